Source: an optimization exercise on an open RTL-to-GDS flow (aim: small area, a short achievable clock period and few clock cycles per item). Production flows keep margins and buffers that such runs may drop. In this exercise RTL edits were held to simulation tests only and were not proved equivalent to the original. Runs are listed by start time; runs that overlapped did not see each other's results, and the first one shown may already differ from the original design. Not every run is shown, and edits may drop behaviour that the tests do not exercise. Power and IR drop assume default switching activity.

--- flow/run.sh ---
#!/bin/bash
# synth_recipe.tcl (not shown) runs the flow's synth.tcl, then flattens the netlist and writes it again
# the make line also repeats each setting of config.mk as NAME=value (left out here)
make -C /OpenROAD-flow-scripts/flow DESIGN_CONFIG=/design/flow/config.mk WORK_HOME=/design/flow/orfs CLKGATE_MAP_FILE= SYNTH_SCRIPT=/design/flow/synth_recipe.tcl finish
--- flow/config.mk ---
export PLATFORM = sky130hd
export DESIGN_NAME = ldpc_encoder
export DESIGN_NICKNAME = ldpc_encoder
export VERILOG_FILES = /design/flow/design.v
export SDC_FILE = /design/flow/constraint.sdc
export NUM_CORES = 8
export LEC_CHECK = 0
export CAP_MARGIN = 30
export CORE_MARGIN = 2
export CORE_UTILIZATION = 40
export SLEW_MARGIN = 30
--- flow/constraint.sdc ---
create_clock -name core_clock -period 12.0 [get_ports {clk}]
set_input_delay 2.4000 -clock core_clock [delete_from_list [all_inputs] [get_ports {clk}]]
set_output_delay 2.4000 -clock core_clock [all_outputs]
set_load 0.01 [all_outputs]
--- flow/design.v ---
`timescale 1ns / 1ps
module rotate_left_vector #(
    parameter MAX_BLOCK_SIZE = 64,   
    localparam WIDTH = $clog2(MAX_BLOCK_SIZE)   
) (
    input wire [MAX_BLOCK_SIZE-1:0] in_vector,   
    input wire [WIDTH-1:0] shift_amount,   
    input wire [WIDTH-1:0] width,   
    output wire [MAX_BLOCK_SIZE-1:0] out_vector   
);
  reg [MAX_BLOCK_SIZE-1:0] effective_bits;
  wire [MAX_BLOCK_SIZE-1:0] only_effective_bits, rotated_bits;
  always @(width) begin
    effective_bits = ~((1 << (MAX_BLOCK_SIZE - width))-1);
  end
  assign only_effective_bits = (in_vector & effective_bits);
  assign rotated_bits = (only_effective_bits << shift_amount) | 
                        (only_effective_bits >> (width-shift_amount));
  assign out_vector = 
    (shift_amount == ((1 << WIDTH) - 1)) ? 0 : rotated_bits & effective_bits;
endmodule
`timescale 1ns / 1ps
module ldpc_encoder #(
    parameter MAX_BLOCK_SIZE = 64,   
    parameter MAX_ROWS = 12,   
    parameter MAX_COLS = 24,   
    localparam CODE_LEN = MAX_COLS * MAX_BLOCK_SIZE,
    localparam WIDTH_BLOCK = $clog2(MAX_BLOCK_SIZE),
    localparam WIDTH_COLS = $clog2(MAX_COLS + 1),
    localparam WIDTH_ROWS = $clog2(MAX_ROWS + 1),
    localparam MAX_ITERATIONS = 
      ((MAX_ROWS * MAX_COLS * WIDTH_BLOCK + MAX_BLOCK_SIZE - 1) 
                                              / MAX_BLOCK_SIZE),
    localparam WIDTH_ITERATIONS = $clog2(MAX_ITERATIONS + 1)
) (
    input wire clk,   
    input wire rst_n,   
    input wire start_input,   
    input wire start_conf_input,
    input wire [MAX_BLOCK_SIZE-1:0] data_in,
    output wire [MAX_BLOCK_SIZE-1:0] data_out,
    output wire done   
);
  reg [MAX_ROWS*MAX_COLS*WIDTH_BLOCK-1:0] g_matrix;
  reg [WIDTH_BLOCK-1:0] block_size;
  reg [WIDTH_ITERATIONS-1:0] iteration;
  reg [WIDTH_ROWS-1:0] row_index, read_index, rows;
  reg [WIDTH_COLS-1:0] col_index, cols, save_index;
  reg [CODE_LEN-1:0] codeword;
  reg [7:0] state, next_state;
  reg [MAX_BLOCK_SIZE-1:0] temp;
  wire [MAX_BLOCK_SIZE-1:0] block_in;
  wire [MAX_BLOCK_SIZE-1:0] block_out;
  wire [WIDTH_BLOCK-1:0] shift;
  wire last_row, last_col;
  localparam IDLE = 8'h1;
  localparam INPUT_METADATA = 8'h2;
  localparam INPUT_MATRIX = 8'h4;
  localparam INPUT_DATA = 8'h8;
  localparam CLC_1 = 8'h10;
  localparam SAVE = 8'h20;
  localparam CLC_2 = 8'h40;
  localparam RET = 8'h80;
  rotate_left_vector #(
      .MAX_BLOCK_SIZE(MAX_BLOCK_SIZE)
  ) rlv (
      .in_vector(block_in),
      .out_vector(block_out),
      .shift_amount(shift),
      .width(block_size)
  );
  always @* begin
    case (state)
      IDLE: begin
        if (start_conf_input) begin
          next_state = INPUT_METADATA;
        end else if (start_input) begin
          next_state = INPUT_DATA;
        end else begin
          next_state = IDLE;
        end
      end
      INPUT_METADATA: begin
        next_state = INPUT_MATRIX;
      end
      INPUT_MATRIX: begin
        if (start_conf_input) begin
          next_state = IDLE;
        end else begin
          next_state = INPUT_MATRIX;
        end
      end
      INPUT_DATA: begin
        if (last_col) begin
          next_state = CLC_1;
        end else begin
          next_state = INPUT_DATA;
        end
      end
      CLC_1: begin
        if (last_row & last_col) begin
          next_state = SAVE;
        end else begin
          next_state = CLC_1;
        end
      end
      SAVE: begin
        if (last_row) begin
          next_state = RET;
        end else begin
          next_state = CLC_2;
        end
      end
      CLC_2: begin
        if (last_col) begin
          next_state = SAVE;
        end else begin
          next_state = CLC_2;
        end
      end
      RET: begin
        if (last_col) begin
          next_state = IDLE;
        end else begin
          next_state = RET;
        end
      end
      default: begin
        next_state = IDLE;
      end
    endcase
  end
  always @(posedge clk or negedge rst_n) begin
    if (!rst_n) state <= IDLE;
    else state <= next_state;
  end
  always @(posedge clk) begin
    if (state == IDLE & start_conf_input) begin
      rows <= data_in[WIDTH_ROWS-1:0];
      cols <= data_in[WIDTH_COLS+7:8];
      block_size <= data_in[WIDTH_BLOCK+15:16];
    end else if (state == INPUT_MATRIX) begin
      g_matrix[iteration*MAX_BLOCK_SIZE+:MAX_BLOCK_SIZE] <= data_in;
    end
  end
  always @(posedge clk or negedge rst_n) begin
    if (!rst_n) begin
      row_index <= 0;
    end else if (state == INPUT_DATA) begin
      row_index <= rows - 1;
    end else if (state == CLC_1 & last_row & last_col) begin
      row_index <= rows - 1;
    end else if (state == CLC_1 & last_col) begin
      row_index <= row_index - 1;
    end else if (state == SAVE) begin
      row_index <= row_index - 1;
    end
  end
  always @(posedge clk or negedge rst_n) begin
    if (!rst_n) begin
      read_index <= 0;
    end else if (state == INPUT_DATA) begin
      read_index <= rows - 1;
    end else if (state == CLC_1 & last_row & last_col) begin
      read_index <= rows - 1;
    end else if (state == CLC_1 & last_col) begin
      read_index <= row_index - 1;
    end else if (state == SAVE) begin
      read_index <= row_index;
    end
  end
  always @(posedge clk) begin
    if (!rst_n) begin
      col_index <= 0;
    end else if (start_input) begin
      col_index <= rows;
    end else if (state == CLC_1 & last_col) begin
      col_index <= rows;
    end else if (state == SAVE) begin
      col_index <= 0;
    end else if (last_col) begin
      col_index <= 0;
    end else if (state == RET | state == INPUT_DATA | state == CLC_1 | state == CLC_2) begin
      col_index <= col_index + 1;
    end
  end
  always @(posedge clk or negedge rst_n) begin
    if (!rst_n) begin
      iteration <= 0;
    end else if (state == INPUT_METADATA) begin
      iteration <= 0;
    end else if (state == INPUT_MATRIX) begin
      iteration <= iteration + 1;
    end
  end
  always @(posedge clk or negedge rst_n) begin
    if (!rst_n) begin
      codeword <= 0;
    end else if (start_input) begin
      codeword <= 0;
    end else if (state == INPUT_DATA) begin
      codeword[col_index*MAX_BLOCK_SIZE+:MAX_BLOCK_SIZE] <= data_in;
    end else if (state == SAVE) begin
      codeword[save_index*MAX_BLOCK_SIZE+:MAX_BLOCK_SIZE] <= temp;
    end
  end
  always @(posedge clk) begin
    case (state)
      INPUT_DATA: begin
        temp <= 0;
      end
      SAVE: begin
        temp <= 0;
      end
      CLC_1: begin
        temp <= temp ^ block_out;
      end
      CLC_2: begin
        temp <= temp ^ block_out;
      end
      default: begin
      end
    endcase
  end
  always @(posedge clk) begin
    if (start_input) begin
      save_index <= rows - 1;
    end else if (state == SAVE) begin
      save_index <= save_index - 1;
    end
  end
  assign shift = g_matrix[(read_index*MAX_COLS+col_index)*WIDTH_BLOCK+:WIDTH_BLOCK];
  assign block_in = codeword[col_index*MAX_BLOCK_SIZE+:MAX_BLOCK_SIZE];
  assign done = (state == RET) ? 1'b1 : 1'b0;
  assign last_row = (row_index == 0) ? 1'b1 : 1'b0;
  assign last_col = (col_index == cols - 1) ? 1'b1 : 1'b0;
  assign data_out = codeword[col_index*MAX_BLOCK_SIZE+:MAX_BLOCK_SIZE];
endmodule
==> results of run 1 <==
## per-layer routing
| layer | up-vias | global-route usage | share of wire |
|---|---|---|---|
| li1 | 75400 | - | - |
| met1 | 93200 | 0.432 | 0.39 |
| met2 | 12000 | 0.480 | 0.44 |
| met3 | 2378 | 0.0811 | 0.12 |
| met4 | 22 | 0.152 | 0.055 |
| met5 | - | 0.000529 | 0.00047 |
## power by group
group / leakage, nW / internal [mW] / switching (mW)
clock: 6.17 / 6.85 / 5.37
sequential: 37.3 / 13.1 / 0.356
combinational: 49.0 / 9.87 / 24.1
total: 92.5 / 29.8 / 29.8
## cells in the mapped netlist, types with 14 or more instances
cell       count
o21ai_0     3774
mux2_2      2150
nand2_1     1983
clkbuf_1    1840
edfxtp_1    1812
a21oi_1     1759
nor2_1      1724
dfrtp_1     1556
mux2i_1     1261
mux4_2       798
a211oi_1     242
buf_1        180
a211o_1      168
nand3_1      118
buf_2        114
buf_4        100
nor3_1        97
a22oi_1       81
inv_1         81
o211ai_1      77
buf_6         58
mux4_1        53
nand2b_1      50
o22ai_1       48
or3_1         45
a31oi_1       42
xnor2_1       40
and2_1        38
a221oi_1      34
or2_2         34
xor2_1        34
nand4_1       32
and3_1        31
o221ai_1      31
nor2b_1       30
o31ai_1       30
ha_1          26
a21o_1        22
nor4_1        22
a2111oi_0     19
a32oi_1       16
a22o_1        15
o21bai_1      14
## logic make-up (layout without fill, tap and decap cells)
group	count (synthesis)	after routing	synth area share
AOI/OAI and AO/OA	6545	6545	0.168
buffers and inverters	2399	1546	0.0476
xor gates and xnor gates	74	74	0.00303
muxes	4266	4266	0.263
other	1	65	0.0000175
adders and majority gates	29	29	0.00180
DFF	3374	3374	0.437
and+or+nand+nor	4260	4260	0.0804
## area by class of cell
type	instances	share of cell area
flip-flops and latches	3374	0.400
clock buffers	564	0.0465
inverters	91	0.00153
multi-input cells	15200	0.477
well taps	7020	0.0375
clock inverters	153	0.00765
diodes	64	0.000685
repair buffers	738	0.0295
## stage by stage
stage          hold slack, ns  area [sq um]  setup WS [ns]  utilization
2_1_floorplan           0.461        214000           2.97            -
3_3_place_gp            0.478        220000           2.60        0.413
4_1_cts                 0.502        233000           2.65        0.438
5_1_grt                 0.526        234000           2.40        0.439
3_5_place_dp            0.489        221000           2.80        0.414
6_report                0.500        234000           2.46        0.439
## worst register-to-register path: stages, from the launching register on
cell and delay (ns):
dfrtp_1 0.43, ha_1 0.33, inv_1 0.06, fa_4 1.10
and2_1 0.89, a211oi_1 0.21, o211ai_1 0.15, nand3_1 0.11
nor4bb_1 0.88, buf_4 0.28, nor4_2 0.06, a21o_2 0.32
inv_2 0.17, ha_2 0.19, inv_1 0.08, fa_2 0.42
xnor2_2 0.58, buf_4 0.37, buf_4 0.51, mux2_2 0.43
o21ai_0 0.55, mux2i_1 0.15, o21ai_0 0.21, a21oi_1 0.07
o32a_1 0.36, or3_1 0.32, a21oi_1 0.16
## path summary, 6_finish.rpt
kind                               start             end  slack [ns]  depth (start not counted)
max reg2reg                read_index[0]        temp[23]        2.46                         26
max in group asynchronous          rst_n   codeword[246]        8.48                          3
max                        read_index[0]        temp[23]        2.46                         26
min in group asynchronous          rst_n  codeword[1423]        1.16                          1
min reg2reg                codeword[608]   codeword[608]        0.50                          2
min                        codeword[608]   codeword[608]        0.50                          2
==> impl_metrics.csv, run 1 <==
group,metric,value,unit
logic_synthesis,synthTopCellsByArea,"edfxtp_1 (25%), dfrtp_1 (18%), mux2_2 (11%)",
clock_tree,post_cts_resized,0,
global_route,track_usage,0.320,
logic_synthesis,syn_inst,20900,
detailed_routing,post-route-drc-count,0,
setup_path,worstPathRequired,12.87,ns
timing,tns,0,ns
clock_tree,clock-root-buffer,"clkbuf_16",
logic_synthesis,synth-async-reset-ratio,0.461,
placed_design,portBuffers,132,
logic_synthesis,yosysTopAreaCellShare,0.254,
run,max_cap_viol_count,0,
detailed_routing,first_pass_iters,9,
clock_tree,clk_pin_slew,0.06,ns
min_path,hp-class,"reg2reg",
cells_and_area,reg_top3,"g_matrix x1728, codeword x1536, temp x64",
clock_tree,clockBufferDepth,4,
timing,finalHoldViolCount,0,
timing,tightest_slew,1.18,ns
global_route,grt_pass1_vias,173000,
setup_path,end_kind,"flop",
logic_synthesis,syn_area_per_cell,10.2,sq um
logic_synthesis,yosysWarnings,2,
cells_and_area,multi_input_area,0.112,sq mm
placed_design,dpl.cell_count,26400,
power_and_ir_drop,leakagePower,92.5,nW
logic_synthesis,ys_seq_elements,3374,
status,status,"finished clean",
detailed_routing,postRouteAntennaNets,0,
global_route,gr-total-overflow,0,
clock_tree,clkSinkCount,3374,
detailed_routing,drt_iter0_drc,27200,
cells_and_area,syn2layout_area_growth,9.29,%
clock_tree,postCtsSetupRepairBufs,0,
timing,period_minus_slack,9.54,ns
cells_and_area,instances_no_fill,27200,
timing,finalCritPeriodShare,0.795,
power_and_ir_drop,peakVddDrop,0.00124,V
die,dieArea,0.541,sq mm
power_and_ir_drop,powerDensity,255,mW/mm^2
cells_and_area,fillers,49200,
global_route,grt_max_degree,228,
cells_and_area,regArea,0.0935,sq mm
cells_and_area,nNetsFinal,19900,
detailed_routing,wl,899000,microns
power_and_ir_drop,power,59.6,mW
timing,setup_viol,0,
timing,slew_viol_final,0,
setup_path,worstPathArrival,10.42,ns
die,ios,133,
logic_synthesis,synth_ff_type,"edfxtp_1",
clock_tree,insertion_delay,1.07,ns
detailed_routing,detail_route.vias_per_cell,6.73,
global_route,grt_pass1_wl,1280000,microns
timing,rsz0062_at_grt,"no",
global_route,antenna_found_initial,93,
timing,fmax,0.105,GHz
placed_design,dp_hpwl,526000,microns
cells_and_area,layout_common_cells,"o21ai_0 (3769), mux2_2 (2150), nand2_1 (1957), edfxtp_1 (1812), a21oi_1 (1755)",
die,std_cell_rows,268,
clock_tree,cts_buffers,391,
setup_path,path_class,"reg2reg",
logic_synthesis,yosysTopAreaCell,"edfxtp_1",
die,initial_utilization,0.402,
setup_path,slowest_stage,"fa_4",
logic_synthesis,yosysSeqAreaShare,0.437,
cells_and_area,drive_gt1_frac,0.220,
timing,slew_headroom,0.213,
clock_tree,htree_levels,5,
placed_design,place_congestion,1.02,
setup_path,worstPathMaxFanout,37,
logic_synthesis,syn_area,0.214,sq mm
clock_tree,hold_buffers,0,
setup_path,cp_common_cell,"buf_4",
timing,clock_skew,0.101,ns
die,core_area,0.533,sq mm
logic_synthesis,synth_edf_count,1812,
setup_path,crit_path_start_kind,"flop",
clock_tree,cts_tree,"yes",
setup_path,timing.critical_path.buf_inv,6,
cells_and_area,largest_register_ffs,1728,
cells_and_area,layout_commonest_cell,"o21ai_0",
logic_synthesis,synth.distinct_cells,113,
setup_path,crit_family,"simple AND/OR/NAND/NOR gates",
setup_path,max_stage_delay,1.10,ns
cells_and_area,max_flop_register,"g_matrix",
die,die_x,736,microns
detailed_routing,num_vias,183000,
logic_synthesis,syn_nets,21000,
die,die_h,736,microns
detailed_routing,wl_per_cell,33.1,microns
Testbench counts, summed over its fixed seeds: cycles 63,808, items 192.
==> run 2, diff against run 1 <==
==> flow/design.v (replaced) <==
`timescale 1ns / 1ps
module rotate_left_vector (
    input  wire [124:0] d_vec,
    input  wire [5:0]   shift_amount,
    output wire [62:0]  out_vector
);
  wire [124:0] shifted = d_vec << shift_amount;
  assign out_vector = shifted[124:62];
endmodule
`timescale 1ns / 1ps
module ldpc_encoder (
    input  wire        clk,
    input  wire        rst_n,
    input  wire        start_input,
    input  wire        start_conf_input,
    input  wire [63:0] data_in,
    output wire [63:0] data_out,
    output wire        done
);
  localparam NR = 12;
  localparam NC = 24;
  localparam S_IDLE = 2'd0;
  localparam S_CONF = 2'd1;
  localparam S_ENC = 2'd2;
  reg [3:0] rows;
  reg [4:0] cols;
  reg [5:0] zsz;
  reg [NR*NC*6-1:0] g;
  reg [6:0] k_nmsg;       
  reg [6:0] k_t0;         
  reg [6:0] k_msgout;     
  reg [6:0] k_last;       
  reg [6:0] k_chain0;     
  reg [6:0] k_chain1;     
  reg [62:0] zmask;
  always @(posedge clk) begin
    k_nmsg   <= {2'b0, cols} - {3'b0, rows};
    k_t0     <= ({2'b0, cols} + {3'b0, rows} >= 7'd23) ? {2'b0, cols} + 7'd2 : 7'd25 - {3'b0, rows};
    k_chain0 <= {2'b0, cols} - {3'b0, rows} + 7'd3;
    k_chain1 <= {2'b0, cols} + 7'd1;
    zmask    <= ~({63{1'b1}} >> zsz);
  end
  always @(posedge clk) begin
    k_msgout <= k_t0 + {3'b0, rows} - 7'd1;
    k_last   <= k_t0 + {2'b0, cols} - 7'd1;
  end
  reg [1:0] state;
  reg [5:0] cyc;
  reg [1:0] nstate;
  always @* begin
    nstate = state;
    case (state)
      S_IDLE:
        if (start_conf_input) nstate = S_CONF;
        else if (start_input) nstate = S_ENC;
      S_CONF:
        if (cyc == 6'd28) nstate = S_IDLE;
      S_ENC:
        if ({1'b0, cyc} == k_last) nstate = S_IDLE;
      default: nstate = S_IDLE;
    endcase
  end
  wire [6:0] cn = (state == S_IDLE) ? 7'd1 : {1'b0, cyc} + 7'd1;
  wire n_enc = (nstate == S_ENC);
  wire n_conf = (nstate == S_CONF);
  reg f_gshift, f_srshift, f_s1msg, f_total, f_chain, f_par, f_msgout, f_clr;
  reg done_r;
  reg [4:0] gcol;    
  reg [3:0] pidx;    
  reg [3:0] rlim;    
  wire [6:0] c_next = {2'b0, cols} + 7'd2 - cn;       
  wire [6:0] k_par  = cn - k_t0 + 7'd2;
  wire f_chain_n = n_enc && cn >= k_chain0 && cn <= k_chain1;
  always @(posedge clk or negedge rst_n) begin
    if (!rst_n) begin
      state <= S_IDLE;
      cyc <= 6'd0;
      f_gshift <= 1'b0;
      f_srshift <= 1'b0;
      f_s1msg <= 1'b0;
      f_total <= 1'b0;
      f_chain <= 1'b0;
      f_par <= 1'b0;
      f_msgout <= 1'b0;
      f_clr <= 1'b0;
      done_r <= 1'b0;
    end else begin
      state <= nstate;
      cyc <= (nstate == S_IDLE) ? 6'd0 : cn[5:0];
      f_gshift <= n_conf && cn >= 7'd2;
      f_srshift <= n_enc && (cn <= 7'd23 || (cn >= k_msgout && cn < k_last));
      f_s1msg <= n_enc && cn >= 7'd2 && cn <= k_nmsg + 7'd1;
      f_total <= n_enc && cn == k_nmsg + 7'd2;
      f_chain <= f_chain_n;
      f_par <= n_enc && cn >= k_t0 && cn < k_msgout;
      f_msgout <= n_enc && cn >= k_msgout && cn < k_last;
      f_clr <= n_enc && cn == 7'd1;
      done_r <= n_enc && cn >= k_t0 && cn <= k_last;
    end
  end
  always @(posedge clk) begin
    if (cn <= k_nmsg + 7'd1) gcol <= rows + cn[4:0] - 5'd2;
    else gcol <= c_next[4:0];
    rlim <= c_next[3:0];
    if (cn < k_t0) pidx <= (c_next[3:0] >= rows) ? 4'd0 : c_next[3:0];
    else if (k_par[3:0] == rows) pidx <= 4'd0;
    else pidx <= k_par[3:0];
  end
  always @(posedge clk) begin
    if (state == S_IDLE && start_conf_input) begin
      rows <= data_in[3:0];
      cols <= data_in[12:8];
      zsz <= data_in[21:16];
    end
    if (f_gshift) g <= {data_in, g[NR*NC*6-1:64]};
  end
  reg [62:0] sr[0:22];
  integer i;
  always @(posedge clk) begin
    if (f_srshift) begin
      sr[0] <= data_in[63:1];
      for (i = 1; i < 23; i = i + 1) sr[i] <= sr[i-1];
    end
  end
  reg [62:0] p_reg;      
  reg [124:0] d_reg;
  reg [5:0] gc_reg[0:NR-1];
  reg [NR-1:0] act;
  wire [62:0] s1_x = f_s1msg ? (sr[0] & zmask) : p_reg;
  wire [124:0] s1_wide = {s1_x, 62'b0};
  wire [124:0] s1_dup = s1_wide | (s1_wide >> zsz);
  integer r;
  always @(posedge clk) begin
    d_reg <= s1_dup;
    for (r = 0; r < NR; r = r + 1) begin
      gc_reg[r] <= g[(r*NC+gcol)*6+:6];
      act[r] <= (g[(r*NC+gcol)*6+:6] != 6'h3f) &&
                ((f_s1msg && r < rows) || (f_chain && r >= 1 && r <= rlim));
    end
  end
  reg [62:0] acc[0:NR-1];
  wire [62:0] rot[0:NR-1];
  reg [62:0] acc_next[0:NR-1];
  reg [62:0] total;
  genvar gr;
  generate
    for (gr = 0; gr < NR; gr = gr + 1) begin : g_row
      rotate_left_vector u_rot (
          .d_vec(d_reg),
          .shift_amount(gc_reg[gr]),
          .out_vector(rot[gr])
      );
    end
  endgenerate
  always @* begin
    total = 63'b0;
    for (r = 0; r < NR; r = r + 1) begin
      acc_next[r] = (acc[r] & {63{~f_clr}}) ^ (rot[r] & {63{act[r]}});
      total = total ^ acc_next[r];
    end
  end
  always @(posedge clk) begin
    for (r = 1; r < NR; r = r + 1) acc[r] <= acc_next[r];
    acc[0] <= f_total ? total : acc_next[0];
  end
  reg [5:0] ds, dzs;
  reg dzero;
  wire [5:0] gdiag = g[(c_next[3:0]*NC+c_next[3:0])*6+:6];
  always @(posedge clk) begin
    ds <= gdiag;
    dzs <= zsz - gdiag;
    dzero <= (gdiag == 6'h3f) || !f_chain_n;
  end
  wire [62:0] fast = ((p_reg << ds) | (p_reg >> dzs)) & {63{~dzero}};
  wire [62:0] accsel = acc_next[pidx];
  always @(posedge clk) begin
    if (f_total) p_reg <= total & zmask;
    else if (f_chain || f_par) p_reg <= (accsel ^ fast) & zmask;
    else if (f_msgout) p_reg <= sr[22];
  end
  assign data_out = {p_reg, 1'b0};
  assign done = done_r;
endmodule
==> run 2 against run 1 <==
The layout now fails its checks (antenna violations). Critical path type unchanged. Hold slack worse by 0.14 ns. Final area up 45%. Clock skew up 0.087 ns. Die area up 42%. Wire length up 100%. Sequential share of layout area down 4.3 points. Highest routed layer unchanged.
==> impl_metrics.csv, run 2 <==
group,metric,value,unit
placed_design,dp_hpwl,1340000,microns
die,std_cell_rows,320,
clock_tree,clk_pin_slew,0.06,ns
timing,rsz0062_at_grt,"no",
timing,slew_headroom,0.115,
status,violations,"antenna violations",
cells_and_area,drive_gt1_frac,0.326,
logic_synthesis,ys_seq_elements,4365,
cells_and_area,largest_register_ffs,1728,
die,core_area,0.759,sq mm
timing,slew_viol_final,0,
die,ios,133,
cells_and_area,reg_top3,"g x1728, sr x1449, acc x756",
setup_path,worstPathRequired,12.97,ns
detailed_routing,postRouteAntennaNets,1,
logic_synthesis,yosysWarnings,9,
status,status,"complete, but fails checks",
timing,period_minus_slack,7.75,ns
setup_path,worstPathArrival,8.73,ns
setup_path,path_cells,"inv_1, ha_1, nand2_1, inv_1, fa_4, inv_1, ha_1, fa_1, xor2_4, buf_12, mux4_2, mux2i_2, o32a_1, o21ai_0, nand2_1, ha_1, a21o_1, a21o_1, a21o_1, a21oi_1, xnor2_1, xnor2_1",
logic_synthesis,yosysTopAreaCellShare,0.321,
cells_and_area,max_flop_register,"g",
die,dieArea,0.768,sq mm
clock_tree,htree_levels,5,
clock_tree,hold_buffers,0,
detailed_routing,post-route-drc-count,0,
clock_tree,cts_buffers,471,
clock_tree,post_cts_resized,0,
logic_synthesis,syn_area,0.305,sq mm
logic_synthesis,synth_commonest_cells,"mux4_2 (3726), edfxtp_1 (3255), nand2_1 (2242)",
placed_design,portBuffers,131,
logic_synthesis,syn_nets,23200,
timing,finalHoldViolCount,0,
setup_path,slowest_stage,"fa_4",
logic_synthesis,syn_area_per_cell,13.2,sq um
detailed_routing,wl_per_cell,54.3,microns
timing,tightest_slew,1.32,ns
setup_path,crit_path_start_kind,"flop",
global_route,track_usage,0.455,
global_route,grt_max_degree,193,
timing,setup_viol,0,
clock_tree,clockBufferDepth,4,
min_path,hp-class,"reg2reg",
cells_and_area,layout_common_cells,"mux4_2 (3725), edfxtp_1 (3255), nand2_1 (2233), mux2i_1 (1715), buf_4 (1227)",
die,die_h,877,microns
cells_and_area,nNetsFinal,22400,
clock_tree,cts_tree,"yes",
cells_and_area,layout_commonest_cell,"mux4_2",
setup_path,worstPathMaxFanout,25,
logic_synthesis,synth.distinct_cells,120,
clock_tree,insertion_delay,1.21,ns
setup_path,max_stage_delay,1.19,ns
clock_tree,postCtsSetupRepairBufs,0,
clock_tree,clkSinkCount,4365,
die,die_x,877,microns
setup_path,rrSetupSlack,4.25,ns
logic_synthesis,yosysTopAreaCell,"edfxtp_1",
detailed_routing,num_vias,249000,
logic_synthesis,synthTopCellsByArea,"edfxtp_1 (32%), mux4_2 (28%), dfxtp_1 (7.2%)",
placed_design,place_ws,4.27,ns
clock_tree,clock-root-buffer,"clkbuf_16",
global_route,grt_pass1_vias,228000,
global_route,antenna_found_initial,331,
detailed_routing,detail_route.vias_per_cell,7.49,
global_route,grt_pass1_wl,2330000,microns
logic_synthesis,synth_ff_type,"edfxtp_1",
timing,fin_ws,4.25,ns
logic_synthesis,synth_edf_count,3255,
timing,fmax,0.129,GHz
setup_path,path_class,"reg2reg",
logic_synthesis,synth.most_common_cell,"mux4_2",
timing,clock_skew,0.188,ns
detailed_routing,first_pass_iters,10,
global_route,gr-total-overflow,0,
placed_design,place_congestion,1.10,
timing,finalCritPeriodShare,0.646,
logic_synthesis,syn_inst,23100,
die,initial_utilization,0.401,
detailed_routing,wl,1810000,microns
detailed_routing,drt_iter0_drc,48300,
logic_synthesis,synth-async-reset-ratio,0.00389,
cells_and_area,syn2layout_area_growth,11.1,%
setup_path,end_kind,"flop",
logic_synthesis,yosysSeqAreaShare,0.394,
run,max_cap_viol_count,0,
[run 2: cell count changes after synthesis, moves of 310 or more]
| cell | change |
|---|---|
| edfxtp_1 | +1443 |
| dfrtp_1 | -1539 |
| xnor2_1 | +1105 |
| nor2b_1 | +310 |
| nor2_1 | -814 |
| dfxtp_1 | +1088 |
| mux4_2 | +2928 |
| o21ai_0 | -3251 |
| mux2_2 | -1342 |
| mux2i_1 | +457 |
| a21oi_1 | -1230 |
| buf_2 | +472 |
[run 2: critical path, delay by kind of cell, from the launching register on]
family	cells	cell delay [ns]
AOI/OAI and AO/OA	6	1.14
xor gates and xnor gates	3	0.46
adders and majority gates	5	2.79
buffers and inverters	4	0.95
DFF	1	0.47
muxes	2	1.25
and+or+nand+nor	2	0.48
[run 2: cells by family (layout without fill, tap and decap cells)]
logic type	after synthesis	in the layout	share of synthesized area
muxes	6311	6311	0.367
and+or+nand+nor	4428	4428	0.0641
DFF	4365	4365	0.394
AOI/OAI and AO/OA	3267	3267	0.0760
buffers and inverters	3101	2719	0.0463
xor gates and xnor gates	1461	1461	0.0476
adders and majority gates	116	116	0.00498
other	1	485	0.0000123
[run 2: path summary, 6_finish.rpt]
path | start | to | depth (start not counted)
setup / recovery | cyc[0] | dzs[5] | 22
hold / removal | sr[11][31] | sr[12][31] | 0
setup reg to reg | cyc[0] | dzs[5] | 22
hold reg to reg | sr[11][31] | sr[12][31] | 0
max in group asynchronous | rst_n | f_total | 1
min in group asynchronous | rst_n | cyc[4] | 1
[run 2: cell type report]
cell class,instances,area [sq um]
inverters,357,1380
diodes,484,1210
multi-input cells,15600,174000
clock inverters,298,3220
repair buffers,1486,12800
flip-flops and latches,4365,121000
clock buffers,578,12500
fillers,68300,421000
well taps,10100,12700
[run 2: layer usage]
metal	vias to the layer above	global-route usage	wire, microns
li1	90600	-	-
met1	129000	0.555	636000
met2	23700	0.625	724000
met3	5637	0.203	260000
met4	84	0.360	187000
met5	-	0.00234	817
[run 2: per-stage QoR]
step	TNS (ns)	util	hold slack, ns	instances	cell area, sq um
floorplan	-643.08	-	0.400	23100	305000
finish	0	0.446	0.364	33300	338000
global placement	0	0.421	0.400	31900	319000
detailed placement	0	0.423	0.405	31900	321000
CTS	0	0.443	0.351	32800	337000
global route	0	0.444	0.362	32900	337000
Testbench counts for the RTL of run 2, summed over its fixed seeds: cycles 10,528, items 192.
Power of run 2 is not shown: the default activity estimate is doubtful for this run.
==> run 3, diff against run 2 <==
==> flow/design.v (replaced) <==
`timescale 1ns / 1ps
module rotate_left_vector #(
    parameter N = 125
) (
    input  wire [N-1:0] d_vec,
    input  wire [3:0]   h,
    input  wire [3:0]   m,
    input  wire [3:0]   l,
    output wire [62:0]  out_vector
);
  wire [N+2:0] d = {d_vec, 3'b0};
  reg [77:0] a;
  reg [65:0] b;
  reg [62:0] o;
  integer i;
  always @* begin
    for (i = 0; i < 78; i = i + 1)
      a[77-i] = (h[0] & d[N+2-i]) | (h[1] & d[N+2-i-16]) | (h[2] & d[N+2-i-32]) |
                (h[3] & d[N+2-i-48]);
    for (i = 0; i < 66; i = i + 1)
      b[65-i] = (m[0] & a[77-i]) | (m[1] & a[73-i]) | (m[2] & a[69-i]) | (m[3] & a[65-i]);
    for (i = 0; i < 63; i = i + 1)
      o[62-i] = (l[0] & b[65-i]) | (l[1] & b[64-i]) | (l[2] & b[63-i]) | (l[3] & b[62-i]);
  end
  assign out_vector = o;
endmodule
`timescale 1ns / 1ps
module ldpc_encoder (
    input  wire        clk,
    input  wire        rst_n,
    input  wire        start_input,
    input  wire        start_conf_input,
    input  wire [63:0] data_in,
    output wire [63:0] data_out,
    output wire        done
);
  localparam NR = 12;
  localparam NC = 24;
  localparam S_IDLE = 2'd0;
  localparam S_CONF = 2'd1;
  localparam S_ENC = 2'd2;
  reg [3:0] rows;
  reg [4:0] cols;
  reg [5:0] zsz;
  reg [NR*NC*6-1:0] g;
  always @(posedge clk) begin
    if (state == S_IDLE && start_conf_input) begin
      rows <= data_in[3:0];
      cols <= data_in[12:8];
      zsz <= data_in[21:16];
    end
    if (f_gshift) g <= {data_in, g[NR*NC*6-1:64]};
  end
  reg [6:0] k_nmsg;     
  reg [6:0] k_t0;       
  reg [6:0] k_msgout;   
  reg [6:0] k_last;     
  reg [6:0] k_chain0;   
  reg [6:0] k_chain1;   
  reg [5:0] k_nz;       
  reg [62:0] zmask;
  wire [6:0] r7 = {3'b0, rows};
  wire [6:0] c7 = {2'b0, cols};
  always @(posedge clk) begin
    k_nmsg <= c7 - r7;
    if (rows == 4'd1) k_t0 <= (c7 >= 7'd22) ? c7 + 7'd3 : 7'd24;
    else k_t0 <= (c7 + r7 >= 7'd23) ? c7 + 7'd2 : 7'd25 - r7;
    k_chain0 <= c7 - r7 + 7'd3;
    k_chain1 <= (rows == 4'd1) ? c7 + 7'd2 : c7 + 7'd1;
    k_nz <= 6'd63 - zsz;
    zmask <= ~({63{1'b1}} >> zsz);
    k_msgout <= k_t0 + r7 - 7'd1;
    k_last <= k_t0 + c7 - 7'd1;
  end
  reg [1:0] state;
  reg [5:0] cyc;
  reg [1:0] nstate;
  always @* begin
    nstate = state;
    case (state)
      S_IDLE:
        if (start_conf_input) nstate = S_CONF;
        else if (start_input) nstate = S_ENC;
      S_CONF:
        if (cyc == 6'd28) nstate = S_IDLE;
      S_ENC:
        if ({1'b0, cyc} == k_last) nstate = S_IDLE;
      default: nstate = S_IDLE;
    endcase
  end
  wire [6:0] cn = (state == S_IDLE) ? 7'd1 : {1'b0, cyc} + 7'd1;
  wire n_enc = (nstate == S_ENC);
  wire n_conf = (nstate == S_CONF);
  wire [6:0] c_next = c7 + 7'd2 - cn;         
  wire [6:0] m_next = r7 + cn - 7'd2;         
  wire [6:0] k_par = cn - k_t0 + 7'd2;        
  wire n_s1msg = n_enc && cn >= 7'd2 && cn <= k_nmsg + 7'd1;
  wire n_chain = n_enc && cn >= k_chain0 && cn <= k_chain1;
  wire n_par = n_enc && cn >= k_t0 && cn < k_msgout;
  reg f_gshift, f_srshift, f_s1msg, f_first, f_chain, f_par, f_msgout, f_clr;
  reg done_r;
  always @(posedge clk or negedge rst_n) begin
    if (!rst_n) begin
      state <= S_IDLE;
      cyc <= 6'd0;
      f_gshift <= 1'b0;
      f_srshift <= 1'b0;
      f_s1msg <= 1'b0;
      f_first <= 1'b0;
      f_chain <= 1'b0;
      f_par <= 1'b0;
      f_msgout <= 1'b0;
      f_clr <= 1'b0;
      done_r <= 1'b0;
    end else begin
      state <= nstate;
      cyc <= (nstate == S_IDLE) ? 6'd0 : cn[5:0];
      f_gshift <= n_conf && cn >= 7'd2;
      f_srshift <= n_enc && (cn <= 7'd23 || (cn >= k_msgout && cn < k_last));
      f_s1msg <= n_s1msg;
      f_first <= n_enc && cn == k_chain0;
      f_chain <= n_chain;
      f_par <= n_par;
      f_msgout <= n_enc && cn >= k_msgout && cn < k_last;
      f_clr <= n_enc && cn == 7'd1;
      done_r <= n_enc && cn >= k_t0 && cn <= k_last;
    end
  end
  reg [NC-1:0] gsel;    
  reg [NR-1:0] rmask;   
  reg [NR-1:0] psel;    
  integer r;
  always @(posedge clk) begin
    for (r = 0; r < NC; r = r + 1)
      gsel[r] <= n_s1msg ? (m_next == r) : (c_next == r);
    for (r = 0; r < NR; r = r + 1) begin
      rmask[r] <= n_s1msg ? (r < rows) : (n_chain && r >= 1 && c_next >= r);
      psel[r] <= n_par ? ((k_par == r) || (r == 0 && k_par == r7)) : (r >= 1 && c_next == r);
    end
  end
  reg [62:0] sr[0:22];
  integer i;
  always @(posedge clk) begin
    if (f_srshift) begin
      sr[0] <= data_in[63:1];
      for (i = 1; i < 23; i = i + 1) sr[i] <= sr[i-1];
    end
  end
  reg [62:0] acc[0:NR-1];
  reg [62:0] acc_next[0:NR-1];
  reg [62:0] total;
  wire [62:0] rot[0:NR-1];
  always @* begin
    total = 63'b0;
    for (r = 0; r < NR; r = r + 1) begin
      acc_next[r] = (acc[r] & {63{~f_clr}}) ^ rot[r];
      total = total ^ acc[r];
    end
  end
  wire [62:0] total_m = total & zmask;
  reg [62:0] p_reg;      
  reg [124:0] d_reg;
  reg [3:0] sh[0:NR-1], sm[0:NR-1], sl[0:NR-1];
  wire [62:0] s1_x = f_s1msg ? (sr[0] & zmask) : f_first ? total_m : p_reg;
  wire [124:0] s1_dup = {s1_x, 62'b0} | ({s1_x, 62'b0} >> zsz);
  reg [5:0] gcv;
  integer c;
  always @(posedge clk) begin
    d_reg <= s1_dup;
    for (r = 0; r < NR; r = r + 1) begin
      gcv = 6'd0;
      for (c = 0; c < NC; c = c + 1)
        gcv = gcv | ({6{gsel[c]}} & g[(r*NC+c)*6+:6]);
      sh[r] <= 4'b1 << gcv[5:4];
      sm[r] <= 4'b1 << gcv[3:2];
      sl[r] <= {4{rmask[r] && gcv != 6'h3f}} & (4'b1 << gcv[1:0]);
    end
  end
  genvar gr;
  generate
    for (gr = 0; gr < NR; gr = gr + 1) begin : g_row
      rotate_left_vector #(.N(125)) u_rot (
          .d_vec(d_reg),
          .h(sh[gr]),
          .m(sm[gr]),
          .l(sl[gr]),
          .out_vector(rot[gr])
      );
    end
  endgenerate
  always @(posedge clk) begin
    for (r = 1; r < NR; r = r + 1) acc[r] <= acc_next[r];
    acc[0] <= f_first ? total : acc_next[0];
  end
  reg [3:0] dc;    
  always @(posedge clk) dc <= cols[3:0] - cyc[3:0];
  reg [5:0] gdiag;
  integer q;
  always @* begin
    gdiag = 6'd0;    
    for (q = 1; q < NR; q = q + 1)
      if (dc == q) gdiag = g[(q*NC+q)*6+:6];
  end
  wire [5:0] gdu = gdiag + k_nz;    
  wire dlive = (gdiag != 6'h3f) && n_chain;
  reg [3:0] fh, fm, fl, uh, um, ul;
  always @(posedge clk) begin
    fh <= 4'b1 << gdiag[5:4];
    fm <= 4'b1 << gdiag[3:2];
    fl <= {4{dlive}} & (4'b1 << gdiag[1:0]);
    uh <= 4'b1 << gdu[5:4];
    um <= 4'b1 << gdu[3:2];
    ul <= {4{dlive}} & (4'b1 << gdu[1:0]);
  end
  wire [62:0] fx = f_first ? total_m : p_reg;
  wire [62:0] f_left, f_right;
  rotate_left_vector #(.N(125)) u_fl (
      .d_vec({fx, 62'b0}),
      .h(fh),
      .m(fm),
      .l(fl),
      .out_vector(f_left)
  );
  rotate_left_vector #(.N(126)) u_fr (
      .d_vec({63'b0, fx}),
      .h(uh),
      .m(um),
      .l(ul),
      .out_vector(f_right)
  );
  reg [62:0] accsel;
  always @* begin
    accsel = 63'b0;
    for (r = 0; r < NR; r = r + 1) accsel = accsel | ({63{psel[r]}} & acc_next[r]);
  end
  wire [62:0] p_new = (accsel ^ f_left ^ f_right) & zmask;
  reg [62:0] out_reg;
  always @(posedge clk) begin
    if (f_chain || f_par) begin
      p_reg <= p_new;
      out_reg <= p_new;
    end else if (f_msgout) begin
      out_reg <= sr[22];
    end
  end
  assign data_out = {out_reg, 1'b0};
  assign done = done_r;
endmodule
==> run 3 against run 2 <==
Now clean on timing, DRC and antenna. Sequential share of layout area is 8.3 points higher. Final area is 16% lower. Critical path type unchanged. Die area is 18% lower. Core utilization is 1.3 points higher. Area after synthesis is 19% lower. Clock skew is 0.037 ns lower.
==> impl_metrics.csv, run 3 <==
group,metric,value,unit
clock_tree,cts_buffers,482,
logic_synthesis,synth.distinct_cells,104,
clock_tree,insertion_delay,1.23,ns
logic_synthesis,ys_seq_elements,4544,
die,die_h,792,microns
clock_tree,postCtsSetupRepairBufs,0,
setup_path,crit_family,"compound AO/OA/AOI/OAI gates",
cells_and_area,layout_common_cells,"edfxtp_1 (3318), o21ai_0 (2929), a22o_1 (2429), xnor2_1 (1346), a41oi_1 (1209)",
clock_tree,clock-root-buffer,"clkbuf_16",
logic_synthesis,synthTopCellsByArea,"edfxtp_1 (40%), dfxtp_1 (9.8%), a22o_1 (8.6%)",
logic_synthesis,synth_edf_count,3318,
logic_synthesis,yosysSeqAreaShare,0.501,
global_route,track_usage,0.498,
setup_path,worstPathRequired,12.86,ns
die,std_cell_rows,289,
timing,slew_viol_final,0,
global_route,grt_pass1_wl,2090000,microns
power_and_ir_drop,peakVddDrop,0.000657,V
setup_path,slowest_stage,"nand4_1",
logic_synthesis,yosysTopAreaCell,"edfxtp_1",
power_and_ir_drop,leakagePower,93.3,nW
run,max_cap_viol_count,0,
min_path,hold_path_depth,0,
power_and_ir_drop,pwr-share-comb,0.538,
setup_path,cp-startpoint,"d_reg[64]",
setup_path,path_cells,"buf_4, buf_4, a22o_1, o21ai_0, nand4_1, a22oi_1, a21oi_1, nor3b_1, a2111oi_1, nand4_1, xnor3_1, and2_1, mux2_2",
setup_path,timing.rr.end,"out_reg[57]",
clock_tree,clockBufferDepth,4,
cells_and_area,reg_top3,"g x1728, sr x1449, acc x756",
detailed_routing,wl,1630000,microns
timing,tightest_slew,1.29,ns
cells_and_area,largest_register_ffs,1728,
cells_and_area,multi_input_area,0.117,sq mm
die,core_area,0.619,sq mm
cells_and_area,fillers,57000,
detailed_routing,detail_route.vias_per_cell,7.80,
clock_tree,clk_pin_slew,0.06,ns
timing,clock_skew,0.151,ns
global_route,grt_max_degree,198,
setup_path,max_stage_delay,1.05,ns
setup_path,rrSetupSlack,4.96,ns
detailed_routing,post-route-drc-count,0,
setup_path,worstPathMaxFanout,20,
timing,slew_headroom,0.140,
global_route,gr-total-overflow,0,
placed_design,place_ws,5.65,ns
global_route,antenna_found_initial,293,
die,ios,133,
cells_and_area,drive_gt1_frac,0.135,
timing,rsz0062_at_grt,"no",
timing,finalHoldViolCount,0,
setup_path,crit_path_start_kind,"flop",
min_path,hp-class,"reg2reg",
power_and_ir_drop,powerDensity,332,mW/mm^2
setup_path,r2r-start,"d_reg[64]",
placed_design,dp_hpwl,1180000,microns
cells_and_area,syn2layout_area_growth,14.4,%
power_and_ir_drop,seqPwrFrac,0.295,
cells_and_area,layout_commonest_cell,"edfxtp_1",
placed_design,portBuffers,131,
die,initial_utilization,0.401,
status,status,"finished clean",
logic_synthesis,syn_area_per_cell,10.9,sq um
logic_synthesis,syn_area,0.248,sq mm
die,die_x,792,microns
placed_design,placed_cell_area,0.265,sq mm
cells_and_area,nNetsFinal,22700,
power_and_ir_drop,p_sw,49.8,mW
logic_synthesis,syn_inst,22700,
clock_tree,htree_levels,5,
logic_synthesis,yosysTopAreaCellShare,0.402,
setup_path,worst-r2r-cell-count,13,
clock_tree,hold_buffers,0,
timing,fmax,0.142,GHz
detailed_routing,drt_iter0_drc,51900,
timing,finalCritPeriodShare,0.586,
power_and_ir_drop,power_frac_clock,0.167,
global_route,grt_pass1_vias,213000,
setup_path,timing.critical_path.buf_inv,2,
setup_path,cp-endpoint,"out_reg[57]",
timing,period_minus_slack,7.04,ns
timing,fin_ws,4.96,ns
setup_path,end_kind,"flop",
cells_and_area,regArea,0.125,sq mm
detailed_routing,first_pass_iters,15,
setup_path,worstPathArrival,7.90,ns
clock_tree,clkSinkCount,4544,
cells_and_area,finalInstanceArea,0.284,sq mm
timing,tns,0,ns
cells_and_area,max_flop_register,"g",
power_and_ir_drop,p_sw_frac,0.529,
setup_path,path_class,"reg2reg",
detailed_routing,num_vias,247000,
logic_synthesis,synth-async-reset-ratio,0.00374,
detailed_routing,wl_per_cell,51.6,microns
placed_design,place_congestion,1.19,
clock_tree,cts_tree,"yes",
timing,setup_viol,0,
logic_synthesis,synth_ff_type,"edfxtp_1",
detailed_routing,postRouteAntennaNets,0,
die,dieArea,0.626,sq mm
clock_tree,post_cts_resized,0,
logic_synthesis,syn_nets,22900,
setup_path,path_depth,13,
power_and_ir_drop,internal_power,44.4,mW
cells_and_area,utilization,0.459,
logic_synthesis,yosysWarnings,15,
logic_synthesis,synth.most_common_cell,"edfxtp_1",
logic_synthesis,synth_commonest_cells,"edfxtp_1 (3318), o21ai_0 (2946), a22o_1 (2430)",
## run 3: metal layers
| metal | routed length, microns | GRT usage | up-vias |
|---|---|---|---|
| met5 | 5820 | 0.0574 | - |
| met4 | 190000 | 0.438 | 139 |
| met3 | 284000 | 0.317 | 7606 |
| met2 | 606000 | 0.642 | 25000 |
| met1 | 548000 | 0.556 | 122000 |
| li1 | - | - | 92200 |
## run 3: worst register-to-register path: cells and delay by family (launching register included)
kind | cells | cell delay (ns)
AO/OA/AOI/OAI | 5 | 1.99
multiplexers | 1 | 0.27
XOR/XNOR | 1 | 0.67
AND/OR/NAND/NOR | 4 | 1.73
buffers and inverters | 2 | 1.42
flip-flops | 1 | 0.70
## run 3: final cells by class
cell class                      instances  share of cell area
Sequential cell                      4544               0.440
Multi-Input combinational cell      15700               0.414
Clock buffer                          615              0.0457
Timing Repair Buffer                 1480              0.0449
Tap cell                             8293              0.0366
Clock inverter                        294              0.0122
Antenna cell                          461             0.00406
Inverter                              251             0.00335
## run 3: how the worst min path moves through the flow
stage / startpoint / endpoint / slack (ns)
after floorplan: sr[9][0] / sr[10][0] / 0.40
after global placement: sr[3][47] / sr[4][47] / 0.40
after detailed placement: sr[9][33] / sr[10][33] / 0.40
after CTS: sr[5][46] / sr[6][46] / 0.33
after global routing: sr[5][46] / sr[6][46] / 0.33
final: sr[5][46] / sr[6][46] / 0.34
## run 3: logic make-up after synthesis
family | synth area share
AOI/OAI and AO/OA | 0.301
DFF | 0.501
and+or+nand+nor | 0.0762
buffers and inverters | 0.0426
xor gates and xnor gates | 0.0600
muxes | 0.0126
adders and majority gates | 0.00636
other | 0.0000151
## run 3: stage by stage
step | total power [mW] | instances | hold slack, ns
2_1_floorplan | 47.2 | 22700 | 0.400
3_5_place_dp | 72.4 | 30200 | 0.405
4_1_cts | 88.2 | 31100 | 0.332
3_3_place_gp | 72.1 | 30100 | 0.400
5_1_grt | 92.8 | 31300 | 0.331
6_report | 94.3 | 31600 | 0.344
## run 3: power groups by stage
stage	Sequential, mW	Clock, mW	Combinational, mW
floorplan	26.1	0	21.1
global placement	27.7	0	44.4
detailed placement	27.8	0	44.6
CTS	27.5	15.8	44.8
global route	27.9	16.4	48.5
finish	27.8	15.8	50.7
Testbench counts for the RTL of run 3, summed over its fixed seeds: cycles 10,528, items 192.
==> run 4, diff against run 3 <==
==> flow/flow/run.sh (new file) <==
#!/bin/bash
# The standard layout (standard.sh), with two repair settings changed:
#  - repair_timing aims for 7.4 ns of setup slack instead of 0, so the layout is
#    optimised for speed (the clock period and constraints are unchanged);
#  - more antenna-repair passes after detailed routing.
# make's full output goes to flow.log in the work folder; ORFS keeps each
# step's log under orfs/logs.
set -euo pipefail
sed 's/CLKGATE_MAP_FILE= /CLKGATE_MAP_FILE= SETUP_SLACK_MARGIN=7.4 MAX_REPAIR_ANTENNAS_ITER_DRT=15 /' \
  standard.sh > standard_tuned.sh
bash standard_tuned.sh > flow.log 2>&1
==> flow/standard.sh (new file) <==
#!/bin/bash
# synth_recipe.tcl (not shown) runs the flow's synth.tcl, then flattens the netlist and writes it again
# the make line also repeats each setting of config.mk as NAME=value (left out here)
make -C /OpenROAD-flow-scripts/flow DESIGN_CONFIG=/design/flow/config.mk WORK_HOME=/design/flow/orfs CLKGATE_MAP_FILE= SYNTH_SCRIPT=/design/flow/synth_recipe.tcl "${@:-finish}"
--- a/flow/config.mk
+++ b/flow/config.mk
@@ -9,3 +9,3 @@
 export CORE_MARGIN = 2
-export CORE_UTILIZATION = 40
+export CORE_UTILIZATION = 55
 export SLEW_MARGIN = 30
removed: flow/run.sh
==> run 4 against run 3 <==
The run now fails in 5_1_grt. Area after synthesis unchanged. Synthesized cell count did not move.
==> impl_metrics.csv, run 4 <==
group,metric,value,unit
placed_design,dpl.cell_count,27700,
die,initial_utilization,0.552,
logic_synthesis,yosysWarnings,15,
clock_tree,clock-root-buffer,"clkbuf_16",
logic_synthesis,synth_commonest_cells,"edfxtp_1 (3318), o21ai_0 (2946), a22o_1 (2430)",
logic_synthesis,yosysTopAreaCell,"edfxtp_1",
die,ios,133,
logic_synthesis,yosysSeqAreaShare,0.501,
die,die_h,676,microns
status,stop_stage,"5_1_grt",
logic_synthesis,ys_seq_elements,4544,
logic_synthesis,synth_ff_type,"edfxtp_1",
global_route,grt_pass1_wl,2350000,microns
placed_design,place_congestion,1.23,
global_route,gr-total-overflow,379,
global_route,track_usage,0.753,
logic_synthesis,syn_area_per_cell,10.9,sq um
global_route,grt_pass1_vias,255000,
clock_tree,htree_levels,5,
clock_tree,clkSinkCount,4544,
logic_synthesis,synth.distinct_cells,104,
logic_synthesis,synthTopCellsByArea,"edfxtp_1 (40%), dfxtp_1 (9.8%), a22o_1 (8.6%)",
logic_synthesis,yosysTopAreaCellShare,0.402,
logic_synthesis,syn_inst,22700,
clock_tree,clockBufferDepth,4,
status,tool.error,"[ERROR GRT-0116] Global routing finished with congestion. Check the congestion regions in the DRC Viewer.",
logic_synthesis,syn_area,0.248,sq mm
logic_synthesis,syn_nets,22900,
placed_design,placed_cell_area,0.259,sq mm
die,std_cell_rows,246,
logic_synthesis,synth-async-reset-ratio,0.00374,
clock_tree,cts_buffers,438,
status,status,"stopped before the end",
placed_design,portBuffers,131,
logic_synthesis,synth.most_common_cell,"edfxtp_1",
placed_design,dp_hpwl,1150000,microns
logic_synthesis,synth_edf_count,3318,
clock_tree,hold_buffers,0,
global_route,grt_max_degree,217,
die,die_x,676,microns
run 4: cell counts after synthesis:
Identical to the previous run, type by type.
run 4: logic make-up after synthesis:
logic type,share of synthesized area
AOI/OAI and AO/OA,0.301
DFF,0.501
and+or+nand+nor,0.0762
buffers and inverters,0.0426
xor gates and xnor gates,0.0600
muxes,0.0126
adders and majority gates,0.00636
other,0.0000151
run 4: what timing repair did:
action                                  in CTS
endpoints found under the setup margin     316
pin swaps                                  403
gates resized for setup                   2328
hold endpoints to repair                     0
setup buffers                              412
cloned                                      31
run 4: stage by stage:
stage,setup TNS (ns),utilization,setup WS (ns)
after global placement,0,0.574,5.17
after CTS,0,0.640,7.13
after detailed placement,0,0.578,5.72
after floorplan,-643.08,-,-0.372
run 4: worst max-delay path by stage:
| stage | endpoint | slack, ns | depth (start not counted) |
|---|---|---|---|
| 3_5_place_dp | out_reg[32] | 5.72 | 14 |
| 3_3_place_gp | out_reg[53] | 5.17 | 13 |
| 4_1_cts | out_reg[32] | 7.13 | 13 |
| 2_1_floorplan | g[0] | -0.37 | 0 |
run 4: routing by layer:
metal / GRT overflow / GRT usage
met1: 9 / 0.757
met2: 193 / 0.898
met5: 2 / 0.433
met4: 170 / 0.735
met3: 5 / 0.609
==> run 5, diff against run 4 <==
--- a/flow/design.v
+++ b/flow/design.v
@@ -25,2 +25,35 @@
   assign out_vector = o;
+endmodule
+module double_block (
+    input  wire [62:0]  x,
+    input  wire [3:0]   h,
+    input  wire [3:0]   m,
+    input  wire [3:0]   l,
+    output wire [124:0] out_vector
+);
+  reg [124:0] s1, s2, s3;
+  reg [124:0] wide;
+  integer k;
+  always @* begin
+    wide = {x, 62'b0};
+    for (k = 0; k < 125; k = k + 1) begin
+      s1[124-k] = (h[0] & wide[124-k]) |
+                  (h[1] & (k >= 16 ? wide[124-k+16] : 1'b0)) |
+                  (h[2] & (k >= 32 ? wide[124-k+32] : 1'b0)) |
+                  (h[3] & (k >= 48 ? wide[124-k+48] : 1'b0));
+    end
+    for (k = 0; k < 125; k = k + 1) begin
+      s2[124-k] = (m[0] & s1[124-k]) |
+                  (m[1] & (k >= 4 ? s1[124-k+4] : 1'b0)) |
+                  (m[2] & (k >= 8 ? s1[124-k+8] : 1'b0)) |
+                  (m[3] & (k >= 12 ? s1[124-k+12] : 1'b0));
+    end
+    for (k = 0; k < 125; k = k + 1) begin
+      s3[124-k] = (l[0] & s2[124-k]) |
+                  (l[1] & (k >= 1 ? s2[124-k+1] : 1'b0)) |
+                  (l[2] & (k >= 2 ? s2[124-k+2] : 1'b0)) |
+                  (l[3] & (k >= 3 ? s2[124-k+3] : 1'b0));
+    end
+  end
+  assign out_vector = wide | s3;
 endmodule
@@ -41,2 +74,6 @@
   localparam S_ENC = 2'd2;
+  reg [1:0] state;
+  reg [5:0] cyc;
+  reg f_gshift, f_srshift, f_s1msg, f_first, f_chain, f_par, f_msgout, f_clr;
+  reg done_r;
   reg [3:0] rows;
@@ -53,50 +90,55 @@
   end
-  reg [6:0] k_nmsg;     
   reg [6:0] k_t0;       
-  reg [6:0] k_msgout;   
+  reg [6:0] e_nm;       
+  reg [6:0] e_dld;      
+  reg [6:0] e_f;        
+  reg [6:0] e_ch1;      
+  reg [6:0] e_t0;       
+  reg [6:0] e_mo;       
+  reg [6:0] e_last;     
   reg [6:0] k_last;     
-  reg [6:0] k_chain0;   
-  reg [6:0] k_chain1;   
+  reg [62:0] zmask;
   reg [5:0] k_nz;       
-  reg [62:0] zmask;
+  reg [3:0] zh, zm, zl;    
+  reg [NC-1:0] oh_r;    
+  reg [NC-1:0] oh_r1;   
+  reg [NR-1:0] th_r;    
+  reg [NR-1:0] p_st;    
   wire [6:0] r7 = {3'b0, rows};
   wire [6:0] c7 = {2'b0, cols};
-  always @(posedge clk) begin
-    k_nmsg <= c7 - r7;
-    if (rows == 4'd1) k_t0 <= (c7 >= 7'd22) ? c7 + 7'd3 : 7'd24;
-    else k_t0 <= (c7 + r7 >= 7'd23) ? c7 + 7'd2 : 7'd25 - r7;
-    k_chain0 <= c7 - r7 + 7'd3;
-    k_chain1 <= (rows == 4'd1) ? c7 + 7'd2 : c7 + 7'd1;
+  integer r;
+  always @(posedge clk) begin
+    if (rows == 4'd1) k_t0 <= (c7 >= 7'd22) ? c7 + 7'd2 : 7'd24;
+    else k_t0 <= (c7 + r7 >= 7'd24) ? c7 + 7'd1 : 7'd25 - r7;
+    e_nm <= c7 - r7 - 7'd1;
+    e_dld <= c7 - r7;
+    e_f <= c7 - r7 + 7'd1;
+    e_ch1 <= (rows == 4'd1) ? c7 : c7 - 7'd1;
+    e_t0 <= k_t0 - 7'd1;
+    e_mo <= k_t0 + r7 - 7'd2;
+    e_last <= k_t0 + c7 - 7'd2;
+    k_last <= k_t0 + c7 - 7'd1;
+    zmask <= ~({63{1'b1}} >> zsz);
     k_nz <= 6'd63 - zsz;
-    zmask <= ~({63{1'b1}} >> zsz);
-    k_msgout <= k_t0 + r7 - 7'd1;
-    k_last <= k_t0 + c7 - 7'd1;
-  end
-  reg [1:0] state;
-  reg [5:0] cyc;
-  reg [1:0] nstate;
-  always @* begin
-    nstate = state;
-    case (state)
-      S_IDLE:
-        if (start_conf_input) nstate = S_CONF;
-        else if (start_input) nstate = S_ENC;
-      S_CONF:
-        if (cyc == 6'd28) nstate = S_IDLE;
-      S_ENC:
-        if ({1'b0, cyc} == k_last) nstate = S_IDLE;
-      default: nstate = S_IDLE;
-    endcase
-  end
-  wire [6:0] cn = (state == S_IDLE) ? 7'd1 : {1'b0, cyc} + 7'd1;
-  wire n_enc = (nstate == S_ENC);
-  wire n_conf = (nstate == S_CONF);
-  wire [6:0] c_next = c7 + 7'd2 - cn;         
-  wire [6:0] m_next = r7 + cn - 7'd2;         
-  wire [6:0] k_par = cn - k_t0 + 7'd2;        
-  wire n_s1msg = n_enc && cn >= 7'd2 && cn <= k_nmsg + 7'd1;
-  wire n_chain = n_enc && cn >= k_chain0 && cn <= k_chain1;
-  wire n_par = n_enc && cn >= k_t0 && cn < k_msgout;
-  reg f_gshift, f_srshift, f_s1msg, f_first, f_chain, f_par, f_msgout, f_clr;
-  reg done_r;
+    zh <= 4'b1 << zsz[5:4];
+    zm <= 4'b1 << zsz[3:2];
+    zl <= 4'b1 << zsz[1:0];
+    for (r = 0; r < NC; r = r + 1) begin
+      oh_r[r] <= (rows == r);
+      oh_r1[r] <= (rows == r + 1);
+    end
+    for (r = 0; r < NR; r = r + 1) begin
+      th_r[r] <= (r < rows);
+      p_st[r] <= (rows >= 4'd3) ? (r == 2) : (rows == 4'd2 && r == 0);
+    end
+  end
+  wire [6:0] c6 = {1'b0, cyc};
+  wire n_enc = (state == S_IDLE) ? (start_input && !start_conf_input) :
+               (state == S_ENC) && (c6 != k_last);
+  wire n_conf = (state == S_IDLE) ? start_conf_input : (state == S_CONF) && (cyc != 6'd28);
+  wire n_s1msg = n_enc && c6 <= e_nm;
+  wire n_first = n_enc && c6 == e_f;
+  wire n_chain = n_enc && c6 >= e_f && c6 <= e_ch1;
+  wire n_par = n_enc && c6 >= e_t0 && c6 < e_mo;
+  wire n_msgout = n_enc && c6 >= e_mo && c6 <= e_last;
   always @(posedge clk or negedge rst_n) begin
@@ -115,13 +157,13 @@
     end else begin
-      state <= nstate;
-      cyc <= (nstate == S_IDLE) ? 6'd0 : cn[5:0];
-      f_gshift <= n_conf && cn >= 7'd2;
-      f_srshift <= n_enc && (cn <= 7'd23 || (cn >= k_msgout && cn < k_last));
+      state <= n_conf ? S_CONF : n_enc ? S_ENC : S_IDLE;
+      cyc <= (n_conf || n_enc) ? cyc + 6'd1 : 6'd0;
+      f_gshift <= n_conf && cyc != 6'd0;
+      f_srshift <= n_enc && (c6 <= 7'd22 || n_msgout);
       f_s1msg <= n_s1msg;
-      f_first <= n_enc && cn == k_chain0;
+      f_first <= n_first;
       f_chain <= n_chain;
       f_par <= n_par;
-      f_msgout <= n_enc && cn >= k_msgout && cn < k_last;
-      f_clr <= n_enc && cn == 7'd1;
-      done_r <= n_enc && cn >= k_t0 && cn <= k_last;
+      f_msgout <= n_msgout;
+      f_clr <= n_enc && cyc == 6'd0;
+      done_r <= n_enc && c6 >= e_t0;
     end
@@ -131,10 +173,19 @@
   reg [NR-1:0] psel;    
-  integer r;
-  always @(posedge clk) begin
-    for (r = 0; r < NC; r = r + 1)
-      gsel[r] <= n_s1msg ? (m_next == r) : (c_next == r);
-    for (r = 0; r < NR; r = r + 1) begin
-      rmask[r] <= n_s1msg ? (r < rows) : (n_chain && r >= 1 && c_next >= r);
-      psel[r] <= n_par ? ((k_par == r) || (r == 0 && k_par == r7)) : (r >= 1 && c_next == r);
-    end
+  reg [NR-1:0] dsel;    
+  always @(posedge clk) begin
+    if (state == S_IDLE || !n_enc) gsel <= oh_r;
+    else if (n_s1msg) gsel <= gsel << 1;
+    else if (n_first) gsel <= oh_r1;
+    else gsel <= gsel >> 1;
+    if (n_s1msg) rmask <= th_r;
+    else if (n_first) rmask <= th_r & ~12'b1;
+    else if (n_chain) rmask <= rmask & (rmask >> 1);
+    else rmask <= 12'b0;
+    if (n_first) psel <= oh_r1[NR-1:0] & ~12'b1;
+    else if (n_chain) psel <= psel >> 1;
+    else if (n_enc && c6 == e_t0) psel <= p_st;
+    else if (!n_par) psel <= 12'b0;
+    else if (n_par) psel <= (psel & oh_r1[NR-1:0]) != 12'b0 ? 12'b1 : psel << 1;
+    if (n_enc && c6 == e_dld) dsel <= oh_r1[NR-1:0];
+    else dsel <= dsel >> 1;
   end
@@ -159,3 +210,2 @@
   end
-  wire [62:0] total_m = total & zmask;
   reg [62:0] p_reg;      
@@ -163,4 +213,17 @@
   reg [3:0] sh[0:NR-1], sm[0:NR-1], sl[0:NR-1];
-  wire [62:0] s1_x = f_s1msg ? (sr[0] & zmask) : f_first ? total_m : p_reg;
-  wire [124:0] s1_dup = {s1_x, 62'b0} | ({s1_x, 62'b0} >> zsz);
+  reg [62:0] zm_msg, zm_first;
+  always @(posedge clk) begin
+    zm_msg <= zmask & {63{n_s1msg}};
+    zm_first <= zmask & {63{n_first}};
+  end
+  wire [62:0] total_f = total & zm_first;
+  wire [62:0] s1_x = (data_in[63:1] & zm_msg) | total_f | p_reg;
+  wire [124:0] s1_dup;
+  double_block u_dbl (
+      .x(s1_x),
+      .h(zh),
+      .m(zm),
+      .l(zl),
+      .out_vector(s1_dup)
+  );
   reg [5:0] gcv;
@@ -194,5 +257,4 @@
   end
-  reg [3:0] dc;    
-  always @(posedge clk) dc <= cols[3:0] - cyc[3:0];
-  reg [5:0] gdiag;
+  wire n_gap = n_enc && c6 > e_ch1 && c6 < e_t0;
+  reg [5:0] gdiag, gsub;
   integer q;
@@ -200,8 +262,14 @@
     gdiag = 6'd0;    
-    for (q = 1; q < NR; q = q + 1)
-      if (dc == q) gdiag = g[(q*NC+q)*6+:6];
+    gsub = 6'h3f;
+    for (q = 1; q < NR; q = q + 1) begin
+      gdiag = gdiag | ({6{dsel[q] & ~n_gap}} & g[(q*NC+q)*6+:6]);
+      if (q >= 2) gsub = gsub & ({6{~dsel[q]}} | g[((q-1)*NC+q)*6+:6]);
+    end
   end
   wire [5:0] gdu = gdiag + k_nz;    
-  wire dlive = (gdiag != 6'h3f) && n_chain;
+  wire [5:0] gsu = gsub + k_nz;
+  wire dlive = (gdiag != 6'h3f) && (n_chain || n_gap);
+  wire slive = (gsub != 6'h3f) && n_chain;
   reg [3:0] fh, fm, fl, uh, um, ul;
+  reg [3:0] bh, bm, bl, vh, vm, vl;
   always @(posedge clk) begin
@@ -213,4 +281,10 @@
     ul <= {4{dlive}} & (4'b1 << gdu[1:0]);
-  end
-  wire [62:0] fx = f_first ? total_m : p_reg;
+    bh <= 4'b1 << gsub[5:4];
+    bm <= 4'b1 << gsub[3:2];
+    bl <= {4{slive}} & (4'b1 << gsub[1:0]);
+    vh <= 4'b1 << gsu[5:4];
+    vm <= 4'b1 << gsu[3:2];
+    vl <= {4{slive}} & (4'b1 << gsu[1:0]);
+  end
+  wire [62:0] fx = total_f | p_reg;
   wire [62:0] f_left, f_right;
@@ -230,2 +304,19 @@
   );
+  wire [62:0] s_left, s_right;
+  rotate_left_vector #(.N(125)) u_sl (
+      .d_vec({fx, 62'b0}),
+      .h(bh),
+      .m(bm),
+      .l(bl),
+      .out_vector(s_left)
+  );
+  rotate_left_vector #(.N(126)) u_sr (
+      .d_vec({63'b0, fx}),
+      .h(vh),
+      .m(vm),
+      .l(vl),
+      .out_vector(s_right)
+  );
+  reg [62:0] pend;
+  always @(posedge clk) pend <= s_left ^ s_right;
   reg [62:0] accsel;
@@ -233,13 +324,9 @@
     accsel = 63'b0;
-    for (r = 0; r < NR; r = r + 1) accsel = accsel | ({63{psel[r]}} & acc_next[r]);
-  end
-  wire [62:0] p_new = (accsel ^ f_left ^ f_right) & zmask;
+    for (r = 0; r < NR; r = r + 1) accsel = accsel | ({63{psel[r]}} & acc[r]);
+  end
+  wire [62:0] p_new = (accsel ^ pend ^ f_left ^ f_right) & zmask;
   reg [62:0] out_reg;
   always @(posedge clk) begin
-    if (f_chain || f_par) begin
-      p_reg <= p_new;
-      out_reg <= p_new;
-    end else if (f_msgout) begin
-      out_reg <= sr[22];
-    end
+    p_reg <= p_new;
+    out_reg <= p_new | (sr[22] & {63{f_msgout}});
   end
--- a/flow/config.mk
+++ b/flow/config.mk
@@ -9,3 +9,5 @@
 export CORE_MARGIN = 2
-export CORE_UTILIZATION = 55
+export CORE_UTILIZATION = 40
+export CTS_CLUSTER_DIAMETER = 60
+export CTS_CLUSTER_SIZE = 30
 export SLEW_MARGIN = 30
==> run 5 against run 4 <==
The run now finishes clean. Area after synthesis shrank 0.43%. Synthesized cell count grew 0.58%.
==> impl_metrics.csv, run 5 <==
group,metric,value,unit
setup_path,worstPathRequired,13.04,ns
logic_synthesis,ys_seq_elements,4822,
timing,slew_headroom,0.163,
logic_synthesis,synthTopCellsByArea,"edfxtp_1 (39%), a22oi_1 (14%), dfxtp_1 (13%)",
power_and_ir_drop,peakVddDrop,0.000398,V
logic_synthesis,yosysTopAreaCellShare,0.388,
min_path,hold_path_depth,0,
timing,finalCritPeriodShare,0.403,
cells_and_area,fillers,57000,
logic_synthesis,syn_nets,23000,
cells_and_area,reg_top3,"g x1728, sr x1449, acc x756",
timing,finalHoldViolCount,0,
placed_design,dpl.cell_count,29500,
logic_synthesis,synth.distinct_cells,92,
power_and_ir_drop,leakagePower,95.8,nW
detailed_routing,first_pass_iters,13,
logic_synthesis,syn_inst,22800,
clock_tree,cts_tree,"yes",
logic_synthesis,yosysSeqAreaShare,0.520,
detailed_routing,wl_per_cell,43.3,microns
placed_design,place_ws,5.40,ns
clock_tree,clock-root-buffer,"clkbuf_16",
die,dieArea,0.624,sq mm
placed_design,portBuffers,131,
logic_synthesis,synth_ff_type,"edfxtp_1",
timing,tightest_slew,1.26,ns
cells_and_area,syn2layout_area_growth,11.0,%
detailed_routing,wl,1320000,microns
clock_tree,clk_pin_slew,0.10,ns
setup_path,cp_common_cell,"buf_4",
logic_synthesis,synth_commonest_cells,"a22oi_1 (4497), edfxtp_1 (3192), nand2_1 (2406)",
cells_and_area,layout_common_cells,"a22oi_1 (4496), edfxtp_1 (3192), nand2_1 (2406), xnor2_1 (1471), a22o_1 (1405)",
setup_path,worstPathMaxFanout,28,
global_route,track_usage,0.403,
global_route,antenna_found_initial,157,
logic_synthesis,synth.most_common_cell,"a22oi_1",
die,core_area,0.615,sq mm
detailed_routing,detail_route.vias_per_cell,7.32,
cells_and_area,instances_no_fill,30500,
setup_path,slowest_stage,"xnor3_2",
clock_tree,cts_buffers,399,
die,die_h,790,microns
logic_synthesis,yosysTopAreaCell,"edfxtp_1",
setup_path,worst-r2r-cell-count,11,
setup_path,worstPathArrival,5.88,ns
clock_tree,insertion_delay,1.16,ns
cells_and_area,largest_register_ffs,1728,
detailed_routing,drt_iter0_drc,44300,
global_route,grt_pass1_vias,205000,
global_route,gr-total-overflow,0,
die,die_x,790,microns
status,status,"finished clean",
die,initial_utilization,0.402,
global_route,grt_max_degree,194,
timing,clock_skew,0.148,ns
setup_path,crit_path_start_kind,"flop",
logic_synthesis,syn_area_per_cell,10.8,sq um
die,ios,133,
run,max_cap_viol_count,0,
cells_and_area,max_flop_register,"g",
placed_design,dp_hpwl,941000,microns
clock_tree,clockBufferDepth,4,
cells_and_area,drive_gt1_frac,0.101,
logic_synthesis,synth-async-reset-ratio,0.00290,
timing,period_minus_slack,4.83,ns
timing,slew_viol_final,0,
timing,rsz0062_at_grt,"yes",
logic_synthesis,synth_edf_count,3192,
timing,fin_ws,7.17,ns
cells_and_area,nNetsFinal,22000,
global_route,grt_pass1_wl,1760000,microns
timing,fmax,0.207,GHz
setup_path,path_class,"reg2reg",
clock_tree,htree_levels,5,
detailed_routing,num_vias,224000,
setup_path,max_stage_delay,0.65,ns
placed_design,place_congestion,1.10,
logic_synthesis,yosysWarnings,16,
setup_path,end_kind,"flop",
setup_path,path_cells,"buf_4, buf_4, inv_1, nor2_2, buf_4, a21oi_1, nand3_1, a21oi_1, o21ai_0, xnor3_2, o21ai_0",
clock_tree,hold_buffers,0,
timing,setup_viol,0,
cells_and_area,layout_commonest_cell,"a22oi_1",
die,std_cell_rows,288,
min_path,hp-class,"reg2reg",
detailed_routing,post-route-drc-count,0,
clock_tree,clkSinkCount,4822,
logic_synthesis,syn_area,0.247,sq mm
detailed_routing,postRouteAntennaNets,0,
power_and_ir_drop,powerDensity,269,mW/mm^2
-- run 5: changes by cell type after synthesis, moves of 407 or more --
cell      before   now
a22oi_1     1040  4497
o21ai_0     2946   313
a221oi_1     550  1230
dfxtp_1     1209  1616
nand2_1      767  2406
clkbuf_1    1466  2149
nand4_1      853   169
a41oi_1     1209     1
a22o_1      2430  1406
-- run 5: power by group --
part | total (mW) | internal [mW] | switching, mW
logic | 28.7 | 6.82 | 21.9
clock network | 14.9 | 7.31 | 7.56
registers | 30.2 | 24.5 | 5.64
-- run 5: metal layers --
layer	global-route usage	wire length (microns)
met1	0.495	474000
met3	0.198	211000
met4	0.282	118000
met5	0.00664	1260
met2	0.548	517000
-- run 5: timing repair --
action / in CTS / in global routing
setup buffers: 13 / 19
cloned: 2 / 1
pin swaps: 8 / 21
gates resized for setup: 67 / 75
endpoints found under the setup margin: 205 / 114
hold endpoints to repair: 0 / 0
-- run 5: worst max-delay path: cells and delay by family, from the launching register on --
kind,cells,cell delay (ns)
buffers and inverters,4,1.61
DFF,1,0.34
xor gates and xnor gates,1,0.65
and+or+nand+nor,2,0.83
AOI/OAI and AO/OA,4,1.22
-- run 5: through the flow --
| stage | instance area, sq um | power (mW) | TNS (ns) | utilization | hold WS (ns) |
|---|---|---|---|---|---|
| 6_report | 274000 | 73.7 | 0 | 0.446 | 0.385 |
| 5_1_grt | 274000 | 74.4 | 0 | 0.445 | 0.366 |
| 4_1_cts | 273000 | 71.0 | 0 | 0.443 | 0.346 |
| 3_5_place_dp | 257000 | 56.2 | 0 | 0.418 | 0.405 |
| 3_3_place_gp | 257000 | 55.9 | 0 | 0.417 | 0.400 |
| 2_1_floorplan | 247000 | 42.0 | -643.08 | - | 0.346 |
-- run 5: final cells by class --
class / count / area, sq um / share of cell area
inverters: 282 / 1070 / 0.00389
multi-input cells: 15300 / 109000 / 0.399
well taps: 8120 / 10200 / 0.0371
flip-flops and latches: 4822 / 129000 / 0.471
clock buffers: 432 / 10400 / 0.0379
diodes: 248 / 621 / 0.00226
repair buffers: 1061 / 8780 / 0.0320
clock inverters: 318 / 4610 / 0.0168
-- run 5: worst paths after layout --
| check | startpoint | end | slack [ns] |
|---|---|---|---|
| max | um[2] | out_reg[29] | 7.17 |
| min | sr[20][26] | sr[21][26] | 0.38 |
| max reg2reg | um[2] | out_reg[29] | 7.17 |
| min reg2reg | sr[20][26] | sr[21][26] | 0.38 |
| max in group asynchronous | rst_n | f_first | 10.24 |
| min in group asynchronous | rst_n | state[1] | 1.26 |
-- run 5: kinds of logic after synthesis --
kind of cell | count (synthesis) | share of synthesized area
AO/OA/AOI/OAI | 8919 | 0.283
flip-flops | 4822 | 0.520
AND/OR/NAND/NOR | 4522 | 0.0845
buffers and inverters | 2742 | 0.0418
XOR/XNOR | 1699 | 0.0651
adder cells (fa/ha/maj) | 94 | 0.00494
multiplexers | 15 | 0.000669
other | 1 | 0.0000152
Testbench counts for the RTL of run 5, summed over its fixed seeds: cycles 10,336, items 192.
==> run 6, diff against run 5 <==
==> flow/design.v (replaced) <==
`timescale 1ns / 1ps
module rotate_left_vector #(
    parameter N = 125
) (
    input  wire [N-1:0] d_vec,
    input  wire [3:0]   h,
    input  wire [3:0]   m,
    input  wire [3:0]   l,
    output wire [62:0]  out_vector
);
  wire [N+2:0] d = {d_vec, 3'b0};
  reg [77:0] a;
  reg [65:0] b;
  reg [62:0] o;
  integer i;
  always @* begin
    for (i = 0; i < 78; i = i + 1)
      a[77-i] = (h[0] & d[N+2-i]) | (h[1] & d[N+2-i-16]) | (h[2] & d[N+2-i-32]) |
                (h[3] & d[N+2-i-48]);
    for (i = 0; i < 66; i = i + 1)
      b[65-i] = (m[0] & a[77-i]) | (m[1] & a[73-i]) | (m[2] & a[69-i]) | (m[3] & a[65-i]);
    for (i = 0; i < 63; i = i + 1)
      o[62-i] = (l[0] & b[65-i]) | (l[1] & b[64-i]) | (l[2] & b[63-i]) | (l[3] & b[62-i]);
  end
  assign out_vector = o;
endmodule
module double_block (
    input  wire [62:0]  x,
    input  wire [3:0]   h,
    input  wire [3:0]   m,
    input  wire [3:0]   l,
    output wire [124:0] out_vector
);
  reg [124:0] s1, s2, s3;
  reg [124:0] wide;
  integer k;
  always @* begin
    wide = {x, 62'b0};
    for (k = 0; k < 125; k = k + 1) begin
      s1[124-k] = (h[0] & wide[124-k]) |
                  (h[1] & (k >= 16 ? wide[124-k+16] : 1'b0)) |
                  (h[2] & (k >= 32 ? wide[124-k+32] : 1'b0)) |
                  (h[3] & (k >= 48 ? wide[124-k+48] : 1'b0));
    end
    for (k = 0; k < 125; k = k + 1) begin
      s2[124-k] = (m[0] & s1[124-k]) |
                  (m[1] & (k >= 4 ? s1[124-k+4] : 1'b0)) |
                  (m[2] & (k >= 8 ? s1[124-k+8] : 1'b0)) |
                  (m[3] & (k >= 12 ? s1[124-k+12] : 1'b0));
    end
    for (k = 0; k < 125; k = k + 1) begin
      s3[124-k] = (l[0] & s2[124-k]) |
                  (l[1] & (k >= 1 ? s2[124-k+1] : 1'b0)) |
                  (l[2] & (k >= 2 ? s2[124-k+2] : 1'b0)) |
                  (l[3] & (k >= 3 ? s2[124-k+3] : 1'b0));
    end
  end
  assign out_vector = wide | s3;
endmodule
`timescale 1ns / 1ps
module ldpc_encoder (
    input  wire        clk,
    input  wire        rst_n,
    input  wire        start_input,
    input  wire        start_conf_input,
    input  wire [63:0] data_in,
    output wire [63:0] data_out,
    output wire        done
);
  localparam NR = 12;
  localparam NC = 24;
  localparam S_IDLE = 2'd0;
  localparam S_CONF = 2'd1;
  localparam S_ENC = 2'd2;
  reg [1:0] state;
  reg [6:0] cyc;
  reg f_gshift, f_s1msg, f_tot, f_keep, f_first, f_msgout, f_clr;
  reg done_r;
  reg [3:0] rows;
  reg [4:0] cols;
  reg [5:0] zsz;
  reg [NR*NC*6-1:0] g;
  always @(posedge clk) begin
    if (state == S_IDLE && start_conf_input) begin
      rows <= data_in[3:0];
      cols <= data_in[12:8];
      zsz <= data_in[21:16];
    end
    if (f_gshift) g <= {data_in, g[NR*NC*6-1:64]};
  end
  reg fm_ok, fmode;
  integer fc, fj;
  always @* begin
    fm_ok = (rows >= 4'd3);
    for (fc = 1; fc <= NR - 2; fc = fc + 1)
      for (fj = fc; fj <= NR - 2; fj = fj + 1)
        if (fj + 2 <= rows)
          fm_ok = fm_ok && ((fj == fc) ? (g[(fc*NC+fj)*6+:6] == 6'd0) :
                                         (g[(fc*NC+fj)*6+:6] == 6'h3f));
  end
  always @(posedge clk) fmode <= fm_ok;
  reg [6:0] k_t0;       
  reg [6:0] e_nm;       
  reg [6:0] e_f;        
  reg [6:0] e_ch;       
  reg [6:0] e_ld;       
  reg [6:0] e_kp;       
  reg [6:0] e_mo;       
  reg [6:0] e_last;     
  reg [6:0] k_last;     
  reg [62:0] zmask;
  reg [3:0] zh, zm, zl;   
  reg [NC-1:0] oh_r;    
  reg [NC-1:0] oh_r1;   
  reg [NR-1:0] th_r;    
  reg [NR-1:0] p_st;    
  reg [NR-1:0] p_lst;   
  wire [6:0] r7 = {3'b0, rows};
  wire [6:0] c7 = {2'b0, cols};
  integer r;
  always @(posedge clk) begin
    if (fmode || rows == 4'd1 || c7 + r7 + r7 <= 7'd28) k_t0 <= 7'd29 - r7;
    else k_t0 <= 7'd56 - r7;
    e_nm <= c7 - r7 - 7'd1;
    e_f <= c7 - r7 + 7'd1;
    e_ch <= fmode ? 7'd0 : c7 + r7 - 7'd3;
    e_ld <= k_t0 - 7'd2;
    e_kp <= k_t0 + r7 - 7'd4;
    e_mo <= k_t0 + r7 - 7'd2;
    e_last <= k_t0 + c7 - 7'd2;
    k_last <= k_t0 + c7 - 7'd1;
    zmask <= ~({63{1'b1}} >> zsz);
    zh <= 4'b1 << zsz[5:4];
    zm <= 4'b1 << zsz[3:2];
    zl <= 4'b1 << zsz[1:0];
    for (r = 0; r < NC; r = r + 1) begin
      oh_r[r] <= (rows == r);
      oh_r1[r] <= (rows == r + 1);
    end
    for (r = 0; r < NR; r = r + 1) begin
      th_r[r] <= (r < rows);
      p_st[r] <= (fmode || rows == 4'd1) ? (r == 0) : (r == 1);
      p_lst[r] <= fmode ? (rows == r + 2) : (rows == r + 1);
    end
  end
  wire [6:0] c6 = cyc;
  wire n_enc = (state == S_IDLE) ? (start_input && !start_conf_input) :
               (state == S_ENC) && (c6 != k_last);
  wire n_conf = (state == S_IDLE) ? start_conf_input : (state == S_CONF) && (cyc != 7'd28);
  wire n_s1msg = n_enc && c6 <= e_nm;
  wire n_first = n_enc && c6 == e_f;
  wire [6:0] d_f = c6 - e_f;
  wire n_lch = n_enc && !fmode && c6 > e_f && c6 <= e_ch && !d_f[0];
  wire n_lch0 = n_lch && d_f == 7'd2;
  wire n_load = n_enc && c6 >= e_ld && c6 < e_mo;
  wire n_tot = n_first || (n_enc && fmode && c6 == e_ld);
  wire n_keep = n_enc && fmode && c6 > e_ld && c6 <= e_kp;
  wire n_msgout = n_enc && c6 >= e_mo && c6 <= e_last;
  always @(posedge clk or negedge rst_n) begin
    if (!rst_n) begin
      state <= S_IDLE;
      cyc <= 7'd0;
      f_gshift <= 1'b0;
      f_s1msg <= 1'b0;
      f_tot <= 1'b0;
      f_keep <= 1'b0;
      f_first <= 1'b0;
      f_msgout <= 1'b0;
      f_clr <= 1'b0;
      done_r <= 1'b0;
    end else begin
      state <= n_conf ? S_CONF : n_enc ? S_ENC : S_IDLE;
      cyc <= (n_conf || n_enc) ? cyc + 7'd1 : 7'd0;
      f_gshift <= n_conf && cyc != 7'd0;
      f_s1msg <= n_s1msg;
      f_tot <= n_tot;
      f_keep <= n_keep;
      f_first <= n_first;
      f_msgout <= n_msgout;
      f_clr <= n_enc && cyc == 7'd0;
      done_r <= n_enc && c6 > e_ld;
    end
  end
  reg [NC-1:0] gsel;    
  reg [NR-1:0] rth;     
  reg [NR-1:0] rmask;   
  reg [NR-1:0] psel;    
  always @(posedge clk) begin
    if (state == S_IDLE || !n_enc) gsel <= oh_r;
    else if (n_s1msg) gsel <= gsel << 1;
    else if (n_first) gsel <= oh_r1;
    else if (n_lch) gsel <= gsel >> 1;
    if (n_first) rth <= th_r & ~12'b1;
    else if (n_lch) rth <= rth & (rth >> 1);
    if (n_s1msg) rmask <= th_r;
    else if (n_first) rmask <= th_r & ~12'b1;
    else if (n_lch) rmask <= rth & (rth >> 1);
    else rmask <= 12'b0;
    if (n_lch0) psel <= oh_r1[NR-1:0];
    else if (n_lch) psel <= psel >> 1;
    else if (n_enc && c6 == e_ld) psel <= p_st;
    else if (n_load) psel <= (psel & p_lst) != 12'b0 ? 12'b1 : psel << 1;
    else if (!(n_enc && !fmode && c6 > e_f && c6 <= e_ch)) psel <= 12'b0;
  end
  reg [62:0] sr[0:26];
  integer i;
  always @(posedge clk) begin
    sr[0] <= f_s1msg ? data_in[63:1] : sr[26];
    for (i = 1; i < 27; i = i + 1) sr[i] <= sr[i-1];
  end
  reg [62:0] acc[0:NR-1];
  reg [62:0] acc_next[0:NR-1];
  reg [62:0] total;
  reg [62:0] accsel;
  wire [62:0] rot[0:NR-1];
  always @* begin
    total = 63'b0;
    accsel = 63'b0;
    for (r = 0; r < NR; r = r + 1) begin
      acc_next[r] = (acc[r] & {63{~f_clr}}) ^ rot[r];
      total = total ^ acc[r];
      accsel = accsel | ({63{psel[r]}} & acc[r]);
    end
  end
  wire [62:0] total_g = total & zmask & {63{f_tot}};
  reg [124:0] d_reg;
  reg [3:0] sh[0:NR-1], sm[0:NR-1], sl[0:NR-1];
  wire [62:0] s1_x = (data_in[63:1] & zmask & {63{f_s1msg}}) | total_g | (accsel & zmask);
  wire [124:0] s1_dup;
  double_block u_dbl (
      .x(s1_x),
      .h(zh),
      .m(zm),
      .l(zl),
      .out_vector(s1_dup)
  );
  reg [5:0] gcv;
  integer c;
  always @(posedge clk) begin
    d_reg <= s1_dup;
    for (r = 0; r < NR; r = r + 1) begin
      gcv = 6'd0;
      for (c = 0; c < NC; c = c + 1)
        gcv = gcv | ({6{gsel[c]}} & g[(r*NC+c)*6+:6]);
      sh[r] <= 4'b1 << gcv[5:4];
      sm[r] <= 4'b1 << gcv[3:2];
      sl[r] <= {4{rmask[r] && gcv != 6'h3f}} & (4'b1 << gcv[1:0]);
    end
  end
  genvar gr;
  generate
    for (gr = 0; gr < NR; gr = gr + 1) begin : g_row
      rotate_left_vector #(.N(125)) u_rot (
          .d_vec(d_reg),
          .h(sh[gr]),
          .m(sm[gr]),
          .l(sl[gr]),
          .out_vector(rot[gr])
      );
    end
  endgenerate
  always @(posedge clk) begin
    for (r = 1; r < NR; r = r + 1) acc[r] <= acc_next[r];
    acc[0] <= f_first ? total : acc_next[0];
  end
  reg [62:0] p_reg;
  wire [62:0] p_new = (accsel & zmask) ^ total_g ^ (p_reg & {63{f_keep}});
  reg [62:0] out_reg;
  always @(posedge clk) begin
    p_reg <= p_new;
    out_reg <= p_new | (sr[26] & {63{f_msgout}});
  end
  assign data_out = {out_reg, 1'b0};
  assign done = done_r;
endmodule
==> run 6 against run 5 <==
Clock skew is 0.064 ns lower. Clock power shrank 3%. Critical path depth is 1 higher. Largest power group unchanged. Highest routed layer unchanged.
==> impl_metrics.csv, run 6 <==
group,metric,value,unit
status,status,"finished clean",
placed_design,place_ws,5.23,ns
setup_path,end_kind,"flop",
logic_synthesis,yosysWarnings,15,
clock_tree,clk_pin_slew,0.09,ns
detailed_routing,first_pass_iters,11,
placed_design,portBuffers,131,
setup_path,worstPathMaxFanout,29,
logic_synthesis,synth_compound_area_frac,0.264,
cells_and_area,max_flop_register,"g",
die,die_h,742,microns
logic_synthesis,synth_commonest_cells,"a22oi_1 (4477), dfxtp_1 (3051), nand2_1 (2369)",
logic_synthesis,yosysTopAreaCellShare,0.280,
logic_synthesis,synth-simple-area-share,0.0895,
logic_synthesis,syn_area_per_cell,10.6,sq um
timing,fmax,0.213,GHz
clock_tree,clockBufferDepth,4,
timing,finalHoldViolCount,0,
global_route,grt_pass1_wl,1520000,microns
detailed_routing,post-route-drc-count,0,
timing,rsz0062_at_grt,"yes",
logic_synthesis,yosysSeqAreaShare,0.527,
die,ios,133,
cells_and_area,syn2layout_area_growth,10.9,%
setup_path,crit_path_start_kind,"flop",
die,std_cell_rows,271,
logic_synthesis,synth-async-reset-ratio,0.00351,
placed_design,dp_hpwl,807000,microns
clock_tree,cts_tree,"yes",
cells_and_area,largest_register_ffs,1728,
die,initial_utilization,0.401,
setup_path,path_class,"reg2reg",
clock_tree,cts_buffers,390,
clock_tree,clkSinkCount,4850,
timing,setup_viol,0,
logic_synthesis,syn_nets,20700,
die,core_area,0.544,sq mm
clock_tree,clock-root-buffer,"clkbuf_16",
logic_synthesis,synth_edf_count,1782,
timing,fin_ws,7.31,ns
global_route,gr-total-overflow,0,
detailed_routing,detail_route.vias_per_cell,7.04,
logic_synthesis,synth.most_common_cell,"a22oi_1",
power_and_ir_drop,leakagePower,89.1,nW
timing,slew_headroom,0.228,
cells_and_area,layout_common_cells,"a22oi_1 (4457), dfxtp_1 (2789), nand2_1 (2330), edfxtp_1 (1782), xnor2_1 (1345)",
clock_tree,insertion_delay,1.10,ns
clock_tree,htree_levels,5,
global_route,antenna_found_initial,91,
logic_synthesis,syn_inst,20500,
min_path,hp-class,"reg2reg",
cells_and_area,regArea,0.116,sq mm
timing,tightest_slew,1.16,ns
detailed_routing,postRouteAntennaNets,0,
placed_design,place_congestion,1.09,
logic_synthesis,synth-xor-area-share,0.0667,
setup_path,worstPathRequired,12.91,ns
die,die_x,742,microns
timing,slew_viol_final,0,
cells_and_area,multi_input_area,0.0953,sq mm
cells_and_area,nNetsFinal,19800,
detailed_routing,wl,1140000,microns
timing,period_minus_slack,4.69,ns
global_route,grt_pass1_vias,171000,
logic_synthesis,ys_seq_elements,4850,
logic_synthesis,synth.area.mux_share,0.00631,
logic_synthesis,synth_ff_type,"dfxtp_1",
logic_synthesis,yosysTopAreaCell,"dfxtp_1",
detailed_routing,wl_per_cell,42.0,microns
die,dieArea,0.551,sq mm
logic_synthesis,syn_area,0.218,sq mm
run,max_cap_viol_count,0,
timing,clock_skew,0.0845,ns
cells_and_area,layout_commonest_cell,"a22oi_1",
logic_synthesis,synthTopCellsByArea,"dfxtp_1 (28%), edfxtp_1 (25%), a22oi_1 (15%)",
setup_path,worstPathArrival,5.61,ns
global_route,grt_max_degree,185,
cells_and_area,fillers,50800,
timing,finalCritPeriodShare,0.391,
power_and_ir_drop,peakVddDrop,0.000239,V
cells_and_area,utilization,0.445,
logic_synthesis,synth.distinct_cells,104,
global_route,track_usage,0.397,
cells_and_area,reg_top3,"g x1728, sr x1701, acc x756",
cells_and_area,drive_gt1_frac,0.0976,
logic_synthesis,synth_top_family_by_area,"compound AO/OA/AOI/OAI gates",
logic_synthesis,synth_adder_area_share,0.00550,
detailed_routing,num_vias,192000,
power_and_ir_drop,powerDensity,293,mW/mm^2
detailed_routing,drt_iter0_drc,37600,
-- run 6: cell count changes in the layout (fill, tap and decap cells not counted), moves of 167 or more --
cell      change
a22o_1      -456
a221oi_1    -272
edfxtp_1   -1410
diode_2     -167
dfxtp_1    +1485
buf_4       -259
-- run 6: worst max-delay path: stages, from the launching register on --
cell and delay, ns:
edfxtp_1 0.51, buf_6 0.30, buf_8 0.33, a22oi_1 0.32, nand2_1 0.37, a2111oi_0 0.51
o32ai_1 0.16, buf_4 0.25, or2_0 0.37, a222oi_1 0.42, a2bb2oi_2 0.35, o21ai_0 0.13
or3_1 0.34
-- run 6: kinds of logic after synthesis --
logic type | count (synthesis)
AOI/OAI and AO/OA | 7388
DFF | 4850
and+or+nand+nor | 4227
buffers and inverters | 2264
xor gates and xnor gates | 1565
muxes | 125
adders and majority gates | 93
other | 1
-- run 6: what timing repair did --
item	in CTS	in global routing
hold buffers	0	0
gates resized for setup	79	105
pin swaps	10	27
setup buffers	10	15
hold endpoints to repair	0	0
setup endpoints to repair	89	88
-- run 6: area by class of cell --
class	instances	area share
Sequential cell	4850	0.478
Multi-Input combinational cell	13400	0.394
Clock buffer	430	0.0420
Tap cell	7234	0.0374
Timing Repair Buffer	770	0.0272
Clock inverter	287	0.0176
Inverter	184	0.00288
Antenna cell	81	0.000838
-- run 6: final timing paths --
kind                       slack (ns)        from         end  cells past startpoint
setup / recovery                 7.31     psel[2]  d_reg[104]                     12
hold reg to reg                  0.31  sr[22][30]  sr[23][30]                      0
setup reg to reg                 7.31     psel[2]  d_reg[104]                     12
hold / removal                   0.31  sr[22][30]  sr[23][30]                      0
max in group asynchronous        9.73       rst_n     f_s1msg                      2
min in group asynchronous        1.79       rst_n    f_gshift                      2
-- run 6: per-stage QoR --
step | std cells | power [mW] | setup TNS (ns) | cell area, sq um | hold WS [ns]
2_1_floorplan | 20500 | 41.4 | -643.08 | 218000 | 0.310
3_3_place_gp | 26400 | 54.2 | 0 | 226000 | 0.309
3_5_place_dp | 26400 | 54.6 | 0 | 226000 | 0.312
4_1_cts | 27100 | 68.9 | 0 | 241000 | 0.276
5_1_grt | 27200 | 71.7 | 0 | 242000 | 0.308
6_report | 27200 | 70.8 | 0 | 242000 | 0.307
-- run 6: report_power, final --
part,internal (mW),switching [mW]
logic,6.83,18.7
registers,24.3,6.46
clock network,7.14,7.30
-- run 6: metal layers --
layer,share of wire,vias up,GRT usage
li1,-,76800,-
met4,0.12,29,0.364
met5,0.00026,-,0.00210
met3,0.12,4423,0.130
met2,0.39,16800,0.546
met1,0.36,93600,0.490
Testbench counts for the RTL of run 6, summed over its fixed seeds: cycles 9,664, items 192.
==> run 7, diff against run 6 <==
--- a/flow/design.v
+++ b/flow/design.v
@@ -110,3 +110,3 @@
   reg [6:0] k_last;     
-  reg [62:0] zmask;
+  wire [62:0] zmask = ~({63{1'b1}} >> zsz);
   reg [3:0] zh, zm, zl;   
@@ -131,3 +131,2 @@
     k_last <= k_t0 + c7 - 7'd1;
-    zmask <= ~({63{1'b1}} >> zsz);
     zh <= 4'b1 << zsz[5:4];
@@ -265,9 +264,5 @@
   end
-  reg [62:0] p_reg;
-  wire [62:0] p_new = (accsel & zmask) ^ total_g ^ (p_reg & {63{f_keep}});
   reg [62:0] out_reg;
-  always @(posedge clk) begin
-    p_reg <= p_new;
-    out_reg <= p_new | (sr[26] & {63{f_msgout}});
-  end
+  wire [62:0] p_new = (accsel & zmask) ^ total_g ^ (out_reg & {63{f_keep}});
+  always @(posedge clk) out_reg <= p_new | (sr[26] & {63{f_msgout}});
   assign data_out = {out_reg, 1'b0};
==> flow/flow/run.sh (replaced) <==
#!/bin/bash
# The standard layout (standard.sh), with these settings changed:
#  - repair_timing aims for 8.0 ns of setup slack instead of 0, so the layout
#    is optimised for speed (the clock period and constraints are unchanged);
#  - the port buffers are sky130_fd_sc_hd__buf_4 rather than the cell the
#    resizer picks by default (a delay cell);
#  - more antenna-repair passes after detailed routing.
# make's full output goes to flow.log in the work folder; ORFS keeps each
# step's log under orfs/logs.
set -euo pipefail
sed "s/CLKGATE_MAP_FILE= /CLKGATE_MAP_FILE= SETUP_SLACK_MARGIN=8.0 MAX_REPAIR_ANTENNAS_ITER_DRT=15 'BUFFER_PORTS_ARGS=-buffer_cell sky130_fd_sc_hd__buf_4' /" \
  standard.sh > standard_tuned.sh
bash standard_tuned.sh > flow.log 2>&1
==> run 7 against run 6 <==
Sequential share of layout area down 0.72 points. Register-to-register slack better by 0.43 ns. Cell count about the same. Combinational power up 2%. Critical path type unchanged. Hold slack worse by 0.011 ns. Global-route usage down 0.59 points. Power down 2.2%. Final area down 0.61%.
==> impl_metrics.csv, run 7 <==
group,metric,value,unit
die,initial_utilization,0.402,
power_and_ir_drop,power_frac_clock,0.195,
setup_path,path_cells,"buf_4, buf_4, a22oi_1, nand2_1, a22oi_1, nand2_1, a22o_1, a221oi_1, xnor2_1, nor2_1, a21oi_1",
clock_tree,hold_buffers,0,
global_route,grt_use_met3,0.219,
clock_tree,insertion_delay,1.17,ns
min_path,min_from,"sr[2][19]",
logic_synthesis,synth_edf_count,1782,
logic_synthesis,yosysTopAreaCell,"dfxtp_1",
clock_tree,clk_pin_slew,0.10,ns
clock_tree,clockBufferDepth,4,
die,ios,133,
setup_path,r2r-start,"d_reg[67]",
timing,finalHoldViolCount,0,
clock_tree,htree_levels,5,
clock_tree,cts_buffers,371,
power_and_ir_drop,seqPwrFrac,0.431,
global_route,grt_pass1_vias,177000,
logic_synthesis,syn_nets,20500,
logic_synthesis,synth.most_common_cell,"a22oi_1",
logic_synthesis,synth-async-reset-ratio,0.00360,
cells_and_area,largest_register_ffs,1728,
setup_path,rrSetupSlack,7.74,ns
timing,finalCritPeriodShare,0.355,
global_route,grt_util_met2,0.530,
min_path,hp-class,"reg2reg",
setup_path,worstPathArrival,5.20,ns
power_and_ir_drop,internal_power,37.1,mW
power_and_ir_drop,peakVddDrop,0.000314,V
clock_tree,clkSinkCount,4724,
logic_synthesis,ys_seq_elements,4724,
placed_design,place_congestion,1.14,
timing,period_minus_slack,4.26,ns
cells_and_area,instances_no_fill,27200,
cells_and_area,max_flop_register,"g",
global_route,busiest_layer,"met2",
global_route,gr-total-overflow,0,
clock_tree,clock-root-buffer,"clkbuf_16",
detailed_routing,detail_route.vias_per_cell,7.18,
cells_and_area,reg_top3,"g x1728, sr x1701, acc x756",
timing,fin_ws,7.74,ns
detailed_routing,drt_iter0_drc,39000,
timing,tightest_slew,1.28,ns
placed_design,place_ws,6.30,ns
timing,slew_viol_final,0,
detailed_routing,wl_per_cell,41.4,microns
setup_path,cp-startpoint,"d_reg[67]",
die,dieArea,0.542,sq mm
cells_and_area,syn2layout_area_growth,12.0,%
placed_design,portBuffers,131,
setup_path,path_class,"reg2reg",
setup_path,crit_path_start_kind,"flop",
setup_path,end_kind,"flop",
placed_design,dpl.cell_count,26200,
logic_synthesis,synthTopCellsByArea,"dfxtp_1 (27%), edfxtp_1 (25%), a22oi_1 (15%)",
logic_synthesis,syn_inst,20300,
global_route,grtUsageMet1,0.465,
detailed_routing,post-route-drc-count,0,
logic_synthesis,yosysSeqAreaShare,0.524,
die,std_cell_rows,268,
logic_synthesis,syn_area_per_cell,10.6,sq um
power_and_ir_drop,p_sw,32.1,mW
logic_synthesis,yosysWarnings,15,
setup_path,worstPathRequired,12.94,ns
global_route,track_usage,0.391,
placed_design,dp_hpwl,787000,microns
timing,setup_viol,0,
cells_and_area,nNetsFinal,19800,
die,die_h,736,microns
timing,rsz0062_at_grt,"yes",
global_route,grt_pass1_wl,1490000,microns
setup_path,max_stage_delay,1.01,ns
logic_synthesis,synth_commonest_cells,"a22oi_1 (4340), dfxtp_1 (2925), nand2_1 (2456)",
detailed_routing,wl,1130000,microns
logic_synthesis,synth_ff_type,"dfxtp_1",
timing,tns,0,ns
run,max_cap_viol_count,0,
timing,clock_skew,0.121,ns
power_and_ir_drop,p_sw_frac,0.464,
detailed_routing,num_vias,195000,
power_and_ir_drop,pwr-share-comb,0.373,
die,core_area,0.533,sq mm
cells_and_area,drive_gt1_frac,0.118,
setup_path,worstPathMaxFanout,23,
die,die_x,736,microns
logic_synthesis,syn_area,0.215,sq mm
setup_path,slowest_stage,"dfxtp_2",
power_and_ir_drop,leakagePower,87.9,nW
timing,slew_headroom,0.143,
global_route,antenna_found_initial,125,
status,status,"finished clean",
cells_and_area,layout_common_cells,"a22oi_1 (4325), dfxtp_1 (2615), nand2_1 (2401), edfxtp_1 (1782), xnor2_1 (1389)",
timing,fmax,0.235,GHz
cells_and_area,layout_commonest_cell,"a22oi_1",
logic_synthesis,synth.distinct_cells,94,
detailed_routing,postRouteAntennaNets,0,
clock_tree,cts_tree,"yes",
logic_synthesis,yosysTopAreaCellShare,0.273,
global_route,grt_max_degree,201,
power_and_ir_drop,powerDensity,288,mW/mm^2
timing,whs,0.296,ns
detailed_routing,first_pass_iters,23,
run 7: final cells by class:
type                       instances  area [sq um]
antenna                          170           425
timing repair buffer             981          8640
sequential                      4724        113000
tap                             7155          8950
fill                           49600        293000
multi-input combinational      13300         95300
clock buffer                     407          9610
inverter                         175           663
clock inverter                   265          3620
run 7: logic make-up after synthesis:
logic type	after synthesis	share of synthesized area
simple gates	4299	0.0921
fa+ha+maj	92	0.00554
flops	4724	0.524
xor+xnor	1578	0.0682
other cells	1	0.0000175
buf+inv	2256	0.0407
mux	56	0.00281
compound gates	7315	0.266
run 7: worst paths after layout:
path | end | depth (start not counted)
hold reg to reg | sr[3][19] | 0
setup / recovery | acc[0][7] | 11
hold / removal | sr[3][19] | 0
min in group asynchronous | f_msgout | 1
max in group asynchronous | f_s1msg | 1
setup reg to reg | acc[0][7] | 11
run 7: critical path, delay by kind of cell (launching register included):
kind,cells,cell delay [ns]
buffers and inverters,2,1.42
DFF,1,1.01
AOI/OAI and AO/OA,5,0.75
xor gates and xnor gates,1,0.15
and+or+nand+nor,3,0.67
run 7: power by group through the flow:
stage | Sequential, mW | Clock (mW) | Combinational [mW]
floorplan | 27.6 | 0 | 12.9
global placement | 29.6 | 0 | 23.3
detailed placement | 29.7 | 0 | 23.5
CTS | 29.3 | 13.6 | 23.8
global route | 30.0 | 14.2 | 25.7
finish | 29.8 | 13.5 | 25.9
run 7: metal layers:
layer  part of all wire  up-vias
met4              0.086      112
met1               0.36    96100
met2               0.39    17500
met3               0.17     5137
li1                   -    76600
met5             0.0049        -
run 7: per-stage QoR:
step	power, mW	util	area, sq um
finish	69.2	0.450	240000
detailed placement	53.2	0.418	223000
floorplan	40.6	-	215000
global route	69.9	0.450	240000
CTS	66.7	0.446	238000
global placement	52.9	0.417	223000
run 7: what timing repair did:
item	CTS	global route
setup buffers	36	89
gates cloned	2	11
endpoints found under the setup margin	249	387
pin swaps	26	94
gates resized for setup	317	183
endpoints found under the hold margin	0	0
Testbench counts for the RTL of run 7, summed over its fixed seeds: cycles 9,664, items 192.
==> run 8, diff against run 7 <==
--- a/flow/config.mk
+++ b/flow/config.mk
@@ -9,3 +9,3 @@
 export CORE_MARGIN = 2
-export CORE_UTILIZATION = 40
+export CORE_UTILIZATION = 55
 export CTS_CLUSTER_DIAMETER = 60
==> run 8 against run 7 <==
Register-to-register slack better by 0.06 ns. Hold slack got worse by 0.0077 ns. Synthesized cell count unchanged. Power is essentially flat. Non-clock buffer count down 78. Clock skew decreased by 0.043 ns. Fmax rose by 1.5%. Global-route usage grew 12 points. Count of clock-buffer cells in the layout shrank 19. Sequential cell count unchanged. Clock power hardly changed.
==> impl_metrics.csv, run 8 <==
group,metric,value,unit
cells_and_area,drive_gt1_frac,0.109,
clock_tree,htree_levels,5,
die,die_x,629,microns
setup_path,crit_path_start_kind,"flop",
detailed_routing,first_pass_iters,17,
placed_design,placed_cell_area,0.220,sq mm
die,dieArea,0.395,sq mm
clock_tree,insertion_delay,1.07,ns
logic_synthesis,synth_ff_type,"dfxtp_1",
timing,rsz0062_at_grt,"yes",
logic_synthesis,synthTopCellsByArea,"dfxtp_1 (27%), edfxtp_1 (25%), a22oi_1 (15%)",
global_route,gr-total-overflow,0,
global_route,grt_pass1_vias,177000,
timing,finalHoldViolCount,0,
clock_tree,cts_tree,"yes",
power_and_ir_drop,leakagePower,87.1,nW
cells_and_area,instances_no_fill,25100,
logic_synthesis,yosysSeqAreaShare,0.524,
logic_synthesis,syn_area_per_cell,10.6,sq um
die,initial_utilization,0.552,
clock_tree,hold_buffers,0,
cells_and_area,nNetsFinal,19700,
timing,fin_ws,7.80,ns
cells_and_area,syn2layout_area_growth,10.1,%
timing,clock_skew,0.0785,ns
min_path,hp-class,"reg2reg",
cells_and_area,largest_register_ffs,1728,
placed_design,dpl.cell_count,24200,
cells_and_area,finalInstanceArea,0.236,sq mm
logic_synthesis,syn_inst,20300,
cells_and_area,layout_commonest_cell,"a22oi_1",
global_route,grt_pass1_wl,1430000,microns
timing,tightest_slew,1.24,ns
timing,slew_headroom,0.170,
cells_and_area,fillers,31700,
power_and_ir_drop,powerDensity,293,mW/mm^2
die,ios,133,
power_and_ir_drop,power,69.2,mW
placed_design,place_congestion,1.11,
cells_and_area,max_flop_register,"g",
detailed_routing,wl,1080000,microns
placed_design,place_ws,6.35,ns
logic_synthesis,syn_nets,20500,
die,std_cell_rows,229,
detailed_routing,num_vias,196000,
timing,whs,0.288,ns
cells_and_area,utilization,0.608,
timing,period_minus_slack,4.20,ns
global_route,antenna_found_initial,99,
clock_tree,cts_buffers,353,
global_route,grt_max_degree,201,
power_and_ir_drop,peakVddDrop,0.000345,V
placed_design,dp_hpwl,737000,microns
clock_tree,clk_pin_slew,0.10,ns
clock_tree,clock-root-buffer,"clkbuf_16",
cells_and_area,layout_common_cells,"a22oi_1 (4331), dfxtp_1 (2629), nand2_1 (2408), edfxtp_1 (1782), xnor2_1 (1389)",
die,die_h,629,microns
detailed_routing,post-route-drc-count,0,
detailed_routing,drt_iter0_drc,41400,
timing,fmax,0.238,GHz
detailed_routing,postRouteAntennaNets,0,
detailed_routing,wl_per_cell,42.9,microns
setup_path,worstPathMaxFanout,19,
setup_path,worstPathRequired,12.91,ns
clock_tree,clkSinkCount,4724,
logic_synthesis,yosysTopAreaCell,"dfxtp_1",
logic_synthesis,yosysWarnings,15,
timing,setup_viol,0,
status,status,"finished clean",
logic_synthesis,synth.most_common_cell,"a22oi_1",
setup_path,path_class,"reg2reg",
clock_tree,clockBufferDepth,4,
global_route,track_usage,0.515,
placed_design,portBuffers,131,
setup_path,worstPathArrival,5.11,ns
logic_synthesis,synth_edf_count,1782,
cells_and_area,multi_input_area,0.0947,sq mm
timing,tns,0,ns
logic_synthesis,syn_area,0.215,sq mm
cells_and_area,regArea,0.113,sq mm
cells_and_area,reg_top3,"g x1728, sr x1701, acc x756",
logic_synthesis,synth-async-reset-ratio,0.00360,
logic_synthesis,yosysTopAreaCellShare,0.273,
run,max_cap_viol_count,0,
timing,finalCritPeriodShare,0.350,
die,core_area,0.389,sq mm
logic_synthesis,ys_seq_elements,4724,
timing,slew_viol_final,0,
setup_path,end_kind,"flop",
logic_synthesis,synth.distinct_cells,94,
logic_synthesis,synth_commonest_cells,"a22oi_1 (4340), dfxtp_1 (2925), nand2_1 (2456)",
detailed_routing,detail_route.vias_per_cell,7.81,
run 8: cell counts after synthesis:
No cell type changed its count.
run 8: area by class of cell:
cell class / instances / share of cell area
tap: 5197 / 0.0275
clock buffer: 388 / 0.0394
sequential: 4724 / 0.478
antenna: 171 / 0.00181
inverter: 175 / 0.00283
multi-input combinational: 13300 / 0.401
timing repair buffer: 903 / 0.0339
clock inverter: 244 / 0.0152
run 8: kinds of logic after synthesis:
family | after synthesis | share of synthesized area
xor gates and xnor gates | 1578 | 0.0682
buffers and inverters | 2256 | 0.0407
muxes | 56 | 0.00281
adders and majority gates | 92 | 0.00554
AOI/OAI and AO/OA | 7315 | 0.266
other | 1 | 0.0000175
DFF | 4724 | 0.524
and+or+nand+nor | 4299 | 0.0921
run 8: repair_timing:
item / 4_1_cts / 5_1_grt
gates cloned: 0 / 15
buffers inserted: 33 / 82
gates resized for setup: 252 / 154
pin swaps: 28 / 70
setup endpoints to repair: 206 / 144
run 8: path summary, 6_finish.rpt:
check,from,slack (ns),cells past startpoint,end
worst max-delay path,d_reg[60],7.80,10,acc[5][43]
worst min-delay path,sr[16][16],0.29,0,sr[17][16]
worst max register to register,d_reg[60],7.80,10,acc[5][43]
worst min register to register,sr[16][16],0.29,0,sr[17][16]
max in group asynchronous,rst_n,10.30,1,f_first
min in group asynchronous,rst_n,1.29,1,state[0]
run 8: where the power goes:
part	leakage [nW]	internal [mW]	switching, mW
sequential	41.6	23.7	6.35
clock	6.21	6.43	6.88
combinational	39.3	6.73	19.0
run 8: layer usage:
metal | wire length [microns] | global-route usage | share of wire
met1 | 372000 | 0.624 | 0.35
met2 | 408000 | 0.680 | 0.38
met3 | 203000 | 0.312 | 0.19
met4 | 86900 | 0.302 | 0.081
met5 | 7490 | 0.112 | 0.0069
run 8: critical path: stages (launching register included):
cell,delay (ns)
dfxtp_2,0.94
buf_4,0.72
buf_4,0.58
a22oi_1,0.19
nand2_1,0.40
a22oi_1,0.12
nand2_1,0.25
a22o_1,0.20
a221oi_2,0.04
buf_4,0.27
xnor2_1,0.17
==> run 9, diff against run 8 <==
--- a/flow/config.mk
+++ b/flow/config.mk
@@ -9,3 +9,3 @@
 export CORE_MARGIN = 2
-export CORE_UTILIZATION = 55
+export CORE_UTILIZATION = 45
 export CTS_CLUSTER_DIAMETER = 60
==> run 9 against run 8 <==
Still clean. Synthesized cell count stayed put. Via count fell by 2.2%. First-iteration DRC count is 14% lower. Combinational power hardly changed. Clock power is 6% higher. Global-route usage shrank 8.5 points. Sequential power down 1%. Final area grew 1.1%. Register-to-register slack is essentially flat.
==> impl_metrics.csv, run 9 <==
group,metric,value,unit
cells_and_area,largest_register_ffs,1728,
power_and_ir_drop,peakVddDrop,0.000372,V
cells_and_area,regArea,0.113,sq mm
timing,finalCritPeriodShare,0.351,
logic_synthesis,syn_nets,20500,
placed_design,place_congestion,1.10,
detailed_routing,first_pass_iters,13,
detailed_routing,wl,1090000,microns
logic_synthesis,synth.area.mux_share,0.00281,
power_and_ir_drop,internal_power,37.5,mW
global_route,grt_pass1_vias,176000,
detailed_routing,postRouteAntennaNets,0,
logic_synthesis,ys_seq_elements,4724,
cells_and_area,reg_top3,"g x1728, sr x1701, acc x756",
die,std_cell_rows,253,
setup_path,worstPathMaxFanout,63,
power_and_ir_drop,leakagePower,87.8,nW
setup_path,cp_common_cell,"a22o_1",
timing,rsz0062_at_grt,"yes",
detailed_routing,drt_iter0_drc,35600,
logic_synthesis,synth_commonest_cells,"a22oi_1 (4340), dfxtp_1 (2925), nand2_1 (2456)",
setup_path,slowest_stage,"edfxtp_1",
power_and_ir_drop,power_frac_clock,0.201,
cells_and_area,nNetsFinal,19700,
detailed_routing,num_vias,192000,
detailed_routing,post-route-drc-count,0,
logic_synthesis,synth_top_family_by_area,"compound AO/OA/AOI/OAI gates",
placed_design,dpl.cell_count,25300,
logic_synthesis,synth-xor-area-share,0.0682,
setup_path,crit_family,"compound AO/OA/AOI/OAI gates",
die,initial_utilization,0.452,
logic_synthesis,synthTopCellsByArea,"dfxtp_1 (27%), edfxtp_1 (25%), a22oi_1 (15%)",
die,dieArea,0.482,sq mm
cells_and_area,fillers,42900,
timing,clock_skew,0.0888,ns
global_route,track_usage,0.429,
status,status,"finished clean",
setup_path,path_cells,"buf_12, a22o_1, a221oi_1, nand3_4, buf_12, a221oi_4, o31ai_1, a211o_1, a22o_1, a211o_1, a22o_1, a221o_1",
logic_synthesis,syn_area_per_cell,10.6,sq um
setup_path,worstPathRequired,12.92,ns
timing,period_minus_slack,4.21,ns
placed_design,dp_hpwl,769000,microns
placed_design,portBuffers,131,
logic_synthesis,yosysTopAreaCell,"dfxtp_1",
setup_path,timing.critical_path.buf_inv,2,
power_and_ir_drop,seqPwrFrac,0.425,
min_path,hp-class,"reg2reg",
cells_and_area,max_flop_register,"g",
cells_and_area,drive_gt1_frac,0.114,
power_and_ir_drop,p_sw,32.4,mW
logic_synthesis,syn_inst,20300,
power_and_ir_drop,p_sw_frac,0.463,
timing,finalHoldViolCount,0,
cells_and_area,layout_commonest_cell,"a22oi_1",
die,die_h,694,microns
cells_and_area,syn2layout_area_growth,11.3,%
run,max_cap_viol_count,0,
cells_and_area,layout_common_cells,"a22oi_1 (4326), dfxtp_1 (2616), nand2_1 (2406), edfxtp_1 (1782), xnor2_1 (1388)",
timing,slew_headroom,0.0936,
cells_and_area,instances_no_fill,26200,
clock_tree,htree_levels,5,
global_route,grt_pass1_wl,1450000,microns
logic_synthesis,synth.most_common_cell,"a22oi_1",
logic_synthesis,synth_edf_count,1782,
timing,slew_viol_final,0,
logic_synthesis,synth_adder_area_share,0.00554,
clock_tree,insertion_delay,1.07,ns
logic_synthesis,synth.distinct_cells,94,
logic_synthesis,synth-async-reset-ratio,0.00360,
logic_synthesis,yosysWarnings,15,
setup_path,max_stage_delay,0.47,ns
global_route,gr-total-overflow,0,
setup_path,end_kind,"flop",
clock_tree,cts_buffers,385,
die,core_area,0.475,sq mm
detailed_routing,detail_route.vias_per_cell,7.32,
clock_tree,clockBufferDepth,4,
global_route,antenna_found_initial,102,
die,die_x,694,microns
timing,tightest_slew,1.36,ns
logic_synthesis,synth-simple-area-share,0.0921,
cells_and_area,multi_input_area,0.0950,sq mm
setup_path,path_class,"reg2reg",
die,ios,133,
global_route,grt_max_degree,192,
clock_tree,clkSinkCount,4724,
logic_synthesis,yosysSeqAreaShare,0.524,
logic_synthesis,synth_ff_type,"dfxtp_1",
timing,fmax,0.238,GHz
logic_synthesis,synth_compound_area_frac,0.266,
setup_path,crit_path_start_kind,"flop",
timing,tns,0,ns
timing,setup_viol,0,
clock_tree,clk_pin_slew,0.10,ns
logic_synthesis,syn_area,0.215,sq mm
detailed_routing,wl_per_cell,41.7,microns
clock_tree,clock-root-buffer,"clkbuf_16",
power_and_ir_drop,pwr-share-comb,0.374,
clock_tree,cts_tree,"yes",
logic_synthesis,yosysTopAreaCellShare,0.273,
setup_path,worstPathArrival,5.13,ns
power_and_ir_drop,powerDensity,293,mW/mm^2
-- run 9: repair_timing --
item                       CTS  global route
setup endpoints to repair  261           288
gates cloned                 0             9
resized for setup          242           157
pin swaps                   27            87
hold buffers                 0             0
setup buffers               29            56
-- run 9: cell type report --
class                   count  share of cell area
diodes                    128             0.00134
flip-flops and latches   4724               0.474
repair buffers            904              0.0323
inverters                 175             0.00281
clock inverters           274              0.0167
well taps                6247              0.0327
multi-input cells       13300               0.398
clock buffers             429              0.0426
-- run 9: path summary, 6_finish.rpt --
kind | start | end | slack [ns] | depth (start not counted)
max | psel[2] | d_reg[43] | 7.79 | 12
min | sr[11][36] | sr[12][36] | 0.31 | 0
max reg2reg | psel[2] | d_reg[43] | 7.79 | 12
min reg2reg | sr[11][36] | sr[12][36] | 0.31 | 0
max in group asynchronous | rst_n | f_tot | 10.38 | 1
min in group asynchronous | rst_n | cyc[6] | 1.27 | 1
-- run 9: power groups by stage --
stage | Combinational (mW) | Clock, mW | Sequential [mW]
detailed placement | 23.9 | 0 | 29.5
global route | 26.1 | 14.7 | 29.9
global placement | 23.7 | 0 | 29.5
finish | 26.1 | 14.1 | 29.7
CTS | 24.1 | 14.1 | 29.2
floorplan | 12.9 | 0 | 27.6
-- run 9: through the flow --
step           instance area [sq um]   util  hold WS (ns)  worst slack [ns]  total power, mW
4_1_cts                       237000  0.499         0.300              7.89             67.5
3_5_place_dp                  222000  0.467         0.312              6.21             53.5
3_3_place_gp                  221000  0.466         0.310              5.70             53.2
6_report                      239000  0.503         0.310              7.79             69.9
2_1_floorplan                 215000      -         0.310            -0.372             40.6
5_1_grt                       239000  0.502         0.303              7.88             70.7
-- run 9: logic make-up after synthesis --
family,count (synthesis)
AND/OR/NAND/NOR,4299
adder cells (fa/ha/maj),92
other,1
buffers and inverters,2256
AO/OA/AOI/OAI,7315
XOR/XNOR,1578
flip-flops,4724
multiplexers,56
-- run 9: routing by layer --
| metal | global-route usage | part of all wire | routed length (microns) | vias to the layer above |
|---|---|---|---|---|
| li1 | - | - | - | 76400 |
| met1 | 0.530 | 0.36 | 396000 | 95000 |
| met2 | 0.585 | 0.39 | 429000 | 16300 |
| met3 | 0.235 | 0.17 | 186000 | 4207 |
| met4 | 0.233 | 0.070 | 76400 | 84 |
| met5 | 0.0639 | 0.0042 | 4540 | - |
==> run 10, diff against run 9 <==
--- a/flow/design.v
+++ b/flow/design.v
@@ -122,3 +122,3 @@
     if (fmode || rows == 4'd1 || c7 + r7 + r7 <= 7'd28) k_t0 <= 7'd29 - r7;
-    else k_t0 <= 7'd56 - r7;
+    else k_t0 <= 7'd52 - r7;
     e_nm <= c7 - r7 - 7'd1;
@@ -203,7 +203,7 @@
   end
-  reg [62:0] sr[0:26];
+  reg [62:0] sr[0:22];
   integer i;
   always @(posedge clk) begin
-    sr[0] <= f_s1msg ? data_in[63:1] : sr[26];
-    for (i = 1; i < 27; i = i + 1) sr[i] <= sr[i-1];
+    sr[0] <= f_s1msg ? data_in[63:1] : sr[22];
+    for (i = 1; i < 23; i = i + 1) sr[i] <= sr[i-1];
   end
@@ -266,3 +266,3 @@
   wire [62:0] p_new = (accsel & zmask) ^ total_g ^ (out_reg & {63{f_keep}});
-  always @(posedge clk) out_reg <= p_new | (sr[26] & {63{f_msgout}});
+  always @(posedge clk) out_reg <= p_new | (sr[3] & {63{f_msgout}});
   assign data_out = {out_reg, 1'b0};
--- a/flow/config.mk
+++ b/flow/config.mk
@@ -9,3 +9,3 @@
 export CORE_MARGIN = 2
-export CORE_UTILIZATION = 45
+export CORE_UTILIZATION = 55
 export CTS_CLUSTER_DIAMETER = 60
==> run 10 against run 9 <==
Sequential power down 2%. Worst setup slack worse by 0.057 ns. Count of clock-buffer cells in the layout down 49. Area after synthesis down 2.5%. Cell count down 6.5%. Wire length down 7.4%. Fmax down 1.3%. Non-clock buffer count down 94. Power down 4.4%. Critical path type unchanged.
==> impl_metrics.csv, run 10 <==
group,metric,value,unit
die,initial_utilization,0.552,
cells_and_area,layout_common_cells,"a22oi_1 (4322), nand2_1 (2386), dfxtp_1 (2386), edfxtp_1 (1782), xnor2_1 (1399)",
global_route,track_usage,0.503,
placed_design,place_congestion,1.10,
status,status,"finished clean",
timing,finalHoldViolCount,0,
timing,period_minus_slack,4.27,ns
clock_tree,hold_buffers,0,
placed_design,dp_hpwl,709000,microns
die,die_x,621,microns
logic_synthesis,synth_edf_count,1782,
setup_path,worstPathRequired,12.87,ns
cells_and_area,layout_commonest_cell,"a22oi_1",
timing,whs,0.311,ns
global_route,antenna_found_initial,70,
logic_synthesis,synth.distinct_cells,89,
detailed_routing,num_vias,189000,
cells_and_area,drive_gt1_frac,0.108,
placed_design,place_ws,6.08,ns
global_route,grt_pass1_vias,173000,
detailed_routing,post-route-drc-count,0,
logic_synthesis,synth_commonest_cells,"a22oi_1 (4340), dfxtp_1 (2673), nand2_1 (2458)",
logic_synthesis,yosysTopAreaCell,"dfxtp_1",
cells_and_area,largest_register_ffs,1728,
logic_synthesis,yosysWarnings,15,
min_path,min_from,"sr[10][17]",
clock_tree,clkSinkCount,4472,
die,std_cell_rows,226,
detailed_routing,drt_iter0_drc,40100,
die,dieArea,0.385,sq mm
clock_tree,clock-root-buffer,"clkbuf_16",
timing,slew_headroom,0.160,
clock_tree,clockBufferDepth,4,
logic_synthesis,synthTopCellsByArea,"dfxtp_1 (26%), edfxtp_1 (26%), a22oi_1 (16%)",
cells_and_area,reg_top3,"g x1728, sr x1449, acc x756",
setup_path,worstPathMaxFanout,63,
logic_synthesis,synth-async-reset-ratio,0.00380,
setup_path,end_kind,"flop",
logic_synthesis,syn_area_per_cell,10.4,sq um
clock_tree,insertion_delay,1.05,ns
placed_design,portBuffers,131,
timing,rsz0062_at_grt,"yes",
detailed_routing,wl_per_cell,41.3,microns
global_route,gr-total-overflow,0,
clock_tree,clk_pin_slew,0.10,ns
cells_and_area,nNetsFinal,19300,
timing,slew_viol_final,0,
min_path,hp-class,"reg2reg",
min_path,whs_endpoint,"sr[11][17]",
logic_synthesis,syn_nets,20200,
setup_path,timing.rr.end,"d_reg[63]",
power_and_ir_drop,leakagePower,84.4,nW
timing,fin_ws,7.73,ns
cells_and_area,max_flop_register,"g",
detailed_routing,first_pass_iters,17,
logic_synthesis,synth.most_common_cell,"a22oi_1",
timing,finalCritPeriodShare,0.356,
placed_design,placed_cell_area,0.214,sq mm
logic_synthesis,yosysTopAreaCellShare,0.256,
global_route,grt_pass1_wl,1360000,microns
power_and_ir_drop,powerDensity,291,mW/mm^2
cells_and_area,finalInstanceArea,0.230,sq mm
detailed_routing,postRouteAntennaNets,0,
setup_path,worstPathArrival,5.14,ns
setup_path,worst-r2r-cell-count,12,
setup_path,rrSetupSlack,7.73,ns
min_path,hold_path_depth,0,
timing,tns,0,ns
timing,clock_skew,0.0976,ns
setup_path,path_class,"reg2reg",
die,die_h,621,microns
detailed_routing,wl,1010000,microns
cells_and_area,fillers,31300,
logic_synthesis,synth_ff_type,"dfxtp_1",
die,core_area,0.379,sq mm
logic_synthesis,syn_area,0.209,sq mm
global_route,grt_max_degree,176,
detailed_routing,detail_route.vias_per_cell,7.71,
timing,setup_viol,0,
logic_synthesis,yosysSeqAreaShare,0.514,
clock_tree,htree_levels,5,
logic_synthesis,syn_inst,20000,
setup_path,crit_path_start_kind,"flop",
cells_and_area,syn2layout_area_growth,9.90,%
power_and_ir_drop,peakVddDrop,0.000298,V
run,max_cap_viol_count,0,
setup_path,r2r-start,"psel[5]",
clock_tree,cts_buffers,348,
logic_synthesis,ys_seq_elements,4472,
die,ios,133,
timing,tightest_slew,1.26,ns
clock_tree,cts_tree,"yes",
timing,fmax,0.234,GHz
==> run 10: metrics by stage <==
step,util,total power [mW],cells
floorplan,-,39.4,20000
global placement,0.563,50.5,23600
detailed placement,0.564,50.8,23700
CTS,0.602,63.8,24300
global route,0.606,67.2,24400
finish,0.607,66.8,24500
==> run 10: repair_timing <==
| item | CTS | global route |
|---|---|---|
| pin swaps | 45 | 67 |
| gates cloned | 0 | 5 |
| buffers inserted | 57 | 40 |
| resized for setup | 259 | 166 |
| setup endpoints to repair | 162 | 166 |
==> run 10: cells by family after synthesis <==
kind of cell,after synthesis,synth area share
simple gates,4294,0.0944
buf+inv,2243,0.0409
compound gates,7271,0.271
other cells,1,0.0000179
fa+ha+maj,91,0.00559
xor+xnor,1562,0.0693
flops,4472,0.514
mux,88,0.00454
==> run 10: area by class of cell <==
| class | count | area [sq um] | share of cell area |
|---|---|---|---|
| sequential | 4472 | 108000 | 0.470 |
| multi-input combinational | 13300 | 94700 | 0.412 |
| clock buffer | 380 | 9030 | 0.0393 |
| timing repair buffer | 810 | 6940 | 0.0302 |
| tap | 5016 | 6280 | 0.0273 |
| clock inverter | 261 | 4000 | 0.0174 |
| inverter | 171 | 649 | 0.00283 |
| antenna | 94 | 235 | 0.00102 |
==> run 10: worst max-delay path: stages (launching register included) <==
cell and delay, ns:
edfxtp_1 0.49, buf_12 0.24, a22oi_2 0.45, nand2_2 0.26, o41a_1 0.48, and2_4 0.20
a2111oi_4 0.32, nand3_2 0.18, a222oi_1 0.46, nand3_2 0.28, buf_6 0.20, a22oi_1 0.19
nand2_1 0.09
==> run 10: report_power, final <==
group	total, mW	internal, mW	switching [mW]	leakage, nW
clock	13.1	6.39	6.71	6.25
combinational	24.6	6.58	18.0	38.7
sequential	29.0	22.8	6.28	39.5
total	66.8	35.7	31.0	84.4
==> run 10: worst max-delay path by stage <==
stage / start / endpoint / cells after the start
floorplan: f_gshift / g[0] / 0
global placement: data_in[12] / d_reg[67] / 10
detailed placement: data_in[51] / d_reg[67] / 9
CTS: psel[3] / d_reg[67] / 11
global route: psel[1] / d_reg[67] / 11
finish: psel[5] / d_reg[63] / 12
==> run 10: routing by layer <==
metal	wire length, microns	global-route usage	share of wire
met1	355000	0.612	0.35
met2	387000	0.667	0.38
met3	193000	0.320	0.19
met4	70000	0.264	0.069
met5	7240	0.106	0.0072
Testbench counts for the RTL of run 10, summed over its fixed seeds: cycles 9,664, items 192.
==> run 11, diff against run 10 <==
--- a/flow/design.v
+++ b/flow/design.v
@@ -76,3 +76,4 @@
   reg [6:0] cyc;
-  reg f_gshift, f_s1msg, f_tot, f_keep, f_first, f_msgout, f_clr;
+  reg [1:0] ph;    
+  reg f_gshift, f_s1msg, f_s1cb, f_tot, f_keep, f_first, f_msgout, f_clr;
   reg done_r;
@@ -104,3 +105,3 @@
   reg [6:0] e_f;        
-  reg [6:0] e_ch;       
+  reg [6:0] e_lc;       
   reg [6:0] e_ld;       
@@ -119,9 +120,11 @@
   wire [6:0] c7 = {2'b0, cols};
+  wire [6:0] t0_lc = (rows == 4'd1) ? c7 + 7'd3 : c7 + r7 + r7;
   integer r;
   always @(posedge clk) begin
-    if (fmode || rows == 4'd1 || c7 + r7 + r7 <= 7'd28) k_t0 <= 7'd29 - r7;
-    else k_t0 <= 7'd52 - r7;
+    if (fmode || t0_lc + r7 <= 7'd30) k_t0 <= 7'd30 - r7;
+    else if (t0_lc + r7 <= 7'd53) k_t0 <= 7'd53 - r7;
+    else k_t0 <= 7'd76 - r7;
     e_nm <= c7 - r7 - 7'd1;
     e_f <= c7 - r7 + 7'd1;
-    e_ch <= fmode ? 7'd0 : c7 + r7 - 7'd3;
+    e_lc <= c7 + r7 + r7 - 7'd5;
     e_ld <= k_t0 - 7'd2;
@@ -150,7 +153,8 @@
   wire n_first = n_enc && c6 == e_f;
-  wire [6:0] d_f = c6 - e_f;
-  wire n_lch = n_enc && !fmode && c6 > e_f && c6 <= e_ch && !d_f[0];
-  wire n_lch0 = n_lch && d_f == 7'd2;
+  wire [1:0] ph_n = n_first ? 2'd0 : (ph == 2'd2) ? 2'd0 : ph + 2'd1;
+  wire in_lc = n_enc && !fmode && c6 > e_f && c6 <= e_lc + 7'd1;
+  wire n_cbld = in_lc && ph_n == 2'd0 && c6 <= e_lc;
+  wire n_s1cb = n_enc && (c6 == e_f + 7'd1 || (in_lc && ph_n == 2'd1));
   wire n_load = n_enc && c6 >= e_ld && c6 < e_mo;
-  wire n_tot = n_first || (n_enc && fmode && c6 == e_ld);
+  wire n_tot = n_enc && fmode && c6 == e_ld;
   wire n_keep = n_enc && fmode && c6 > e_ld && c6 <= e_kp;
@@ -161,4 +165,6 @@
       cyc <= 7'd0;
+      ph <= 2'd0;
       f_gshift <= 1'b0;
       f_s1msg <= 1'b0;
+      f_s1cb <= 1'b0;
       f_tot <= 1'b0;
@@ -172,4 +178,6 @@
       cyc <= (n_conf || n_enc) ? cyc + 7'd1 : 7'd0;
+      ph <= ph_n;
       f_gshift <= n_conf && cyc != 7'd0;
       f_s1msg <= n_s1msg;
+      f_s1cb <= n_s1cb;
       f_tot <= n_tot;
@@ -189,15 +197,14 @@
     else if (n_s1msg) gsel <= gsel << 1;
-    else if (n_first) gsel <= oh_r1;
-    else if (n_lch) gsel <= gsel >> 1;
-    if (n_first) rth <= th_r & ~12'b1;
-    else if (n_lch) rth <= rth & (rth >> 1);
+    else if (n_s1cb && c6 == e_f + 7'd1) gsel <= oh_r1;
+    else if (n_s1cb) gsel <= gsel >> 1;
+    if (n_s1cb && c6 == e_f + 7'd1) rth <= th_r & ~12'b1;
+    else if (n_s1cb) rth <= rth & (rth >> 1);
     if (n_s1msg) rmask <= th_r;
-    else if (n_first) rmask <= th_r & ~12'b1;
-    else if (n_lch) rmask <= rth & (rth >> 1);
+    else if (n_s1cb && c6 == e_f + 7'd1) rmask <= th_r & ~12'b1;
+    else if (n_s1cb) rmask <= rth & (rth >> 1);
     else rmask <= 12'b0;
-    if (n_lch0) psel <= oh_r1[NR-1:0];
-    else if (n_lch) psel <= psel >> 1;
+    if (n_cbld) psel <= rth & ~(rth >> 1);    
     else if (n_enc && c6 == e_ld) psel <= p_st;
     else if (n_load) psel <= (psel & p_lst) != 12'b0 ? 12'b1 : psel << 1;
-    else if (!(n_enc && !fmode && c6 > e_f && c6 <= e_ch)) psel <= 12'b0;
+    else psel <= 12'b0;
   end
@@ -223,6 +230,7 @@
   end
-  wire [62:0] total_g = total & zmask & {63{f_tot}};
+  reg [62:0] cb;
+  always @(posedge clk) cb <= (total & {63{f_first}}) | accsel;
   reg [124:0] d_reg;
   reg [3:0] sh[0:NR-1], sm[0:NR-1], sl[0:NR-1];
-  wire [62:0] s1_x = (data_in[63:1] & zmask & {63{f_s1msg}}) | total_g | (accsel & zmask);
+  wire [62:0] s1_x = ((data_in[63:1] & {63{f_s1msg}}) | (cb & {63{f_s1cb}})) & zmask;
   wire [124:0] s1_dup;
@@ -265,4 +273,4 @@
   reg [62:0] out_reg;
-  wire [62:0] p_new = (accsel & zmask) ^ total_g ^ (out_reg & {63{f_keep}});
-  always @(posedge clk) out_reg <= p_new | (sr[3] & {63{f_msgout}});
+  wire [62:0] p_new = accsel ^ (total & {63{f_tot}}) ^ (out_reg & {63{f_keep}});
+  always @(posedge clk) out_reg <= p_new | (sr[4] & {63{f_msgout}});
   assign data_out = {out_reg, 1'b0};
==> run 11 against run 10 <==
Global-route usage decreased by 0.93 points. Sequential power about the same. Sequential share of layout area increased by 0.92 points. Critical path depth decreased by 3. Non-clock buffer count decreased by 78. Area after synthesis about the same. Cell count decreased by 0.42%. Sequential cell count increased by 67. Die area about the same. Combinational power increased by 4%. Wire length decreased by 2.0%. Largest power group unchanged.
==> impl_metrics.csv, run 11 <==
group,metric,value,unit
clock_tree,clkSinkCount,4539,
detailed_routing,wl_per_cell,40.6,microns
logic_synthesis,synthTopCellsByArea,"dfxtp_1 (26%), edfxtp_1 (25%), a22oi_1 (16%)",
setup_path,timing.rr.end,"d_reg[82]",
cells_and_area,drive_gt1_frac,0.0962,
detailed_routing,detail_route.vias_per_cell,7.65,
global_route,grt_pass1_wl,1340000,microns
setup_path,end_kind,"flop",
setup_path,crit_path_start_kind,"flop",
timing,slew_viol_final,0,
cells_and_area,largest_register_ffs,1728,
run,max_cap_viol_count,0,
detailed_routing,num_vias,187000,
power_and_ir_drop,p_sw_frac,0.466,
setup_path,r2r-start,"f_s1msg",
setup_path,max_stage_delay,0.62,ns
power_and_ir_drop,power_frac_clock,0.195,
power_and_ir_drop,pwr-share-comb,0.379,
global_route,antenna_found_initial,54,
detailed_routing,first_pass_iters,17,
placed_design,dpl.cell_count,23600,
setup_path,cp-endpoint,"d_reg[82]",
cells_and_area,syn2layout_area_growth,9.02,%
logic_synthesis,synth-async-reset-ratio,0.00441,
clock_tree,htree_levels,5,
die,dieArea,0.385,sq mm
logic_synthesis,yosysTopAreaCell,"dfxtp_1",
logic_synthesis,synth_edf_count,1770,
logic_synthesis,yosysSeqAreaShare,0.519,
die,initial_utilization,0.552,
setup_path,path_cells,"clkbuf_8, buf_8, a22oi_1, nor2_1, a22o_1, a222oi_1, nand2_1, a221o_1, a221o_1",
setup_path,worstPathRequired,12.84,ns
die,die_x,621,microns
power_and_ir_drop,peakVddDrop,0.000287,V
cells_and_area,fillers,31400,
power_and_ir_drop,leakagePower,83.1,nW
placed_design,dp_hpwl,701000,microns
status,status,"finished clean",
placed_design,portBuffers,131,
logic_synthesis,yosysWarnings,15,
power_and_ir_drop,p_sw,31.4,mW
logic_synthesis,syn_inst,20000,
placed_design,place_congestion,1.10,
cells_and_area,max_flop_register,"g",
cells_and_area,layout_common_cells,"a22oi_1 (4521), nand2_1 (2472), dfxtp_1 (2472), edfxtp_1 (1770), xnor2_1 (1542)",
power_and_ir_drop,powerDensity,295,mW/mm^2
timing,clock_skew,0.0770,ns
cells_and_area,reg_top3,"g x1728, sr x1449, acc x756",
clock_tree,clock-root-buffer,"clkbuf_16",
timing,finalCritPeriodShare,0.333,
die,std_cell_rows,226,
global_route,gr-total-overflow,0,
die,core_area,0.379,sq mm
detailed_routing,drt_iter0_drc,43800,
global_route,grt_pass1_vias,169000,
timing,period_minus_slack,3.99,ns
power_and_ir_drop,seqPwrFrac,0.426,
timing,setup_viol,0,
clock_tree,clockBufferDepth,4,
power_and_ir_drop,power,67.4,mW
timing,rsz0062_at_grt,"yes",
clock_tree,clk_pin_slew,0.10,ns
setup_path,slowest_stage,"dfrtp_4",
setup_path,cp_common_cell,"a221o_1",
cells_and_area,multi_input_area,0.0928,sq mm
detailed_routing,postRouteAntennaNets,0,
logic_synthesis,yosysTopAreaCellShare,0.263,
min_path,hp-class,"reg2reg",
detailed_routing,post-route-drc-count,0,
logic_synthesis,synth_ff_type,"dfxtp_1",
setup_path,worstPathMaxFanout,56,
logic_synthesis,synth_commonest_cells,"a22oi_1 (4529), dfxtp_1 (2749), nand2_1 (2478)",
cells_and_area,layout_commonest_cell,"a22oi_1",
logic_synthesis,syn_nets,20200,
logic_synthesis,syn_area_per_cell,10.4,sq um
power_and_ir_drop,internal_power,36.0,mW
timing,slew_headroom,0.186,
logic_synthesis,synth.distinct_cells,89,
setup_path,rrSetupSlack,8.01,ns
timing,fmax,0.250,GHz
logic_synthesis,syn_area,0.209,sq mm
setup_path,worst-r2r-cell-count,9,
timing,finalHoldViolCount,0,
logic_synthesis,synth.most_common_cell,"a22oi_1",
cells_and_area,instances_no_fill,24400,
setup_path,worstPathArrival,4.83,ns
min_path,min_from,"sr[11][21]",
timing,tightest_slew,1.22,ns
detailed_routing,wl,992000,microns
global_route,grt_max_degree,197,
clock_tree,cts_tree,"yes",
cells_and_area,regArea,0.109,sq mm
die,die_h,621,microns
logic_synthesis,ys_seq_elements,4539,
clock_tree,insertion_delay,1.03,ns
global_route,track_usage,0.494,
die,ios,133,
setup_path,cp-startpoint,"f_s1msg",
clock_tree,cts_buffers,348,
cells_and_area,nNetsFinal,19200,
setup_path,path_class,"reg2reg",
==> run 11: changes by cell type after synthesis, sizes merged, moves of 48 or more <==
cell,previous run,this run
a22o,1058,955
xnor3,59,0
a221oi,1005,914
dfxtp,2673,2749
clkbuf,1718,1766
xnor2,1400,1567
a22oi,4340,4529
nand4,226,283
a21oi,235,175
==> run 11: kinds of logic after synthesis <==
group           synth area share
compound gates             0.269
xor+xnor                  0.0693
fa+ha+maj                0.00633
buf+inv                   0.0404
flops                      0.519
mux                      0.00357
other cells            0.0000179
simple gates              0.0922
==> run 11: power groups by stage <==
| stage | clock network (mW) | registers (mW) | logic, mW |
|---|---|---|---|
| after CTS | 13.1 | 28.2 | 23.0 |
| after global routing | 13.6 | 28.8 | 25.6 |
| final | 13.1 | 28.7 | 25.5 |
| after detailed placement | 0 | 28.5 | 22.8 |
| after floorplan | 0 | 26.6 | 13.3 |
| after global placement | 0 | 28.4 | 22.6 |
==> run 11: what timing repair did <==
action	4_1_cts	5_1_grt
setup buffers	18	14
endpoints found under the setup margin	259	64
gates cloned	1	0
pin swaps	1	11
gates resized for setup	134	41
hold buffers	0	0
==> run 11: how the worst min path moves through the flow <==
stage               slack (ns)  cells past startpoint         end
floorplan                 0.31                      0   sr[10][0]
global placement          0.31                      0  sr[19][62]
detailed placement        0.31                      0  sr[22][40]
CTS                       0.31                      0  sr[22][52]
global route              0.32                      0  sr[12][29]
finish                    0.30                      0  sr[12][21]
==> run 11: area by class of cell <==
class / count / share of cell area
antenna: 71 / 0.000779
inverter: 161 / 0.00271
tap: 5016 / 0.0275
sequential: 4539 / 0.479
multi-input combinational: 13200 / 0.407
timing repair buffer: 732 / 0.0266
clock buffer: 383 / 0.0401
clock inverter: 261 / 0.0168
==> run 11: critical path, delay by kind of cell (launching register included) <==
family / cells / cell delay (ns)
flops: 1 / 0.62
buf+inv: 2 / 0.71
compound gates: 5 / 1.83
simple gates: 2 / 0.49
==> run 11: routing by layer <==
| layer | vias to the layer above | track usage | share of wire |
|---|---|---|---|
| met4 | 62 | 0.287 | 0.075 |
| met5 | - | 0.0307 | 0.0022 |
| met3 | 4069 | 0.280 | 0.18 |
| met1 | 90500 | 0.626 | 0.36 |
| li1 | 74800 | - | - |
| met2 | 17400 | 0.645 | 0.38 |
==> run 11: metrics by stage <==
step / worst slack (ns) / hold WS, ns / TNS (ns) / util / instance area [sq um]
after detailed placement: 6.27 / 0.312 / 0 / 0.564 / 214000
after CTS: 7.96 / 0.307 / 0 / 0.600 / 227000
after global routing: 7.86 / 0.320 / 0 / 0.602 / 228000
after floorplan: -0.372 / 0.310 / -643.08 / - / 209000
final: 8.01 / 0.298 / 0 / 0.602 / 228000
after global placement: 6.28 / 0.309 / 0 / 0.563 / 213000
Testbench counts for the RTL of run 11, summed over its fixed seeds: cycles 9,856, items 192.
==> run 12, diff against run 11 <==
--- a/flow/design.v
+++ b/flow/design.v
@@ -77,3 +77,3 @@
   reg [1:0] ph;    
-  reg f_gshift, f_s1msg, f_s1cb, f_tot, f_keep, f_first, f_msgout, f_clr;
+  reg f_gshift, f_s1msg, f_tot, f_keep, f_first, f_msgout, f_clr;
   reg done_r;
@@ -121,7 +121,12 @@
   wire [6:0] t0_lc = (rows == 4'd1) ? c7 + 7'd3 : c7 + r7 + r7;
+  reg fit30, fit53;
+  reg [6:0] k30, k53, k76;
   integer r;
   always @(posedge clk) begin
-    if (fmode || t0_lc + r7 <= 7'd30) k_t0 <= 7'd30 - r7;
-    else if (t0_lc + r7 <= 7'd53) k_t0 <= 7'd53 - r7;
-    else k_t0 <= 7'd76 - r7;
+    fit30 <= t0_lc + r7 <= 7'd30;
+    fit53 <= t0_lc + r7 <= 7'd53;
+    k30 <= 7'd30 - r7;
+    k53 <= 7'd53 - r7;
+    k76 <= 7'd76 - r7;
+    k_t0 <= (fmode || fit30) ? k30 : fit53 ? k53 : k76;
     e_nm <= c7 - r7 - 7'd1;
@@ -168,3 +173,2 @@
       f_s1msg <= 1'b0;
-      f_s1cb <= 1'b0;
       f_tot <= 1'b0;
@@ -181,3 +185,2 @@
       f_s1msg <= n_s1msg;
-      f_s1cb <= n_s1cb;
       f_tot <= n_tot;
@@ -234,3 +237,5 @@
   reg [3:0] sh[0:NR-1], sm[0:NR-1], sl[0:NR-1];
-  wire [62:0] s1_x = ((data_in[63:1] & {63{f_s1msg}}) | (cb & {63{f_s1cb}})) & zmask;
+  reg [62:0] zm_msg;
+  always @(posedge clk) zm_msg <= zmask & {63{n_s1msg}};
+  wire [62:0] s1_x = (data_in[63:1] & zm_msg) | (cb & zmask);
   wire [124:0] s1_dup;
==> run 12 against run 11 <==
Critical path depth is 8 lower. Fmax is 0.69% lower. Core utilization is 0.14 points lower. Die area is 1.3% higher. Sequential share of layout area is 0.32 points higher. Critical endpoint is now data_out[38]. Largest cell class unchanged.
==> impl_metrics.csv, run 12 <==
group,metric,value,unit
placed_design,portBuffers,131,
status,status,"finished clean",
power_and_ir_drop,powerDensity,289,mW/mm^2
cells_and_area,layout_common_cells,"a22oi_1 (4266), dfxtp_1 (2523), nand2_1 (2413), edfxtp_1 (1770), xnor2_1 (1538)",
power_and_ir_drop,seqPwrFrac,0.436,
die,die_h,625,microns
clock_tree,cts_tree,"yes",
clock_tree,cts_buffers,360,
timing,whs,0.298,ns
setup_path,crit_path_start_kind,"flop",
setup_path,timing.critical_path.buf_inv,1,
power_and_ir_drop,power_frac_clock,0.197,
detailed_routing,post-route-drc-count,0,
die,dieArea,0.390,sq mm
setup_path,cp-endpoint,"data_out[38]",
logic_synthesis,synth.most_common_cell,"a22oi_1",
die,die_x,625,microns
logic_synthesis,synthTopCellsByArea,"dfxtp_1 (27%), edfxtp_1 (25%), a22oi_1 (15%)",
detailed_routing,drt_iter0_drc,41400,
timing,tightest_slew,1.30,ns
clock_tree,insertion_delay,1.06,ns
clock_tree,hold_buffers,0,
timing,rsz0062_at_grt,"yes",
detailed_routing,num_vias,187000,
timing,fmax,0.249,GHz
setup_path,r2r-start,"zsz[5]",
clock_tree,clock-root-buffer,"clkbuf_16",
cells_and_area,syn2layout_area_growth,8.50,%
logic_synthesis,synth.distinct_cells,86,
power_and_ir_drop,leakagePower,83.7,nW
min_path,hp-class,"reg2reg",
logic_synthesis,syn_area,0.212,sq mm
timing,clock_skew,0.0906,ns
global_route,grt_pass1_wl,1340000,microns
setup_path,rrSetupSlack,8.13,ns
run,max_cap_viol_count,0,
placed_design,place_ws,6.34,ns
power_and_ir_drop,p_sw_frac,0.461,
die,core_area,0.383,sq mm
setup_path,timing.rr.end,"d_reg[74]",
placed_design,place_congestion,1.05,
detailed_routing,postRouteAntennaNets,0,
cells_and_area,instances_no_fill,24600,
power_and_ir_drop,p_sw,30.7,mW
detailed_routing,wl,979000,microns
min_path,hold_path_depth,0,
clock_tree,clk_pin_slew,0.09,ns
cells_and_area,drive_gt1_frac,0.0910,
detailed_routing,wl_per_cell,39.8,microns
clock_tree,clockBufferDepth,4,
cells_and_area,max_flop_register,"g",
global_route,track_usage,0.481,
cells_and_area,layout_commonest_cell,"a22oi_1",
placed_design,dp_hpwl,686000,microns
logic_synthesis,synth_ff_type,"dfxtp_1",
clock_tree,htree_levels,5,
timing,period_minus_slack,4.02,ns
setup_path,crit_family,"flip-flops",
timing,slew_viol_final,0,
logic_synthesis,synth_edf_count,1770,
setup_path,slowest_stage,"dfxtp_4",
die,initial_utilization,0.554,
setup_path,worstPathRequired,9.60,ns
setup_path,end_kind,"primary output",
logic_synthesis,syn_area_per_cell,10.5,sq um
die,ios,133,
detailed_routing,first_pass_iters,14,
setup_path,path_class,"reg2out",
detailed_routing,detail_route.vias_per_cell,7.61,
logic_synthesis,yosysTopAreaCell,"dfxtp_1",
cells_and_area,reg_top3,"g x1728, sr x1449, acc x756",
setup_path,path_cells,"buf_6",
setup_path,worstPathArrival,1.62,ns
logic_synthesis,yosysWarnings,15,
setup_path,worst-r2r-cell-count,11,
setup_path,cp-startpoint,"out_reg[37]",
global_route,antenna_found_initial,42,
die,std_cell_rows,227,
logic_synthesis,syn_inst,20300,
cells_and_area,nNetsFinal,19400,
timing,finalHoldViolCount,0,
global_route,gr-total-overflow,0,
cells_and_area,largest_register_ffs,1728,
power_and_ir_drop,peakVddDrop,0.000270,V
timing,fin_ws,7.98,ns
setup_path,worstPathMaxFanout,2,
global_route,grt_pass1_vias,173000,
logic_synthesis,yosysTopAreaCellShare,0.267,
setup_path,max_stage_delay,0.44,ns
timing,setup_viol,0,
logic_synthesis,ys_seq_elements,4619,
placed_design,dpl.cell_count,23900,
logic_synthesis,yosysSeqAreaShare,0.520,
global_route,grt_max_degree,182,
clock_tree,clkSinkCount,4619,
timing,finalCritPeriodShare,0.335,
power_and_ir_drop,internal_power,35.8,mW
logic_synthesis,syn_nets,20400,
timing,slew_headroom,0.125,
setup_path,path_depth,1,
logic_synthesis,synth-async-reset-ratio,0.00411,
power_and_ir_drop,pwr-share-comb,0.367,
logic_synthesis,synth_commonest_cells,"a22oi_1 (4266), dfxtp_1 (2830), nand2_1 (2417)",
[run 12: cell count changes after synthesis, moves of 40 or more]
cell      change
a22oi_1     -263
buf_1        +83
nand3_1      +40
o21ai_0     +167
a22o_1      +118
nand2_1      -61
clkbuf_1     -79
dfxtp_1      +81
[run 12: power groups by stage]
stage	sequential, mW	combinational (mW)	clock [mW]
after floorplan	26.8	13.1	0
after global placement	28.6	21.8	0
after detailed placement	28.7	22.0	0
after CTS	28.5	22.2	13.1
after global routing	29.1	24.6	13.7
final	29.0	24.4	13.1
[run 12: metrics by stage]
stage / total power, mW / utilization / area, sq um / TNS, ns
6_report: 66.6 / 0.601 / 230000 / 0
3_3_place_gp: 50.4 / 0.564 / 216000 / 0
3_5_place_dp: 50.7 / 0.564 / 216000 / 0
2_1_floorplan: 39.9 / - / 212000 / -643.08
5_1_grt: 67.4 / 0.600 / 230000 / 0
4_1_cts: 63.7 / 0.599 / 229000 / 0
[run 12: layout make-up]
cell class	instances	area, sq um
Antenna cell	44	110
Clock buffer	395	9380
Clock inverter	263	3550
Fill cell	31700	153000
Inverter	158	594
Multi-Input combinational cell	13400	93600
Sequential cell	4619	111000
Tap cell	5038	6300
Timing Repair Buffer	658	5570
[run 12: logic make-up (layout without fill, tap and decap cells)]
group	Yosys count	count (layout)	synth area share
other	1	45	0.0000177
adder cells (fa/ha/maj)	101	101	0.00614
XOR/XNOR	1657	1657	0.0685
flip-flops	4619	4619	0.520
multiplexers	103	103	0.00528
buffers and inverters	2240	1474	0.0399
AO/OA/AOI/OAI	7310	7310	0.268
AND/OR/NAND/NOR	4239	4240	0.0921
[run 12: worst min-delay path by stage]
| stage | start | end | slack [ns] |
|---|---|---|---|
| 2_1_floorplan | sr[9][0] | sr[10][0] | 0.31 |
| 3_3_place_gp | sr[0][49] | sr[1][49] | 0.31 |
| 3_5_place_dp | sr[12][32] | sr[13][32] | 0.31 |
| 4_1_cts | sr[19][50] | sr[20][50] | 0.29 |
| 5_1_grt | sr[19][50] | sr[20][50] | 0.30 |
| 6_report | sr[19][50] | sr[20][50] | 0.30 |
[run 12: per-layer routing]
metal	track usage	up-vias	part of all wire
li1	-	75500	-
met1	0.638	90800	0.37
met2	0.639	17100	0.38
met3	0.248	3634	0.18
met4	0.225	40	0.060
met5	0.00766	-	0.00076
[run 12: what timing repair did]
item / in CTS / in global routing
cloned: 1 / 1
setup buffers: 11 / 3
pin swaps: 1 / 6
resized for setup: 122 / 17
setup endpoints to repair: 109 / 58
Testbench counts for the RTL of run 12, summed over its fixed seeds: cycles 9,856, items 192.
==> run 13, diff against run 12 <==
--- a/flow/design.v
+++ b/flow/design.v
@@ -120,3 +120,3 @@
   wire [6:0] c7 = {2'b0, cols};
-  wire [6:0] t0_lc = (rows == 4'd1) ? c7 + 7'd3 : c7 + r7 + r7;
+  wire [6:0] t0_lc = (rows == 4'd1) ? c7 + 7'd3 : c7 + r7 + r7 - 7'd1;
   reg fit30, fit53;
@@ -125,7 +125,7 @@
   always @(posedge clk) begin
-    fit30 <= t0_lc + r7 <= 7'd30;
-    fit53 <= t0_lc + r7 <= 7'd53;
-    k30 <= 7'd30 - r7;
-    k53 <= 7'd53 - r7;
-    k76 <= 7'd76 - r7;
+    fit30 <= t0_lc + r7 <= 7'd29;
+    fit53 <= t0_lc + r7 <= 7'd52;
+    k30 <= 7'd29 - r7;
+    k53 <= 7'd52 - r7;
+    k76 <= 7'd75 - r7;
     k_t0 <= (fmode || fit30) ? k30 : fit53 ? k53 : k76;
@@ -133,3 +133,3 @@
     e_f <= c7 - r7 + 7'd1;
-    e_lc <= c7 + r7 + r7 - 7'd5;
+    e_lc <= c7 + r7 + r7 - 7'd6;
     e_ld <= k_t0 - 7'd2;
@@ -160,4 +160,4 @@
   wire in_lc = n_enc && !fmode && c6 > e_f && c6 <= e_lc + 7'd1;
-  wire n_cbld = in_lc && ph_n == 2'd0 && c6 <= e_lc;
-  wire n_s1cb = n_enc && (c6 == e_f + 7'd1 || (in_lc && ph_n == 2'd1));
+  wire n_cbld = in_lc && ph_n == 2'd2 && c6 <= e_lc;
+  wire n_s1cb = in_lc && ph_n == 2'd0;
   wire n_load = n_enc && c6 >= e_ld && c6 < e_mo;
@@ -200,8 +200,8 @@
     else if (n_s1msg) gsel <= gsel << 1;
-    else if (n_s1cb && c6 == e_f + 7'd1) gsel <= oh_r1;
+    else if (n_first) gsel <= oh_r1;
     else if (n_s1cb) gsel <= gsel >> 1;
-    if (n_s1cb && c6 == e_f + 7'd1) rth <= th_r & ~12'b1;
+    if (n_first) rth <= th_r & ~12'b1;
     else if (n_s1cb) rth <= rth & (rth >> 1);
     if (n_s1msg) rmask <= th_r;
-    else if (n_s1cb && c6 == e_f + 7'd1) rmask <= th_r & ~12'b1;
+    else if (n_first) rmask <= th_r & ~12'b1;
     else if (n_s1cb) rmask <= rth & (rth >> 1);
@@ -234,8 +234,11 @@
   reg [62:0] cb;
-  always @(posedge clk) cb <= (total & {63{f_first}}) | accsel;
+  always @(posedge clk) cb <= accsel;
   reg [124:0] d_reg;
   reg [3:0] sh[0:NR-1], sm[0:NR-1], sl[0:NR-1];
-  reg [62:0] zm_msg;
-  always @(posedge clk) zm_msg <= zmask & {63{n_s1msg}};
-  wire [62:0] s1_x = (data_in[63:1] & zm_msg) | (cb & zmask);
+  reg [62:0] zm_msg, zm_tot;
+  always @(posedge clk) begin
+    zm_msg <= zmask & {63{n_s1msg}};
+    zm_tot <= zmask & {63{n_first}};
+  end
+  wire [62:0] s1_x = (data_in[63:1] & zm_msg) | (total & zm_tot) | (cb & zmask);
   wire [124:0] s1_dup;
@@ -279,3 +282,3 @@
   wire [62:0] p_new = accsel ^ (total & {63{f_tot}}) ^ (out_reg & {63{f_keep}});
-  always @(posedge clk) out_reg <= p_new | (sr[4] & {63{f_msgout}});
+  always @(posedge clk) out_reg <= p_new | (sr[3] & {63{f_msgout}});
   assign data_out = {out_reg, 1'b0};
==> run 13 against run 12 <==
Fmax down 5.4%. Register-to-register slack worse by 0.38 ns. Power up 7.3%. Clock skew down 0.015 ns. Critical path type is now reg2reg. Combinational power up 19%. Highest routed layer unchanged. Core utilization up 0.29 points. Sequential share of layout area down 0.41 points.
==> impl_metrics.csv, run 13 <==
group,metric,value,unit
setup_path,rrSetupSlack,7.75,ns
cells_and_area,largest_register_ffs,1728,
power_and_ir_drop,power_frac_clock,0.190,
timing,finalCritPeriodShare,0.354,
power_and_ir_drop,power,71.4,mW
global_route,grt_pass1_wl,1390000,microns
detailed_routing,num_vias,193000,
logic_synthesis,synth_edf_count,1770,
run,max_cap_viol_count,0,
placed_design,dp_hpwl,720000,microns
setup_path,r2r-start,"d_reg[71]",
clock_tree,clk_pin_slew,0.10,ns
cells_and_area,syn2layout_area_growth,9.55,%
setup_path,crit_path_start_kind,"flop",
clock_tree,htree_levels,5,
cells_and_area,reg_top3,"g x1728, sr x1449, acc x756",
placed_design,placed_cell_area,0.219,sq mm
logic_synthesis,syn_area_per_cell,10.6,sq um
power_and_ir_drop,pwr-share-comb,0.406,
timing,finalHoldViolCount,0,
die,std_cell_rows,229,
die,core_area,0.388,sq mm
timing,clock_skew,0.0758,ns
timing,slew_headroom,0.0961,
logic_synthesis,synth-async-reset-ratio,0.00406,
logic_synthesis,synth.distinct_cells,88,
setup_path,worstPathRequired,12.88,ns
clock_tree,cts_tree,"yes",
global_route,gr-total-overflow,0,
die,dieArea,0.394,sq mm
power_and_ir_drop,powerDensity,305,mW/mm^2
setup_path,end_kind,"flop",
logic_synthesis,yosysTopAreaCellShare,0.271,
logic_synthesis,yosysWarnings,15,
global_route,grt_max_degree,193,
logic_synthesis,syn_inst,20200,
setup_path,worstPathMaxFanout,18,
clock_tree,clockBufferDepth,4,
logic_synthesis,syn_area,0.214,sq mm
logic_synthesis,syn_nets,20400,
global_route,track_usage,0.503,
cells_and_area,drive_gt1_frac,0.101,
placed_design,portBuffers,131,
setup_path,path_class,"reg2reg",
detailed_routing,detail_route.vias_per_cell,7.70,
timing,setup_viol,0,
cells_and_area,utilization,0.604,
setup_path,cp-endpoint,"acc[5][34]",
timing,rsz0062_at_grt,"yes",
power_and_ir_drop,peakVddDrop,0.000378,V
logic_synthesis,yosysTopAreaCell,"dfxtp_1",
cells_and_area,finalInstanceArea,0.234,sq mm
logic_synthesis,synth.most_common_cell,"a22oi_1",
setup_path,worstPathArrival,5.13,ns
timing,whs,0.310,ns
timing,period_minus_slack,4.25,ns
cells_and_area,fillers,32200,
setup_path,timing.rr.end,"acc[5][34]",
logic_synthesis,yosysSeqAreaShare,0.521,
detailed_routing,post-route-drc-count,0,
die,die_x,628,microns
clock_tree,insertion_delay,1.04,ns
logic_synthesis,synth_commonest_cells,"a22oi_1 (4112), dfxtp_1 (2891), nand2_1 (2267)",
die,ios,133,
cells_and_area,nNetsFinal,19500,
detailed_routing,wl,1030000,microns
placed_design,place_congestion,1.09,
clock_tree,cts_buffers,362,
timing,fmax,0.235,GHz
placed_design,place_ws,6.45,ns
timing,tns,0,ns
die,die_h,628,microns
timing,fin_ws,7.75,ns
setup_path,cp-startpoint,"d_reg[71]",
global_route,grt_pass1_vias,172000,
cells_and_area,instances_no_fill,25000,
clock_tree,clock-root-buffer,"clkbuf_16",
logic_synthesis,synth_ff_type,"dfxtp_1",
min_path,hp-class,"reg2reg",
power_and_ir_drop,p_sw,34.2,mW
cells_and_area,max_flop_register,"g",
timing,slew_viol_final,0,
detailed_routing,first_pass_iters,16,
cells_and_area,layout_common_cells,"a22oi_1 (4110), dfxtp_1 (2606), nand2_1 (2262), edfxtp_1 (1770), xnor2_1 (1369)",
status,status,"finished clean",
power_and_ir_drop,p_sw_frac,0.479,
detailed_routing,wl_per_cell,41.3,microns
detailed_routing,drt_iter0_drc,42100,
power_and_ir_drop,leakagePower,86.4,nW
clock_tree,clkSinkCount,4680,
logic_synthesis,ys_seq_elements,4680,
setup_path,worst-r2r-cell-count,9,
die,initial_utilization,0.551,
logic_synthesis,synthTopCellsByArea,"dfxtp_1 (27%), edfxtp_1 (25%), a22oi_1 (14%)",
global_route,antenna_found_initial,89,
power_and_ir_drop,internal_power,37.2,mW
clock_tree,hold_buffers,0,
detailed_routing,postRouteAntennaNets,0,
power_and_ir_drop,seqPwrFrac,0.404,
cells_and_area,layout_commonest_cell,"a22oi_1",
placed_design,dpl.cell_count,24100,
timing,tightest_slew,1.36,ns
## run 13: worst min-delay path by stage
stage / depth (start not counted) / slack, ns / start / endpoint
final: 0 / 0.31 / sr[1][20] / sr[2][20]
after CTS: 0 / 0.31 / sr[17][19] / sr[18][19]
after global routing: 0 / 0.32 / sr[9][27] / sr[10][27]
after global placement: 0 / 0.31 / sr[20][1] / sr[21][1]
after floorplan: 0 / 0.31 / sr[9][0] / sr[10][0]
after detailed placement: 0 / 0.31 / sr[13][49] / sr[14][49]
## run 13: power groups by stage
stage | registers [mW] | logic [mW] | clock network (mW)
6_report | 28.9 | 29.0 | 13.5
5_1_grt | 29.0 | 28.6 | 14.1
4_1_cts | 28.4 | 26.1 | 13.5
3_5_place_dp | 28.8 | 26.0 | 0
3_3_place_gp | 28.7 | 25.7 | 0
2_1_floorplan | 27.1 | 13.8 | 0
## run 13: worst max-delay path, cell delays in order, from the launching register on
cell      delay (ns)
dfxtp_2         0.65
buf_4           0.46
a22oi_1         0.21
nand2_1         0.38
a22oi_1         0.93
nand2_1         0.39
a22o_1          0.33
a221oi_1        0.30
buf_4           0.33
xnor2_1         0.11
## run 13: cell families (layout without fill, tap and decap cells)
family | count (synthesis) | count (layout) | synth area share
muxes | 93 | 93 | 0.00479
DFF | 4680 | 4680 | 0.521
buffers and inverters | 2250 | 1668 | 0.0395
other | 1 | 158 | 0.0000175
and+or+nand+nor | 4165 | 4165 | 0.0901
adders and majority gates | 109 | 109 | 0.00655
xor gates and xnor gates | 1551 | 1551 | 0.0677
AOI/OAI and AO/OA | 7394 | 7394 | 0.270
## run 13: area by class of cell
type / instances / area [sq um] / area share
inverter: 167 / 644 / 0.00275
timing repair buffer: 832 / 6680 / 0.0285
timing repair inverter: 1 / 7.51 / 0.0000320
antenna: 157 / 393 / 0.00168
tap: 5197 / 6500 / 0.0277
sequential: 4680 / 112000 / 0.478
multi-input combinational: 13300 / 94700 / 0.404
clock buffer: 392 / 9470 / 0.0404
clock inverter: 276 / 3950 / 0.0169
## run 13: what timing repair did
action,4_1_cts,5_1_grt
setup endpoints to repair,172,541
gates cloned,0,1
gates resized for setup,90,69
setup buffers,20,17
pin swaps,17,20
## run 13: layer usage
layer / part of all wire / global-route usage / vias to the layer above / wire [microns]
li1: - / - / 76300 / -
met1: 0.35 / 0.619 / 93500 / 363000
met2: 0.38 / 0.654 / 18100 / 390000
met3: 0.19 / 0.301 / 4619 / 193000
met4: 0.080 / 0.307 / 79 / 82900
met5: 0.0033 / 0.0806 / - / 3430
Testbench counts for the RTL of run 13, summed over its fixed seeds: cycles 9,664, items 192.
==> run 14, diff against run 13 <==
--- a/flow/design.v
+++ b/flow/design.v
@@ -120,16 +120,11 @@
   wire [6:0] c7 = {2'b0, cols};
-  wire [6:0] t0_lc = (rows == 4'd1) ? c7 + 7'd3 : c7 + r7 + r7 - 7'd1;
-  reg fit30, fit53;
-  reg [6:0] k30, k53, k76;
+  wire [6:0] t0_lc = (rows == 4'd1) ? c7 + 7'd3 : c7 + r7 + r7;
   integer r;
   always @(posedge clk) begin
-    fit30 <= t0_lc + r7 <= 7'd29;
-    fit53 <= t0_lc + r7 <= 7'd52;
-    k30 <= 7'd29 - r7;
-    k53 <= 7'd52 - r7;
-    k76 <= 7'd75 - r7;
-    k_t0 <= (fmode || fit30) ? k30 : fit53 ? k53 : k76;
+    if (fmode || t0_lc + r7 <= 7'd30) k_t0 <= 7'd30 - r7;
+    else if (t0_lc + r7 <= 7'd53) k_t0 <= 7'd53 - r7;
+    else k_t0 <= 7'd76 - r7;
     e_nm <= c7 - r7 - 7'd1;
     e_f <= c7 - r7 + 7'd1;
-    e_lc <= c7 + r7 + r7 - 7'd6;
+    e_lc <= c7 + r7 + r7 - 7'd5;
     e_ld <= k_t0 - 7'd2;
@@ -160,6 +155,6 @@
   wire in_lc = n_enc && !fmode && c6 > e_f && c6 <= e_lc + 7'd1;
-  wire n_cbld = in_lc && ph_n == 2'd2 && c6 <= e_lc;
-  wire n_s1cb = in_lc && ph_n == 2'd0;
+  wire n_cbld = in_lc && ph_n == 2'd0 && c6 <= e_lc;
+  wire n_s1cb = n_enc && (c6 == e_f + 7'd1 || (in_lc && ph_n == 2'd1));
   wire n_load = n_enc && c6 >= e_ld && c6 < e_mo;
-  wire n_tot = n_enc && fmode && c6 == e_ld;
+  wire n_tot = n_first || (n_enc && fmode && c6 == e_ld);
   wire n_keep = n_enc && fmode && c6 > e_ld && c6 <= e_kp;
@@ -200,8 +195,8 @@
     else if (n_s1msg) gsel <= gsel << 1;
-    else if (n_first) gsel <= oh_r1;
+    else if (n_s1cb && c6 == e_f + 7'd1) gsel <= oh_r1;
     else if (n_s1cb) gsel <= gsel >> 1;
-    if (n_first) rth <= th_r & ~12'b1;
+    if (n_s1cb && c6 == e_f + 7'd1) rth <= th_r & ~12'b1;
     else if (n_s1cb) rth <= rth & (rth >> 1);
     if (n_s1msg) rmask <= th_r;
-    else if (n_first) rmask <= th_r & ~12'b1;
+    else if (n_s1cb && c6 == e_f + 7'd1) rmask <= th_r & ~12'b1;
     else if (n_s1cb) rmask <= rth & (rth >> 1);
@@ -233,12 +228,6 @@
   end
-  reg [62:0] cb;
-  always @(posedge clk) cb <= accsel;
   reg [124:0] d_reg;
   reg [3:0] sh[0:NR-1], sm[0:NR-1], sl[0:NR-1];
-  reg [62:0] zm_msg, zm_tot;
-  always @(posedge clk) begin
-    zm_msg <= zmask & {63{n_s1msg}};
-    zm_tot <= zmask & {63{n_first}};
-  end
-  wire [62:0] s1_x = (data_in[63:1] & zm_msg) | (total & zm_tot) | (cb & zmask);
+  reg [62:0] out_reg;
+  wire [62:0] s1_x = ((data_in[63:1] & {63{f_s1msg}}) | out_reg) & zmask;
   wire [124:0] s1_dup;
@@ -280,5 +269,4 @@
   end
-  reg [62:0] out_reg;
   wire [62:0] p_new = accsel ^ (total & {63{f_tot}}) ^ (out_reg & {63{f_keep}});
-  always @(posedge clk) out_reg <= p_new | (sr[3] & {63{f_msgout}});
+  always @(posedge clk) out_reg <= p_new | (sr[4] & {63{f_msgout}});
   assign data_out = {out_reg, 1'b0};
==> run 14 against run 13 <==
Still clean on timing, DRC and antenna. Global-route usage increased by 7.5 points. Register-to-register slack got worse by 0.21 ns. Sequential share of layout area decreased by 0.23 points. Count of clock-buffer cells in the layout decreased by 57. Cell count decreased by 2.4%. Critical path depth unchanged. Wire length increased by 10%. Sequential cell count decreased by 205. Combinational power decreased by 16%. Largest power group is now sequential cells.
==> impl_metrics.csv, run 14 <==
group,metric,value,unit
clock_tree,clkSinkCount,4475,
timing,finalCritPeriodShare,0.372,
setup_path,crit_path_start_kind,"flop",
setup_path,rrSetupSlack,7.53,ns
cells_and_area,largest_register_ffs,1728,
placed_design,place_congestion,1.21,
placed_design,placed_cell_area,0.214,sq mm
die,die_x,618,microns
placed_design,portBuffers,131,
timing,tightest_slew,1.42,ns
clock_tree,clockBufferDepth,4,
setup_path,end_kind,"flop",
logic_synthesis,yosysTopAreaCell,"dfxtp_1",
cells_and_area,instances_no_fill,24400,
timing,rsz0062_at_grt,"yes",
detailed_routing,drt_iter0_drc,49600,
power_and_ir_drop,leakagePower,82.1,nW
power_and_ir_drop,peakVddDrop,0.000558,V
die,dieArea,0.382,sq mm
timing,clock_skew,0.0993,ns
logic_synthesis,synth_edf_count,1770,
global_route,grt_pass1_vias,180000,
clock_tree,insertion_delay,1.04,ns
logic_synthesis,syn_inst,19800,
detailed_routing,num_vias,200000,
timing,slew_headroom,0.0518,
clock_tree,hold_buffers,0,
cells_and_area,layout_commonest_cell,"a22oi_1",
setup_path,r2r-start,"d_reg[95]",
setup_path,worst-r2r-cell-count,9,
logic_synthesis,synthTopCellsByArea,"dfxtp_1 (26%), edfxtp_1 (26%), a22oi_1 (14%)",
die,std_cell_rows,225,
min_path,hold_path_depth,0,
timing,slew_viol_final,0,
placed_design,dpl.cell_count,23500,
logic_synthesis,ys_seq_elements,4475,
logic_synthesis,synth-async-reset-ratio,0.00425,
detailed_routing,wl,1140000,microns
logic_synthesis,syn_area_per_cell,10.5,sq um
logic_synthesis,synth_ff_type,"dfxtp_1",
die,core_area,0.376,sq mm
power_and_ir_drop,powerDensity,283,mW/mm^2
clock_tree,clk_pin_slew,0.11,ns
min_path,hp-class,"reg2reg",
cells_and_area,reg_top3,"g x1728, sr x1449, acc x756",
detailed_routing,wl_per_cell,46.7,microns
die,ios,133,
detailed_routing,post-route-drc-count,0,
logic_synthesis,synth.most_common_cell,"a22oi_1",
placed_design,dp_hpwl,778000,microns
run,max_cap_viol_count,0,
global_route,grt_max_degree,203,
cells_and_area,syn2layout_area_growth,9.40,%
cells_and_area,max_flop_register,"g",
global_route,gr-total-overflow,0,
clock_tree,htree_levels,5,
logic_synthesis,yosysSeqAreaShare,0.517,
global_route,grt_pass1_wl,1530000,microns
status,status,"finished clean",
cells_and_area,nNetsFinal,19100,
global_route,track_usage,0.577,
clock_tree,cts_buffers,305,
setup_path,path_class,"reg2reg",
logic_synthesis,yosysTopAreaCellShare,0.259,
logic_synthesis,synth_commonest_cells,"a22oi_1 (3850), dfxtp_1 (2686), nand2_1 (2295)",
setup_path,worstPathMaxFanout,18,
global_route,antenna_found_initial,157,
clock_tree,clock-root-buffer,"clkbuf_16",
cells_and_area,layout_common_cells,"a22oi_1 (3845), dfxtp_1 (2377), nand2_1 (2283), edfxtp_1 (1770), xnor2_1 (1483)",
timing,finalHoldViolCount,0,
timing,fmax,0.224,GHz
detailed_routing,detail_route.vias_per_cell,8.21,
setup_path,worstPathRequired,12.82,ns
die,die_h,618,microns
timing,setup_viol,0,
logic_synthesis,yosysWarnings,15,
cells_and_area,drive_gt1_frac,0.106,
detailed_routing,postRouteAntennaNets,0,
timing,period_minus_slack,4.47,ns
min_path,min_from,"sr[3][24]",
cells_and_area,finalInstanceArea,0.227,sq mm
die,initial_utilization,0.552,
setup_path,worstPathArrival,5.29,ns
logic_synthesis,syn_area,0.208,sq mm
setup_path,timing.rr.end,"acc[0][34]",
logic_synthesis,syn_nets,19900,
clock_tree,cts_tree,"yes",
min_path,whs_endpoint,"sr[4][24]",
logic_synthesis,synth.distinct_cells,89,
detailed_routing,first_pass_iters,29,
## run 14: changes by cell type after synthesis, sizes merged, moves of 60 or more
cell,change
a221o,+61
a22o,+110
nor2,-91
a22oi,-262
dfxtp,-205
clkbuf,-73
xnor3,-63
o21ai,+162
xnor2,+130
a211o,-60
## run 14: worst max-delay path by stage
| stage | from | endpoint | slack [ns] | cells after the start |
|---|---|---|---|---|
| after detailed placement | start_conf_input | gsel[8] | 6.89 | 10 |
| after global placement | data_in[58] | d_reg[65] | 6.83 | 9 |
| after CTS | out_reg[43] | data_out[44] | 7.91 | 1 |
| after floorplan | f_gshift | g[0] | -0.37 | 0 |
| after global routing | d_reg[64] | acc[2][52] | 7.69 | 9 |
| final | d_reg[95] | acc[0][34] | 7.53 | 9 |
## run 14: cell type report
type                    instances  area [sq um]
multi-input cells           13100         93000
diodes                        229           573
flip-flops and latches       4475        108000
clock buffers                 335          7920
fillers                     30400        149000
repair buffers                924          7480
inverters                     153           588
clock inverters               215          3260
well taps                    4994          6250
## run 14: metrics by stage
stage | power, mW | hold WS [ns] | util | setup TNS (ns) | setup slack, ns
floorplan | 38.8 | 0.310 | - | -643.08 | -0.372
global placement | 48.5 | 0.310 | 0.567 | 0 | 6.83
detailed placement | 49.0 | 0.312 | 0.569 | 0 | 6.89
CTS | 60.7 | 0.292 | 0.601 | 0 | 7.91
global route | 64.3 | 0.313 | 0.603 | 0 | 7.69
finish | 64.2 | 0.292 | 0.604 | 0 | 7.53
## run 14: power breakdown
part	switching [mW]	internal (mW)
logic	18.2	6.16
clock network	6.34	5.46
registers	5.48	22.6
total	30.0	34.2
## run 14: layer usage
| layer | up-vias | GRT usage | part of all wire | wire, microns |
|---|---|---|---|---|
| met4 | 197 | 0.426 | 0.10 | 118000 |
| li1 | 74700 | - | - | - |
| met2 | 21900 | 0.729 | 0.37 | 420000 |
| met5 | - | 0.221 | 0.0083 | 9440 |
| met1 | 96100 | 0.665 | 0.34 | 383000 |
| met3 | 7396 | 0.383 | 0.18 | 211000 |
## run 14: logic make-up (layout without fill, tap and decap cells)
kind of cell | after synthesis | after routing | share of synthesized area
xor+xnor | 1654 | 1654 | 0.0698
simple gates | 3975 | 3975 | 0.0882
fa+ha+maj | 102 | 102 | 0.00633
compound gates | 7262 | 7262 | 0.273
flops | 4475 | 4475 | 0.517
buf+inv | 2220 | 1627 | 0.0404
other cells | 1 | 230 | 0.0000181
mux | 84 | 84 | 0.00448
## run 14: what timing repair did
action                     in CTS  in global routing
pin swaps                       0                  4
resized for setup             171                 46
setup endpoints to repair     166                103
setup buffers                  34                 12
## run 14: critical path, cell delays in order (launching register included)
cell       delay (ns)
dfxtp_1          0.33
buf_4            0.26
buf_4            0.36
a22o_1           0.33
o21ai_0          0.93
o2111ai_1        0.89
a22o_1           0.43
a221oi_1         0.42
xnor2_1          0.17
o21ai_0          0.08
Testbench counts for the RTL of run 14, summed over its fixed seeds: cycles 9,856, items 192.
==> run 15, diff against run 14 <==
--- a/flow/config.mk
+++ b/flow/config.mk
@@ -9,3 +9,3 @@
 export CORE_MARGIN = 2
-export CORE_UTILIZATION = 55
+export CORE_UTILIZATION = 45
 export CTS_CLUSTER_DIAMETER = 60
==> run 15 against run 14 <==
Die area is 22% higher. Register-to-register slack gained 0.10 ns. Fmax up 2.4%. Area after synthesis is the same. Synthesized cell count stayed put. Still clean. Sequential power about the same. Critical path depth shrank 1. Power down 3.2%. Count of clock-buffer cells in the layout grew 41. Critical path type unchanged. Clock power increased by 8%. Hold slack improved by 0.026 ns.
==> impl_metrics.csv, run 15 <==
group,metric,value,unit
status,status,"finished clean",
global_route,grtUsageMet1,0.543,
logic_synthesis,synth-async-reset-ratio,0.00425,
global_route,grt_util_met2,0.596,
logic_synthesis,yosysSeqAreaShare,0.517,
global_route,antenna_found_initial,152,
detailed_routing,first_pass_iters,28,
logic_synthesis,synth_adder_area_share,0.00633,
logic_synthesis,syn_nets,19900,
timing,period_minus_slack,4.36,ns
die,dieArea,0.467,sq mm
cells_and_area,max_flop_register,"g",
timing,slew_viol_final,0,
global_route,busiest_layer,"met2",
die,ios,133,
timing,tightest_slew,1.36,ns
cells_and_area,drive_gt1_frac,0.114,
clock_tree,cts_buffers,343,
logic_synthesis,synth.distinct_cells,89,
clock_tree,htree_levels,5,
logic_synthesis,synth_ff_type,"dfxtp_1",
detailed_routing,wl_per_cell,43.9,microns
cells_and_area,largest_register_ffs,1728,
placed_design,dpl.cell_count,24700,
logic_synthesis,synth-simple-area-share,0.0882,
logic_synthesis,synth-xor-area-share,0.0698,
detailed_routing,num_vias,194000,
logic_synthesis,synth_compound_area_frac,0.273,
detailed_routing,postRouteAntennaNets,0,
logic_synthesis,ys_seq_elements,4475,
global_route,grt_use_met3,0.277,
setup_path,path_class,"reg2reg",
timing,fmax,0.229,GHz
timing,fin_ws,7.64,ns
min_path,hp-class,"reg2reg",
cells_and_area,nNetsFinal,19200,
die,die_x,683,microns
logic_synthesis,synth.most_common_cell,"a22oi_1",
power_and_ir_drop,leakagePower,83.0,nW
placed_design,place_congestion,1.15,
timing,rsz0062_at_grt,"yes",
placed_design,place_ws,6.70,ns
timing,finalHoldViolCount,0,
logic_synthesis,syn_area_per_cell,10.5,sq um
power_and_ir_drop,power,62.2,mW
logic_synthesis,synth_edf_count,1770,
setup_path,end_kind,"flop",
clock_tree,clk_pin_slew,0.10,ns
power_and_ir_drop,powerDensity,270,mW/mm^2
global_route,gr-total-overflow,0,
setup_path,crit_path_start_kind,"flop",
logic_synthesis,synth_commonest_cells,"a22oi_1 (3850), dfxtp_1 (2686), nand2_1 (2295)",
cells_and_area,layout_common_cells,"a22oi_1 (3850), dfxtp_1 (2360), nand2_1 (2294), edfxtp_1 (1770), xnor2_1 (1498)",
logic_synthesis,yosysTopAreaCellShare,0.259,
timing,slew_headroom,0.0904,
die,die_h,683,microns
setup_path,slowest_stage,"a221oi_1",
setup_path,path_cells,"buf_4, buf_4, a22o_1, o21ai_0, nand4_1, a221oi_1, xnor2_1, o21ai_0",
setup_path,worstPathRequired,12.92,ns
power_and_ir_drop,peakVddDrop,0.000183,V
placed_design,placed_cell_area,0.216,sq mm
global_route,track_usage,0.461,
detailed_routing,wl,1130000,microns
detailed_routing,post-route-drc-count,0,
logic_synthesis,synthTopCellsByArea,"dfxtp_1 (26%), edfxtp_1 (26%), a22oi_1 (14%)",
logic_synthesis,yosysWarnings,15,
clock_tree,clkSinkCount,4475,
timing,clock_skew,0.0988,ns
setup_path,worstPathArrival,5.29,ns
clock_tree,hold_buffers,0,
die,core_area,0.460,sq mm
die,initial_utilization,0.452,
logic_synthesis,synth_top_family_by_area,"compound AO/OA/AOI/OAI gates",
placed_design,dp_hpwl,777000,microns
clock_tree,clockBufferDepth,4,
global_route,grt_max_degree,192,
detailed_routing,drt_iter0_drc,42400,
placed_design,portBuffers,131,
logic_synthesis,syn_area,0.208,sq mm
global_route,grt_pass1_vias,173000,
cells_and_area,syn2layout_area_growth,11.1,%
die,std_cell_rows,249,
cells_and_area,finalInstanceArea,0.231,sq mm
timing,whs,0.318,ns
run,max_cap_viol_count,0,
logic_synthesis,yosysTopAreaCell,"dfxtp_1",
timing,setup_viol,0,
global_route,grt_pass1_wl,1500000,microns
cells_and_area,reg_top3,"g x1728, sr x1449, acc x756",
logic_synthesis,syn_inst,19800,
detailed_routing,detail_route.vias_per_cell,7.53,
clock_tree,cts_tree,"yes",
setup_path,crit_family,"compound AO/OA/AOI/OAI gates",
cells_and_area,instances_no_fill,25700,
clock_tree,clock-root-buffer,"clkbuf_16",
setup_path,worstPathMaxFanout,25,
timing,finalCritPeriodShare,0.363,
logic_synthesis,synth.area.mux_share,0.00448,
clock_tree,insertion_delay,1.07,ns
cells_and_area,layout_commonest_cell,"a22oi_1",
setup_path,max_stage_delay,1.04,ns
setup_path,timing.critical_path.buf_inv,2,
-- run 15: layout make-up --
type,count,area (sq um)
Multi-Input combinational cell,13100,93000
Tap cell,6149,7690
Clock inverter,253,3510
Antenna cell,235,588
Timing Repair Buffer,992,8110
Clock buffer,376,8990
Inverter,153,598
Fill cell,41400,229000
Sequential cell,4475,108000
-- run 15: report_power, final --
group	internal, mW	switching, mW	total, mW
clock network	6.25	6.50	12.7
logic	5.83	15.3	21.2
registers	22.6	5.68	28.3
total	34.7	27.5	62.2
-- run 15: layer usage --
metal | part of all wire | up-vias | wire, microns
met1 | 0.35 | 94400 | 397000
met2 | 0.37 | 18500 | 421000
met4 | 0.096 | 147 | 108000
met3 | 0.17 | 5707 | 195000
met5 | 0.0078 | - | 8820
li1 | - | 74900 | -
-- run 15: kinds of logic (layout without fill, tap and decap cells) --
group / Yosys count / after routing
AOI/OAI and AO/OA: 7262 / 7262
xor gates and xnor gates: 1654 / 1654
adders and majority gates: 102 / 102
buffers and inverters: 2220 / 1774
DFF: 4475 / 4475
muxes: 84 / 84
other: 1 / 236
and+or+nand+nor: 3975 / 3975
-- run 15: timing repair --
item,CTS,global route
setup buffers,62,15
resized for setup,225,41
pin swaps,0,3
setup endpoints to repair,155,255
cloned,0,0
-- run 15: worst paths after layout --
path,depth (start not counted),end,start,slack [ns]
worst max register to register,8,acc[0][38],d_reg[67],7.64
max in group asynchronous,1,f_gshift,rst_n,10.42
min in group asynchronous,1,f_first,rst_n,1.27
worst min register to register,0,sr[20][31],sr[19][31],0.32
worst max-delay path,8,acc[0][38],d_reg[67],7.64
worst min-delay path,0,sr[20][31],sr[19][31],0.32
-- run 15: stage by stage --
stage | util | TNS [ns]
floorplan | - | -643.08
global placement | 0.468 | 0
detailed placement | 0.469 | 0
CTS | 0.499 | 0
global route | 0.501 | 0
finish | 0.502 | 0

==> re-timing with driven ports <==
How much do the figures lean on ideal ports? The routed layouts below were timed once more, with nothing changed but the port constraints.
Step 1: set_driving_cell puts a clkbuf_16 on clk and a buf_2 on each other input, an assumption about the parent block.
Step 2, shift: input delay + t, output delay - t, t = (earliest + latest rising clock arrival at the registers) / 2. This alone moves slack from input paths to output paths.
a / b / c = ideal ports / drivers / drivers and shift; a / b = the first two.
| run | t (ns) | setup WS [ns] | hold WS [ns] | worst setup path at the end | clock arrival spread, ns |
|---|---|---|---|---|---|
| run 1 | 1.149 | 2.456 / 2.456 / 2.456 | 0.500 / 0.500 / 0.500 | register to register | 0.113 / 0.113 |
| run 2 | 1.284 | 4.246 / 4.246 / 4.246 | 0.364 / 0.364 / 0.364 | register to register | 0.188 / 0.188 |
| run 3 | 1.313 | 4.964 / 4.964 / 4.964 | 0.344 / 0.344 / 0.344 | register to register | 0.154 / 0.155 |
| run 5 | 1.244 | 7.165 / 7.165 / 6.237 | 0.385 / 0.385 / 0.385 | input to register | 0.154 / 0.153 |
| run 6 | 1.196 | 7.307 / 7.257 / 6.295 | 0.307 / 0.307 / 0.307 | input to register | 0.093 / 0.093 |
| run 7 | 1.211 | 7.740 / 7.740 / 6.842 | 0.296 / 0.296 / 0.296 | input to register | 0.126 / 0.126 |
| run 8 | 1.167 | 7.803 / 7.803 / 6.974 | 0.288 / 0.288 / 0.288 | input to register | 0.079 / 0.079 |
| run 9 | 1.165 | 7.790 / 7.790 / 6.900 | 0.310 / 0.310 / 0.310 | input to register | 0.100 / 0.100 |
| run 10 | 1.147 | 7.734 / 7.734 / 6.821 | 0.311 / 0.311 / 0.311 | input to register | 0.103 / 0.104 |
| run 11 | 1.116 | 8.007 / 7.883 / 6.999 | 0.298 / 0.298 / 0.298 | input to register | 0.085 / 0.086 |
| run 12 | 1.142 | 7.979 / 7.849 / 6.974 | 0.298 / 0.298 / 0.298 | input to register | 0.098 / 0.098 |
| run 13 | 1.132 | 7.748 / 7.748 / 6.935 | 0.310 / 0.310 / 0.310 | input to register | 0.079 / 0.079 |
| run 14 | 1.123 | 7.534 / 7.534 / 6.968 | 0.292 / 0.292 / 0.292 | input to register | 0.104 / 0.104 |
| run 15 | 1.160 | 7.638 / 7.638 / 6.994 | 0.318 / 0.318 / 0.318 | input to register | 0.100 / 0.100 |
The setup slack of run 6, which loses most, moves by -0.050 ns with the drivers and by -1.012 ns with both steps.
